Source: an optimization exercise on an open RTL-to-GDS flow (aim: small area and a short achievable clock period). Production flows keep margins and buffers that such runs may drop. Where RTL was checked, it was by simulation tests only, not by an equivalence proof against the original. The runs stand in the order in which they began. Some may have run side by side, so a run need not build on the results above it, and the first need not be the original design. Not every run is shown, and edits may drop behaviour that the tests do not exercise. Function not checked in runs 2 to 4, 13 and 16 to 30: the RTL went through the layout flow alone. The clock port is modelled as an ideal driver; clocking choices that lean on that would not hold on a real chip. No activity file was given, so power comes from the tool's default toggle rates.

==> design/flow/design.v <==
module cpu(clock,rst,inputs,leds3,leds2,leds1,leds0,setButton,displayButton,executeButton,reset,LED4,LED9,LED0,LED8);
	input clock,setButton,executeButton,reset;  
	input rst;  
	reg lastPush,currentPush;
	reg setButtonLast;  
	input displayButton;  
	input [7:0] inputs;  
	reg [2:0] Q;  
	output reg LED4;
	wire [7:0] bytes [7:0];  
	wire [3:0] opCode;  
	wire [2:0] regID1,regID2;
	wire [7:0] immValue;
	wire [17:0] instruction;
	wire [17:0] instructionMem0,instructionMem1,instructionMem2,instructionMem3,instructionMem4,
instructionMem5,instructionMem6,instructionMem7,instructionMem8,instructionMem9;  
	wire [1:7] opCodeDisplay3,opCodeDisplay2,opCodeDisplay1,opCodeDisplay0;  
	wire [1:7] reg1Display3,reg1Display2,reg1Display1,reg1Display0;  
	wire [1:7] reg2Display3,reg2Display2,reg2Display1,reg2Display0;  
	wire [1:7] immDisplay3,immDisplay2,immDisplay1,immDisplay0;
	wire [1:7] display3,display2,display1,display0;  
	output reg [1:7] leds3,leds2,leds1,leds0;  
	reg instructionDone;  
	output LED9,LED0,LED8;
	wire [3:0] instructionsSet;  
	always@(posedge clock) begin
		if(rst) begin
			setButtonLast <= 1;
			currentPush <= 0;
		end
		else begin
			setButtonLast <= setButton;
			if(setButtonLast && !setButton) currentPush <= !currentPush;
		end
	end
	always@(posedge clock)begin
		if(rst) begin
			LED4 <= 0;
			Q <= 0;
			lastPush <= 0;
			instructionDone <= 0;
			leds3 <= 7'b1111111;
			leds2 <= 7'b1111111;
			leds1 <= 7'b1111111;
			leds0 <= 7'b1111111;
		end
		else begin
		if(bytes[0]==0) LED4<=1;
		else LED4 <= 0;
		if(!displayButton)begin  
			leds3 <= display3;
			leds2 <= display2;
			leds1 <= display1;
			leds0 <= display0;
		end
		else if(lastPush!=currentPush)begin
			case(Q)
				0 : begin  
				Q <= 1;
				end
				1 : begin   
				Q <= 2;
				end
				2 : begin  
				Q <= 3;
				end
				3 : begin  
				instructionDone <= 1;
				Q <= 0;
				end
			endcase
			lastPush <= currentPush;
		end
		else begin
		case(Q)
		0 : begin  
		leds3 <= opCodeDisplay3;  
		leds2 <= opCodeDisplay2;
		leds1 <= opCodeDisplay1;
		leds0 <= opCodeDisplay0;
		instructionDone <= 0;
		end
		1 : begin
		leds3 <= reg1Display3;  
		leds2 <= reg1Display2;
		leds1 <= reg1Display1;
		leds0 <= reg1Display0;
		end
		2 : begin
		leds3 <= reg2Display3;  
		leds2 <= reg2Display2;
		leds1 <= reg2Display1;
		leds0 <= reg2Display0;
		end
		3: begin
		leds3 <= immDisplay3;  
		leds2 <= immDisplay2;
		leds1 <= immDisplay1;
		leds0 <= immDisplay0;
		end
		endcase
		end
		end
	end
	setOpCodeDisplay op1(clock,rst,opCode,opCodeDisplay3,opCodeDisplay2,opCodeDisplay1,opCodeDisplay0);
	setRegDisplay regDis1(clock,rst,{1'b0,regID1},reg1Display3,reg1Display2,reg1Display1,reg1Display0);
	setRegDisplay regDis2(clock,rst,{1'b0,regID2},reg2Display3,reg2Display2,reg2Display1,reg2Display0);
	setImmValueDisplay immDis1(clock,rst,Q,immValue,immDisplay3,immDisplay2,immDisplay1,immDisplay0);
	setDisplay stage1(clock,rst,Q,{1'b0,regID1},{1'b0,regID2},bytes[0],bytes[1],bytes[2],bytes[3],bytes[4],bytes[5],bytes[6],
		bytes[7],display3,display2,display1,display0);
	instructionFetcher fetch1(LED0,clock,rst,inputs,Q,instruction,opCode,regID1,regID2,immValue);
	instructionMemory mem1(clock,rst,instruction,instructionDone,reset,Q,instructionMem0,
		instructionMem1,instructionMem2,instructionMem3,instructionMem4,
		instructionMem5,instructionMem6,instructionMem7,instructionMem8,instructionMem9,instructionsSet);
	alu alu1(clock,rst,executeButton,instructionsSet,LED8,LED9,bytes[0],bytes[1],bytes[2],bytes[3],bytes[4],bytes[5],bytes[6],bytes[7],
		instructionMem0,instructionMem1,instructionMem2,instructionMem3,instructionMem4,
		instructionMem5,instructionMem6,instructionMem7,instructionMem8,instructionMem9);
endmodule
module instructionFetcher(LED0,clock,rst,switches,state,instruction,opCode,regID1,regID2,immValue);
input [7:0] switches;  
input clock;  
input rst;
input [2:0] state;  
output reg [17:0] instruction;  
output reg [3:0] opCode;
output reg [2:0] regID1,regID2;
output reg [7:0] immValue;
output reg LED0;
	always@(posedge clock)begin
		if(rst) begin
			instruction <= 0;
			opCode <= 0;
			regID1 <= 0;
			regID2 <= 0;
			immValue <= 0;
			LED0 <= 0;
		end
		else begin
		case(state)
			0 : begin  
				opCode <= switches[3:0];
			end
			1 : begin  
				regID1 <= switches[2:0];
			end
			2 : begin 
				regID2 <= switches[2:0];
			end
			3 : begin 
				immValue <= switches;
				if (immValue==192) LED0<=1;
				else LED0<=0;
			end
		endcase
			instruction[17:14] <= opCode;
			instruction[13:11] <= regID1;
			instruction[10:8] <= regID2;
			instruction[7:0] <= immValue;
		end
	end
endmodule
module instructionMemory(clock,rst,instruction,instructionDone,reset,state,instructionMem0,
instructionMem1,instructionMem2,instructionMem3,instructionMem4,
instructionMem5,instructionMem6,instructionMem7,instructionMem8,instructionMem9,instructionsSet);
input clock,rst,reset;
input [2:0] state;
input[17:0]instruction;
input instructionDone;
reg[3:0] i;
reg instructionDoneLast;  
output reg[3:0] instructionsSet;  
output reg [17:0] instructionMem0,
instructionMem1,instructionMem2,instructionMem3,instructionMem4,
instructionMem5,instructionMem6,instructionMem7,instructionMem8,instructionMem9;
always@(posedge clock)begin
	if(rst) begin
		i <= 0;
		instructionsSet <= 0;
		instructionDoneLast <= 0;
		instructionMem0 <= 0;
		instructionMem1 <= 0;
		instructionMem2 <= 0;
		instructionMem3 <= 0;
		instructionMem4 <= 0;
		instructionMem5 <= 0;
		instructionMem6 <= 0;
		instructionMem7 <= 0;
		instructionMem8 <= 0;
		instructionMem9 <= 0;
	end
	else begin
		instructionDoneLast <= instructionDone;
		if(instructionDone && !instructionDoneLast) begin
		case(i)
			0 : instructionMem0 <= instruction;
			1 : instructionMem1 <= instruction;
			2 : instructionMem2 <= instruction;
			3 : instructionMem3 <= instruction;
			4 : instructionMem4 <= instruction;
			5 : instructionMem5 <= instruction;
			6 : instructionMem6 <= instruction;
			7 : instructionMem7 <= instruction;
			8 : instructionMem8 <= instruction;
			9 : instructionMem9 <= instruction;
		endcase
		instructionsSet <= i;  
		if(reset) i <= 0;  
		else i <= i + 1;
		end
	end
end
endmodule
module alu(clock,rst,executeButton,instructionsSet,LED8,LED9,reg0,reg1,reg2,reg3,reg4,reg5,reg6,reg7,instructionMem0,instructionMem1,instructionMem2,instructionMem3,instructionMem4,
instructionMem5,instructionMem6,instructionMem7,instructionMem8,instructionMem9);
input clock,rst,executeButton;
input [17:0] instructionMem0,instructionMem1,instructionMem2,instructionMem3,instructionMem4,
instructionMem5,instructionMem6,instructionMem7,instructionMem8,instructionMem9;
input [3:0] instructionsSet;  
reg [17:0] instruction;
output reg [7:0] reg0,reg1,reg2,reg3,reg4,reg5,reg6,reg7;
output LED8;
output reg LED9;
assign LED8 = 1'b0;  
reg execute;
reg [7:0] r0,r1,r2,r3,r4,r5,r6,r7;
reg [7:0] opReg1,opReg2;
wire [3:0] j = 0;
always@(posedge clock)begin
if(rst) begin
	execute <= 0;
	LED9 <= 0;
	reg0 <= 2; reg1 <= 4; reg2 <= 44; reg3 <= 0; reg4 <= 0; reg5 <= 0;
	reg6 <= 0; reg7 <= 77;
end
else begin
if(!executeButton)begin
	execute <= 1;
end
if(execute)begin
	r0 = reg0; r1 = reg1; r2 = reg2; r3 = reg3;
	r4 = reg4; r5 = reg5; r6 = reg6; r7 = reg7;
	case(j)
	0 : instruction = instructionMem0;
	1 : instruction = instructionMem1;
	2 : instruction = instructionMem2;
	3 : instruction = instructionMem3;
	4 : instruction = instructionMem4;
	5 : instruction = instructionMem5;
	6 : instruction = instructionMem6;
	7 : instruction = instructionMem7;
	8 : instruction = instructionMem8;
	9 : instruction = instructionMem9;
	default : instruction = instructionMem0;
	endcase
	case(instruction[13:11]) 
	3'b000 : opReg1 = r0;
	3'b001 : opReg1 = r1;
	3'b010 : opReg1 = r2;
	3'b011 : opReg1 = r3;
	3'b100 : opReg1 = r4;
	3'b101 : opReg1 = r5;
	3'b110 : opReg1 = r6;
	3'b111 : opReg1 = r7;
	endcase
	case(instruction[10:8]) 
	3'b000 : opReg2 = r0;
	3'b001 : opReg2 = r1;
	3'b010 : opReg2 = r2;
	3'b011 : opReg2 = r3;
	3'b100 : opReg2 = r4;
	3'b101 : opReg2 = r5;
	3'b110 : opReg2 = r6;
	3'b111 : opReg2 = r7;
	endcase
	case(instruction[17:14]) 
	4'b0000 : begin
		r7 = opReg1 + opReg2;
	end
	4'b0001 : begin
	 	r7 = opReg1 - opReg2;
	 end
	4'b0010 : begin
		opReg1[7] = !opReg1[7];
		opReg1[6] = !opReg1[6];
		opReg1[5] = !opReg1[5];
		opReg1[4] = !opReg1[4];
		opReg1[3] = !opReg1[3];
		opReg1[2] = !opReg1[2];
		opReg1[1] = !opReg1[1];
		opReg1[0] = !opReg1[0];
	end
	4'b0011 : begin
		r7[7] = opReg1[7] & opReg2[7];
		r7[6] = opReg1[6] & opReg2[6];
		r7[5] = opReg1[5] & opReg2[5];
		r7[4] = opReg1[4] & opReg2[4];
		r7[3] = opReg1[3] & opReg2[3];
		r7[2] = opReg1[2] & opReg2[2];
		r7[1] = opReg1[1] & opReg2[1];
		r7[0] = opReg1[0] & opReg2[0];
	end
	4'b0100 : begin
		r7[7] = opReg1[7] | opReg2[7];
		r7[6] = opReg1[6] | opReg2[6];
		r7[5] = opReg1[5] | opReg2[5];
		r7[4] = opReg1[4] | opReg2[4];
		r7[3] = opReg1[3] | opReg2[3];
		r7[2] = opReg1[2] | opReg2[2];
		r7[1] = opReg1[1] | opReg2[1];
		r7[0] = opReg1[0] | opReg2[0];
	end
	4'b0101 : begin
		r7[7] = opReg1[7] ^ opReg2[7];
		r7[6] = opReg1[6] ^ opReg2[6];
		r7[5] = opReg1[5] ^ opReg2[5];
		r7[4] = opReg1[4] ^ opReg2[4];
		r7[3] = opReg1[3] ^ opReg2[3];
		r7[2] = opReg1[2] ^ opReg2[2];
		r7[1] = opReg1[1] ^ opReg2[1];
		r7[0] = opReg1[0] ^ opReg2[0];
	end
	4'b0110 : begin
		opReg1 = opReg1 + 1;
	end
	4'b0111 : begin
		opReg1[0] = opReg1[1];
		opReg1[1] = opReg1[2];
		opReg1[2] = opReg1[3];
		opReg1[3] = opReg1[4];
		opReg1[4] = opReg1[5];
		opReg1[5] = opReg1[6];
		opReg1[6] = opReg1[7];
		opReg1[7] = 0;
	end
	4'b1000 : begin
		opReg1[7] = opReg1[6];
		opReg1[6] = opReg1[5];
		opReg1[5] = opReg1[4];
		opReg1[4] = opReg1[3];
		opReg1[3] = opReg1[2];
		opReg1[2] = opReg1[1];
		opReg1[1] = opReg1[0];
		opReg1[0] = 0;
	end
	4'b1001 : ;
	4'b1010 : begin
		case(opReg1)  
		8'd0 : r0 = instruction[7:0];  
		8'd1 : r1 = instruction[7:0];
		8'd2 : r2 = instruction[7:0];
		8'd3 : r3 = instruction[7:0];
		8'd4 : r4 = instruction[7:0];
		default : ;
		endcase
	end
	4'b1011 : ;
	4'b1100 : begin
		opReg2 = opReg1;
	end
	4'b1101 : ;
	4'b1110 : ;
	4'b1111 : ;
	endcase
	case(instruction[13:11]) 
	3'b000 : r0 = opReg1;
	3'b001 : r1 = opReg1;
	3'b010 : r2 = opReg1;
	3'b011 : r3 = opReg1;
	3'b100 : r4 = opReg1;
	3'b101 : r5 = opReg1;
	3'b110 : r6 = opReg1;
	3'b111 : r7 = opReg1;
	endcase
	case(instruction[10:8]) 
	3'b000 : r0 = opReg2;
	3'b001 : r1 = opReg2;
	3'b010 : r2 = opReg2;
	3'b011 : r3 = opReg2;
	3'b100 : r4 = opReg2;
	3'b101 : r5 = opReg2;
	3'b110 : r6 = opReg2;
	3'b111 : r7 = opReg2;
	endcase
	reg0 <= r0; reg1 <= r1; reg2 <= r2; reg3 <= r3;
	reg4 <= r4; reg5 <= r5; reg6 <= r6; reg7 <= r7;
LED9<=1;  
end  
end  
end  
endmodule
module setOpCodeDisplay(clock, rst, opCode, display3,display2,display1,display0);
input clock;
input rst;
input [3:0] opCode;
output reg [1:7] display3,display2,display1,display0;
always@(posedge clock)
	if(rst) begin
	display3 <= 7'b1111111;
	display2 <= 7'b1111111;
	display1 <= 7'b1111111;
	display0 <= 7'b1111111;
	end
	else
	case(opCode)
	4'b0000 : begin  
	display3 <= 7'b1111111;  
	display2 <= 7'b0001000;  
	display1 <= 7'b1000010;  
	display0 <= 7'b1000010;  
	end
	4'b0001 : begin  
	display3 <= 7'b1111111;  
	display2 <= 7'b0100100;  
	display1 <= 7'b1100011;  
	display0 <= 7'b1100000;  
	end
	4'b0010 : begin  
	display3 <= 7'b1111111;  
	display2 <= 7'b1101111;  
	display1 <= 7'b1101010;  
	display0 <= 7'b1100011;  
	end
	4'b0011 : begin  
	display3 <= 7'b1111111;  
	display2 <= 7'b0001000;  
	display1 <= 7'b1101010;  
	display0 <= 7'b1000010;  
	end
	4'b0100 : begin  
	display3 <= 7'b1111111;  
	display2 <= 7'b1111111;  
	display1 <= 7'b1100010;  
	display0 <= 7'b1111010;  
	end
	4'b0101 : begin  
	display3 <= 7'b0110000;  
	display2 <= 7'b1001000;  
	display1 <= 7'b1100010;  
	display0 <= 7'b1111010;  
	end
	4'b0110 : begin  
	display3 <= 7'b1111111;  
	display2 <= 7'b1101111;  
	display1 <= 7'b1101010;  
	display0 <= 7'b1110010;  
	end
	4'b0111 : begin  
	display3 <= 7'b1111111;  
	display2 <= 7'b1111111;  
	display1 <= 7'b0100100;  
	display0 <= 7'b1111010;  
	end
	4'b1000 : begin  
	display3 <= 7'b1111111;  
	display2 <= 7'b1111111;  
	display1 <= 7'b0100100;  
	display0 <= 7'b1110001;  
	end
	4'b1001 : begin  
	display3 <= 7'b1111111;  
	display2 <= 7'b1111111;  
	display1 <= 7'b1110010;  
	display0 <= 7'b0011000;  
	end
	4'b1010 : begin  
	display3 <= 7'b1110001;  
	display2 <= 7'b0000001;  
	display1 <= 7'b0001000;  
	display0 <= 7'b1000010;  
	end
	4'b1011 : begin  
	display3 <= 7'b1111111;  
	display2 <= 7'b1111111;  
	display1 <= 7'b1111111;  
	display0 <= 7'b0010010;  
	end
	4'b1100 : begin  
	display3 <= 7'b1111010;  
	display2 <= 7'b1101010;  
	display1 <= 7'b1100010;  
	display0 <= 7'b1100011;  
	end
	4'b1101 : begin  
	display3 <= 7'b1111111;  
	display2 <= 7'b1100000;  
	display1 <= 7'b1111010;  
	display0 <= 7'b0110000;  
	end
	4'b1110 : begin  
	display3 <= 7'b1111111;  
	display2 <= 7'b1100000;  
	display1 <= 7'b1111010;  
	display0 <= 7'b0100000;  
	end
	4'b1111 : begin  
	display3 <= 7'b1111111;  
	display2 <= 7'b0001111;  
	display1 <= 7'b1100000;  
	display0 <= 7'b1000010;  
	end
	endcase
endmodule
module setRegDisplay(clock, rst, regID, display3,display2,display1,display0);
input clock;
input rst;
input [3:0] regID;
output reg [1:7] display3,display2,display1,display0;
always@(posedge clock)begin
	if(rst) begin
	display3 <= 7'b1111111;
	display2 <= 7'b1111111;
	display1 <= 7'b1111111;
	display0 <= 7'b1111111;
	end
	else
	case(regID)
	4'b0000 : begin  
	display3 <= 7'b1111010;  
	display2 <= 7'b0110000;  
	display1 <= 7'b0000100;  
	display0 <= 7'b0000001;  
	end
	4'b0001 : begin  
	display3 <= 7'b1111010;  
	display2 <= 7'b0110000;  
	display1 <= 7'b0000100;  
	display0 <= 7'b1001111;  
	end
	4'b0010 : begin  
	display3 <= 7'b1111010;  
	display2 <= 7'b0110000;  
	display1 <= 7'b0000100;  
	display0 <= 7'b0010010;  
	end
	4'b0011 : begin 
	display3 <= 7'b1111010;  
	display2 <= 7'b0110000;  
	display1 <= 7'b0000100;  
	display0 <= 7'b0000110;  
	end
	4'b0100 : begin 
	display3 <= 7'b1111010;  
	display2 <= 7'b0110000;  
	display1 <= 7'b0000100;  
	display0 <= 7'b1001100;  
	end
	4'b0101 : begin 
	display3 <= 7'b1111010;  
	display2 <= 7'b0110000;  
	display1 <= 7'b0000100;  
	display0 <= 7'b0100100;  
	end
	4'b0110 : begin 
	display3 <= 7'b1111010;  
	display2 <= 7'b0110000;  
	display1 <= 7'b0000100;  
	display0 <= 7'b0100000;  
	end
	4'b0111 : begin 
	display3 <= 7'b1111010;  
	display2 <= 7'b0110000;  
	display1 <= 7'b0000100;  
	display0 <= 7'b0001111;  
	end
	endcase
end
endmodule
module setImmValueDisplay(clock,rst,Q,immValue,display3,display2,display1,display0);
	input clock;
	input rst;
	input [2:0] Q;
	output reg [1:7] display3,display2,display1,display0;
	input [7:0] immValue;  
	reg [3:0] noRem1;  
	reg [3:0] noRem2;
	reg [11:0] BCD;  
	always@(posedge clock)begin
		if(rst) begin
		display3 <= 7'b1111111;
		display2 <= 7'b1111111;
		display1 <= 7'b1111111;
		display0 <= 7'b1111111;
		end
		else begin
		BCD[3:0] = immValue % 10;  
		noRem1 = (immValue-BCD[3:0])/10;
		BCD[7:4] = noRem1 % 10;  
		noRem2 = (noRem1-BCD[7:4])/10;
		BCD[11:8] = noRem2 % 10;  
		display3 <= 7'b0000001;  
		case(BCD[11:8])   
			0: display2<=7'b0000001; 
			1: display2<=7'b1001111; 
			2: display2<=7'b0010010; 
			3: display2<=7'b0000110; 
			4: display2<=7'b1001100; 
			5: display2<=7'b0100100; 
			6: display2<=7'b0100000; 
			7: display2<=7'b0001111; 
			8: display2<=7'b0000000; 
			9: display2<=7'b0000100; 
		endcase
		case(BCD[7:4])   
			0: display1<=7'b0000001; 
			1: display1<=7'b1001111; 
			2: display1<=7'b0010010; 
			3: display1<=7'b0000110; 
			4: display1<=7'b1001100; 
			5: display1<=7'b0100100; 
			6: display1<=7'b0100000; 
			7: display1<=7'b0001111; 
			8: display1<=7'b0000000; 
			9: display1<=7'b0000100; 
		endcase
		case(BCD[3:0])   
			0: display0<=7'b0000001; 
			1: display0<=7'b1001111; 
			2: display0<=7'b0010010; 
			3: display0<=7'b0000110; 
			4: display0<=7'b1001100; 
			5: display0<=7'b0100100; 
			6: display0<=7'b0100000; 
			7: display0<=7'b0001111; 
			8: display0<=7'b0000000; 
			9: display0<=7'b0000100; 
		endcase
	end
	end
endmodule
module setDisplay(clock,rst,Q,regID1,regID2,reg0,reg1,reg2,reg3,reg4,
	reg5,reg6,reg7,display3,display2,display1,display0);
	input clock;
	input rst;
	input [2:0] Q;
	input [3:0] regID1,regID2;
	input [7:0] reg0,reg1,reg2,reg3,reg4,reg5,reg6,reg7;
	output reg [1:7] display3,display2,display1,display0;
	reg [7:0] displayReg;  
	reg [3:0] noRem1;  
	reg [3:0] noRem2;
	reg [11:0] BCD;  
	always@(posedge clock)begin
		if(rst) begin
		displayReg <= 0;
		display3 <= 7'b1111111;
		display2 <= 7'b1111111;
		display1 <= 7'b1111111;
		display0 <= 7'b1111111;
		end
		else begin
		case(Q)
		0 : ;
		1 : begin  
			case(regID1)
			4'b0000 : displayReg <= reg0;
			4'b0001 : displayReg <= reg1;
			4'b0010 : displayReg <= reg2;
			4'b0011 : displayReg <= reg3;
			4'b0100 : displayReg <= reg4;
			4'b0101 : displayReg <= reg5;
			4'b0110 : displayReg <= reg6;
			4'b0111 : displayReg <= reg7;
			endcase
		end
		2 : begin  
			case(regID2)
			4'b0000 : displayReg <= reg0;
			4'b0001 : displayReg <= reg1;
			4'b0010 : displayReg <= reg2;
			4'b0011 : displayReg <= reg3;
			4'b0100 : displayReg <= reg4;
			4'b0101 : displayReg <= reg5;
			4'b0110 : displayReg <= reg6;
			4'b0111 : displayReg <= reg7;
			endcase
		end
		3 : begin  
			case(regID1)
			4'b0000 : displayReg <= reg0;
			4'b0001 : displayReg <= reg1;
			4'b0010 : displayReg <= reg2;
			4'b0011 : displayReg <= reg3;
			4'b0100 : displayReg <= reg4;
			4'b0101 : displayReg <= reg5;
			4'b0110 : displayReg <= reg6;
			4'b0111 : displayReg <= reg7;
			endcase
		end
		endcase
		BCD[3:0] = displayReg % 10;  
		noRem1 = (displayReg-BCD[3:0])/10;
		BCD[7:4] = noRem1 % 10;  
		noRem2 = (noRem1-BCD[7:4])/10;
		BCD[11:8] = noRem2 % 10;  
		display3 <= 7'b0000001;  
		case(BCD[11:8])   
			0: display2<=7'b0000001; 
			1: display2<=7'b1001111; 
			2: display2<=7'b0010010; 
			3: display2<=7'b0000110; 
			4: display2<=7'b1001100; 
			5: display2<=7'b0100100; 
			6: display2<=7'b0100000; 
			7: display2<=7'b0001111; 
			8: display2<=7'b0000000; 
			9: display2<=7'b0000100; 
		endcase
		case(BCD[7:4])   
			0: display1<=7'b0000001; 
			1: display1<=7'b1001111; 
			2: display1<=7'b0010010; 
			3: display1<=7'b0000110; 
			4: display1<=7'b1001100; 
			5: display1<=7'b0100100; 
			6: display1<=7'b0100000; 
			7: display1<=7'b0001111; 
			8: display1<=7'b0000000; 
			9: display1<=7'b0000100; 
		endcase
		case(BCD[3:0])   
			0: display0<=7'b0000001; 
			1: display0<=7'b1001111; 
			2: display0<=7'b0010010; 
			3: display0<=7'b0000110; 
			4: display0<=7'b1001100; 
			5: display0<=7'b0100100; 
			6: display0<=7'b0100000; 
			7: display0<=7'b0001111; 
			8: display0<=7'b0000000; 
			9: display0<=7'b0000100; 
		endcase
	end
	end
endmodule
==> design/flow/run.sh <==
#!/bin/bash
# synth_recipe.tcl (not shown) runs the flow's synth.tcl, then flattens the netlist and writes it again
# the make line also repeats each setting of config.mk as NAME=value (left out here)
make -C /OpenROAD-flow-scripts/flow DESIGN_CONFIG=/design/flow/config.mk WORK_HOME=/design/flow/orfs CLKGATE_MAP_FILE= SYNTH_SCRIPT=/design/flow/synth_recipe.tcl finish
==> design/flow/config.mk <==
export PLATFORM = sky130hd
export DESIGN_NAME = cpu
export DESIGN_NICKNAME = cpu
export VERILOG_FILES = /design/flow/design.v
export SDC_FILE = /design/flow/constraint.sdc
export NUM_CORES = 4
export LEC_CHECK = 0
export ABC_AREA = 1
export CAP_MARGIN = 20
export CORE_MARGIN = 2
export CORE_UTILIZATION = 40
export SLEW_MARGIN = 20
==> design/flow/constraint.sdc <==
create_clock -name core_clock -period 12.0 [get_ports {clock}]
set_input_delay 2.4000 -clock core_clock [delete_from_list [all_inputs] [get_ports {clock}]]
set_output_delay 2.4000 -clock core_clock [all_outputs]
set_load 0.01 [all_outputs]
==> results of run 1 <==
-- worst register-to-register path, delay by kind of cell, from the launching register on --
family | cells | cell delay [ns]
AND/OR/NAND/NOR | 39 | 4.47
adder cells (fa/ha/maj) | 6 | 1.66
buffers and inverters | 16 | 1.15
AO/OA/AOI/OAI | 5 | 1.02
XOR/XNOR | 2 | 0.50
flip-flops | 1 | 0.44
-- per-layer routing --
| layer | part of all wire, % | vias up |
|---|---|---|
| met3 | 9.7 | 114 |
| met4 | 3.1 | 0 |
| met1 | 46 | 7943 |
| met5 | 0 | - |
| met2 | 41 | 781 |
| li1 | - | 8180 |
-- state kept, by name, indices dropped and copies added (netlist names), 8 cells and up --
name                  cells
alu1.reg4                 8
alu1.reg7                 8
alu1.reg2                 8
alu1.reg0                 8
alu1.reg1                 8
fetch1.immValue           8
alu1.reg3                 8
stage1.displayReg         8
fetch1.instruction       18
alu1.reg6                 8
mem1.instructionMem0     18
alu1.reg5                 8
-- final timing paths --
kind                              end  slack [ns]  cells past startpoint
min          mem1.instructionDoneLast        0.44                      2
min reg2reg  mem1.instructionDoneLast        0.44                      2
max                stage1.display2[4]        2.70                     68
max reg2reg        stage1.display2[4]        2.70                     68
-- cell families after synthesis --
family / Yosys count
simple gates: 887
compound gates: 725
buf+inv: 410
flops: 251
fa+ha+maj: 67
xor+xnor: 33
other cells: 2
-- placed cells by master, fill, tap and decap left out, drive strengths merged, types with 2 or more instances in the layout --
| cell | n |
|---|---|
| nand4 | 37 |
| clkbuf | 39 |
| nand3b | 5 |
| nor2 | 175 |
| fa | 2 |
| nand2 | 484 |
| xnor2 | 11 |
| ha | 65 |
| buf | 21 |
| o31ai | 6 |
| a22oi | 33 |
| a31oi | 30 |
| xor2 | 22 |
| o2111ai | 12 |
| a211oi | 7 |
| a41oi | 7 |
| clkinv | 19 |
| a2111oi | 9 |
| or2 | 6 |
| o21ai | 226 |
| and2 | 5 |
| bufinv | 3 |
| conb | 4 |
| a221oi | 24 |
| dfxtp | 251 |
| inv | 320 |
| clkinvlp | 2 |
| nor4 | 5 |
| a21oi | 233 |
| clkdlybuf4s50 | 43 |
| o211ai | 35 |
| o22ai | 80 |
| nand3 | 151 |
| o221ai | 13 |
| nor3 | 19 |
-- cell type report --
cell class	instances	area, sq um	area share (%)
multi-input combinational	1716	9490	52.8
clock buffer	39	823	4.58
inverter	333	1250	6.98
sequential	251	5020	27.9
timing repair buffer	64	586	3.26
clock inverter	11	153	0.849
tap	525	657	3.65
-- metrics by stage --
stage	cells	util, %
after floorplan	2377	-
after global routing	2939	45.4
after global placement	2889	42.9
after detailed placement	2889	42.9
final	2939	45.4
after CTS	2939	45.3
==> results.sh, run 1 <==
export IMPL_synth_most_common_cell="nand2_1"
export IMPL_synthArstFlopShare_pct=0
export IMPL_grt_busiest_layer="met1"
export IMPL_insertedDiodeCount=0
export IMPL_clock_root_buffer="clkbuf_16"
export IMPL_critPathTopFamily="simple AND/OR/NAND/NOR gates"
export IMPL_synthXorXnorAreaFrac_pct=2.06
export IMPL_synth_top_family_by_area="compound AO/OA/AOI/OAI gates"
export IMPL_worstHoldStart="instructionDone"
export IMPL_timing_final_max_slew_violations=0
export IMPL_die_y_um=204
export IMPL_slew_headroom_pct=18.4
export IMPL_fin_ws_ns=2.70
export IMPL_ys_ff_latch=251
export IMPL_grt_total_usage_pct=27.4
export IMPL_routabilityCongestion=0.989
export IMPL_cts_sinks=251
export IMPL_syn_area_per_cell_sq_um=6.75
export IMPL_drt_pre_antenna_iters=5
export IMPL_crit_type="flip-flop to flip-flop"
export IMPL_dieArea_sq_mm=0.0417
export IMPL_coreArea_sq_mm=0.0396
export IMPL_path_max_fanout=8
export IMPL_post_cts_resized=0
export IMPL_r2r_start="stage1.displayReg[6]"
export IMPL_syn_cell_area_sq_mm=0.0160
export IMPL_critPathLaunchType="flip-flop"
export IMPL_post_cts_buffers=0
export IMPL_area_growth_pct=12.2
export IMPL_cts_made_buffers=28
export IMPL_tightestPinTransition_ns=1.21
export IMPL_fin_setup_tns_ns=0
export IMPL_grt_first_pass_wirelength_mm=89.7
export IMPL_grt_pass1_vias=15800
export IMPL_fill_cells=4168
export IMPL_crit_top_cell="nand2_1"
export IMPL_routed_wirelength_mm=57.6
export IMPL_syn_instance_count=2375
export IMPL_die_w_um=204
export IMPL_netlist_cell_type_count=65
export IMPL_startpoint="stage1.displayReg[6]"
export IMPL_final_nets=2475
export IMPL_rsz0062_at_grt="no"
export IMPL_design_area_sq_mm=0.0180
export IMPL_drv_cap=0
export IMPL_drive_gt1_share_pct=8.00
export IMPL_port_buffers=44
export IMPL_critPathCaptureType="flip-flop"
export IMPL_met1_usage_pct=40.3
export IMPL_htreeDepth=1
export IMPL_global_route_usage_met2_pct=40.2
export IMPL_status="timing/DRC/antenna clean"
export IMPL_met3_usage_pct=5.02
export IMPL_crit_arrival_ns=9.78
export IMPL_hold_ws_ns=0.444
export IMPL_synthAdderAreaFrac_pct=5.32
export IMPL_synth_mux_area_fraction_pct=0
export IMPL_timing_final_crit_share_pct=77.5
export IMPL_hold_viol=0
export IMPL_num_vias=17000
export IMPL_detail_route_wl_per_cell_um=19.6
export IMPL_cts_hold_buffers=0
export IMPL_ios=46
export IMPL_cts_buffer_depth=3
export IMPL_synth_commonest_cells="nand2_1, inv_1, dfxtp_1"
export IMPL_rows=73
export IMPL_grt_max_degree=78
export IMPL_placed_area_sq_mm=0.0170
export IMPL_slowest_stage="dfxtp_1"
export IMPL_setup_violations_final=0
export IMPL_yosysSeqAreaShare_pct=31.3
export IMPL_yosys_warnings=8
export IMPL_antenna_found_initial=0
export IMPL_drcViolationCount=0
export IMPL_drt_iter0_drc=1782
export IMPL_start_util_pct=40.5
export IMPL_min_period_ns=9.30
export IMPL_crit_buf_inv=16
export IMPL_synth_compound_area_share_pct=26.8
export IMPL_dp_slack_ns=2.84
export IMPL_critPathMaxStageDelay_ns=0.44
export IMPL_yosys_area_top_type="dfxtp_1"
export IMPL_fin_skew_ns=0.0173
export IMPL_ys_flop_type="dfxtp_1"
export IMPL_fmax_mhz=108
export IMPL_synth_edf_count=0
export IMPL_synthSimpleGateAreaFrac_pct=24.7
export IMPL_via_per_inst=5.79
export IMPL_grt_overflow=0
export IMPL_crit_required_ns=12.48
export IMPL_cts_tree="yes"
export IMPL_synth_top_area_share_pct=31.3
export IMPL_worstSkewPairLatency_ns=0.56
export IMPL_dpl_hpwl_mm=43.6
export IMPL_min_path_type="flip-flop to flip-flop"
export IMPL_final_antenna_net_count=0
export IMPL_clk_pin_slew_ns=0.06
export IMPL_synth_area_leaders="dfxtp_1, nand2_1, a21oi_1"
Power of run 1 is left out: the tool's default activity adds up to more than one toggle a clock period on the data nets, which glitch-free logic cannot reach.
==> run 2, diff against run 1 <==
==> design/flow/design.v (replaced) <==
module cpu(clock,rst,inputs,leds3,leds2,leds1,leds0,setButton,displayButton,executeButton,reset,LED4,LED9,LED0,LED8);
	input clock,rst,setButton,displayButton,executeButton,reset;
	input [7:0] inputs;
	output [1:7] leds3,leds2,leds1,leds0;
	output reg LED4,LED9,LED0;
	output LED8;
	assign LED8 = 1'b0;
	function [7:0] conv;
		input [7:0] x;
		reg [7:0] q, o;
		begin
			q = x / 8'd10;
			o = x - q * 8'd10;
			conv = {q[3:0], o[3:0]};
		end
	endfunction
	reg setButtonLast, pend;
	reg [1:0] Q;
	wire press = setButtonLast & ~setButton;
	wire consume = displayButton & pend;
	wire [1:0] Qn = consume ? Q + 2'd1 : Q;
	always @(posedge clock)
		if (rst) begin
			setButtonLast <= 1'b1;
			pend <= 1'b0;
			Q <= 2'd0;
		end else begin
			setButtonLast <= setButton;
			pend <= (pend & ~displayButton) ^ press;
			Q <= Qn;
		end
	reg [3:0] opCode;
	reg [2:0] regID1, regID2;
	reg [7:0] immValue;
	reg [7:0] immLast;    
	reg [3:0] viewLast;   
	always @(posedge clock) begin
		if (rst) begin
			opCode <= 0; regID1 <= 0; regID2 <= 0; immValue <= 0; LED0 <= 0;
		end else
			case (Q)
				2'd0: opCode <= inputs[3:0];
				2'd1: regID1 <= inputs[2:0];
				2'd2: regID2 <= inputs[2:0];
				2'd3: begin immValue <= inputs; LED0 <= (immValue == 8'd192); end
			endcase
		immLast <= immValue;
		case (Qn)
			2'd0: viewLast <= opCode;
			2'd1: viewLast <= {1'b0, regID1};
			default: viewLast <= {1'b0, regID2};
		endcase
	end
	reg instructionDone, wr;
	reg [3:0] slot;
	reg [17:0] mem0;
	always @(posedge clock)
		if (rst) begin
			instructionDone <= 0; wr <= 0; slot <= 0; mem0 <= 0;
		end else begin
			wr <= consume & (Q == 2'd3) & ~instructionDone;
			if (consume & (Q == 2'd3)) instructionDone <= 1'b1;
			else if (displayButton & ~pend & (Q == 2'd0)) instructionDone <= 1'b0;
			if (wr) begin
				if (slot == 4'd0) mem0 <= {opCode, regID1, regID2, immLast};
				slot <= reset ? 4'd0 : slot + 4'd1;
			end
		end
	reg execute;
	reg [7:0] r0,r1,r2,r3,r4,r5,r6,r7;
	wire [3:0] op = mem0[17:14];
	wire [2:0] ra = mem0[13:11], rb = mem0[10:8];
	wire [7:0] imm = mem0[7:0];
	reg [7:0] A, B;
	always @* begin
		case (ra)
			3'd0: A = r0; 3'd1: A = r1; 3'd2: A = r2; 3'd3: A = r3;
			3'd4: A = r4; 3'd5: A = r5; 3'd6: A = r6; default: A = r7;
		endcase
		case (rb)
			3'd0: B = r0; 3'd1: B = r1; 3'd2: B = r2; 3'd3: B = r3;
			3'd4: B = r4; 3'd5: B = r5; 3'd6: B = r6; default: B = r7;
		endcase
	end
	wire isSub = (op == 4'd1);
	wire isInc = (op == 4'd6);
	wire [7:0] sum = A + ((B & {8{~isInc}}) ^ {8{isSub}}) + {7'd0, isSub | isInc};
	wire binOp = (op == 4'd0) | (op == 4'd1) | (op == 4'd3) | (op == 4'd4) | (op == 4'd5);
	wire unOp = (op == 4'd2) | (op == 4'd6) | (op == 4'd7) | (op == 4'd8);
	wire mvOp = (op == 4'd12);
	wire ldOp = (op == 4'd10);
	reg [7:0] wd;
	reg [2:0] wa;
	always @* begin
		case (op)
			4'd0, 4'd1, 4'd6: wd = sum;
			4'd3: wd = A & B;
			4'd4: wd = A | B;
			4'd5: wd = A ^ B;
			4'd2: wd = ~A;
			4'd7: wd = {1'b0, A[7:1]};
			4'd8: wd = {A[6:0], 1'b0};
			4'd12: wd = A;
			default: wd = imm;
		endcase
		wa = binOp ? 3'd7 : unOp ? ra : mvOp ? rb : A[2:0];
	end
	wire ldOk = (A[7:3] == 5'd0) & (A[2:0] <= 3'd4) & (A[2:0] != ra) & (A[2:0] != rb);
	wire we = execute & ((binOp & (ra != 3'd7) & (rb != 3'd7)) | (unOp & (ra != rb)) | mvOp | (ldOp & ldOk));
	always @(posedge clock)
		if (rst) begin
			execute <= 0; LED9 <= 0;
			r0 <= 8'd2; r1 <= 8'd4; r2 <= 8'd44; r3 <= 0; r4 <= 0; r5 <= 0; r6 <= 0; r7 <= 8'd77;
		end else begin
			if (!executeButton) execute <= 1'b1;
			LED9 <= execute;
			if (we)
				case (wa)
					3'd0: r0 <= wd; 3'd1: r1 <= wd; 3'd2: r2 <= wd; 3'd3: r3 <= wd;
					3'd4: r4 <= wd; 3'd5: r5 <= wd; 3'd6: r6 <= wd; default: r7 <= wd;
				endcase
		end
	reg [7:0] displayReg;
	reg [7:0] dispDec;    
	reg rstLast;
	reg [7:0] S;
	always @* begin
		case (Q == 2'd2 ? regID2 : regID1)
			3'd0: S = r0; 3'd1: S = r1; 3'd2: S = r2; 3'd3: S = r3;
			3'd4: S = r4; 3'd5: S = r5; 3'd6: S = r6; default: S = r7;
		endcase
	end
	always @(posedge clock) begin
		if (rst) begin
			displayReg <= 0; LED4 <= 0;
		end else begin
			if (Q != 2'd0) displayReg <= S;
			LED4 <= (r0 == 8'd0);
		end
		dispDec <= conv(displayReg);
		rstLast <= rst;
	end
	localparam BLANK = 2'd0, OPV = 2'd1, REGV = 2'd2, DECV = 2'd3;
	reg [1:0] lm;
	reg [7:0] ld;
	always @(posedge clock)
		if (rst) lm <= BLANK;
		else if (!displayButton) begin
			lm <= rstLast ? BLANK : DECV;
			ld <= dispDec;
		end else if (!pend) begin
			lm <= rstLast ? BLANK : (Q == 2'd0) ? OPV : (Q == 2'd3) ? DECV : REGV;
			ld <= (Q == 2'd3) ? conv(immLast) : {4'd0, viewLast};
		end
	localparam [15:0] SEG1 = 16'h4812;
	localparam [15:0] SEG2 = 16'h8060;
	localparam [15:0] SEG3 = 16'h1004;
	localparam [15:0] SEG4 = 16'h4892;
	localparam [15:0] SEG5 = 16'heaba;
	localparam [15:0] SEG6 = 16'h388e;
	localparam [15:0] SEG7 = 16'h0c83;
	localparam [15:0] OP3_1 = 16'hffdf;
	localparam [15:0] OP3_2 = 16'hffff;
	localparam [15:0] OP3_3 = 16'hffff;
	localparam [15:0] OP3_4 = 16'hfbdf;
	localparam [15:0] OP3_5 = 16'hebdf;
	localparam [15:0] OP3_6 = 16'hfbdf;
	localparam [15:0] OP3_7 = 16'hefdf;
	localparam [15:0] OP2_1 = 16'h7bf4;
	localparam [15:0] OP2_2 = 16'h7bd6;
	localparam [15:0] OP2_3 = 16'h0b90;
	localparam [15:0] OP2_4 = 16'h9bfd;
	localparam [15:0] OP2_5 = 16'h8bd6;
	localparam [15:0] OP2_6 = 16'h9bd4;
	localparam [15:0] OP2_7 = 16'h8fd4;
	localparam [15:0] OP1_1 = 16'hfa7f;
	localparam [15:0] OP1_2 = 16'hfbfe;
	localparam [15:0] OP1_3 = 16'h6a00;
	localparam [15:0] OP1_4 = 16'h6c4c;
	localparam [15:0] OP1_5 = 16'h0980;
	localparam [15:0] OP1_6 = 16'h7a7f;
	localparam [15:0] OP1_7 = 16'h0802;
	localparam [15:0] OP0_1 = 16'h95ff;
	localparam [15:0] OP0_2 = 16'h71f6;
	localparam [15:0] OP0_3 = 16'h2bf0;
	localparam [15:0] OP0_4 = 16'h02b0;
	localparam [15:0] OP0_5 = 16'h0000;
	localparam [15:0] OP0_6 = 16'h9cfd;
	localparam [15:0] OP0_7 = 16'h1104;
	function [6:0] seg;   
		input [3:0] d;
		seg = {SEG1[d], SEG2[d], SEG3[d], SEG4[d], SEG5[d], SEG6[d], SEG7[d]};
	endfunction
	wire [3:0] o = ld[3:0];
	wire [27:0] opName = {OP3_1[o], OP3_2[o], OP3_3[o], OP3_4[o], OP3_5[o], OP3_6[o], OP3_7[o],
		OP2_1[o], OP2_2[o], OP2_3[o], OP2_4[o], OP2_5[o], OP2_6[o], OP2_7[o],
		OP1_1[o], OP1_2[o], OP1_3[o], OP1_4[o], OP1_5[o], OP1_6[o], OP1_7[o],
		OP0_1[o], OP0_2[o], OP0_3[o], OP0_4[o], OP0_5[o], OP0_6[o], OP0_7[o]};
	reg [27:0] view;
	always @*
		case (lm)
			BLANK: view = {28{1'b1}};
			OPV:   view = opName;
			REGV:  view = {7'b1111010, 7'b0110000, 7'b0000100, seg(ld[3:0])};
			default: view = {7'b0000001, (ld[7:4] >= 4'd10) ? 7'b1001111 : 7'b0000001, seg(ld[7:4]), seg(ld[3:0])};
		endcase
	assign {leds3, leds2, leds1, leds0} = view;
endmodule
==> results.sh, run 2 <==
export IMPL_p_int_uw=933
export IMPL_grt_max_degree=73
export IMPL_insertedDiodeCount=0
export IMPL_min_period_ns=5.10
export IMPL_timing_final_max_slew_violations=0
export IMPL_crit_arrival_ns=2.70
export IMPL_setup_violations_final=0
export IMPL_crit_required_ns=9.60
export IMPL_post_cts_resized=0
export IMPL_drv_cap=0
export IMPL_reg2reg_slack_ns=7.50
export IMPL_status="timing/DRC/antenna clean"
export IMPL_synthArstFlopShare_pct=0
export IMPL_synth_edf_count=8
export IMPL_fin_setup_tns_ns=0
export IMPL_syn_area_per_cell_sq_um=6.57
export IMPL_cts_buffer_depth=2
export IMPL_syn_cell_area_sq_mm=0.00981
export IMPL_ir_drop_mv=0.0789
export IMPL_post_cts_buffers=0
export IMPL_grt_overflow=0
export IMPL_tightestPinTransition_ns=1.11
export IMPL_grt_first_pass_wirelength_mm=52.1
export IMPL_cts_hold_buffers=0
export IMPL_design_area_sq_mm=0.0111
export IMPL_ys_ff_latch=153
export IMPL_drcViolationCount=0
export IMPL_syn_instance_count=1492
export IMPL_port_buffers=44
export IMPL_die_y_um=161
export IMPL_area_growth_pct=13.4
export IMPL_synth_commonest_cells="nand2_1, inv_1, nor2_1"
export IMPL_power_per_cell_area_mw_per_mm2=118
export IMPL_grt_total_usage_pct=25.4
export IMPL_dp_cells=1822
export IMPL_hold_depth=0
export IMPL_hold_viol=0
export IMPL_path_max_fanout=12
export IMPL_hold_ws_ns=0.357
export IMPL_critPathCaptureType="output port"
export IMPL_cts_tree="yes"
export IMPL_synth_area_leaders="dfxtp_1, nand2_1, inv_1"
export IMPL_coreArea_sq_mm=0.0242
export IMPL_rsz0062_at_grt="no"
export IMPL_routabilityCongestion=1.02
export IMPL_finalNonFillerCells=1854
export IMPL_dieArea_sq_mm=0.0258
export IMPL_slew_headroom_pct=25.4
export IMPL_detail_route_wl_per_cell_um=17.8
export IMPL_holdPathEnd="dispDec[0]"
export IMPL_dpl_hpwl_mm=24.6
export IMPL_start_util_pct=40.6
export IMPL_largest_register="mem0"
export IMPL_cts_sinks=153
export IMPL_grt_pass1_vias=9442
export IMPL_fill_cells=2496
export IMPL_power_share_sequential_pct=42.3
export IMPL_drt_pre_antenna_iters=6
export IMPL_cts_made_buffers=17
export IMPL_synth_top_area_share_pct=29.6
export IMPL_clk_pin_slew_ns=0.06
export IMPL_layout_commonest_cell="nand2_1"
export IMPL_layout_common_cells="nand2_1, inv_1, nor2_1, dfxtp_1, nand3_1"
export IMPL_total_power_mw=1.31
export IMPL_final_antenna_net_count=0
export IMPL_yosysSeqAreaShare_pct=32.0
export IMPL_htreeDepth=4
export IMPL_r2r_start="mem0[8]"
export IMPL_drive_gt1_share_pct=4.97
export IMPL_combinationalPowerShare_pct=14.1
export IMPL_yosys_area_top_type="dfxtp_1"
export IMPL_yosys_warnings=1
export IMPL_netlist_cell_type_count=50
export IMPL_ys_flop_type="dfxtp_1"
export IMPL_largest_reg_flops=18
export IMPL_via_per_inst=5.57
export IMPL_fmax_mhz=196
export IMPL_placed_area_sq_mm=0.0105
export IMPL_worstHoldStart="displayReg[0]"
export IMPL_p_switching_uw=381
export IMPL_critPathLaunchType="flip-flop"
export IMPL_p_sw_share_pct=29.0
export IMPL_reg2reg_depth=25
export IMPL_rows=57
export IMPL_drt_iter0_drc=1118
export IMPL_ios=46
export IMPL_clock_power_share_pct=43.6
export IMPL_r2r_end="r7[6]"
export IMPL_fin_skew_ns=0.0133
export IMPL_p_leak_nw=4.79
export IMPL_final_nets=1577
export IMPL_crit_type="flip-flop to output port"
export IMPL_antenna_found_initial=0
export IMPL_timing_final_crit_share_pct=42.5
export IMPL_num_vias=10300
export IMPL_worstSkewPairLatency_ns=0.43
export IMPL_die_w_um=161
export IMPL_synth_most_common_cell="nand2_1"
export IMPL_min_path_type="flip-flop to flip-flop"
export IMPL_routed_wirelength_mm=33.0
export IMPL_clock_root_buffer="clkbuf_16"
==> run 2: cell count changes after synthesis, sizes merged, moves of 26 or more <==
cell,previous run,this run
nand3,151,112
clkbuf,58,31
nand2,484,319
dfxtp,251,145
a21oi,233,86
a22oi,33,0
inv,317,211
o21ai,226,116
nand4,37,11
==> run 2: through the flow <==
| stage | utilization [%] | worst slack, ns |
|---|---|---|
| after floorplan | - | 8.10 |
| after global placement | 43.4 | 7.41 |
| after detailed placement | 43.4 | 7.38 |
| after CTS | 46.0 | 6.93 |
| after global routing | 46.0 | 6.70 |
| final | 46.0 | 6.90 |
==> run 2: final cells by class <==
type / instances / area, sq um / area share (%)
multi-input combinational: 1079 / 5650 / 50.8
inverter: 215 / 812 / 7.30
clock buffer: 18 / 450 / 4.05
clock inverter: 14 / 175 / 1.58
tap: 324 / 405 / 3.65
sequential: 153 / 3140 / 28.3
timing repair buffer: 51 / 488 / 4.39
==> run 2: logic make-up (layout without fill, tap and decap cells) <==
family          after synthesis  in the layout  synth area share (%)
compound gates              358            358                  21.6
simple gates                655            655                  28.0
fa+ha+maj                    46             46                  6.17
flops                       153            153                  32.0
xor+xnor                     19             19                  1.70
buf+inv                     260            298                  10.4
other cells                   1              1                0.0382
==> run 2: power groups by stage <==
stage          combinational [mW]  clock, mW  sequential, mW
2_1_floorplan               0.128          0           0.557
3_3_place_gp                0.183          0           0.567
3_5_place_dp                0.183          0           0.567
4_1_cts                     0.184      0.583           0.555
5_1_grt                     0.209      0.602           0.559
6_report                    0.185      0.573           0.556
==> run 2: routing by layer <==
metal | vias to the layer above | track usage, % | part of all wire, %
li1 | 5035 | - | -
met5 | - | 0 | 0
met1 | 4811 | 33.7 | 45
met3 | 75 | 4.00 | 5.9
met2 | 411 | 42.3 | 46
met4 | 0 | 8.11 | 3.0
==> run 2: worst max-delay path by stage <==
stage / depth (start not counted) / from / endpoint
floorplan: 7 / ld[1] / leds2[4]
global placement: 7 / ld[2] / leds2[4]
detailed placement: 7 / ld[2] / leds2[4]
CTS: 7 / ld[2] / leds2[4]
global route: 7 / ld[2] / leds2[4]
finish: 7 / ld[2] / leds2[4]
==> run 2: worst max-delay path: stages, from the launching register on <==
cell and delay (ns):
edfxtp_1 0.57, clkinv_1 0.35, nor2_1 0.32, inv_1 0.11
nand3_1 0.10, o21ai_0 0.09, o21ai_0 0.17, clkdlybuf4s50_1 0.56
==> run 3, diff against run 2 <==
--- a/design/flow/design.v
+++ b/design/flow/design.v
@@ -140,18 +140,6 @@
 		dispDec <= conv(displayReg);
 		rstLast <= rst;
 	end
-	localparam BLANK = 2'd0, OPV = 2'd1, REGV = 2'd2, DECV = 2'd3;
-	reg [1:0] lm;
-	reg [7:0] ld;
-	always @(posedge clock)
-		if (rst) lm <= BLANK;
-		else if (!displayButton) begin
-			lm <= rstLast ? BLANK : DECV;
-			ld <= dispDec;
-		end else if (!pend) begin
-			lm <= rstLast ? BLANK : (Q == 2'd0) ? OPV : (Q == 2'd3) ? DECV : REGV;
-			ld <= (Q == 2'd3) ? conv(immLast) : {4'd0, viewLast};
-		end
 	localparam [15:0] SEG1 = 16'h4812;
 	localparam [15:0] SEG2 = 16'h8060;
 	localparam [15:0] SEG3 = 16'h1004;
@@ -191,18 +179,22 @@
 		input [3:0] d;
 		seg = {SEG1[d], SEG2[d], SEG3[d], SEG4[d], SEG5[d], SEG6[d], SEG7[d]};
 	endfunction
-	wire [3:0] o = ld[3:0];
+	wire [3:0] o = viewLast;
 	wire [27:0] opName = {OP3_1[o], OP3_2[o], OP3_3[o], OP3_4[o], OP3_5[o], OP3_6[o], OP3_7[o],
 		OP2_1[o], OP2_2[o], OP2_3[o], OP2_4[o], OP2_5[o], OP2_6[o], OP2_7[o],
 		OP1_1[o], OP1_2[o], OP1_3[o], OP1_4[o], OP1_5[o], OP1_6[o], OP1_7[o],
 		OP0_1[o], OP0_2[o], OP0_3[o], OP0_4[o], OP0_5[o], OP0_6[o], OP0_7[o]};
-	reg [27:0] view;
-	always @*
-		case (lm)
-			BLANK: view = {28{1'b1}};
-			OPV:   view = opName;
-			REGV:  view = {7'b1111010, 7'b0110000, 7'b0000100, seg(ld[3:0])};
-			default: view = {7'b0000001, (ld[7:4] >= 4'd10) ? 7'b1001111 : 7'b0000001, seg(ld[7:4]), seg(ld[3:0])};
-		endcase
-	assign {leds3, leds2, leds1, leds0} = view;
+	function [27:0] decView;
+		input [7:0] d;
+		decView = {7'b0000001, (d[7:4] >= 4'd10) ? 7'b1001111 : 7'b0000001, seg(d[7:4]), seg(d[3:0])};
+	endfunction
+	wire [27:0] regView = {7'b1111010, 7'b0110000, 7'b0000100, seg(viewLast)};
+	wire [27:0] normView = rstLast ? {28{1'b1}} : (Q == 2'd0) ? opName : (Q == 2'd3) ? decView(conv(immLast)) : regView;
+	wire [27:0] dispView = rstLast ? {28{1'b1}} : decView(dispDec);
+	reg [27:0] leds;
+	always @(posedge clock)
+		if (rst) leds <= {28{1'b1}};
+		else if (!displayButton) leds <= dispView;
+		else if (!pend) leds <= normView;
+	assign {leds3, leds2, leds1, leds0} = leds;
 endmodule
==> design/flow/flow/run.sh (new file) <==
#!/bin/bash
# Standard layout with fast port buffers and timing repair aimed at a short period.
set -uo pipefail
export BUFFER_PORTS_ARGS="-buffer_cell sky130_fd_sc_hd__buf_2"
export SETUP_SLACK_MARGIN=8.6
bash standard.sh > make.log 2>&1
==> design/flow/standard.sh (new file) <==
#!/bin/bash
# synth_recipe.tcl (not shown) runs the flow's synth.tcl, then flattens the netlist and writes it again
# the make line also repeats each setting of config.mk as NAME=value (left out here)
make -C /OpenROAD-flow-scripts/flow DESIGN_CONFIG=/design/flow/config.mk WORK_HOME=/design/flow/orfs CLKGATE_MAP_FILE= SYNTH_SCRIPT=/design/flow/synth_recipe.tcl "${@:-finish}"
removed: design/flow/run.sh
==> results.sh, run 3 <==
export IMPL_ys_flop_type="dfxtp_1"
export IMPL_die_y_um=169
export IMPL_ir_drop_mv=0.0741
export IMPL_min_period_ns=4.00
export IMPL_met3_usage_pct=3.65
export IMPL_syn_area_per_cell_sq_um=6.78
export IMPL_cts_hold_buffers=0
export IMPL_netlist_cell_type_count=59
export IMPL_dpl_hpwl_mm=25.9
export IMPL_cts_tree="yes"
export IMPL_synthArstFlopShare_pct=0
export IMPL_fmax_mhz=250
export IMPL_grt_pass1_vias=10900
export IMPL_cts_buffer_depth=2
export IMPL_dp_slack_ns=7.42
export IMPL_r2r_start="immLast[7]"
export IMPL_reg2reg_depth=32
export IMPL_layout_common_cells="nand2_1, inv_1, nor2_1, dfxtp_1, a21oi_1"
export IMPL_worstSkewPairLatency_ns=0.45
export IMPL_hold_viol=0
export IMPL_fill_cells=2607
export IMPL_start_util_pct=40.6
export IMPL_drt_iter0_drc=1406
export IMPL_ys_ff_latch=169
export IMPL_placed_area_sq_mm=0.0114
export IMPL_routabilityCongestion=0.935
export IMPL_post_route_util_pct=53.0
export IMPL_global_route_usage_met2_pct=42.8
export IMPL_drive_gt1_share_pct=27.5
export IMPL_slew_headroom_pct=40.5
export IMPL_grt_first_pass_wirelength_mm=59.0
export IMPL_yosys_warnings=1
export IMPL_grt_total_usage_pct=26.0
export IMPL_design_area_sq_mm=0.0142
export IMPL_critPathMaxStageDelay_ns=0.53
export IMPL_rows=60
export IMPL_area_growth_pct=30.7
export IMPL_dp_cells=1935
export IMPL_timing_final_crit_share_pct=33.3
export IMPL_drcViolationCount=0
export IMPL_p_leak_nw=6.01
export IMPL_status="timing/DRC/antenna clean"
export IMPL_largest_register="leds"
export IMPL_num_vias=11800
export IMPL_largest_reg_flops=26
export IMPL_routed_wirelength_mm=38.8
export IMPL_fin_skew_ns=0.0198
export IMPL_grt_busiest_layer="met2"
export IMPL_tightestPinTransition_ns=0.887
export IMPL_holdPathEnd="dispDec[0]"
export IMPL_syn_cell_area_sq_mm=0.0109
export IMPL_total_power_mw=1.65
export IMPL_syn_instance_count=1604
export IMPL_cts_sinks=169
export IMPL_insertedDiodeCount=0
export IMPL_ios=46
export IMPL_htreeDepth=4
export IMPL_fin_ws_ns=8.00
export IMPL_power_per_cell_area_mw_per_mm2=116
export IMPL_synth_edf_count=0
export IMPL_grt_overflow=0
export IMPL_timing_final_max_slew_violations=0
export IMPL_grt_max_degree=116
export IMPL_cts_made_buffers=17
export IMPL_met1_usage_pct=34.1
export IMPL_slowest_stage="fa_2"
export IMPL_crit_required_ns=12.35
export IMPL_synth_commonest_cells="nand2_1, inv_1, nor2_1"
export IMPL_clk_pin_slew_ns=0.08
export IMPL_drv_cap=0
export IMPL_top_regs="leds: 26 flops, mem0: 18 flops"
export IMPL_yosysSeqAreaShare_pct=31.1
export IMPL_yosys_area_top_type="dfxtp_1"
export IMPL_clock_root_buffer="clkbuf_16"
export IMPL_synth_area_leaders="dfxtp_1, nand2_1, inv_1"
export IMPL_fin_setup_tns_ns=0
export IMPL_min_path_type="flip-flop to flip-flop"
export IMPL_die_w_um=169
export IMPL_r2r_end="leds[0]"
export IMPL_worstHoldStart="displayReg[0]"
export IMPL_reg2reg_slack_ns=8.00
export IMPL_final_nets=1798
export IMPL_via_per_inst=5.70
export IMPL_critPathCaptureType="flip-flop"
export IMPL_synth_top_area_share_pct=31.1
export IMPL_crit_top_cell="nand2_1"
export IMPL_finalNonFillerCells=2072
export IMPL_crit_arrival_ns=4.35
export IMPL_path_max_fanout=8
export IMPL_crit_type="flip-flop to flip-flop"
export IMPL_hold_ws_ns=0.353
export IMPL_final_antenna_net_count=0
export IMPL_port_buffers=44
export IMPL_hold_depth=0
export IMPL_coreArea_sq_mm=0.0268
export IMPL_drt_pre_antenna_iters=7
export IMPL_setup_violations_final=0
export IMPL_rsz0062_at_grt="yes"
export IMPL_layout_commonest_cell="nand2_1"
export IMPL_dieArea_sq_mm=0.0285
export IMPL_antenna_found_initial=0
export IMPL_critPathLaunchType="flip-flop"
export IMPL_synth_most_common_cell="nand2_1"
export IMPL_detail_route_wl_per_cell_um=18.7
run 3: worst max-delay path, delay by kind of cell, from the launching register on:
family / cells / cell delay [ns]
AO/OA/AOI/OAI: 5 / 0.56
adder cells (fa/ha/maj): 3 / 0.97
buffers and inverters: 3 / 0.20
flip-flops: 1 / 0.41
AND/OR/NAND/NOR: 21 / 1.74
run 3: worst max path at each step:
stage / start / end / slack, ns / cells past startpoint
6_report: immLast[7] / leds[0] / 8.00 / 32
3_5_place_dp: mem0[10] / r5[6] / 7.42 / 20
3_3_place_gp: mem0[10] / r5[6] / 7.47 / 20
4_1_cts: immLast[7] / leds[5] / 8.08 / 33
2_1_floorplan: immLast[7] / leds[3] / 8.25 / 32
5_1_grt: immLast[7] / leds[5] / 7.76 / 33
run 3: what timing repair did:
action	4_1_cts	5_1_grt
cloned	2	1
pin swaps	95	112
resized for setup	183	181
endpoints found under the setup margin	147	96
buffers inserted	65	36
endpoints found under the hold margin	0	0
run 3: power by group:
part           leakage [nW]  total, mW  internal, mW  switching, mW
clock network         0.294      0.583         0.299          0.284
logic                  4.33      0.432         0.177          0.255
registers              1.39      0.631         0.593         0.0385
run 3: cells by family (layout without fill, tap and decap cells):
family | count (synthesis) | after routing | synth area share, %
and+or+nand+nor | 604 | 604 | 23.4
xor gates and xnor gates | 23 | 23 | 1.85
AOI/OAI and AO/OA | 448 | 448 | 25.0
buffers and inverters | 293 | 420 | 10.7
other | 1 | 1 | 0.0345
adders and majority gates | 66 | 66 | 7.87
DFF | 169 | 169 | 31.1
run 3: layer usage:
layer	wire length (um)	vias to the layer above	part of all wire (%)
li1	-	5659	-
met1	16500	5540	43
met2	18300	506	47
met3	2480	114	6.4
met4	1510	0	3.9
met5	0	-	0
run 3: final cells by class:
class,count,area [sq um],share of cell area (%)
clock inverter,15,178,1.25
multi-input combinational,1142,7610,53.6
inverter,235,930,6.54
sequential,169,3430,24.1
timing repair buffer,151,1200,8.48
timing repair inverter,2,12.5,0.0880
tap,341,427,3.00
clock buffer,17,425,2.99
==> run 4, diff against run 3 <==
==> design/flow/run.sh (new file) <==
#!/bin/bash
# synth_recipe.tcl (not shown) runs the flow's synth.tcl, then flattens the netlist and writes it again
# the make line also repeats each setting of config.mk as NAME=value (left out here)
make -C /OpenROAD-flow-scripts/flow DESIGN_CONFIG=/design/flow/config.mk WORK_HOME=/design/flow/orfs CLKGATE_MAP_FILE= SYNTH_SCRIPT=/design/flow/synth_recipe.tcl finish
--- a/design/flow/config.mk
+++ b/design/flow/config.mk
@@ -9,4 +9,5 @@
 export CAP_MARGIN = 20
 export CORE_MARGIN = 2
 export CORE_UTILIZATION = 40
+export SETUP_SLACK_MARGIN = 5
 export SLEW_MARGIN = 20
removed: design/flow/flow/run.sh
removed: design/flow/standard.sh
==> results.sh, run 4 <==
export IMPL_crit_arrival_ns=5.65
export IMPL_via_per_inst=5.53
export IMPL_fmax_mhz=188
export IMPL_layout_common_cells="nand2_1, inv_1, nor2_1, dfxtp_1, o21ai_0"
export IMPL_start_util_pct=40.6
export IMPL_drt_pre_antenna_iters=5
export IMPL_coreArea_sq_mm=0.0268
export IMPL_ys_ff_latch=169
export IMPL_final_antenna_net_count=0
export IMPL_critPathLaunchType="flip-flop"
export IMPL_tightestPinTransition_ns=0.972
export IMPL_yosysSeqAreaShare_pct=31.1
export IMPL_clock_root_buffer="clkbuf_16"
export IMPL_path_max_fanout=11
export IMPL_insertedDiodeCount=0
export IMPL_routabilityCongestion=0.978
export IMPL_antenna_found_initial=0
export IMPL_largest_reg_flops=26
export IMPL_cts_sinks=169
export IMPL_min_period_ns=5.31
export IMPL_worstSkewPairLatency_ns=0.45
export IMPL_critPathCaptureType="flip-flop"
export IMPL_ios=46
export IMPL_syn_instance_count=1604
export IMPL_timing_final_crit_share_pct=44.3
export IMPL_yosys_warnings=1
export IMPL_post_cts_buffers=0
export IMPL_slowest_stage="fa_1"
export IMPL_drv_cap=0
export IMPL_area_growth_pct=11.1
export IMPL_htreeDepth=4
export IMPL_min_path_type="flip-flop to flip-flop"
export IMPL_grt_max_degree=116
export IMPL_cts_made_buffers=17
export IMPL_clk_pin_slew_ns=0.07
export IMPL_crit_required_ns=12.33
export IMPL_post_cts_resized=0
export IMPL_die_w_um=169
export IMPL_drive_gt1_share_pct=4.79
export IMPL_synthArstFlopShare_pct=0
export IMPL_netlist_cell_type_count=59
export IMPL_synth_most_common_cell="nand2_1"
export IMPL_yosys_area_top_type="dfxtp_1"
export IMPL_fin_skew_ns=0.0144
export IMPL_drt_iter0_drc=1033
export IMPL_dpl_hpwl_mm=25.2
export IMPL_routed_wirelength_mm=34.3
export IMPL_num_vias=10900
export IMPL_cts_hold_buffers=0
export IMPL_grt_first_pass_wirelength_mm=54.9
export IMPL_ir_drop_mv=0.0751
export IMPL_drcViolationCount=0
export IMPL_p_leak_nw=5.25
export IMPL_syn_cell_area_sq_mm=0.0109
export IMPL_synth_edf_count=0
export IMPL_grt_overflow=0
export IMPL_placed_area_sq_mm=0.0115
export IMPL_status="timing/DRC/antenna clean"
export IMPL_synth_area_leaders="dfxtp_1, nand2_1, inv_1"
export IMPL_rows=60
export IMPL_layout_commonest_cell="nand2_1"
export IMPL_slew_headroom_pct=34.9
export IMPL_power_per_cell_area_mw_per_mm2=125
export IMPL_synth_commonest_cells="nand2_1, inv_1, nor2_1"
export IMPL_crit_type="flip-flop to flip-flop"
export IMPL_total_power_mw=1.51
export IMPL_post_route_util_pct=45.1
export IMPL_die_y_um=169
export IMPL_rsz0062_at_grt="no"
export IMPL_cts_buffer_depth=2
export IMPL_grt_total_usage_pct=24.3
export IMPL_cts_tree="yes"
export IMPL_detail_route_wl_per_cell_um=17.4
export IMPL_final_nets=1696
export IMPL_setup_violations_final=0
export IMPL_syn_area_per_cell_sq_um=6.78
export IMPL_top_regs="leds: 26 flops, mem0: 18 flops"
export IMPL_fill_cells=2819
export IMPL_design_area_sq_mm=0.0121
export IMPL_dieArea_sq_mm=0.0285
export IMPL_fin_setup_tns_ns=0
export IMPL_ys_flop_type="dfxtp_1"
export IMPL_timing_final_max_slew_violations=0
export IMPL_grt_pass1_vias=10200
export IMPL_synth_top_area_share_pct=31.1
export IMPL_largest_register="leds"
export IMPL_critPathMaxStageDelay_ns=0.49
export IMPL_port_buffers=44
export IMPL_crit_top_cell="nand2_1"
export IMPL_hold_viol=0
## run 4: cell counts after synthesis
No cell type changed its count.
## run 4: cells by family (layout without fill, tap and decap cells)
kind of cell | count (synthesis) | after routing | share of synthesized area [%]
fa+ha+maj | 66 | 66 | 7.87
simple gates | 604 | 604 | 23.4
flops | 169 | 169 | 31.1
other cells | 1 | 1 | 0.0345
compound gates | 448 | 448 | 25.0
xor+xnor | 23 | 23 | 1.85
buf+inv | 293 | 318 | 10.7
## run 4: cell type report
cell class	count	area, sq um	area share [%]
timing repair buffer	51	497	4.11
clock inverter	13	111	0.922
inverter	235	882	7.30
tap	341	427	3.53
sequential	169	3380	28.0
multi-input combinational	1142	6330	52.4
clock buffer	19	453	3.75
## run 4: worst max-delay path: cells and delay by family, from the launching register on
family,cells,cell delay (ns)
AND/OR/NAND/NOR,23,2.44
adder cells (fa/ha/maj),3,1.05
buffers and inverters,5,0.69
AO/OA/AOI/OAI,3,0.62
flip-flops,1,0.43
## run 4: worst paths after layout
| path | start | cells past startpoint | slack [ns] | to |
|---|---|---|---|---|
| min | displayReg[0] | 0 | 0.35 | dispDec[0] |
| max | immLast[7] | 34 | 6.69 | leds[6] |
| min reg2reg | displayReg[0] | 0 | 0.35 | dispDec[0] |
| max reg2reg | immLast[7] | 34 | 6.69 | leds[6] |
## run 4: stage by stage
stage	cells	setup WS [ns]	hold slack, ns
after floorplan	1604	7.75	0.326
after global placement	1938	6.73	0.335
after detailed placement	1938	6.75	0.336
after CTS	1970	6.69	0.350
after global routing	1970	5.91	0.368
final	1970	6.69	0.353
## run 4: metal layers
layer | GRT usage (%) | wire length, um
met1 | 32.3 | 16000
met2 | 40.1 | 15800
met3 | 3.81 | 1510
met4 | 8.21 | 891
met5 | 0 | 0
## run 4: where the power goes
group	internal, mW	switching [mW]
clock network	0.282	0.260
logic	0.124	0.211
registers	0.594	0.0364
==> run 5, diff against run 4 <==
--- a/design/flow/design.v
+++ b/design/flow/design.v
@@ -33,6 +33,7 @@
 	reg [2:0] regID1, regID2;
 	reg [7:0] immValue;
 	reg [7:0] immLast;    
+	reg [7:0] immDec;     
 	reg [3:0] viewLast;   
 	always @(posedge clock) begin
 		if (rst) begin
@@ -45,6 +46,7 @@
 				2'd3: begin immValue <= inputs; LED0 <= (immValue == 8'd192); end
 			endcase
 		immLast <= immValue;
+		immDec <= conv(immValue);
 		case (Qn)
 			2'd0: viewLast <= opCode;
 			2'd1: viewLast <= {1'b0, regID1};
@@ -66,17 +68,21 @@
 				slot <= reset ? 4'd0 : slot + 4'd1;
 			end
 		end
+	reg [7:0] S;
+	always @* begin
+		case (Q == 2'd2 ? regID2 : regID1)
+			3'd0: S = r0; 3'd1: S = r1; 3'd2: S = r2; 3'd3: S = r3;
+			3'd4: S = r4; 3'd5: S = r5; 3'd6: S = r6; default: S = r7;
+		endcase
+	end
 	reg execute;
 	reg [7:0] r0,r1,r2,r3,r4,r5,r6,r7;
 	wire [3:0] op = mem0[17:14];
 	wire [2:0] ra = mem0[13:11], rb = mem0[10:8];
 	wire [7:0] imm = mem0[7:0];
-	reg [7:0] A, B;
+	reg [7:0] A;
+	reg [7:0] B;
 	always @* begin
-		case (ra)
-			3'd0: A = r0; 3'd1: A = r1; 3'd2: A = r2; 3'd3: A = r3;
-			3'd4: A = r4; 3'd5: A = r5; 3'd6: A = r6; default: A = r7;
-		endcase
 		case (rb)
 			3'd0: B = r0; 3'd1: B = r1; 3'd2: B = r2; 3'd3: B = r3;
 			3'd4: B = r4; 3'd5: B = r5; 3'd6: B = r6; default: B = r7;
@@ -111,7 +117,10 @@
 		if (rst) begin
 			execute <= 0; LED9 <= 0;
 			r0 <= 8'd2; r1 <= 8'd4; r2 <= 8'd44; r3 <= 0; r4 <= 0; r5 <= 0; r6 <= 0; r7 <= 8'd77;
-		end else begin
+			A <= 8'd2;
+		end else begin
+			if (wr & (slot == 4'd0)) A <= (we & (wa == regID1)) ? wd : S;
+			else if (we & unOp) A <= wd;
 			if (!executeButton) execute <= 1'b1;
 			LED9 <= execute;
 			if (we)
@@ -123,13 +132,6 @@
 	reg [7:0] displayReg;
 	reg [7:0] dispDec;    
 	reg rstLast;
-	reg [7:0] S;
-	always @* begin
-		case (Q == 2'd2 ? regID2 : regID1)
-			3'd0: S = r0; 3'd1: S = r1; 3'd2: S = r2; 3'd3: S = r3;
-			3'd4: S = r4; 3'd5: S = r5; 3'd6: S = r6; default: S = r7;
-		endcase
-	end
 	always @(posedge clock) begin
 		if (rst) begin
 			displayReg <= 0; LED4 <= 0;
@@ -189,12 +191,13 @@
 		decView = {7'b0000001, (d[7:4] >= 4'd10) ? 7'b1001111 : 7'b0000001, seg(d[7:4]), seg(d[3:0])};
 	endfunction
 	wire [27:0] regView = {7'b1111010, 7'b0110000, 7'b0000100, seg(viewLast)};
-	wire [27:0] normView = rstLast ? {28{1'b1}} : (Q == 2'd0) ? opName : (Q == 2'd3) ? decView(conv(immLast)) : regView;
+	wire [27:0] normView = rstLast ? {28{1'b1}} : (Q == 2'd0) ? opName : (Q == 2'd3) ? decView(immDec) : regView;
 	wire [27:0] dispView = rstLast ? {28{1'b1}} : decView(dispDec);
 	reg [27:0] leds;
 	always @(posedge clock)
 		if (rst) leds <= {28{1'b1}};
 		else if (!displayButton) leds <= dispView;
 		else if (!pend) leds <= normView;
-	assign {leds3, leds2, leds1, leds0} = leds;
+	assign leds3 = {leds[27:26], leds[26], leds[24:23], leds[24], leds[21]};
+	assign {leds2, leds1, leds0} = leds[20:0];
 endmodule
==> design/flow/flow/run.sh (new file) <==
#!/bin/bash
# Standard layout with fast port buffers and timing repair aimed at a short period.
set -uo pipefail
export BUFFER_PORTS_ARGS="-buffer_cell sky130_fd_sc_hd__buf_2"
export SETUP_SLACK_MARGIN=8.6
bash standard.sh > make.log 2>&1
==> design/flow/standard.sh (new file) <==
#!/bin/bash
# synth_recipe.tcl (not shown) runs the flow's synth.tcl, then flattens the netlist and writes it again
# the make line also repeats each setting of config.mk as NAME=value (left out here)
make -C /OpenROAD-flow-scripts/flow DESIGN_CONFIG=/design/flow/config.mk WORK_HOME=/design/flow/orfs CLKGATE_MAP_FILE= SYNTH_SCRIPT=/design/flow/synth_recipe.tcl "${@:-finish}"
--- a/design/flow/config.mk
+++ b/design/flow/config.mk
@@ -9,5 +9,4 @@
 export CAP_MARGIN = 20
 export CORE_MARGIN = 2
 export CORE_UTILIZATION = 40
-export SETUP_SLACK_MARGIN = 5
 export SLEW_MARGIN = 20
removed: design/flow/run.sh
==> results.sh, run 5 <==
export IMPL_port_buffers=44
export IMPL_critPathMaxStageDelay_ns=0.41
export IMPL_dp_slack_ns=7.42
export IMPL_cts_tree="yes"
export IMPL_layout_commonest_cell="inv_1"
export IMPL_r2r_start="mem0[8]"
export IMPL_status="timing/DRC/antenna clean"
export IMPL_grt_total_usage_pct=23.5
export IMPL_synth_top_area_share_pct=33.4
export IMPL_synth_most_common_cell="nand2_1"
export IMPL_power_per_cell_area_mw_per_mm2=122
export IMPL_clk_pin_slew_ns=0.08
export IMPL_yosys_warnings=1
export IMPL_timing_final_max_slew_violations=0
export IMPL_cts_made_buffers=17
export IMPL_area_growth_pct=16.2
export IMPL_drv_cap=0
export IMPL_fmax_mhz=286
export IMPL_htreeDepth=4
export IMPL_largest_register="leds"
export IMPL_fill_cells=2705
export IMPL_reg2reg_depth=20
export IMPL_slew_headroom_pct=47.6
export IMPL_hold_depth=0
export IMPL_routabilityCongestion=1.01
export IMPL_dieArea_sq_mm=0.0289
export IMPL_ir_drop_mv=0.0720
export IMPL_worstHoldStart="displayReg[0]"
export IMPL_yosysSeqAreaShare_pct=33.4
export IMPL_crit_arrival_ns=3.81
export IMPL_syn_cell_area_sq_mm=0.0110
export IMPL_drcViolationCount=0
export IMPL_path_max_fanout=7
export IMPL_rsz0062_at_grt="yes"
export IMPL_hold_viol=0
export IMPL_setup_violations_final=0
export IMPL_design_area_sq_mm=0.0128
export IMPL_synth_area_leaders="dfxtp_1, o21ai_0, nand2_1"
export IMPL_ios=46
export IMPL_holdPathEnd="dispDec[0]"
export IMPL_coreArea_sq_mm=0.0270
export IMPL_r2r_end="A[2]"
export IMPL_fin_skew_ns=0.0164
export IMPL_top_regs="leds: 26 flops, mem0: 18 flops"
export IMPL_cp_cell_sequence="clkinvlp_4, nand3_4, o22ai_2, nor3_2, o221ai_2, o21ai_2, nor2_1, xor2_1, fa_2, inv_2, fa_2, buf_4, nor2_2, nor2_1, a221oi_2, nand3_2, inv_4, nand2_1, nand2_1, a21oi_1"
export IMPL_detail_route_wl_per_cell_um=17.5
export IMPL_grt_max_degree=113
export IMPL_crit_required_ns=12.31
export IMPL_dpl_hpwl_mm=24.3
export IMPL_cts_sinks=184
export IMPL_syn_area_per_cell_sq_um=7.09
export IMPL_drive_gt1_share_pct=18.0
export IMPL_grt_pass1_vias=10100
export IMPL_synthArstFlopShare_pct=0
export IMPL_grt_overflow=0
export IMPL_layout_common_cells="inv_1, nand2_1, dfxtp_1, o21ai_0, a21oi_1"
export IMPL_timing_final_crit_share_pct=29.2
export IMPL_cts_hold_buffers=0
export IMPL_synth_edf_count=0
export IMPL_finalNonFillerCells=1954
export IMPL_insertedDiodeCount=0
export IMPL_ys_flop_type="dfxtp_1"
export IMPL_clock_root_buffer="clkbuf_16"
export IMPL_cts_buffer_depth=2
export IMPL_grt_first_pass_wirelength_mm=53.6
export IMPL_reg2reg_slack_ns=8.50
export IMPL_num_vias=11000
export IMPL_p_leak_nw=5.23
export IMPL_slowest_stage="dfxtp_4"
export IMPL_drt_iter0_drc=1001
export IMPL_fin_ws_ns=8.50
export IMPL_critPathLaunchType="flip-flop"
export IMPL_synth_commonest_cells="nand2_1, inv_1, dfxtp_1"
export IMPL_min_path_type="flip-flop to flip-flop"
export IMPL_dp_cells=1886
export IMPL_final_nets=1681
export IMPL_crit_type="flip-flop to flip-flop"
export IMPL_placed_area_sq_mm=0.0114
export IMPL_tightestPinTransition_ns=0.784
export IMPL_final_antenna_net_count=0
export IMPL_fin_setup_tns_ns=0
export IMPL_netlist_cell_type_count=61
export IMPL_min_period_ns=3.50
export IMPL_drt_pre_antenna_iters=6
export IMPL_largest_reg_flops=26
export IMPL_via_per_inst=5.64
export IMPL_die_w_um=170
export IMPL_die_y_um=170
export IMPL_start_util_pct=40.8
export IMPL_critPathCaptureType="flip-flop"
export IMPL_routed_wirelength_mm=34.2
export IMPL_rows=60
export IMPL_ys_ff_latch=184
export IMPL_yosys_area_top_type="dfxtp_1"
export IMPL_syn_instance_count=1556
export IMPL_antenna_found_initial=0
export IMPL_hold_ws_ns=0.348
export IMPL_worstSkewPairLatency_ns=0.45
==> run 5: cell count changes after synthesis, sizes merged, moves of 15 or more <==
cell / delta
a21oi: +52
dfxtp: +15
nand2: -55
nand3: +18
nor2: -65
o21ai: +41
o22ai: -24
==> run 5: layout make-up <==
cell class	count	area [sq um]	area share, %
Multi-Input combinational cell	1081	6590	51.4
Sequential cell	184	3710	29.0
Inverter	233	912	7.12
Timing Repair Buffer	84	566	4.42
Clock buffer	22	474	3.70
Tap cell	341	427	3.33
Clock inverter	7	119	0.928
Timing Repair inverter	2	12.5	0.0977
==> run 5: power by group <==
group	switching (mW)	internal, mW
registers	0.0420	0.642
clock network	0.242	0.341
logic	0.188	0.107
total	0.473	1.09
==> run 5: worst max-delay path by stage <==
stage	startpoint	endpoint	slack (ns)	cells after the start
after detailed placement	rst	mem0[9]	7.42	5
final	mem0[8]	A[2]	8.50	20
after floorplan	mem0[8]	A[4]	8.64	23
after global placement	rst	mem0[9]	7.40	5
after global routing	mem0[8]	r4[6]	8.33	25
after CTS	mem0[8]	r4[6]	8.51	25
==> run 5: cell families (layout without fill, tap and decap cells) <==
family	count (synthesis)	count (layout)	synth area share, %
buffers and inverters	292	348	10.6
AOI/OAI and AO/OA	503	504	26.6
xor gates and xnor gates	19	19	1.51
adders and majority gates	64	64	7.54
other	1	1	0.0340
and+or+nand+nor	493	493	20.4
DFF	184	184	33.4
==> run 5: stage by stage <==
step	power [mW]	util (%)
after detailed placement	0.969	42.2
after global routing	1.65	47.4
final	1.56	47.4
after floorplan	0.888	-
after CTS	1.55	45.8
after global placement	0.967	42.2
==> run 5: worst max-delay path: cells and delay by family (launching register included) <==
kind | cells | cell delay (ns)
DFF | 1 | 0.41
xor gates and xnor gates | 1 | 0.17
and+or+nand+nor | 8 | 0.98
buffers and inverters | 4 | 0.53
adders and majority gates | 2 | 0.58
AOI/OAI and AO/OA | 5 | 0.69
==> run 5: metal layers <==
metal | GRT usage [%] | vias up | share of wire (%)
met4 | 12.9 | 0 | 5.1
met2 | 37.4 | 428 | 45
li1 | - | 5389 | -
met3 | 3.63 | 112 | 5.7
met5 | 0 | - | 0
met1 | 30.6 | 5086 | 44
==> run 5: repair_timing <==
action	4_1_cts	5_1_grt
buffers inserted	20	16
resized for setup	62	89
endpoints found under the setup margin	149	78
pin swaps	10	26
gates cloned	2	1
==> run 6, diff against run 5 <==
==> design/flow/flow/run.sh (replaced) <==
#!/bin/bash
# Layout flow: the standard synthesis, its combinational logic re-mapped with a
# stronger ABC script (flip-flops kept, equivalence proven, else the standard
# netlist is used), then the standard layout with buf_2 port buffers and timing
# repair aimed at a short clock period.
set -uo pipefail
export BUFFER_PORTS_ARGS="-buffer_cell sky130_fd_sc_hd__buf_2"
export SETUP_SLACK_MARGIN=8.6
R=orfs/results/${FLOW_PLATFORM}/cpu/base
bash standard.sh synth > make_synth.log 2>&1 || exit 1
cp $R/1_2_yosys.v std_synth.v
if yosys -c flow/resyn.tcl > resyn.log 2>&1 && yosys -c flow/equiv.tcl > equiv.log 2>&1 && grep -q '^RESYN_EQUIV_OK' equiv.log; then
  cp resyn.v $R/1_2_yosys.v
  rm -f $R/1_synth.odb
  echo "using re-mapped netlist" > resyn_used.txt
else
  echo "using standard netlist" > resyn_used.txt
fi
bash standard.sh > make.log 2>&1
==> design/flow/flow/deep.abc (new file) <==
strash
&get -n
&deepsyn -T 30
&put
dch -f
amap
topo
==> design/flow/flow/equiv.tcl (new file) <==
# Proves resyn.v equivalent to std_synth.v (same flip-flops, paired by name).
set lib $::env(FLOW_HOME)/platforms/sky130hd/lib/sky130_fd_sc_hd__tt_025C_1v80.lib
yosys read_liberty -ignore_miss_func $lib
yosys read_verilog std_synth.v
yosys rename cpu gold
yosys read_verilog resyn.v
yosys rename cpu gate
yosys hierarchy -check
yosys flatten gold gate
yosys opt_clean
yosys equiv_make gold gate equiv
yosys hierarchy -top equiv
yosys equiv_simple
yosys equiv_induct
yosys equiv_status -assert
puts "RESYN_EQUIV_OK"
==> design/flow/flow/resyn.tcl (new file) <==
# Re-maps the combinational logic of the standard synthesis (std_synth.v) with a
# stronger ABC script; flip-flops and tie cells are kept as they are, by name.
set lib $::env(FLOW_HOME)/platforms/sky130hd/lib/sky130_fd_sc_hd__tt_025C_1v80.lib
yosys read_liberty -ignore_miss_func $lib
yosys read_verilog std_synth.v
yosys hierarchy -top cpu
yosys setattr -mod -set keep_hierarchy 1 sky130_fd_sc_hd__dfxtp_* sky130_fd_sc_hd__edfxtp_* sky130_fd_sc_hd__conb_1
yosys flatten
yosys opt_clean
yosys opt -fast
yosys abc -script flow/deep.abc -liberty $lib -dont_use sky130_fd_sc_hd__probe_p_8 -dont_use sky130_fd_sc_hd__probec_p_8 -dont_use *lpflow*
yosys opt_clean -purge
yosys hilomap -singleton -hicell sky130_fd_sc_hd__conb_1 HI -locell sky130_fd_sc_hd__conb_1 LO
yosys splitnets
yosys opt_clean -purge
yosys insbuf -buf sky130_fd_sc_hd__buf_4 A X
yosys tee -o resyn_stat.txt stat -liberty $lib
yosys select -module cpu
yosys write_verilog -noattr -noexpr -selected resyn.v
==> results.sh, run 6 <==
export IMPL_dieArea_sq_mm=0.0229
export IMPL_grt_max_degree=25
export IMPL_tightestPinTransition_ns=1.38
export IMPL_regArea_sq_mm=0.00370
export IMPL_coreArea_sq_mm=0.0212
export IMPL_reg2reg_depth=22
export IMPL_fmax_mhz=239
export IMPL_hold_depth=0
export IMPL_crit_top_cell="a21oi_2"
export IMPL_largest_reg_flops=26
export IMPL_crit_arrival_ns=4.45
export IMPL_crit_type="flip-flop to flip-flop"
export IMPL_fill_cells=1995
export IMPL_detail_route_wl_per_cell_um=20.5
export IMPL_drt_iter0_drc=945
export IMPL_hold_viol=0
export IMPL_routed_wirelength_mm=31.1
export IMPL_fin_setup_tns_ns=0
export IMPL_multi_input_area_sq_mm=0.00493
export IMPL_htreeDepth=4
export IMPL_critPathLaunchType="flip-flop"
export IMPL_rsz0062_at_grt="yes"
export IMPL_cts_hold_buffers=0
export IMPL_timing_final_crit_share_pct=34.9
export IMPL_power_per_cell_area_mw_per_mm2=123
export IMPL_critPathCaptureType="flip-flop"
export IMPL_top_regs="leds: 26 flops, mem0: 18 flops"
export IMPL_layout_commonest_cell="dfxtp_1"
export IMPL_insertedDiodeCount=0
export IMPL_drcViolationCount=0
export IMPL_die_w_um=151
export IMPL_slew_headroom_pct=7.13
export IMPL_cts_buffer_depth=2
export IMPL_setup_violations_final=0
export IMPL_largest_register="leds"
export IMPL_rows=53
export IMPL_grt_total_usage_pct=27.1
export IMPL_layout_common_cells="dfxtp_1, clkinv_1, o22ai_1, nor2_1, nand2_1"
export IMPL_start_util_pct=41.1
export IMPL_timing_final_max_slew_violations=0
export IMPL_reg2reg_slack_ns=7.81
export IMPL_ir_drop_mv=0.0819
export IMPL_cts_sinks=184
export IMPL_worstSkewPairLatency_ns=0.43
export IMPL_via_per_inst=6.10
export IMPL_syn_area_per_cell_sq_um=7.62
export IMPL_area_growth_pct=26.6
export IMPL_final_antenna_net_count=0
export IMPL_drive_gt1_share_pct=21.4
export IMPL_num_vias=9279
export IMPL_r2r_start="mem0[10]"
export IMPL_post_route_util_pct=52.0
export IMPL_path_max_fanout=6
export IMPL_min_path_type="flip-flop to flip-flop"
export IMPL_syn_cell_area_sq_mm=0.00869
export IMPL_die_y_um=151
export IMPL_grt_pass1_vias=8400
export IMPL_yosys_warnings=1
export IMPL_p_leak_nw=3.71
export IMPL_r2r_end="A[7]"
export IMPL_critPathMaxStageDelay_ns=0.39
export IMPL_drt_pre_antenna_iters=8
export IMPL_dpl_hpwl_mm=21.6
export IMPL_ios=46
export IMPL_slowest_stage="dfxtp_4"
export IMPL_grt_first_pass_wirelength_mm=47.5
export IMPL_clock_root_buffer="clkbuf_16"
export IMPL_placed_area_sq_mm=0.00932
export IMPL_crit_required_ns=12.27
export IMPL_antenna_found_initial=0
export IMPL_routabilityCongestion=1.02
export IMPL_status="timing/DRC/antenna clean"
export IMPL_drv_cap=0
export IMPL_cp_cell_sequence="buf_4, nand3_4, buf_4, o22ai_1, nor4_4, clkinv_1, o22ai_1, nand2_1, o21ai_0, nor2_2, a21oi_2, nor2_2, a21oi_2, nor2_2, a21oi_2, nor2_1, a21oi_2, o21ai_2, o311ai_4, o2111ai_4, o21ai_4, a311oi_1"
export IMPL_fin_skew_ns=0.0107
export IMPL_cts_tree="yes"
export IMPL_design_area_sq_mm=0.0110
export IMPL_holdPathEnd="immLast[4]"
export IMPL_final_nets=1246
export IMPL_clk_pin_slew_ns=0.07
export IMPL_min_period_ns=4.19
export IMPL_port_buffers=44
export IMPL_grt_overflow=0
export IMPL_syn_instance_count=1140
export IMPL_cts_made_buffers=17
export IMPL_worstHoldStart="immValue[4]"
[run 6: cell count changes in the layout (fill, tap and decap cells not counted), sizes merged, moves of 14 or more]
| cell | change |
|---|---|
| nor3 | +15 |
| nand3 | -77 |
| inv | -214 |
| nor2 | +31 |
| nor4 | +14 |
| o22ai | +124 |
| nand2 | -150 |
| ha | -60 |
| o211ai | -17 |
| a21oi | -120 |
| o22a | +15 |
| clkinv | +170 |
| o21ai | -122 |
[run 6: final cells by class]
class                      count  area share (%)
clock buffer                  21            4.18
sequential                   184            33.7
timing repair inverter         1          0.0796
tap                          275            3.13
clock inverter                11           0.830
timing repair buffer          96            6.17
inverter                     185            7.20
multi-input combinational    747            44.8
[run 6: metrics by stage]
stage | cells | setup WS [ns] | power [mW] | hold slack, ns
finish | 1520 | 7.81 | 1.35 | 0.352
global route | 1520 | 7.63 | 1.41 | 0.355
CTS | 1501 | 8.01 | 1.35 | 0.354
detailed placement | 1434 | 7.70 | 0.817 | 0.342
global placement | 1434 | 7.70 | 0.819 | 0.344
floorplan | 1140 | 8.40 | 0.773 | 0.338
[run 6: report_power, final]
group	leakage (nW)	total, mW	internal [mW]	switching (mW)
sequential	1.50	0.646	0.630	0.0165
combinational	1.95	0.175	0.0577	0.118
clock	0.262	0.529	0.280	0.249
[run 6: worst max-delay path: cells and delay by family (launching register included)]
kind / cells / cell delay [ns]
compound gates: 12 / 2.23
buf+inv: 3 / 0.45
flops: 1 / 0.39
simple gates: 7 / 0.96
[run 6: routing by layer]
metal  up-vias  wire [um]  global-route usage (%)
li1       4340          -                       -
met5         -          0                       0
met2       537      13400                    41.5
met1      4285      13400                    37.7
met4         0       1590                    10.7
met3       117       2760                    5.06
[run 6: worst max-delay path by stage]
stage,startpoint,end,slack (ns),cells after the start
3_3_place_gp,mem0[17],A[1],7.70,10
3_5_place_dp,mem0[9],A[7],7.70,24
6_report,mem0[10],A[7],7.81,22
5_1_grt,mem0[10],A[7],7.63,27
2_1_floorplan,mem0[10],A[7],8.40,24
4_1_cts,mem0[8],A[7],8.01,26
[run 6: repair_timing]
| item | CTS | global route |
|---|---|---|
| buffers inserted | 31 | 18 |
| endpoints found under the setup margin | 124 | 83 |
| pin swaps | 27 | 19 |
| cloned | 4 | 1 |
| resized for setup | 83 | 70 |
==> run 7, diff against run 6 <==
==> design/flow/flow/deep.abc (replaced) <==
strash
&get -n
&deepsyn -T 30
&put
dch -f
map -D 1500
topo
==> results.sh, run 7 <==
export IMPL_slowest_stage="dfxtp_1"
export IMPL_ios=46
export IMPL_global_route_usage_met2_pct=41.8
export IMPL_die_y_um=155
export IMPL_dpl_hpwl_mm=22.9
export IMPL_final_antenna_net_count=0
export IMPL_start_util_pct=40.6
export IMPL_placed_area_sq_mm=0.00972
export IMPL_dp_cells=1588
export IMPL_critPathMaxStageDelay_ns=0.35
export IMPL_ir_drop_mv=0.0837
export IMPL_r2r_end="r2[7]"
export IMPL_drv_cap=0
export IMPL_setup_violations_final=0
export IMPL_min_path_type="flip-flop to flip-flop"
export IMPL_grt_max_degree=55
export IMPL_holdPathEnd="dispDec[0]"
export IMPL_timing_final_crit_share_pct=27.8
export IMPL_critPathCaptureType="output port"
export IMPL_grt_first_pass_wirelength_mm=47.8
export IMPL_critPathTopFamily="flip-flops"
export IMPL_cts_tree="yes"
export IMPL_regArea_sq_mm=0.00370
export IMPL_met1_usage_pct=31.9
export IMPL_tightestPinTransition_ns=0.802
export IMPL_clk_pin_slew_ns=0.07
export IMPL_slew_headroom_pct=46.0
export IMPL_met3_usage_pct=4.99
export IMPL_clock_root_buffer="clkbuf_16"
export IMPL_grt_pass1_vias=8795
export IMPL_power_per_cell_area_mw_per_mm2=126
export IMPL_fmax_mhz=300
export IMPL_coreArea_sq_mm=0.0225
export IMPL_path_max_fanout=2
export IMPL_cts_sinks=184
export IMPL_worstSkewPairLatency_ns=0.45
export IMPL_status="timing/DRC/antenna clean"
export IMPL_crit_type="flip-flop to output port"
export IMPL_layout_commonest_cell="clkinv_1"
export IMPL_dp_slack_ns=7.59
export IMPL_fin_ws_ns=8.67
export IMPL_grt_busiest_layer="met2"
export IMPL_detail_route_wl_per_cell_um=18.7
export IMPL_cp_cell_sequence="buf_2"
export IMPL_timing_final_max_slew_violations=0
export IMPL_die_w_um=155
export IMPL_fill_cells=2261
export IMPL_reg2reg_slack_ns=8.72
export IMPL_num_vias=9496
export IMPL_dieArea_sq_mm=0.0241
export IMPL_drt_iter0_drc=903
export IMPL_syn_area_per_cell_sq_um=7.14
export IMPL_port_buffers=44
export IMPL_grt_total_usage_pct=25.4
export IMPL_top_regs="leds: 26 flops, mem0: 18 flops"
export IMPL_area_growth_pct=19.2
export IMPL_syn_cell_area_sq_mm=0.00913
export IMPL_largest_reg_flops=26
export IMPL_critPathLaunchType="flip-flop"
export IMPL_worstHoldStart="displayReg[0]"
export IMPL_largest_register="leds"
export IMPL_routed_wirelength_mm=30.9
export IMPL_crit_arrival_ns=0.93
export IMPL_via_per_inst=5.76
export IMPL_fin_skew_ns=0.0152
export IMPL_antenna_found_initial=0
export IMPL_reg2reg_depth=15
export IMPL_yosys_warnings=1
export IMPL_fin_setup_tns_ns=0
export IMPL_total_power_mw=1.37
export IMPL_drcViolationCount=0
export IMPL_rows=55
export IMPL_htreeDepth=4
export IMPL_routabilityCongestion=0.960
export IMPL_final_nets=1365
export IMPL_crit_buf_inv=1
export IMPL_syn_instance_count=1280
export IMPL_rsz0062_at_grt="yes"
export IMPL_grt_overflow=0
export IMPL_cts_made_buffers=17
export IMPL_finalNonFillerCells=1649
export IMPL_r2r_start="mem0[9]"
export IMPL_layout_common_cells="clkinv_1, dfxtp_1, nand2_1, nor2_1, o22ai_1"
export IMPL_design_area_sq_mm=0.0109
export IMPL_hold_viol=0
export IMPL_drive_gt1_share_pct=14.7
export IMPL_min_period_ns=3.33
export IMPL_drt_pre_antenna_iters=8
export IMPL_multi_input_area_sq_mm=0.00482
export IMPL_cts_buffer_depth=2
export IMPL_hold_depth=0
export IMPL_crit_required_ns=9.60
export IMPL_p_leak_nw=3.91
export IMPL_insertedDiodeCount=0
## run 7: cell types whose count changed in the layout (fill, tap and decap cells not counted), moves of 10 or more
| cell | delta |
|---|---|
| nand3_1 | +64 |
| a21oi_1 | +27 |
| nand2_1 | +89 |
| or2_0 | -10 |
| clkinv_1 | +53 |
| o22ai_1 | -49 |
| nand4_1 | +20 |
| o22a_1 | -15 |
| a22oi_1 | +27 |
## run 7: how the worst max path moves through the flow
stage                        from        to  slack, ns  cells after the start
floorplan           displayButton  leds[14]       8.47                      6
global placement    displayButton        wr       7.58                      7
detailed placement  displayButton        wr       7.59                      7
CTS                 displayButton   leds[0]       8.60                     11
global route              mem0[8]     r1[7]       8.55                     14
finish                    leds[0]  leds0[7]       8.67                      1
## run 7: power by group
part / internal, mW / switching (mW) / total, mW
Sequential: 0.629 / 0.0133 / 0.643
Combinational: 0.0484 / 0.108 / 0.157
Clock: 0.316 / 0.259 / 0.575
## run 7: layout make-up
class	instances	area share [%]
flip-flops and latches	184	34.0
clock inverters	12	1.30
clock buffers	20	4.10
inverters	225	8.44
repair buffers	79	4.67
well taps	285	3.28
multi-input cells	844	44.3
## run 7: repair_timing
action,in CTS,in global routing
hold endpoints to repair,0,0
cloned,0,1
hold buffers,0,0
buffers inserted,14,14
gates resized for setup,38,49
endpoints found under the setup margin,128,71
pin swaps,4,7
## run 7: stage by stage
stage,util [%],hold slack (ns)
after detailed placement,43.2,0.341
after floorplan,-,0.331
after CTS,47.0,0.355
after global routing,48.4,0.366
final,48.4,0.355
after global placement,43.2,0.339
## run 7: routing by layer
layer	up-vias	wire, um
li1	4647	-
met1	4343	13000
met2	408	14300
met3	98	2080
met4	0	1470
met5	-	0
==> run 8, diff against run 7 <==
--- a/design/flow/design.v
+++ b/design/flow/design.v
@@ -89,44 +89,49 @@
 		endcase
 	end
 	wire isSub = (op == 4'd1);
-	wire isInc = (op == 4'd6);
-	wire [7:0] sum = A + ((B & {8{~isInc}}) ^ {8{isSub}}) + {7'd0, isSub | isInc};
 	wire binOp = (op == 4'd0) | (op == 4'd1) | (op == 4'd3) | (op == 4'd4) | (op == 4'd5);
 	wire unOp = (op == 4'd2) | (op == 4'd6) | (op == 4'd7) | (op == 4'd8);
 	wire mvOp = (op == 4'd12);
 	wire ldOp = (op == 4'd10);
-	reg [7:0] wd;
-	reg [2:0] wa;
-	always @* begin
+	wire [7:0] sum = A + (B ^ {8{isSub}}) + {7'd0, isSub};
+	reg [7:0] wdBin;
+	always @*
+		case (op[2:0])
+			3'd3: wdBin = A & B;
+			3'd4: wdBin = A | B;
+			3'd5: wdBin = A ^ B;
+			default: wdBin = sum;
+		endcase
+	reg [7:0] wdNb;
+	always @*
 		case (op)
-			4'd0, 4'd1, 4'd6: wd = sum;
-			4'd3: wd = A & B;
-			4'd4: wd = A | B;
-			4'd5: wd = A ^ B;
-			4'd2: wd = ~A;
-			4'd7: wd = {1'b0, A[7:1]};
-			4'd8: wd = {A[6:0], 1'b0};
-			4'd12: wd = A;
-			default: wd = imm;
-		endcase
-		wa = binOp ? 3'd7 : unOp ? ra : mvOp ? rb : A[2:0];
-	end
+			4'd2: wdNb = ~A;
+			4'd6: wdNb = A + 8'd1;
+			4'd7: wdNb = {1'b0, A[7:1]};
+			4'd8: wdNb = {A[6:0], 1'b0};
+			4'd12: wdNb = A;
+			default: wdNb = imm;
+		endcase
+	wire [2:0] waNb = unOp ? ra : mvOp ? rb : A[2:0];
 	wire ldOk = (A[7:3] == 5'd0) & (A[2:0] <= 3'd4) & (A[2:0] != ra) & (A[2:0] != rb);
-	wire we = execute & ((binOp & (ra != 3'd7) & (rb != 3'd7)) | (unOp & (ra != rb)) | mvOp | (ldOp & ldOk));
+	wire weBin = execute & binOp & (ra != 3'd7) & (rb != 3'd7);
+	wire weNb = execute & ((unOp & (ra != rb)) | mvOp | (ldOp & ldOk));
 	always @(posedge clock)
 		if (rst) begin
 			execute <= 0; LED9 <= 0;
 			r0 <= 8'd2; r1 <= 8'd4; r2 <= 8'd44; r3 <= 0; r4 <= 0; r5 <= 0; r6 <= 0; r7 <= 8'd77;
 			A <= 8'd2;
 		end else begin
-			if (wr & (slot == 4'd0)) A <= (we & (wa == regID1)) ? wd : S;
-			else if (we & unOp) A <= wd;
+			if (wr & (slot == 4'd0))
+				A <= (weBin & (regID1 == 3'd7)) ? wdBin : (weNb & (waNb == regID1)) ? wdNb : S;
+			else if (weNb & unOp) A <= wdNb;
 			if (!executeButton) execute <= 1'b1;
 			LED9 <= execute;
-			if (we)
-				case (wa)
-					3'd0: r0 <= wd; 3'd1: r1 <= wd; 3'd2: r2 <= wd; 3'd3: r3 <= wd;
-					3'd4: r4 <= wd; 3'd5: r5 <= wd; 3'd6: r6 <= wd; default: r7 <= wd;
+			if (weBin) r7 <= wdBin;
+			if (weNb)
+				case (waNb)
+					3'd0: r0 <= wdNb; 3'd1: r1 <= wdNb; 3'd2: r2 <= wdNb; 3'd3: r3 <= wdNb;
+					3'd4: r4 <= wdNb; 3'd5: r5 <= wdNb; 3'd6: r6 <= wdNb; default: r7 <= wdNb;
 				endcase
 		end
 	reg [7:0] displayReg;
==> results.sh, run 8 <==
export IMPL_insertedDiodeCount=0
export IMPL_largest_reg_flops=26
export IMPL_global_route_usage_met2_pct=41.3
export IMPL_holdPathEnd="dispDec[0]"
export IMPL_r2r_start="Q[1]"
export IMPL_grt_busiest_layer="met2"
export IMPL_drt_pre_antenna_iters=5
export IMPL_fmax_mhz=295
export IMPL_layout_commonest_cell="clkinv_1"
export IMPL_grt_overflow=0
export IMPL_top_regs="leds: 26 flops, mem0: 18 flops"
export IMPL_tightestPinTransition_ns=1.19
export IMPL_p_sw_share_pct=27.1
export IMPL_worstHoldStart="displayReg[0]"
export IMPL_grt_max_degree=56
export IMPL_antenna_found_initial=0
export IMPL_met1_usage_pct=36.4
export IMPL_final_nets=1354
export IMPL_die_y_um=156
export IMPL_yosys_warnings=1
export IMPL_post_route_util_pct=47.4
export IMPL_p_leak_nw=3.83
export IMPL_rows=55
export IMPL_multi_input_area_sq_mm=0.00486
export IMPL_fin_setup_tns_ns=0
export IMPL_timing_final_max_slew_violations=0
export IMPL_min_period_ns=3.39
export IMPL_combinationalPowerShare_pct=10.7
export IMPL_clk_pin_slew_ns=0.07
export IMPL_routed_wirelength_mm=31.9
export IMPL_setup_violations_final=0
export IMPL_detail_route_wl_per_cell_um=19.5
export IMPL_drt_iter0_drc=994
export IMPL_path_max_fanout=25
export IMPL_fin_skew_ns=0.0105
export IMPL_reg2reg_slack_ns=8.70
export IMPL_drcViolationCount=0
export IMPL_htreeDepth=4
export IMPL_crit_required_ns=12.30
export IMPL_cts_buffer_depth=2
export IMPL_p_int_mw=1.03
export IMPL_crit_type="input pin to flip-flop"
export IMPL_syn_instance_count=1288
export IMPL_layout_common_cells="clkinv_1, dfxtp_1, nand2_1, nor2_1, nand3_1"
export IMPL_ir_drop_mv=0.0940
export IMPL_routabilityCongestion=0.959
export IMPL_cts_tree="yes"
export IMPL_power_share_sequential_pct=45.6
export IMPL_timing_final_crit_share_pct=28.3
export IMPL_dieArea_sq_mm=0.0243
export IMPL_num_vias=9694
export IMPL_regArea_sq_mm=0.00369
export IMPL_slew_headroom_pct=20.6
export IMPL_fill_cells=2261
export IMPL_grt_pass1_vias=8768
export IMPL_ios=46
export IMPL_grt_first_pass_wirelength_mm=49.4
export IMPL_port_buffers=44
export IMPL_die_w_um=156
export IMPL_critPathLaunchType="input pin"
export IMPL_critPathCaptureType="flip-flop"
export IMPL_reg2reg_depth=13
export IMPL_met3_usage_pct=5.14
export IMPL_hold_depth=0
export IMPL_syn_cell_area_sq_mm=0.00924
export IMPL_grt_total_usage_pct=26.2
export IMPL_largest_register="leds"
export IMPL_status="timing/DRC/antenna clean"
export IMPL_cts_made_buffers=17
export IMPL_crit_arrival_ns=3.69
export IMPL_r2r_end="A[6]"
export IMPL_placed_area_sq_mm=0.00976
export IMPL_dpl_hpwl_mm=23.8
export IMPL_total_power_mw=1.41
export IMPL_hold_viol=0
export IMPL_clock_root_buffer="clkbuf_16"
export IMPL_final_antenna_net_count=0
export IMPL_min_path_type="flip-flop to flip-flop"
export IMPL_via_per_inst=5.92
export IMPL_design_area_sq_mm=0.0107
export IMPL_drive_gt1_share_pct=12.9
export IMPL_power_per_cell_area_mw_per_mm2=132
export IMPL_area_growth_pct=16.1
export IMPL_syn_area_per_cell_sq_um=7.17
export IMPL_p_switching_uw=383
export IMPL_rsz0062_at_grt="yes"
export IMPL_worstSkewPairLatency_ns=0.44
export IMPL_cts_sinks=184
export IMPL_drv_cap=0
export IMPL_coreArea_sq_mm=0.0226
export IMPL_start_util_pct=40.8
export IMPL_clock_power_share_pct=43.7
-- run 8: cell type report --
cell class | instances | share of cell area [%]
Timing Repair Buffer | 61 | 3.40
Sequential cell | 184 | 34.5
Inverter | 200 | 7.47
Tap cell | 285 | 3.33
Clock buffer | 17 | 3.97
Clock inverter | 15 | 2.00
Multi-Input combinational cell | 876 | 45.4
-- run 8: worst max-delay path by stage --
stage / from / endpoint / slack, ns / cells after the start
6_report: rst / r5[3] / 8.61 / 5
5_1_grt: mem0[15] / r7[6] / 8.50 / 13
4_1_cts: rst / mem0[12] / 8.58 / 4
3_5_place_dp: rst / mem0[3] / 7.24 / 4
3_3_place_gp: rst / mem0[3] / 7.29 / 4
2_1_floorplan: displayButton / leds[0] / 8.44 / 9
-- run 8: timing repair --
action                     in CTS  in global routing
pin swaps                       4                  4
setup endpoints to repair     154                 88
gates resized for setup        35                 39
hold buffers                    0                  0
setup buffers                   5                  4
-- run 8: power by group through the flow --
stage	sequential [mW]	combinational, mW	clock (mW)
after detailed placement	0.659	0.140	0
after global routing	0.648	0.166	0.650
after CTS	0.645	0.144	0.622
final	0.645	0.151	0.619
after global placement	0.659	0.140	0
after floorplan	0.655	0.107	0
-- run 8: routing by layer --
layer  vias up  wire length [um]  share of wire (%)
met5         -                 0                  0
met4         0               719                2.3
met3        43              2560                8.0
met2       431             14200                 45
met1      4520             14400                 45
li1       4700                 -                  -
-- run 8: stage by stage --
stage	setup slack [ns]	hold WS, ns	instances
floorplan	8.44	0.331	1288
global placement	7.29	0.350	1597
detailed placement	7.24	0.347	1597
CTS	8.58	0.360	1634
global route	8.50	0.363	1638
finish	8.61	0.359	1638
-- run 8: worst max-delay path, stage by stage --
cell	delay [ns]
buf_6	0.18
nor3_1	0.31
nand2_1	0.40
nand2_1	0.28
o22ai_1	0.10
==> run 9, diff against run 8 <==
--- a/design/flow/config.mk
+++ b/design/flow/config.mk
@@ -8,5 +8,6 @@
 export ABC_AREA = 1
 export CAP_MARGIN = 20
 export CORE_MARGIN = 2
-export CORE_UTILIZATION = 40
+export CORE_UTILIZATION = 60
+export CTS_BUF_LIST = sky130_fd_sc_hd__clkbuf_4 sky130_fd_sc_hd__clkbuf_8
 export SLEW_MARGIN = 20
==> results.sh, run 9 <==
export IMPL_status="timing/DRC/antenna clean"
export IMPL_layout_common_cells="clkinv_1, dfxtp_1, nand2_1, nor2_1, nand3_1"
export IMPL_drt_pre_antenna_iters=6
export IMPL_crit_arrival_ns=3.74
export IMPL_clk_pin_slew_ns=0.09
export IMPL_startpoint="rst"
export IMPL_final_antenna_net_count=0
export IMPL_rows=45
export IMPL_endpoint="r3[5]"
export IMPL_final_nets=1350
export IMPL_drv_cap=0
export IMPL_top_regs="leds: 26 flops, mem0: 18 flops"
export IMPL_rsz0062_at_grt="yes"
export IMPL_grt_first_pass_wirelength_mm=46.7
export IMPL_critPathMaxStageDelay_ns=0.30
export IMPL_reg2reg_depth=14
export IMPL_routed_wirelength_mm=29.7
export IMPL_insertedDiodeCount=0
export IMPL_worstSkewPairLatency_ns=0.48
export IMPL_cts_made_buffers=17
export IMPL_num_vias=9789
export IMPL_crit_buf_inv=2
export IMPL_p_leak_nw=3.71
export IMPL_syn_instance_count=1288
export IMPL_antenna_found_initial=0
export IMPL_cts_tree="yes"
export IMPL_largest_reg_flops=26
export IMPL_crit_required_ns=12.32
export IMPL_layout_commonest_cell="clkinv_1"
export IMPL_drcViolationCount=0
export IMPL_ir_drop_mv=0.171
export IMPL_timing_final_max_slew_violations=0
export IMPL_setup_violations_final=0
export IMPL_ios=46
export IMPL_hold_depth=0
export IMPL_dp_slack_ns=7.36
export IMPL_cts_hold_buffers=0
export IMPL_global_route_usage_met2_pct=52.6
export IMPL_coreArea_sq_mm=0.0151
export IMPL_dieArea_sq_mm=0.0164
export IMPL_hold_viol=0
export IMPL_yosys_warnings=1
export IMPL_via_per_inst=6.37
export IMPL_fin_skew_ns=0.0138
export IMPL_path_max_fanout=25
export IMPL_dpl_hpwl_mm=22.4
export IMPL_fin_ws_ns=8.58
export IMPL_min_period_ns=3.42
export IMPL_area_growth_pct=12.1
export IMPL_reg2reg_slack_ns=8.64
export IMPL_htreeDepth=4
export IMPL_detail_route_wl_per_cell_um=19.3
export IMPL_clock_root_buffer="clkbuf_8"
export IMPL_drt_iter0_drc=1241
export IMPL_grt_overflow=0
export IMPL_slowest_stage="nor2_2"
export IMPL_tightestPinTransition_ns=1.09
export IMPL_r2r_end="A[6]"
export IMPL_grt_max_degree=56
export IMPL_critPathTopFamily="simple AND/OR/NAND/NOR gates"
export IMPL_syn_cell_area_sq_mm=0.00924
export IMPL_fill_cells=1359
export IMPL_fmax_mhz=293
export IMPL_critPathLaunchType="input pin"
export IMPL_die_w_um=128
export IMPL_timing_final_crit_share_pct=28.5
export IMPL_drive_gt1_share_pct=12.5
export IMPL_syn_area_per_cell_sq_um=7.17
export IMPL_grt_busiest_layer="met1"
export IMPL_die_y_um=128
export IMPL_met1_usage_pct=53.3
export IMPL_hold_ws_ns=0.360
export IMPL_port_buffers=44
export IMPL_r2r_start="mem0[10]"
export IMPL_crit_type="input pin to flip-flop"
export IMPL_power_per_cell_area_mw_per_mm2=123
export IMPL_cts_buffer_depth=2
export IMPL_routabilityCongestion=1.04
export IMPL_grt_pass1_vias=8559
export IMPL_cp_cell_sequence="buf_6, nor2_1, clkinv_1, nor2_4, nor2_2, nand3_4, nand2_2, o22ai_1"
export IMPL_grt_total_usage_pct=36.6
export IMPL_min_path_type="flip-flop to flip-flop"
export IMPL_fin_setup_tns_ns=0
export IMPL_largest_register="leds"
export IMPL_cp_depth=8
export IMPL_met3_usage_pct=11.0
export IMPL_critPathCaptureType="flip-flop"
export IMPL_cts_sinks=184
export IMPL_total_power_mw=1.27
export IMPL_slew_headroom_pct=27.1
export IMPL_start_util_pct=61.0
[run 9: final cells by class]
class	count	area, sq um	area share, %
Clock buffer	21	270	2.61
Multi-Input combinational cell	876	4830	46.6
Tap cell	188	235	2.27
Inverter	200	790	7.62
Clock inverter	11	184	1.78
Sequential cell	184	3700	35.8
Timing Repair Buffer	57	344	3.32
[run 9: worst min path at each step]
stage / endpoint / start / slack, ns
3_5_place_dp: immDec[0] / immValue[0] / 0.34
2_1_floorplan: dispDec[0] / displayReg[0] / 0.33
4_1_cts: immDec[0] / immValue[0] / 0.36
6_report: immDec[0] / immValue[0] / 0.36
3_3_place_gp: immDec[0] / immValue[0] / 0.34
5_1_grt: immDec[0] / immValue[0] / 0.37
[run 9: metrics by stage]
step | cell area [sq um] | util (%) | cells
after floorplan | 9320 | - | 1288
after global placement | 9640 | 63.6 | 1499
after detailed placement | 9640 | 63.6 | 1499
after CTS | 10200 | 67.3 | 1533
after global routing | 10400 | 68.4 | 1537
final | 10400 | 68.4 | 1537
[run 9: per-layer routing]
metal / vias up / share of wire (%)
li1: 4664 / -
met1: 4473 / 44
met2: 594 / 42
met3: 58 / 12
met4: 0 / 2.1
met5: - / 0
[run 9: worst register-to-register path, delay by kind of cell (launching register included)]
family,cells,cell delay (ns)
and+or+nand+nor,7,1.19
AOI/OAI and AO/OA,6,1.19
buffers and inverters,1,0.29
DFF,1,0.57
[run 9: timing repair]
item	in CTS	in global routing
pin swaps	2	6
setup buffers	2	4
hold endpoints to repair	0	0
gates resized for setup	31	40
setup endpoints to repair	151	70
[run 9: where the power goes]
part / leakage (nW) / internal, mW / switching [mW]
clock network: 0.226 / 0.244 / 0.231
logic: 1.99 / 0.0466 / 0.104
registers: 1.50 / 0.631 / 0.0145
total: 3.71 / 0.922 / 0.350
==> run 10, diff against run 9 <==
--- a/design/flow/flow/run.sh
+++ b/design/flow/flow/run.sh
@@ -5,7 +5,7 @@
 # repair aimed at a short clock period.
 set -uo pipefail
 export BUFFER_PORTS_ARGS="-buffer_cell sky130_fd_sc_hd__buf_2"
-export SETUP_SLACK_MARGIN=8.6
+export SETUP_SLACK_MARGIN=8.85
 R=orfs/results/${FLOW_PLATFORM}/cpu/base
 bash standard.sh synth > make_synth.log 2>&1 || exit 1
 cp $R/1_2_yosys.v std_synth.v
==> results.sh, run 10 <==
export IMPL_fmax_mhz=296
export IMPL_ios=46
export IMPL_port_buffers=44
export IMPL_routabilityCongestion=1.06
export IMPL_fin_setup_tns_ns=0
export IMPL_drive_gt1_share_pct=21.4
export IMPL_area_growth_pct=23.8
export IMPL_cts_buffer_depth=2
export IMPL_critPathMaxStageDelay_ns=0.37
export IMPL_crit_type="flip-flop to output port"
export IMPL_slowest_stage="dfxtp_4"
export IMPL_grt_first_pass_wirelength_mm=50.3
export IMPL_grt_total_usage_pct=39.3
export IMPL_crit_buf_inv=1
export IMPL_yosys_warnings=1
export IMPL_die_w_um=128
export IMPL_fin_skew_ns=0.0149
export IMPL_grt_max_degree=56
export IMPL_syn_instance_count=1288
export IMPL_clk_pin_slew_ns=0.10
export IMPL_critPathCaptureType="output port"
export IMPL_dieArea_sq_mm=0.0164
export IMPL_final_nets=1407
export IMPL_worstSkewPairLatency_ns=0.48
export IMPL_insertedDiodeCount=0
export IMPL_fill_cells=1192
export IMPL_largest_reg_flops=26
export IMPL_min_period_ns=3.37
export IMPL_layout_commonest_cell="clkinv_1"
export IMPL_final_antenna_net_count=0
export IMPL_cts_hold_buffers=0
export IMPL_cp_cell_sequence="buf_6"
export IMPL_path_max_fanout=3
export IMPL_setup_violations_final=0
export IMPL_timing_final_crit_share_pct=28.1
export IMPL_largest_register="leds"
export IMPL_routed_wirelength_mm=32.5
export IMPL_critPathLaunchType="flip-flop"
export IMPL_drv_cap=0
export IMPL_drcViolationCount=0
export IMPL_timing_final_max_slew_violations=0
export IMPL_antenna_found_initial=0
export IMPL_syn_cell_area_sq_mm=0.00924
export IMPL_detail_route_wl_per_cell_um=20.4
export IMPL_grt_pass1_vias=9244
export IMPL_cts_tree="yes"
export IMPL_ir_drop_mv=0.129
export IMPL_start_util_pct=61.0
export IMPL_num_vias=10400
export IMPL_min_path_type="flip-flop to flip-flop"
export IMPL_via_per_inst=6.52
export IMPL_coreArea_sq_mm=0.0151
export IMPL_crit_arrival_ns=0.97
export IMPL_grt_overflow=0
export IMPL_die_y_um=128
export IMPL_drt_iter0_drc=1650
export IMPL_htreeDepth=4
export IMPL_drt_pre_antenna_iters=7
export IMPL_hold_viol=0
export IMPL_rsz0062_at_grt="yes"
export IMPL_syn_area_per_cell_sq_um=7.17
export IMPL_status="timing/DRC/antenna clean"
export IMPL_top_regs="leds: 26 flops, mem0: 18 flops"
export IMPL_critPathTopFamily="flip-flops"
export IMPL_tightestPinTransition_ns=1.10
export IMPL_dpl_hpwl_mm=22.9
export IMPL_p_leak_nw=4.24
export IMPL_layout_common_cells="clkinv_1, nand2_1, dfxtp_1, nor2_1, nand3_1"
export IMPL_rows=45
export IMPL_power_per_cell_area_mw_per_mm2=111
export IMPL_slew_headroom_pct=26.8
export IMPL_crit_required_ns=9.60
export IMPL_post_route_util_pct=75.5
export IMPL_cts_made_buffers=17
export IMPL_cts_sinks=184
export IMPL_clock_root_buffer="clkbuf_8"
run 10: area by class of cell:
| class | instances | area, sq um | share of cell area [%] |
|---|---|---|---|
| Tap cell | 188 | 235 | 2.06 |
| Inverter | 200 | 841 | 7.35 |
| Timing Repair Buffer | 113 | 1030 | 9.02 |
| Sequential cell | 184 | 3740 | 32.7 |
| Clock buffer | 22 | 284 | 2.48 |
| Multi-Input combinational cell | 877 | 5190 | 45.4 |
| Clock inverter | 10 | 110 | 0.963 |
run 10: routing by layer:
layer	global-route usage (%)	up-vias	share of wire [%]
li1	-	4796	-
met1	55.4	4743	41
met2	57.5	732	42
met3	12.0	117	13
met4	12.6	0	3.3
met5	0	-	0
run 10: worst paths after layout:
| check | start | endpoint | slack [ns] | depth (start not counted) |
|---|---|---|---|---|
| max | leds[26] | leds3[3] | 8.63 | 1 |
| max reg2reg | mem0[16] | r7[2] | 8.96 | 9 |
| min reg2reg | immValue[0] | immDec[0] | 0.36 | 0 |
| min | immValue[0] | immDec[0] | 0.36 | 0 |
run 10: power by group:
part           leakage (nW)  internal (mW)  total (mW)  switching [mW]
Sequential             1.49          0.632       0.650          0.0178
Clock                 0.201          0.187       0.424           0.237
Combinational          2.54         0.0742       0.195           0.121
run 10: metrics by stage:
stage | power, mW | std cells | worst slack, ns | hold WS (ns) | instance area [sq um]
finish | 1.27 | 1594 | 8.63 | 0.364 | 11400
global route | 1.31 | 1594 | 8.60 | 0.382 | 11400
CTS | 1.24 | 1564 | 8.62 | 0.366 | 10900
detailed placement | 0.804 | 1498 | 7.73 | 0.353 | 9820
global placement | 0.804 | 1498 | 7.75 | 0.336 | 9810
floorplan | 0.765 | 1288 | 8.44 | 0.331 | 9500
run 10: timing repair:
action / in CTS / in global routing
endpoints found under the setup margin: 176 / 114
resized for setup: 109 / 74
cloned: 3 / 0
pin swaps: 18 / 17
buffers inserted: 31 / 30
==> run 11, diff against run 10 <==
--- a/design/flow/flow/run.sh
+++ b/design/flow/flow/run.sh
@@ -5,7 +5,7 @@
 # repair aimed at a short clock period.
 set -uo pipefail
 export BUFFER_PORTS_ARGS="-buffer_cell sky130_fd_sc_hd__buf_2"
-export SETUP_SLACK_MARGIN=8.85
+export SETUP_SLACK_MARGIN=8.3
 R=orfs/results/${FLOW_PLATFORM}/cpu/base
 bash standard.sh synth > make_synth.log 2>&1 || exit 1
 cp $R/1_2_yosys.v std_synth.v
==> results.sh, run 11 <==
export IMPL_drt_pre_antenna_iters=6
export IMPL_p_sw_share_pct=29.0
export IMPL_final_antenna_net_count=0
export IMPL_dpl_hpwl_mm=22.4
export IMPL_clock_root_buffer="clkbuf_8"
export IMPL_cts_sinks=184
export IMPL_antenna_found_initial=0
export IMPL_final_nets=1351
export IMPL_syn_cell_area_sq_mm=0.00924
export IMPL_drv_cap=0
export IMPL_timing_final_max_slew_violations=0
export IMPL_setup_violations_final=0
export IMPL_hold_viol=0
export IMPL_power_per_cell_area_mw_per_mm2=122
export IMPL_post_route_util_pct=67.0
export IMPL_fin_setup_tns_ns=0
export IMPL_layout_common_cells="clkinv_1, dfxtp_1, nand2_1, nor2_1, nand3_1"
export IMPL_start_util_pct=61.0
export IMPL_insertedDiodeCount=0
export IMPL_timing_final_crit_share_pct=30.1
export IMPL_fmax_mhz=277
export IMPL_layout_commonest_cell="clkinv_1"
export IMPL_area_growth_pct=9.94
export IMPL_status="timing/DRC/antenna clean"
export IMPL_clk_pin_slew_ns=0.10
export IMPL_drt_iter0_drc=1358
export IMPL_critPathCaptureType="flip-flop"
export IMPL_crit_arrival_ns=3.95
export IMPL_cts_made_buffers=17
export IMPL_syn_instance_count=1288
export IMPL_drcViolationCount=0
export IMPL_combinationalPowerShare_pct=11.7
export IMPL_fin_ws_ns=8.39
export IMPL_die_y_um=128
export IMPL_p_switching_uw=358
export IMPL_fin_skew_ns=0.0163
export IMPL_largest_register="leds"
export IMPL_rows=45
export IMPL_syn_area_per_cell_sq_um=7.17
export IMPL_min_period_ns=3.61
export IMPL_fill_cells=1383
export IMPL_grt_overflow=0
export IMPL_path_max_fanout=25
export IMPL_grt_first_pass_wirelength_mm=46.3
export IMPL_ir_drop_mv=0.0925
export IMPL_regArea_sq_mm=0.00369
export IMPL_rsz0062_at_grt="yes"
export IMPL_power_share_sequential_pct=52.3
export IMPL_grt_total_usage_pct=36.6
export IMPL_via_per_inst=6.46
export IMPL_die_w_um=128
export IMPL_reg2reg_slack_ns=8.43
export IMPL_crit_type="input pin to flip-flop"
export IMPL_multi_input_area_sq_mm=0.00470
export IMPL_worstSkewPairLatency_ns=0.48
export IMPL_tightestPinTransition_ns=1.21
export IMPL_routed_wirelength_mm=30.0
export IMPL_p_int_uw=877
export IMPL_cts_hold_buffers=0
export IMPL_num_vias=9929
export IMPL_grt_pass1_vias=8575
export IMPL_htreeDepth=4
export IMPL_routabilityCongestion=1.01
export IMPL_detail_route_wl_per_cell_um=19.5
export IMPL_largest_reg_flops=26
export IMPL_hold_ws_ns=0.348
export IMPL_crit_required_ns=12.34
export IMPL_cts_buffer_depth=2
export IMPL_critPathLaunchType="input pin"
export IMPL_yosys_warnings=1
export IMPL_drive_gt1_share_pct=9.86
export IMPL_slew_headroom_pct=19.5
export IMPL_coreArea_sq_mm=0.0151
export IMPL_p_leak_nw=3.66
export IMPL_dieArea_sq_mm=0.0164
export IMPL_top_regs="leds: 26 flops, mem0: 18 flops"
export IMPL_grt_max_degree=56
export IMPL_port_buffers=44
export IMPL_clock_power_share_pct=36.0
export IMPL_dp_slack_ns=7.37
export IMPL_ios=46
export IMPL_min_path_type="flip-flop to flip-flop"
export IMPL_cts_tree="yes"
==> run 11: what timing repair did <==
item                                    in CTS  in global routing
pin swaps                                    1                  2
endpoints found under the setup margin     136                 46
resized for setup                           15                 22
setup buffers                                2                  5
==> run 11: metal layers <==
layer  up-vias  share of wire, %  global-route usage [%]  routed length (um)
met3        59                13                    9.22                3830
met5         -             0.047                       0                  14
li1       4677                 -                       -                   -
met2       640                42                    52.4               12500
met4         2               2.6                    12.1                 775
met1      4551                43                    53.8               12900
==> run 11: layout make-up <==
type / instances / share of cell area [%]
well taps: 188 / 2.32
inverters: 200 / 7.69
repair buffers: 58 / 3.25
flip-flops and latches: 184 / 36.3
multi-input cells: 876 / 46.3
clock buffers: 19 / 2.58
clock inverters: 12 / 1.52
==> run 11: power by group through the flow <==
stage	sequential, mW	combinational [mW]	clock (mW)
after floorplan	0.655	0.104	0
after global placement	0.659	0.138	0
after detailed placement	0.659	0.137	0
after CTS	0.645	0.139	0.445
after global routing	0.648	0.158	0.471
final	0.645	0.144	0.445
==> run 11: path summary, 6_finish.rpt <==
check | cells after the start | start | to
worst min register to register | 0 | displayReg[0] | dispDec[0]
worst max register to register | 10 | Q[1] | A[6]
worst min-delay path | 0 | displayReg[0] | dispDec[0]
worst max-delay path | 8 | rst | r3[5]
==> run 11: metrics by stage <==
stage	total power, mW	std cells	instance area (sq um)
final	1.23	1537	10200
after global routing	1.28	1537	10200
after CTS	1.23	1530	10000
after detailed placement	0.796	1497	9550
after global placement	0.796	1497	9550
after floorplan	0.759	1288	9250
==> run 11: worst max-delay path: stages <==
cell      delay [ns]
buf_4           0.30
nor2_1          0.12
clkinv_1        0.08
nor2_1          0.08
nor2_1          0.29
nand3_2         0.29
nand2_1         0.26
o22ai_1         0.10
==> run 12, diff against run 11 <==
--- a/design/flow/flow/run.sh
+++ b/design/flow/flow/run.sh
@@ -5,7 +5,7 @@
 # repair aimed at a short clock period.
 set -uo pipefail
 export BUFFER_PORTS_ARGS="-buffer_cell sky130_fd_sc_hd__buf_2"
-export SETUP_SLACK_MARGIN=8.3
+export SETUP_SLACK_MARGIN=8.75
 R=orfs/results/${FLOW_PLATFORM}/cpu/base
 bash standard.sh synth > make_synth.log 2>&1 || exit 1
 cp $R/1_2_yosys.v std_synth.v
==> design/flow/flow/deep.abc (replaced) <==
strash
&get -n
&deepsyn -T 30
&put
&get -n
&dch -f
&nf -D 1500
&put
topo
==> results.sh, run 12 <==
export IMPL_status="timing/DRC/antenna clean"
export IMPL_power_share_sequential_pct=53.1
export IMPL_startpoint="leds[26]"
export IMPL_start_util_pct=61.7
export IMPL_clock_root_buffer="clkbuf_8"
export IMPL_rsz0062_at_grt="yes"
export IMPL_hold_ws_ns=0.359
export IMPL_cp_cell_sequence="buf_6"
export IMPL_cts_tree="yes"
export IMPL_routabilityCongestion=1.03
export IMPL_fill_cells=1103
export IMPL_top_regs="leds: 26 flops, mem0: 18 flops"
export IMPL_syn_cell_area_sq_mm=0.00900
export IMPL_clock_power_share_pct=33.2
export IMPL_worstHoldStart="displayReg[0]"
export IMPL_p_int_uw=863
export IMPL_critPathLaunchType="flip-flop"
export IMPL_finalNonFillerCells=1332
export IMPL_r2r_start="mem0[9]"
export IMPL_layout_commonest_cell="dfxtp_1"
export IMPL_fin_skew_ns=0.0162
export IMPL_dp_slack_ns=7.79
export IMPL_grt_pass1_vias=8013
export IMPL_routed_wirelength_mm=29.7
export IMPL_critPathTopFamily="flip-flops"
export IMPL_grt_total_usage_pct=35.2
export IMPL_crit_type="flip-flop to output port"
export IMPL_htreeDepth=4
export IMPL_ios=46
export IMPL_slew_headroom_pct=21.4
export IMPL_insertedDiodeCount=0
export IMPL_critPathCaptureType="output port"
export IMPL_area_growth_pct=21.0
export IMPL_crit_buf_inv=1
export IMPL_drt_iter0_drc=1358
export IMPL_cts_buffer_depth=2
export IMPL_syn_instance_count=1046
export IMPL_p_switching_uw=375
export IMPL_yosys_warnings=1
export IMPL_largest_reg_flops=26
export IMPL_setup_violations_final=0
export IMPL_grt_overflow=0
export IMPL_power_per_cell_area_mw_per_mm2=114
export IMPL_critPathMaxStageDelay_ns=0.37
export IMPL_via_per_inst=6.96
export IMPL_dp_cells=1255
export IMPL_num_vias=9272
export IMPL_coreArea_sq_mm=0.0146
export IMPL_p_leak_nw=4.10
export IMPL_grt_first_pass_wirelength_mm=44.5
export IMPL_min_path_type="flip-flop to flip-flop"
export IMPL_hold_viol=0
export IMPL_drcViolationCount=0
export IMPL_grt_max_degree=26
export IMPL_clk_pin_slew_ns=0.11
export IMPL_worstSkewPairLatency_ns=0.49
export IMPL_timing_final_crit_share_pct=28.1
export IMPL_final_antenna_net_count=0
export IMPL_fmax_mhz=297
export IMPL_combinationalPowerShare_pct=13.7
export IMPL_cts_made_buffers=17
export IMPL_drt_pre_antenna_iters=8
export IMPL_cts_sinks=184
export IMPL_crit_arrival_ns=0.97
export IMPL_ir_drop_mv=0.0926
export IMPL_die_y_um=126
export IMPL_rows=44
export IMPL_detail_route_wl_per_cell_um=22.3
export IMPL_crit_required_ns=9.60
export IMPL_timing_final_max_slew_violations=0
export IMPL_fin_ws_ns=8.63
export IMPL_drv_cap=0
export IMPL_syn_area_per_cell_sq_um=8.60
export IMPL_largest_register="leds"
export IMPL_dpl_hpwl_mm=20.0
export IMPL_final_nets=1149
export IMPL_port_buffers=44
export IMPL_slowest_stage="dfxtp_2"
export IMPL_p_sw_share_pct=30.3
export IMPL_die_w_um=126
export IMPL_layout_common_cells="dfxtp_1, nand2_1, nor2_1, a22o_1"
export IMPL_antenna_found_initial=0
export IMPL_path_max_fanout=3
export IMPL_min_period_ns=3.37
export IMPL_drive_gt1_share_pct=21.3
export IMPL_fin_setup_tns_ns=0
export IMPL_tightestPinTransition_ns=1.17
export IMPL_dieArea_sq_mm=0.0160
run 12: cell types whose count changed in the layout (fill, tap and decap cells not counted), sizes merged, moves of 18 or more:
cell / change
o21ai: -27
nand2b: +27
a22o: +90
a222oi: +18
and3: +21
nand3: -78
o22ai: -78
a21oi: -18
buf: +40
nor2: -26
nand2: -71
clkinv: -167
run 12: area by class of cell:
type                       count  area, sq um  area share, %
tap                          184          230           2.11
sequential                   184         3740           34.3
inverter                      26          140           1.29
timing repair buffer          97          903           8.30
clock inverter                12          111           1.02
multi-input combinational    809         5510           50.6
clock buffer                  20          263           2.41
run 12: repair_timing:
| action | 4_1_cts | 5_1_grt |
|---|---|---|
| endpoints found under the setup margin | 170 | 84 |
| gates resized for setup | 95 | 63 |
| gates cloned | 2 | 1 |
| hold buffers | 0 | 0 |
| setup buffers | 12 | 30 |
| pin swaps | 6 | 18 |
| endpoints found under the hold margin | 0 | 0 |
run 12: path summary, 6_finish.rpt:
check,to,cells past startpoint,slack [ns]
min,dispDec[0],0,0.36
max,leds3[2],1,8.63
max reg2reg,A[6],12,8.70
min reg2reg,dispDec[0],0,0.36
run 12: per-stage QoR:
step	cell area, sq um	power, mW	util, %
after floorplan	9210	0.767	-
after global placement	9520	0.805	65.3
after detailed placement	9540	0.806	65.4
after CTS	10400	1.22	71.2
after global routing	10900	1.27	74.6
final	10900	1.24	74.6
run 12: metal layers:
metal	global-route usage (%)	vias up	part of all wire, %
met3	10.1	124	12
met4	10.9	0	4.2
met5	0	-	0
met1	49.6	4332	42
li1	-	4188	-
met2	52.4	628	42
run 12: power groups by stage:
stage               Combinational [mW]  Clock (mW)  Sequential, mW
floorplan                        0.107           0           0.660
global placement                 0.139           0           0.666
detailed placement               0.140           0           0.666
CTS                              0.156       0.406           0.655
global route                     0.181       0.432           0.660
finish                           0.170       0.412           0.657
==> run 13, diff against run 12 <==
--- a/design/flow/design.v
+++ b/design/flow/design.v
@@ -33,8 +33,7 @@
 	reg [2:0] regID1, regID2;
 	reg [7:0] immValue;
 	reg [7:0] immLast;    
-	reg [7:0] immDec;     
-	reg [3:0] viewLast;   
+	reg [7:0] viewLast;   
 	always @(posedge clock) begin
 		if (rst) begin
 			opCode <= 0; regID1 <= 0; regID2 <= 0; immValue <= 0; LED0 <= 0;
@@ -46,11 +45,11 @@
 				2'd3: begin immValue <= inputs; LED0 <= (immValue == 8'd192); end
 			endcase
 		immLast <= immValue;
-		immDec <= conv(immValue);
 		case (Qn)
-			2'd0: viewLast <= opCode;
-			2'd1: viewLast <= {1'b0, regID1};
-			default: viewLast <= {1'b0, regID2};
+			2'd0: viewLast <= {4'd0, opCode};
+			2'd1: viewLast <= {5'd0, regID1};
+			2'd2: viewLast <= {5'd0, regID2};
+			default: viewLast <= conv(immValue);
 		endcase
 	end
 	reg instructionDone, wr;
@@ -186,7 +185,7 @@
 		input [3:0] d;
 		seg = {SEG1[d], SEG2[d], SEG3[d], SEG4[d], SEG5[d], SEG6[d], SEG7[d]};
 	endfunction
-	wire [3:0] o = viewLast;
+	wire [3:0] o = viewLast[3:0];
 	wire [27:0] opName = {OP3_1[o], OP3_2[o], OP3_3[o], OP3_4[o], OP3_5[o], OP3_6[o], OP3_7[o],
 		OP2_1[o], OP2_2[o], OP2_3[o], OP2_4[o], OP2_5[o], OP2_6[o], OP2_7[o],
 		OP1_1[o], OP1_2[o], OP1_3[o], OP1_4[o], OP1_5[o], OP1_6[o], OP1_7[o],
@@ -195,8 +194,8 @@
 		input [7:0] d;
 		decView = {7'b0000001, (d[7:4] >= 4'd10) ? 7'b1001111 : 7'b0000001, seg(d[7:4]), seg(d[3:0])};
 	endfunction
-	wire [27:0] regView = {7'b1111010, 7'b0110000, 7'b0000100, seg(viewLast)};
-	wire [27:0] normView = rstLast ? {28{1'b1}} : (Q == 2'd0) ? opName : (Q == 2'd3) ? decView(immDec) : regView;
+	wire [27:0] regView = {7'b1111010, 7'b0110000, 7'b0000100, seg(viewLast[3:0])};
+	wire [27:0] normView = rstLast ? {28{1'b1}} : (Q == 2'd0) ? opName : (Q == 2'd3) ? decView(viewLast) : regView;
 	wire [27:0] dispView = rstLast ? {28{1'b1}} : decView(dispDec);
 	reg [27:0] leds;
 	always @(posedge clock)
--- a/design/flow/flow/run.sh
+++ b/design/flow/flow/run.sh
@@ -5,7 +5,7 @@
 # repair aimed at a short clock period.
 set -uo pipefail
 export BUFFER_PORTS_ARGS="-buffer_cell sky130_fd_sc_hd__buf_2"
-export SETUP_SLACK_MARGIN=8.75
+export SETUP_SLACK_MARGIN=8.6
 R=orfs/results/${FLOW_PLATFORM}/cpu/base
 bash standard.sh synth > make_synth.log 2>&1 || exit 1
 cp $R/1_2_yosys.v std_synth.v
==> results.sh, run 13 <==
export IMPL_cts_sinks=181
export IMPL_critPathLaunchType="flip-flop"
export IMPL_fin_setup_tns_ns=0
export IMPL_r2r_start="Q[0]"
export IMPL_syn_instance_count=1085
export IMPL_yosys_warnings=1
export IMPL_grt_max_degree=34
export IMPL_cp_cell_sequence="nand2b_1, mux2i_1, nor3_1, a221oi_1, and3_1, nor3_1, a221o_1, a21o_1"
export IMPL_area_growth_pct=13.8
export IMPL_cts_tree="yes"
export IMPL_worstHoldStart="displayReg[0]"
export IMPL_die_y_um=127
export IMPL_ios=46
export IMPL_reg2reg_slack_ns=8.62
export IMPL_min_path_type="flip-flop to flip-flop"
export IMPL_p_switching_uw=349
export IMPL_min_period_ns=3.38
export IMPL_drt_iter0_drc=1210
export IMPL_path_max_fanout=9
export IMPL_layout_commonest_cell="dfxtp_1"
export IMPL_routabilityCongestion=1.05
export IMPL_drive_gt1_share_pct=13.7
export IMPL_cts_buffer_depth=2
export IMPL_fill_cells=1282
export IMPL_setup_violations_final=0
export IMPL_total_power_mw=1.22
export IMPL_r2r_end="A[5]"
export IMPL_tightestPinTransition_ns=1.18
export IMPL_top_regs="leds: 26 flops, mem0: 18 flops"
export IMPL_hold_viol=0
export IMPL_largest_reg_flops=26
export IMPL_fmax_mhz=296
export IMPL_critPathMaxStageDelay_ns=0.99
export IMPL_status="timing/DRC/antenna clean"
export IMPL_largest_register="leds"
export IMPL_port_buffers=44
export IMPL_final_antenna_net_count=0
export IMPL_clock_root_buffer="clkbuf_8"
export IMPL_dp_slack_ns=7.83
export IMPL_reg2reg_depth=8
export IMPL_critPathTopFamily="simple AND/OR/NAND/NOR gates"
export IMPL_dpl_hpwl_mm=20.7
export IMPL_grt_overflow=0
export IMPL_power_share_sequential_pct=52.9
export IMPL_die_w_um=127
export IMPL_power_per_cell_area_mw_per_mm2=118
export IMPL_routed_wirelength_mm=30.2
export IMPL_drv_cap=0
export IMPL_syn_cell_area_sq_mm=0.00912
export IMPL_timing_final_max_slew_violations=0
export IMPL_holdPathEnd="dispDec[0]"
export IMPL_start_util_pct=60.7
export IMPL_grt_pass1_vias=8218
export IMPL_antenna_found_initial=1
export IMPL_slew_headroom_pct=21.0
export IMPL_ir_drop_mv=0.103
export IMPL_crit_buf_inv=0
export IMPL_via_per_inst=6.88
export IMPL_crit_required_ns=12.43
export IMPL_slowest_stage="nor3_1"
export IMPL_rsz0062_at_grt="yes"
export IMPL_clock_power_share_pct=34.7
export IMPL_cts_made_buffers=17
export IMPL_p_int_uw=872
export IMPL_crit_type="flip-flop to flip-flop"
export IMPL_detail_route_wl_per_cell_um=22.5
export IMPL_syn_area_per_cell_sq_um=8.40
export IMPL_crit_top_cell="nor3_1"
export IMPL_grt_total_usage_pct=36.4
export IMPL_layout_common_cells="dfxtp_1, nand2_1, nor2_1, o21ai_0, a22o_1"
export IMPL_timing_final_crit_share_pct=28.2
export IMPL_p_leak_nw=3.82
export IMPL_dieArea_sq_mm=0.0162
export IMPL_rows=45
export IMPL_final_nets=1158
export IMPL_worstSkewPairLatency_ns=0.48
export IMPL_crit_arrival_ns=3.81
export IMPL_clk_pin_slew_ns=0.10
export IMPL_grt_first_pass_wirelength_mm=46.1
export IMPL_combinationalPowerShare_pct=12.5
export IMPL_critPathCaptureType="flip-flop"
export IMPL_fin_ws_ns=8.62
export IMPL_drcViolationCount=0
export IMPL_htreeDepth=4
export IMPL_drt_pre_antenna_iters=8
export IMPL_fin_skew_ns=0.0181
export IMPL_cts_hold_buffers=0
export IMPL_coreArea_sq_mm=0.0150
export IMPL_num_vias=9259
export IMPL_hold_depth=0
export IMPL_p_sw_share_pct=28.6
run 13: repair_timing:
item,CTS,global route
cloned,2,1
endpoints found under the setup margin,115,58
resized for setup,34,44
pin swaps,3,6
endpoints found under the hold margin,0,0
setup buffers,1,13
run 13: worst max path at each step:
stage / from / to / slack, ns / depth (start not counted)
detailed placement: rst / r3[2] / 7.83 / 7
global placement: rst / r3[5] / 7.84 / 6
CTS: mem0[8] / r7[7] / 8.55 / 11
finish: Q[0] / A[5] / 8.62 / 8
global route: mem0[10] / r7[7] / 8.51 / 12
floorplan: displayButton / leds[10] / 8.50 / 7
run 13: worst register-to-register path, stage by stage (launching register included):
cell,delay (ns)
dfxtp_1,0.53
nand2b_1,0.36
mux2i_1,0.26
nor3_1,0.99
a221oi_1,0.36
and3_1,0.35
nor3_1,0.25
a221o_1,0.18
a21o_1,0.08
run 13: layout make-up:
class / count / area, sq um / area share (%)
repair buffers: 68 / 503 / 4.85
clock inverters: 12 / 144 / 1.39
well taps: 188 / 235 / 2.27
inverters: 14 / 56.3 / 0.543
multi-input cells: 862 / 5530 / 53.3
clock buffers: 18 / 248 / 2.39
diodes: 2 / 5.00 / 0.0482
flip-flops and latches: 181 / 3650 / 35.2
run 13: power by group through the flow:
stage                     Clock (mW)  Sequential (mW)  Combinational [mW]
final                          0.424            0.645               0.152
after global placement             0            0.658               0.136
after detailed placement           0            0.658               0.135
after floorplan                    0            0.650               0.105
after global routing           0.450            0.648               0.165
after CTS                      0.423            0.644               0.141
run 13: through the flow:
step                      util, %  cells  hold WS [ns]  instance area, sq um
after detailed placement     63.3   1296         0.350                  9520
after CTS                    67.1   1329         0.363                 10100
after global placement       63.3   1296         0.342                  9520
after global routing         69.0   1343         0.368                 10400
final                        69.0   1345         0.358                 10400
after floorplan                 -   1085         0.331                  9210
run 13: routing by layer:
metal	track usage (%)	share of wire (%)
met1	52.5	42
met2	53.0	42
met3	9.51	12
met4	12.0	3.0
met5	0	0
==> run 14, diff against run 13 <==
--- a/design/flow/design.v
+++ b/design/flow/design.v
@@ -33,7 +33,8 @@
 	reg [2:0] regID1, regID2;
 	reg [7:0] immValue;
 	reg [7:0] immLast;    
-	reg [7:0] viewLast;   
+	reg [7:0] immDec;     
+	reg [3:0] viewLast;   
 	always @(posedge clock) begin
 		if (rst) begin
 			opCode <= 0; regID1 <= 0; regID2 <= 0; immValue <= 0; LED0 <= 0;
@@ -45,11 +46,11 @@
 				2'd3: begin immValue <= inputs; LED0 <= (immValue == 8'd192); end
 			endcase
 		immLast <= immValue;
+		immDec <= conv(immValue);
 		case (Qn)
-			2'd0: viewLast <= {4'd0, opCode};
-			2'd1: viewLast <= {5'd0, regID1};
-			2'd2: viewLast <= {5'd0, regID2};
-			default: viewLast <= conv(immValue);
+			2'd0: viewLast <= opCode;
+			2'd1: viewLast <= {1'b0, regID1};
+			default: viewLast <= {1'b0, regID2};
 		endcase
 	end
 	reg instructionDone, wr;
@@ -185,7 +186,7 @@
 		input [3:0] d;
 		seg = {SEG1[d], SEG2[d], SEG3[d], SEG4[d], SEG5[d], SEG6[d], SEG7[d]};
 	endfunction
-	wire [3:0] o = viewLast[3:0];
+	wire [3:0] o = viewLast;
 	wire [27:0] opName = {OP3_1[o], OP3_2[o], OP3_3[o], OP3_4[o], OP3_5[o], OP3_6[o], OP3_7[o],
 		OP2_1[o], OP2_2[o], OP2_3[o], OP2_4[o], OP2_5[o], OP2_6[o], OP2_7[o],
 		OP1_1[o], OP1_2[o], OP1_3[o], OP1_4[o], OP1_5[o], OP1_6[o], OP1_7[o],
@@ -194,8 +195,8 @@
 		input [7:0] d;
 		decView = {7'b0000001, (d[7:4] >= 4'd10) ? 7'b1001111 : 7'b0000001, seg(d[7:4]), seg(d[3:0])};
 	endfunction
-	wire [27:0] regView = {7'b1111010, 7'b0110000, 7'b0000100, seg(viewLast[3:0])};
-	wire [27:0] normView = rstLast ? {28{1'b1}} : (Q == 2'd0) ? opName : (Q == 2'd3) ? decView(viewLast) : regView;
+	wire [27:0] regView = {7'b1111010, 7'b0110000, 7'b0000100, seg(viewLast)};
+	wire [27:0] normView = rstLast ? {28{1'b1}} : (Q == 2'd0) ? opName : (Q == 2'd3) ? decView(immDec) : regView;
 	wire [27:0] dispView = rstLast ? {28{1'b1}} : decView(dispDec);
 	reg [27:0] leds;
 	always @(posedge clock)
--- a/design/flow/config.mk
+++ b/design/flow/config.mk
@@ -9,5 +9,7 @@
 export CAP_MARGIN = 20
 export CORE_MARGIN = 2
 export CORE_UTILIZATION = 60
-export CTS_BUF_LIST = sky130_fd_sc_hd__clkbuf_4 sky130_fd_sc_hd__clkbuf_8
+export CTS_BUF_LIST = sky130_fd_sc_hd__clkbuf_8
+export CTS_CLUSTER_DIAMETER = 100
+export CTS_CLUSTER_SIZE = 30
 export SLEW_MARGIN = 20
==> results.sh, run 14 <==
export IMPL_crit_type="flip-flop to flip-flop"
export IMPL_critPathCaptureType="flip-flop"
export IMPL_multi_input_area_sq_mm=0.00534
export IMPL_final_nets=1122
export IMPL_timing_final_crit_share_pct=28.1
export IMPL_grt_max_degree=46
export IMPL_routabilityCongestion=0.992
export IMPL_dpl_hpwl_mm=19.9
export IMPL_crit_arrival_ns=3.75
export IMPL_drcViolationCount=0
export IMPL_fin_skew_ns=0.0178
export IMPL_crit_required_ns=12.38
export IMPL_critPathLaunchType="flip-flop"
export IMPL_cts_tree="yes"
export IMPL_critPathTopFamily="compound AO/OA/AOI/OAI gates"
export IMPL_syn_cell_area_sq_mm=0.00900
export IMPL_drt_pre_antenna_iters=9
export IMPL_p_leak_nw=3.83
export IMPL_fmax_mhz=297
export IMPL_rsz0062_at_grt="yes"
export IMPL_grt_pass1_vias=7917
export IMPL_crit_buf_inv=1
export IMPL_clk_pin_slew_ns=0.10
export IMPL_clock_root_buffer="clkbuf_8"
export IMPL_cts_sinks=184
export IMPL_via_per_inst=6.89
export IMPL_min_period_ns=3.37
export IMPL_final_antenna_net_count=0
export IMPL_cts_made_buffers=17
export IMPL_routed_wirelength_mm=28.6
export IMPL_min_path_type="flip-flop to flip-flop"
export IMPL_fin_setup_tns_ns=0
export IMPL_grt_first_pass_wirelength_mm=43.4
export IMPL_fill_cells=1189
export IMPL_drv_cap=0
export IMPL_start_util_pct=61.7
export IMPL_ios=46
export IMPL_syn_area_per_cell_sq_um=8.60
export IMPL_regArea_sq_mm=0.00371
export IMPL_critPathMaxStageDelay_ns=0.51
export IMPL_coreArea_sq_mm=0.0146
export IMPL_largest_reg_flops=26
export IMPL_cts_buffer_depth=2
export IMPL_slew_headroom_pct=34.3
export IMPL_cp_cell_sequence="buf_8, nor3b_4, a211oi_1, a31oi_1, o21ai_0, o31ai_4, o211ai_1, a32oi_2, mux2i_1, a21oi_1, o22ai_1, a2111oi_0"
export IMPL_slowest_stage="a211oi_1"
export IMPL_ir_drop_mv=0.103
export IMPL_area_growth_pct=13.9
export IMPL_setup_violations_final=0
export IMPL_hold_viol=0
export IMPL_num_vias=9003
export IMPL_status="timing/DRC/antenna clean"
export IMPL_port_buffers=44
export IMPL_die_y_um=126
export IMPL_detail_route_wl_per_cell_um=21.9
export IMPL_worstSkewPairLatency_ns=0.50
export IMPL_htreeDepth=4
export IMPL_syn_instance_count=1046
export IMPL_layout_commonest_cell="dfxtp_1"
export IMPL_drive_gt1_share_pct=15.5
export IMPL_power_per_cell_area_mw_per_mm2=119
export IMPL_rows=44
export IMPL_grt_total_usage_pct=34.4
export IMPL_largest_register="leds"
export IMPL_grt_overflow=0
export IMPL_yosys_warnings=1
export IMPL_dieArea_sq_mm=0.0160
export IMPL_path_max_fanout=24
export IMPL_top_regs="leds: 26 flops, mem0: 18 flops"
export IMPL_post_route_util_pct=70.2
export IMPL_layout_common_cells="dfxtp_1, nand2_1, nor2_1, a22o_1, o21ai_0"
export IMPL_drt_iter0_drc=1164
export IMPL_antenna_found_initial=0
export IMPL_cts_hold_buffers=0
export IMPL_timing_final_max_slew_violations=0
export IMPL_tightestPinTransition_ns=0.983
export IMPL_die_w_um=126
-- run 14: layout make-up --
class	count	share of cell area, %
Multi-Input combinational cell	808	52.1
Inverter	26	1.03
Clock buffer	18	2.42
Tap cell	184	2.25
Clock inverter	14	1.37
Timing Repair Buffer	71	4.59
Sequential cell	184	36.2
Antenna cell	1	0.0244
-- run 14: what timing repair did --
item                                    in CTS  in global routing
gates cloned                                 0                  1
endpoints found under the hold margin        0                  0
endpoints found under the setup margin     125                 98
resized for setup                           25                 56
pin swaps                                    3                  4
buffers inserted                             4                 12
-- run 14: path summary, 6_finish.rpt --
path | end | cells after the start | from | slack, ns
setup reg to reg | A[6] | 12 | mem0[9] | 8.63
hold reg to reg | dispDec[0] | 0 | displayReg[0] | 0.36
hold / removal | dispDec[0] | 0 | displayReg[0] | 0.36
setup / recovery | A[6] | 12 | mem0[9] | 8.63
-- run 14: metal layers --
metal | wire, um | vias to the layer above | global-route usage, % | part of all wire [%]
met2 | 12300 | 568 | 49.7 | 43
li1 | - | 4128 | - | -
met4 | 822 | 0 | 12.8 | 2.9
met1 | 12000 | 4221 | 48.7 | 42
met3 | 3430 | 86 | 10.0 | 12
met5 | 0 | - | 0 | 0
-- run 14: per-stage QoR --
stage          power (mW)  cells  setup WS, ns  hold slack [ns]  area (sq um)
4_1_cts              1.21   1292          8.59            0.359          9930
3_3_place_gp        0.802   1256          7.66            0.336          9430
3_5_place_dp        0.802   1256          7.64            0.343          9440
6_report             1.22   1306          8.63            0.360         10200
2_1_floorplan       0.764   1046          8.59            0.331          9110
5_1_grt              1.26   1305          8.48            0.370         10200
-- run 14: report_power, final --
part           internal (mW)  switching, mW
combinational         0.0521         0.0941
clock                  0.176          0.247
sequential             0.632         0.0211
total                  0.860          0.362
==> run 15, diff against run 14 <==
--- a/design/flow/config.mk
+++ b/design/flow/config.mk
@@ -9,7 +9,5 @@
 export CAP_MARGIN = 20
 export CORE_MARGIN = 2
 export CORE_UTILIZATION = 60
-export CTS_BUF_LIST = sky130_fd_sc_hd__clkbuf_8
-export CTS_CLUSTER_DIAMETER = 100
-export CTS_CLUSTER_SIZE = 30
+export CTS_BUF_LIST = sky130_fd_sc_hd__clkbuf_4 sky130_fd_sc_hd__clkbuf_8
 export SLEW_MARGIN = 20
==> results.sh, run 15 <==
export IMPL_cts_buffer_depth=2
export IMPL_cts_tree="yes"
export IMPL_reg2reg_slack_ns=8.62
export IMPL_critPathLaunchType="input pin"
export IMPL_largest_reg_flops=26
export IMPL_grt_pass1_vias=7917
export IMPL_layout_common_cells="dfxtp_1, nand2_1, nor2_1, a22o_1, o21ai_0"
export IMPL_area_growth_pct=13.9
export IMPL_fill_cells=1190
export IMPL_timing_final_max_slew_violations=0
export IMPL_rsz0062_at_grt="yes"
export IMPL_grt_overflow=0
export IMPL_cts_hold_buffers=0
export IMPL_min_path_type="flip-flop to flip-flop"
export IMPL_syn_cell_area_sq_mm=0.00900
export IMPL_start_util_pct=61.7
export IMPL_finalNonFillerCells=1305
export IMPL_worstSkewPairLatency_ns=0.49
export IMPL_ios=46
export IMPL_dieArea_sq_mm=0.0160
export IMPL_cp_depth=8
export IMPL_layout_commonest_cell="dfxtp_1"
export IMPL_tightestPinTransition_ns=0.966
export IMPL_timing_final_crit_share_pct=28.1
export IMPL_drive_gt1_share_pct=15.6
export IMPL_rows=44
export IMPL_die_y_um=126
export IMPL_hold_viol=0
export IMPL_die_w_um=126
export IMPL_critPathTopFamily="buffers and inverters"
export IMPL_cts_sinks=184
export IMPL_antenna_found_initial=0
export IMPL_htreeDepth=4
export IMPL_power_per_cell_area_mw_per_mm2=119
export IMPL_post_route_util_pct=70.3
export IMPL_cp_cell_sequence="buf_2, buf_12, clkinv_4, nand2_4, o21ai_2, nor2_4, buf_4, a22o_1"
export IMPL_ir_drop_mv=0.102
export IMPL_routed_wirelength_mm=28.5
export IMPL_fin_setup_tns_ns=0
export IMPL_global_route_usage_met2_pct=49.7
export IMPL_syn_area_per_cell_sq_um=8.60
export IMPL_grt_first_pass_wirelength_mm=43.4
export IMPL_insertedDiodeCount=0
export IMPL_hold_depth=0
export IMPL_detail_route_wl_per_cell_um=21.8
export IMPL_critPathMaxStageDelay_ns=0.28
export IMPL_fmax_mhz=296
export IMPL_largest_register="leds"
export IMPL_slowest_stage="o21ai_2"
export IMPL_placed_area_sq_mm=0.00944
export IMPL_fin_skew_ns=0.0173
export IMPL_port_buffers=44
export IMPL_top_regs="leds: 26 flops, mem0: 18 flops"
export IMPL_status="timing/DRC/antenna clean"
export IMPL_setup_violations_final=0
export IMPL_crit_arrival_ns=3.75
export IMPL_drt_pre_antenna_iters=10
export IMPL_crit_buf_inv=4
export IMPL_grt_max_degree=46
export IMPL_drv_cap=0
export IMPL_path_max_fanout=23
export IMPL_grt_total_usage_pct=34.4
export IMPL_routabilityCongestion=0.992
export IMPL_crit_type="input pin to flip-flop"
export IMPL_dpl_hpwl_mm=19.9
export IMPL_yosys_warnings=1
export IMPL_min_period_ns=3.38
export IMPL_met3_usage_pct=10.0
export IMPL_cts_made_buffers=17
export IMPL_dp_cells=1256
export IMPL_regArea_sq_mm=0.00371
export IMPL_drt_iter0_drc=1180
export IMPL_num_vias=8922
export IMPL_met1_usage_pct=48.7
export IMPL_clock_root_buffer="clkbuf_8"
export IMPL_via_per_inst=6.84
export IMPL_p_leak_nw=3.83
export IMPL_design_area_sq_mm=0.0102
export IMPL_critPathCaptureType="flip-flop"
export IMPL_final_nets=1122
export IMPL_multi_input_area_sq_mm=0.00534
export IMPL_coreArea_sq_mm=0.0146
export IMPL_slew_headroom_pct=35.4
export IMPL_grt_busiest_layer="met2"
export IMPL_clk_pin_slew_ns=0.09
export IMPL_final_antenna_net_count=0
export IMPL_reg2reg_depth=12
export IMPL_drcViolationCount=0
export IMPL_syn_instance_count=1046
export IMPL_crit_required_ns=12.38
-- run 15: final timing paths --
check / from / end
setup reg to reg: mem0[9] / A[6]
hold reg to reg: displayReg[0] / dispDec[0]
hold / removal: displayReg[0] / dispDec[0]
setup / recovery: rst / r3[3]
-- run 15: what timing repair did --
action / 4_1_cts / 5_1_grt
resized for setup: 25 / 56
setup endpoints to repair: 125 / 98
setup buffers: 4 / 12
cloned: 0 / 1
pin swaps: 3 / 4
-- run 15: routing by layer --
layer | vias to the layer above | wire length [um]
met5 | - | 0
met4 | 0 | 960
met3 | 90 | 3400
met2 | 518 | 12100
met1 | 4196 | 12000
li1 | 4118 | -
-- run 15: layout make-up --
type                    instances  share of cell area, %
inverters                      26                   1.03
multi-input cells             808                   52.1
repair buffers                 71                   4.59
well taps                     184                   2.25
clock inverters                13                   1.33
clock buffers                  19                   2.49
flip-flops and latches        184                   36.2
-- run 15: worst register-to-register path, delay by kind of cell, from the launching register on --
| family | cells | cell delay (ns) |
|---|---|---|
| AOI/OAI and AO/OA | 9 | 2.41 |
| DFF | 1 | 0.35 |
| buffers and inverters | 1 | 0.23 |
| muxes | 1 | 0.16 |
| and+or+nand+nor | 1 | 0.10 |
-- run 15: per-stage QoR --
step	power, mW	hold WS, ns	setup slack, ns
after floorplan	0.764	0.331	8.59
after CTS	1.22	0.359	8.59
after global routing	1.26	0.370	8.48
final	1.22	0.360	8.62
after global placement	0.802	0.336	7.66
after detailed placement	0.802	0.343	7.64
-- run 15: report_power, final --
part	internal, mW	total, mW	switching [mW]	leakage [nW]
clock	0.179	0.424	0.244	0.202
combinational	0.0521	0.146	0.0942	2.13
sequential	0.632	0.653	0.0210	1.50
==> run 16, diff against run 15 <==
--- a/design/flow/design.v
+++ b/design/flow/design.v
@@ -33,8 +33,7 @@
 	reg [2:0] regID1, regID2;
 	reg [7:0] immValue;
 	reg [7:0] immLast;    
-	reg [7:0] immDec;     
-	reg [3:0] viewLast;   
+	reg [7:0] viewLast;   
 	always @(posedge clock) begin
 		if (rst) begin
 			opCode <= 0; regID1 <= 0; regID2 <= 0; immValue <= 0; LED0 <= 0;
@@ -46,11 +45,11 @@
 				2'd3: begin immValue <= inputs; LED0 <= (immValue == 8'd192); end
 			endcase
 		immLast <= immValue;
-		immDec <= conv(immValue);
 		case (Qn)
-			2'd0: viewLast <= opCode;
-			2'd1: viewLast <= {1'b0, regID1};
-			default: viewLast <= {1'b0, regID2};
+			2'd0: viewLast <= {4'd0, opCode};
+			2'd1: viewLast <= {5'd0, regID1};
+			2'd2: viewLast <= {5'd0, regID2};
+			default: viewLast <= conv(immValue);
 		endcase
 	end
 	reg instructionDone, wr;
@@ -186,7 +185,7 @@
 		input [3:0] d;
 		seg = {SEG1[d], SEG2[d], SEG3[d], SEG4[d], SEG5[d], SEG6[d], SEG7[d]};
 	endfunction
-	wire [3:0] o = viewLast;
+	wire [3:0] o = viewLast[3:0];
 	wire [27:0] opName = {OP3_1[o], OP3_2[o], OP3_3[o], OP3_4[o], OP3_5[o], OP3_6[o], OP3_7[o],
 		OP2_1[o], OP2_2[o], OP2_3[o], OP2_4[o], OP2_5[o], OP2_6[o], OP2_7[o],
 		OP1_1[o], OP1_2[o], OP1_3[o], OP1_4[o], OP1_5[o], OP1_6[o], OP1_7[o],
@@ -195,8 +194,8 @@
 		input [7:0] d;
 		decView = {7'b0000001, (d[7:4] >= 4'd10) ? 7'b1001111 : 7'b0000001, seg(d[7:4]), seg(d[3:0])};
 	endfunction
-	wire [27:0] regView = {7'b1111010, 7'b0110000, 7'b0000100, seg(viewLast)};
-	wire [27:0] normView = rstLast ? {28{1'b1}} : (Q == 2'd0) ? opName : (Q == 2'd3) ? decView(immDec) : regView;
+	wire [27:0] regView = {7'b1111010, 7'b0110000, 7'b0000100, seg(viewLast[3:0])};
+	wire [27:0] normView = rstLast ? {28{1'b1}} : (Q == 2'd0) ? opName : (Q == 2'd3) ? decView(viewLast) : regView;
 	wire [27:0] dispView = rstLast ? {28{1'b1}} : decView(dispDec);
 	reg [27:0] leds;
 	always @(posedge clock)
--- a/design/flow/flow/run.sh
+++ b/design/flow/flow/run.sh
@@ -16,4 +16,4 @@
 else
   echo "using standard netlist" > resyn_used.txt
 fi
-bash standard.sh > make.log 2>&1
+bash standard.sh MATCH_CELL_FOOTPRINT=0 finish > make.log 2>&1
==> results.sh, run 16 <==
export IMPL_cp_depth=8
export IMPL_clock_power_share_pct=34.7
export IMPL_clock_root_buffer="clkbuf_8"
export IMPL_cts_buffer_depth=2
export IMPL_p_sw_share_pct=28.7
export IMPL_min_period_ns=3.37
export IMPL_timing_final_crit_share_pct=28.1
export IMPL_cp_cell_sequence="nand2b_1, mux2i_1, nor3_1, a221oi_1, and3_1, nor3_1, a221o_1, a21o_1"
export IMPL_fmax_mhz=297
export IMPL_setup_violations_final=0
export IMPL_largest_register="leds"
export IMPL_worstSkewPairLatency_ns=0.48
export IMPL_p_leak_nw=3.83
export IMPL_grt_first_pass_wirelength_mm=46.4
export IMPL_tightestPinTransition_ns=1.18
export IMPL_grt_pass1_vias=8256
export IMPL_htreeDepth=4
export IMPL_drive_gt1_share_pct=13.8
export IMPL_syn_cell_area_sq_mm=0.00912
export IMPL_fin_skew_ns=0.0168
export IMPL_drv_cap=0
export IMPL_dieArea_sq_mm=0.0162
export IMPL_combinationalPowerShare_pct=12.5
export IMPL_final_nets=1163
export IMPL_grt_overflow=0
export IMPL_num_vias=9374
export IMPL_critPathTopFamily="simple AND/OR/NAND/NOR gates"
export IMPL_port_buffers=44
export IMPL_p_switching_uw=351
export IMPL_min_path_type="flip-flop to flip-flop"
export IMPL_crit_buf_inv=0
export IMPL_routabilityCongestion=1.05
export IMPL_rows=45
export IMPL_critPathMaxStageDelay_ns=0.99
export IMPL_detail_route_wl_per_cell_um=22.4
export IMPL_ios=46
export IMPL_timing_final_max_slew_violations=0
export IMPL_crit_required_ns=12.43
export IMPL_via_per_inst=6.94
export IMPL_top_regs="leds: 26 flops, mem0: 18 flops"
export IMPL_area_growth_pct=14.0
export IMPL_die_y_um=127
export IMPL_crit_type="flip-flop to flip-flop"
export IMPL_critPathLaunchType="flip-flop"
export IMPL_yosys_warnings=1
export IMPL_antenna_found_initial=2
export IMPL_syn_instance_count=1085
export IMPL_crit_top_cell="nor3_1"
export IMPL_power_share_sequential_pct=52.8
export IMPL_r2r_start="Q[0]"
export IMPL_cts_made_buffers=17
export IMPL_slowest_stage="nor3_1"
export IMPL_layout_commonest_cell="dfxtp_1"
export IMPL_clk_pin_slew_ns=0.10
export IMPL_path_max_fanout=9
export IMPL_cts_tree="yes"
export IMPL_hold_depth=0
export IMPL_layout_common_cells="dfxtp_1, nand2_1, nor2_1, o21ai_0, a22o_1"
export IMPL_hold_viol=0
export IMPL_die_w_um=127
export IMPL_power_per_cell_area_mw_per_mm2=118
export IMPL_cts_sinks=181
export IMPL_drt_iter0_drc=1202
export IMPL_dpl_hpwl_mm=20.7
export IMPL_crit_arrival_ns=3.80
export IMPL_status="timing/DRC/antenna clean"
export IMPL_drcViolationCount=0
export IMPL_slew_headroom_pct=20.7
export IMPL_p_int_uw=872
export IMPL_routed_wirelength_mm=30.2
export IMPL_coreArea_sq_mm=0.0150
export IMPL_grt_max_degree=34
export IMPL_placed_area_sq_mm=0.00952
export IMPL_cts_hold_buffers=0
export IMPL_largest_reg_flops=26
export IMPL_syn_area_per_cell_sq_um=8.40
export IMPL_fill_cells=1274
export IMPL_grt_total_usage_pct=36.7
export IMPL_fin_setup_tns_ns=0
export IMPL_reg2reg_depth=8
export IMPL_holdPathEnd="dispDec[0]"
export IMPL_design_area_sq_mm=0.0104
export IMPL_critPathCaptureType="flip-flop"
export IMPL_start_util_pct=60.7
export IMPL_reg2reg_slack_ns=8.63
export IMPL_r2r_end="A[5]"
export IMPL_final_antenna_net_count=0
export IMPL_worstHoldStart="displayReg[0]"
export IMPL_drt_pre_antenna_iters=9
export IMPL_ir_drop_mv=0.105
export IMPL_rsz0062_at_grt="yes"
==> run 16: power by group through the flow <==
stage	combinational, mW	sequential (mW)	clock, mW
6_report	0.153	0.645	0.425
5_1_grt	0.166	0.648	0.451
4_1_cts	0.143	0.644	0.423
3_5_place_dp	0.135	0.658	0
3_3_place_gp	0.136	0.658	0
2_1_floorplan	0.105	0.650	0
==> run 16: timing repair <==
action	CTS	global route
setup buffers	9	9
pin swaps	3	6
resized for setup	33	45
cloned	2	1
endpoints found under the setup margin	115	80
==> run 16: worst max path at each step <==
| stage | from | endpoint |
|---|---|---|
| after floorplan | displayButton | leds[10] |
| after global placement | rst | r3[5] |
| after detailed placement | rst | r3[2] |
| after CTS | mem0[10] | r7[7] |
| after global routing | mem0[10] | r7[7] |
| final | Q[0] | A[5] |
==> run 16: final cells by class <==
type | count | area [sq um] | area share (%)
Multi-Input combinational cell | 862 | 5510 | 53.0
Sequential cell | 181 | 3650 | 35.1
Timing Repair Buffer | 73 | 543 | 5.22
Clock buffer | 18 | 248 | 2.38
Tap cell | 188 | 235 | 2.26
Clock inverter | 12 | 144 | 1.38
Inverter | 14 | 56.3 | 0.542
Antenna cell | 3 | 7.51 | 0.0722
==> run 16: through the flow <==
step | hold slack [ns] | setup slack (ns) | instances | util [%] | total power [mW]
finish | 0.357 | 8.63 | 1351 | 69.1 | 1.22
floorplan | 0.331 | 8.50 | 1085 | - | 0.755
detailed placement | 0.350 | 7.83 | 1296 | 63.3 | 0.793
global placement | 0.342 | 7.84 | 1296 | 63.3 | 0.794
global route | 0.368 | 8.55 | 1348 | 69.1 | 1.26
CTS | 0.363 | 8.54 | 1337 | 67.4 | 1.21
==> run 16: metal layers <==
metal / track usage [%] / vias to the layer above / part of all wire, %
li1: - / 4270 / -
met1: 51.6 / 4383 / 42
met2: 53.6 / 624 / 42
met3: 11.3 / 97 / 13
met4: 12.3 / 0 / 3.0
met5: 0 / - / 0
==> run 17, diff against run 16 <==
--- a/design/flow/design.v
+++ b/design/flow/design.v
@@ -67,9 +67,14 @@
 				slot <= reset ? 4'd0 : slot + 4'd1;
 			end
 		end
+	reg [2:0] sSel;
+	always @(posedge clock)
+		if (rst) sSel <= 3'd0;
+		else if (Qn == 2'd2) sSel <= (Q == 2'd2) ? inputs[2:0] : regID2;
+		else sSel <= (Q == 2'd1) ? inputs[2:0] : regID1;
 	reg [7:0] S;
 	always @* begin
-		case (Q == 2'd2 ? regID2 : regID1)
+		case (sSel)
 			3'd0: S = r0; 3'd1: S = r1; 3'd2: S = r2; 3'd3: S = r3;
 			3'd4: S = r4; 3'd5: S = r5; 3'd6: S = r6; default: S = r7;
 		endcase
@@ -195,11 +200,11 @@
 		decView = {7'b0000001, (d[7:4] >= 4'd10) ? 7'b1001111 : 7'b0000001, seg(d[7:4]), seg(d[3:0])};
 	endfunction
 	wire [27:0] regView = {7'b1111010, 7'b0110000, 7'b0000100, seg(viewLast[3:0])};
-	wire [27:0] normView = rstLast ? {28{1'b1}} : (Q == 2'd0) ? opName : (Q == 2'd3) ? decView(viewLast) : regView;
-	wire [27:0] dispView = rstLast ? {28{1'b1}} : decView(dispDec);
+	wire [27:0] normView = (Q == 2'd0) ? opName : (Q == 2'd3) ? decView(viewLast) : regView;
+	wire [27:0] dispView = decView(dispDec);
 	reg [27:0] leds;
 	always @(posedge clock)
-		if (rst) leds <= {28{1'b1}};
+		if (rst | rstLast) leds <= {28{1'b1}};
 		else if (!displayButton) leds <= dispView;
 		else if (!pend) leds <= normView;
 	assign leds3 = {leds[27:26], leds[26], leds[24:23], leds[24], leds[21]};
==> design/flow/flow/run.sh (replaced) <==
#!/bin/bash
# Layout flow: the standard synthesis; its combinational logic re-mapped with a
# stronger ABC script from four random seeds, keeping the smallest netlist whose
# equivalence with the standard one is proven (flip-flops kept by name; the
# standard netlist is used if none is); then the standard layout with buf_2
# port buffers and timing repair aimed at a short clock period.
set -uo pipefail
export BUFFER_PORTS_ARGS="-buffer_cell sky130_fd_sc_hd__buf_2"
export SETUP_SLACK_MARGIN=8.6
R=orfs/results/${FLOW_PLATFORM}/cpu/base
bash standard.sh synth > make_synth.log 2>&1 || exit 1
cp $R/1_2_yosys.v std_synth.v
for s in 0 1 2 3; do
  sed "s/&deepsyn -T 30/\&deepsyn -T 30 -S $s/" flow/deep.abc > deep_$s.abc
  RESYN_ABC=deep_$s.abc RESYN_OUT=resyn_$s.v yosys -c flow/resyn.tcl > resyn_$s.log 2>&1 &
done
wait
best=""
for s in $(for s in 0 1 2 3; do a=$(grep -m1 "Chip area for module '\\\\cpu'" resyn_$s.v.stat 2>/dev/null | awk '{print $NF}'); [ -n "$a" ] && echo "$a $s"; done | sort -g | awk '{print $2}'); do
  if RESYN_OUT=resyn_$s.v yosys -c flow/equiv.tcl > equiv_$s.log 2>&1 && grep -q '^RESYN_EQUIV_OK' equiv_$s.log; then best=$s; break; fi
done
if [ -n "$best" ]; then
  cp resyn_$best.v $R/1_2_yosys.v
  rm -f $R/1_synth.odb
  echo "using re-mapped netlist from seed $best" > resyn_used.txt
else
  echo "using standard netlist" > resyn_used.txt
fi
bash standard.sh > make.log 2>&1
--- a/design/flow/flow/equiv.tcl
+++ b/design/flow/flow/equiv.tcl
@@ -3,7 +3,7 @@
 yosys read_liberty -ignore_miss_func $lib
 yosys read_verilog std_synth.v
 yosys rename cpu gold
-yosys read_verilog resyn.v
+yosys read_verilog $::env(RESYN_OUT)
 yosys rename cpu gate
 yosys hierarchy -check
 yosys flatten gold gate
==> design/flow/flow/resyn.tcl (replaced) <==
# Re-maps the combinational logic of the standard synthesis (std_synth.v) with a
# stronger ABC script; flip-flops and tie cells are kept as they are, by name.
# RESYN_ABC names the ABC script and RESYN_OUT the netlist to write.
set lib $::env(FLOW_HOME)/platforms/sky130hd/lib/sky130_fd_sc_hd__tt_025C_1v80.lib
set out $::env(RESYN_OUT)
yosys read_liberty -ignore_miss_func $lib
yosys read_verilog std_synth.v
yosys hierarchy -top cpu
yosys setattr -mod -set keep_hierarchy 1 sky130_fd_sc_hd__dfxtp_* sky130_fd_sc_hd__edfxtp_* sky130_fd_sc_hd__conb_1
yosys flatten
yosys opt_clean
yosys opt -fast
yosys abc -script $::env(RESYN_ABC) -liberty $lib -dont_use sky130_fd_sc_hd__probe_p_8 -dont_use sky130_fd_sc_hd__probec_p_8 -dont_use *lpflow*
yosys opt_clean -purge
yosys hilomap -singleton -hicell sky130_fd_sc_hd__conb_1 HI -locell sky130_fd_sc_hd__conb_1 LO
yosys splitnets
yosys opt_clean -purge
yosys insbuf -buf sky130_fd_sc_hd__buf_4 A X
yosys tee -o $out.stat stat -liberty $lib
yosys select -module cpu
yosys write_verilog -noattr -noexpr -selected $out
==> results.sh, run 17 <==
export IMPL_drcViolationCount=0
export IMPL_die_w_um=126
export IMPL_fin_setup_tns_ns=0
export IMPL_syn_instance_count=1074
export IMPL_rows=44
export IMPL_clock_root_buffer="clkbuf_8"
export IMPL_fmax_mhz=284
export IMPL_clk_pin_slew_ns=0.09
export IMPL_dieArea_sq_mm=0.0159
export IMPL_rsz0062_at_grt="yes"
export IMPL_yosys_warnings=1
export IMPL_drive_gt1_share_pct=17.0
export IMPL_area_growth_pct=16.6
export IMPL_post_route_util_pct=71.7
export IMPL_crit_arrival_ns=3.94
export IMPL_drt_iter0_drc=1326
export IMPL_insertedDiodeCount=0
export IMPL_crit_buf_inv=2
export IMPL_cts_hold_buffers=0
export IMPL_dp_cells=1280
export IMPL_cts_tree="yes"
export IMPL_tightestPinTransition_ns=1.09
export IMPL_htreeDepth=4
export IMPL_start_util_pct=61.5
export IMPL_layout_commonest_cell="dfxtp_1"
export IMPL_placed_area_sq_mm=0.00938
export IMPL_ir_drop_mv=0.0899
export IMPL_critPathTopFamily="simple AND/OR/NAND/NOR gates"
export IMPL_p_leak_nw=3.85
export IMPL_critPathMaxStageDelay_ns=0.44
export IMPL_detail_route_wl_per_cell_um=21.5
export IMPL_hold_ws_ns=0.363
export IMPL_largest_reg_flops=26
export IMPL_syn_area_per_cell_sq_um=8.32
export IMPL_port_buffers=44
export IMPL_routed_wirelength_mm=28.9
export IMPL_routabilityCongestion=0.935
export IMPL_crit_required_ns=12.42
export IMPL_layout_common_cells="dfxtp_1, nand2_1, nor2_1, a22o_1, a21oi_1"
export IMPL_final_antenna_net_count=0
export IMPL_min_period_ns=3.52
export IMPL_via_per_inst=6.78
export IMPL_largest_register="leds"
export IMPL_grt_total_usage_pct=34.5
export IMPL_drt_pre_antenna_iters=9
export IMPL_regArea_sq_mm=0.00371
export IMPL_cts_sinks=184
export IMPL_grt_first_pass_wirelength_mm=43.8
export IMPL_crit_type="input pin to flip-flop"
export IMPL_status="timing/DRC/antenna clean"
export IMPL_min_path_type="flip-flop to flip-flop"
export IMPL_grt_overflow=0
export IMPL_coreArea_sq_mm=0.0145
export IMPL_multi_input_area_sq_mm=0.00533
export IMPL_slew_headroom_pct=26.7
export IMPL_die_y_um=126
export IMPL_met3_usage_pct=10.7
export IMPL_hold_viol=0
export IMPL_critPathLaunchType="input pin"
export IMPL_grt_pass1_vias=8138
export IMPL_power_per_cell_area_mw_per_mm2=123
export IMPL_ios=46
export IMPL_cts_buffer_depth=2
export IMPL_timing_final_max_slew_violations=0
export IMPL_dp_slack_ns=7.47
export IMPL_num_vias=9136
export IMPL_cp_cell_sequence="buf_12, clkinv_8, nor2_4, nand2_2, a21oi_2, nand2_1, or4_4, o32ai_2, a21oi_1, o21ai_1"
export IMPL_cts_made_buffers=17
export IMPL_dpl_hpwl_mm=19.1
export IMPL_total_power_mw=1.28
export IMPL_fin_ws_ns=8.48
export IMPL_antenna_found_initial=0
export IMPL_timing_final_crit_share_pct=29.4
export IMPL_met1_usage_pct=50.0
export IMPL_grt_busiest_layer="met1"
export IMPL_syn_cell_area_sq_mm=0.00894
export IMPL_slowest_stage="or4_4"
export IMPL_critPathCaptureType="flip-flop"
export IMPL_global_route_usage_met2_pct=48.7
export IMPL_design_area_sq_mm=0.0104
export IMPL_finalNonFillerCells=1347
export IMPL_grt_max_degree=39
export IMPL_setup_violations_final=0
export IMPL_path_max_fanout=6
export IMPL_worstSkewPairLatency_ns=0.49
export IMPL_fill_cells=1176
export IMPL_top_regs="leds: 26 flops, mem0: 18 flops"
export IMPL_final_nets=1165
export IMPL_fin_skew_ns=0.0143
export IMPL_drv_cap=0
[run 17: layout make-up]
| class | instances | area share [%] |
|---|---|---|
| multi-input cells | 835 | 51.2 |
| flip-flops and latches | 184 | 35.6 |
| repair buffers | 84 | 5.82 |
| clock buffers | 19 | 2.45 |
| well taps | 184 | 2.21 |
| clock inverters | 12 | 1.55 |
| inverters | 29 | 1.21 |
[run 17: power breakdown]
| group | switching (mW) | total, mW | internal, mW | leakage (nW) |
|---|---|---|---|---|
| clock network | 0.231 | 0.446 | 0.215 | 0.203 |
| logic | 0.111 | 0.177 | 0.0659 | 2.15 |
| registers | 0.0280 | 0.661 | 0.633 | 1.50 |
| total | 0.370 | 1.28 | 0.915 | 3.85 |
[run 17: path summary, 6_finish.rpt]
check        depth (start not counted)         end  slack [ns]     startpoint
max                                 10     leds[9]        8.48  displayButton
min                                  0  dispDec[0]        0.36  displayReg[0]
max reg2reg                         12       r7[7]        8.63       mem0[10]
min reg2reg                          0  dispDec[0]        0.36  displayReg[0]
[run 17: repair_timing]
action / 4_1_cts / 5_1_grt
resized for setup: 42 / 50
endpoints found under the setup margin: 130 / 75
pin swaps: 4 / 11
cloned: 2 / 2
buffers inserted: 24 / 8
[run 17: per-layer routing]
| layer | vias to the layer above | share of wire [%] |
|---|---|---|
| li1 | 4196 | - |
| met1 | 4204 | 43 |
| met2 | 620 | 41 |
| met3 | 116 | 12 |
| met4 | 0 | 3.4 |
| met5 | - | 0 |
==> run 18, diff against run 17 <==
--- a/design/flow/flow/run.sh
+++ b/design/flow/flow/run.sh
@@ -11,7 +11,7 @@
 bash standard.sh synth > make_synth.log 2>&1 || exit 1
 cp $R/1_2_yosys.v std_synth.v
 for s in 0 1 2 3; do
-  sed "s/&deepsyn -T 30/\&deepsyn -T 30 -S $s/" flow/deep.abc > deep_$s.abc
+  sed "s/&deepsyn -T 30/\&deepsyn -T 60 -S $s/" flow/deep.abc > deep_$s.abc
   RESYN_ABC=deep_$s.abc RESYN_OUT=resyn_$s.v yosys -c flow/resyn.tcl > resyn_$s.log 2>&1 &
 done
 wait
==> results.sh, run 18 <==
export IMPL_status="timing/DRC/antenna clean"
export IMPL_final_antenna_net_count=0
export IMPL_drcViolationCount=0
export IMPL_cts_sinks=184
export IMPL_dieArea_sq_mm=0.0160
export IMPL_rows=44
export IMPL_min_period_ns=3.55
export IMPL_grt_max_degree=23
export IMPL_drive_gt1_share_pct=21.6
export IMPL_p_switching_uw=386
export IMPL_dp_slack_ns=7.53
export IMPL_power_per_cell_area_mw_per_mm2=115
export IMPL_timing_final_max_slew_violations=0
export IMPL_fin_ws_ns=8.45
export IMPL_clk_pin_slew_ns=0.10
export IMPL_r2r_start="mem0[9]"
export IMPL_antenna_found_initial=0
export IMPL_clock_root_buffer="clkbuf_8"
export IMPL_path_max_fanout=7
export IMPL_cts_tree="yes"
export IMPL_area_growth_pct=20.6
export IMPL_ios=46
export IMPL_startpoint="mem0[9]"
export IMPL_tightestPinTransition_ns=1.13
export IMPL_drv_cap=0
export IMPL_syn_cell_area_sq_mm=0.00899
export IMPL_fill_cells=1127
export IMPL_via_per_inst=6.89
export IMPL_critPathMaxStageDelay_ns=0.50
export IMPL_grt_total_usage_pct=36.1
export IMPL_drt_iter0_drc=1310
export IMPL_reg2reg_slack_ns=8.45
export IMPL_coreArea_sq_mm=0.0146
export IMPL_cts_made_buffers=17
export IMPL_crit_arrival_ns=3.99
export IMPL_fmax_mhz=282
export IMPL_p_sw_share_pct=30.9
export IMPL_num_vias=9255
export IMPL_min_path_type="flip-flop to flip-flop"
export IMPL_grt_pass1_vias=8273
export IMPL_power_share_sequential_pct=53.3
export IMPL_dpl_hpwl_mm=19.1
export IMPL_regArea_sq_mm=0.00371
export IMPL_rsz0062_at_grt="yes"
export IMPL_drt_pre_antenna_iters=8
export IMPL_detail_route_wl_per_cell_um=22.1
export IMPL_syn_area_per_cell_sq_um=8.62
export IMPL_largest_reg_flops=26
export IMPL_layout_common_cells="dfxtp_1, nand2_1, a22o_1, a21oi_1, nor2_1"
export IMPL_crit_type="flip-flop to flip-flop"
export IMPL_syn_instance_count=1043
export IMPL_critPathCaptureType="flip-flop"
export IMPL_ir_drop_mv=0.123
export IMPL_final_nets=1160
export IMPL_p_int_uw=864
export IMPL_crit_required_ns=12.44
export IMPL_endpoint="r7[6]"
export IMPL_htreeDepth=4
export IMPL_die_y_um=126
export IMPL_grt_overflow=0
export IMPL_slew_headroom_pct=24.4
export IMPL_multi_input_area_sq_mm=0.00556
export IMPL_slowest_stage="a2111o_1"
export IMPL_routabilityCongestion=0.980
export IMPL_port_buffers=44
export IMPL_layout_commonest_cell="dfxtp_1"
export IMPL_cts_hold_buffers=0
export IMPL_clock_power_share_pct=32.0
export IMPL_combinationalPowerShare_pct=14.7
export IMPL_timing_final_crit_share_pct=29.6
export IMPL_cts_buffer_depth=2
export IMPL_top_regs="leds: 26 flops, mem0: 18 flops"
export IMPL_start_util_pct=61.6
export IMPL_setup_violations_final=0
export IMPL_largest_register="leds"
export IMPL_fin_setup_tns_ns=0
export IMPL_hold_viol=0
export IMPL_yosys_warnings=1
export IMPL_fin_skew_ns=0.0158
export IMPL_die_w_um=126
export IMPL_insertedDiodeCount=0
export IMPL_grt_first_pass_wirelength_mm=45.5
export IMPL_critPathLaunchType="flip-flop"
export IMPL_routed_wirelength_mm=29.6
export IMPL_r2r_end="r7[6]"
export IMPL_reg2reg_depth=13
export IMPL_cp_cell_sequence="buf_12, nor2b_4, a2111o_1, a22o_4, a2111oi_4, a21o_1, o211ai_1, o211a_1, or3_4, and3_4, or2_0, a22oi_2, a211o_1"
export IMPL_worstSkewPairLatency_ns=0.49
export IMPL_p_leak_nw=4.06
-- run 18: final cells by class --
type | count | area share [%]
Timing Repair Buffer | 109 | 7.82
Inverter | 31 | 1.18
Clock inverter | 13 | 1.00
Sequential cell | 184 | 34.2
Tap cell | 184 | 2.12
Clock buffer | 19 | 2.35
Multi-Input combinational cell | 803 | 51.3
-- run 18: what timing repair did --
action / CTS / global route
cloned: 5 / 0
setup endpoints to repair: 104 / 103
pin swaps: 24 / 23
setup buffers: 34 / 22
gates resized for setup: 71 / 47
-- run 18: worst max-delay path, delay by kind of cell (launching register included) --
kind            cells  cell delay (ns)
compound gates      8             2.08
simple gates        4             0.91
flops               1             0.38
buf+inv             1             0.13
-- run 18: power by group through the flow --
stage          clock network, mW  logic, mW  registers [mW]
2_1_floorplan                  0      0.118           0.668
3_3_place_gp                   0      0.151           0.677
3_5_place_dp                   0      0.152           0.677
4_1_cts                    0.401      0.172           0.664
5_1_grt                    0.424      0.197           0.670
6_report                   0.400      0.184           0.666
-- run 18: worst min path at each step --
stage          cells past startpoint     startpoint          to  slack [ns]
2_1_floorplan                      0  displayReg[0]  dispDec[0]        0.33
3_3_place_gp                       0  displayReg[0]  dispDec[0]        0.34
5_1_grt                            0  displayReg[0]  dispDec[0]        0.37
6_report                           0  displayReg[0]  dispDec[0]        0.36
3_5_place_dp                       0  displayReg[0]  dispDec[0]        0.34
4_1_cts                            0  displayReg[0]  dispDec[0]        0.36
-- run 18: stage by stage --
step           power (mW)  utilization, %  std cells  cell area [sq um]  hold slack, ns
2_1_floorplan       0.786               -       1043               9200           0.331
3_3_place_gp        0.829            65.0       1249               9480           0.341
3_5_place_dp        0.829            65.1       1250               9490           0.343
4_1_cts              1.24            72.0       1321              10500           0.359
5_1_grt              1.29            74.3       1343              10800           0.374
6_report             1.25            74.3       1343              10800           0.358
-- run 18: routing by layer --
| layer | GRT usage [%] | vias to the layer above | share of wire, % |
|---|---|---|---|
| li1 | - | 4223 | - |
| met1 | 51.6 | 4323 | 42 |
| met2 | 51.2 | 606 | 42 |
| met3 | 12.4 | 103 | 13 |
| met4 | 12.0 | 0 | 2.8 |
| met5 | 0 | - | 0 |
==> run 19, diff against run 18 <==
--- a/design/flow/design.v
+++ b/design/flow/design.v
@@ -67,14 +67,9 @@
 				slot <= reset ? 4'd0 : slot + 4'd1;
 			end
 		end
-	reg [2:0] sSel;
-	always @(posedge clock)
-		if (rst) sSel <= 3'd0;
-		else if (Qn == 2'd2) sSel <= (Q == 2'd2) ? inputs[2:0] : regID2;
-		else sSel <= (Q == 2'd1) ? inputs[2:0] : regID1;
 	reg [7:0] S;
 	always @* begin
-		case (sSel)
+		case (Q == 2'd2 ? regID2 : regID1)
 			3'd0: S = r0; 3'd1: S = r1; 3'd2: S = r2; 3'd3: S = r3;
 			3'd4: S = r4; 3'd5: S = r5; 3'd6: S = r6; default: S = r7;
 		endcase
@@ -200,11 +195,11 @@
 		decView = {7'b0000001, (d[7:4] >= 4'd10) ? 7'b1001111 : 7'b0000001, seg(d[7:4]), seg(d[3:0])};
 	endfunction
 	wire [27:0] regView = {7'b1111010, 7'b0110000, 7'b0000100, seg(viewLast[3:0])};
-	wire [27:0] normView = (Q == 2'd0) ? opName : (Q == 2'd3) ? decView(viewLast) : regView;
-	wire [27:0] dispView = decView(dispDec);
+	wire [27:0] normView = rstLast ? {28{1'b1}} : (Q == 2'd0) ? opName : (Q == 2'd3) ? decView(viewLast) : regView;
+	wire [27:0] dispView = rstLast ? {28{1'b1}} : decView(dispDec);
 	reg [27:0] leds;
 	always @(posedge clock)
-		if (rst | rstLast) leds <= {28{1'b1}};
+		if (rst) leds <= {28{1'b1}};
 		else if (!displayButton) leds <= dispView;
 		else if (!pend) leds <= normView;
 	assign leds3 = {leds[27:26], leds[26], leds[24:23], leds[24], leds[21]};
==> results.sh, run 19 <==
export IMPL_largest_register="leds"
export IMPL_fin_skew_ns=0.0125
export IMPL_grt_max_degree=56
export IMPL_worstSkewPairLatency_ns=0.47
export IMPL_drive_gt1_share_pct=15.2
export IMPL_r2r_end="A[7]"
export IMPL_drcViolationCount=0
export IMPL_cts_tree="yes"
export IMPL_r2r_start="mem0[9]"
export IMPL_fin_setup_tns_ns=0
export IMPL_fmax_mhz=292
export IMPL_post_route_util_pct=70.0
export IMPL_tightestPinTransition_ns=1.22
export IMPL_hold_depth=0
export IMPL_critPathTopFamily="compound AO/OA/AOI/OAI gates"
export IMPL_num_vias=9144
export IMPL_crit_arrival_ns=3.82
export IMPL_finalNonFillerCells=1323
export IMPL_syn_cell_area_sq_mm=0.00899
export IMPL_grt_pass1_vias=7923
export IMPL_rsz0062_at_grt="yes"
export IMPL_clock_root_buffer="clkbuf_8"
export IMPL_slew_headroom_pct=18.1
export IMPL_ios=46
export IMPL_slowest_stage="dfxtp_4"
export IMPL_cp_depth=13
export IMPL_htreeDepth=4
export IMPL_crit_required_ns=12.39
export IMPL_start_util_pct=61.6
export IMPL_dp_cells=1269
export IMPL_status="timing/DRC/antenna clean"
export IMPL_layout_common_cells="dfxtp_1, nand2_1, nor2_1, a22o_1, o21ai_0"
export IMPL_drt_iter0_drc=1389
export IMPL_insertedDiodeCount=0
export IMPL_cts_buffer_depth=2
export IMPL_clk_pin_slew_ns=0.10
export IMPL_cts_hold_buffers=0
export IMPL_critPathMaxStageDelay_ns=0.42
export IMPL_fin_ws_ns=8.58
export IMPL_path_max_fanout=14
export IMPL_layout_commonest_cell="dfxtp_1"
export IMPL_reg2reg_depth=13
export IMPL_critPathLaunchType="flip-flop"
export IMPL_power_per_cell_area_mw_per_mm2=122
export IMPL_hold_viol=0
export IMPL_grt_first_pass_wirelength_mm=43.8
export IMPL_largest_reg_flops=26
export IMPL_antenna_found_initial=0
export IMPL_coreArea_sq_mm=0.0146
export IMPL_crit_buf_inv=1
export IMPL_setup_violations_final=0
export IMPL_reg2reg_slack_ns=8.58
export IMPL_rows=44
export IMPL_min_period_ns=3.42
export IMPL_routabilityCongestion=1.07
export IMPL_timing_final_crit_share_pct=28.5
export IMPL_port_buffers=44
export IMPL_syn_area_per_cell_sq_um=8.42
export IMPL_grt_total_usage_pct=34.7
export IMPL_final_antenna_net_count=0
export IMPL_crit_type="flip-flop to flip-flop"
export IMPL_cp_cell_sequence="buf_4, or3b_1, nand4_1, a22o_1, nor2_2, a311o_1, a21oi_2, o311ai_2, o32ai_2, xor2_1, o31a_1, o21ai_0, nor3b_1"
export IMPL_p_leak_nw=3.72
export IMPL_fill_cells=1194
export IMPL_routed_wirelength_mm=28.9
export IMPL_total_power_mw=1.25
export IMPL_critPathCaptureType="flip-flop"
export IMPL_top_regs="leds: 26 flops, mem0: 18 flops"
export IMPL_syn_instance_count=1067
export IMPL_ir_drop_mv=0.0808
export IMPL_min_path_type="flip-flop to flip-flop"
export IMPL_die_w_um=126
export IMPL_cts_sinks=181
export IMPL_grt_overflow=0
export IMPL_die_y_um=126
export IMPL_yosys_warnings=1
export IMPL_dp_slack_ns=7.71
export IMPL_via_per_inst=6.91
export IMPL_timing_final_max_slew_violations=0
export IMPL_endpoint="A[7]"
export IMPL_cts_made_buffers=17
export IMPL_worstHoldStart="displayReg[0]"
export IMPL_drv_cap=0
export IMPL_dieArea_sq_mm=0.0160
export IMPL_drt_pre_antenna_iters=8
export IMPL_dpl_hpwl_mm=20.2
export IMPL_final_nets=1140
export IMPL_area_growth_pct=13.6
export IMPL_startpoint="mem0[9]"
export IMPL_detail_route_wl_per_cell_um=21.8
==> run 19: layout make-up <==
type	count	area (sq um)	area share [%]
clock inverters	11	138	1.35
multi-input cells	834	5390	52.8
clock buffers	21	283	2.77
inverters	24	101	0.993
repair buffers	68	419	4.10
flip-flops and latches	181	3650	35.8
well taps	184	230	2.25
==> run 19: power by group <==
part	internal, mW	switching [mW]	leakage, nW
clock	0.209	0.232	0.217
sequential	0.622	0.0264	1.47
combinational	0.0555	0.102	2.03
==> run 19: through the flow <==
step | instance area, sq um | hold WS, ns
floorplan | 9100 | 0.331
detailed placement | 9360 | 0.338
CTS | 9920 | 0.356
global placement | 9360 | 0.334
finish | 10200 | 0.356
global route | 10200 | 0.368
==> run 19: timing repair <==
action / 4_1_cts / 5_1_grt
setup endpoints to repair: 116 / 59
setup buffers: 5 / 17
resized for setup: 37 / 46
pin swaps: 5 / 16
==> run 19: how the worst min path moves through the flow <==
stage | endpoint | slack, ns
6_report | dispDec[0] | 0.36
5_1_grt | dispDec[0] | 0.37
4_1_cts | dispDec[0] | 0.36
3_5_place_dp | dispDec[0] | 0.34
3_3_place_gp | dispDec[0] | 0.33
2_1_floorplan | dispDec[0] | 0.33
==> run 19: metal layers <==
| layer | track usage [%] | vias to the layer above | routed length, um |
|---|---|---|---|
| li1 | - | 4188 | - |
| met1 | 50.5 | 4208 | 12400 |
| met2 | 48.7 | 637 | 11800 |
| met3 | 10.4 | 111 | 3670 |
| met4 | 11.6 | 0 | 1020 |
| met5 | 0 | - | 0 |
==> run 20, diff against run 19 <==
--- a/design/flow/flow/run.sh
+++ b/design/flow/flow/run.sh
@@ -11,7 +11,7 @@
 bash standard.sh synth > make_synth.log 2>&1 || exit 1
 cp $R/1_2_yosys.v std_synth.v
 for s in 0 1 2 3; do
-  sed "s/&deepsyn -T 30/\&deepsyn -T 60 -S $s/" flow/deep.abc > deep_$s.abc
+  sed "s/&deepsyn -T 30/\&deepsyn -J 100 -T 150 -S $s/" flow/deep.abc > deep_$s.abc
   RESYN_ABC=deep_$s.abc RESYN_OUT=resyn_$s.v yosys -c flow/resyn.tcl > resyn_$s.log 2>&1 &
 done
 wait
--- a/design/flow/config.mk
+++ b/design/flow/config.mk
@@ -8,6 +8,7 @@
 export ABC_AREA = 1
 export CAP_MARGIN = 20
 export CORE_MARGIN = 2
-export CORE_UTILIZATION = 60
+export CORE_UTILIZATION = 70
 export CTS_BUF_LIST = sky130_fd_sc_hd__clkbuf_4 sky130_fd_sc_hd__clkbuf_8
+export PLACE_DENSITY = 0.8
 export SLEW_MARGIN = 20
==> results.sh, run 20 <==
export IMPL_routed_wirelength_mm=28.1
export IMPL_critPathCaptureType="flip-flop"
export IMPL_power_per_cell_area_mw_per_mm2=118
export IMPL_grt_first_pass_wirelength_mm=41.9
export IMPL_placed_area_sq_mm=0.00920
export IMPL_clk_pin_slew_ns=0.10
export IMPL_die_w_um=117
export IMPL_drv_cap=0
export IMPL_cts_buffer_depth=2
export IMPL_design_area_sq_mm=0.0103
export IMPL_rsz0062_at_grt="yes"
export IMPL_fmax_mhz=268
export IMPL_cts_tree="yes"
export IMPL_via_per_inst=6.90
export IMPL_die_y_um=117
export IMPL_cts_hold_buffers=0
export IMPL_crit_buf_inv=2
export IMPL_hold_ws_ns=0.358
export IMPL_setup_violations_final=0
export IMPL_cp_depth=13
export IMPL_hold_viol=0
export IMPL_start_util_pct=70.9
export IMPL_slowest_stage="mux2_4"
export IMPL_syn_area_per_cell_sq_um=8.32
export IMPL_largest_register="leds"
export IMPL_rows=41
export IMPL_reg2reg_depth=8
export IMPL_area_growth_pct=15.6
export IMPL_grt_overflow=0
export IMPL_dieArea_sq_mm=0.0136
export IMPL_top_regs="leds: 26 flops, mem0: 18 flops"
export IMPL_ios=46
export IMPL_htreeDepth=4
export IMPL_min_period_ns=3.74
export IMPL_tightestPinTransition_ns=1.12
export IMPL_drcViolationCount=0
export IMPL_crit_arrival_ns=4.15
export IMPL_critPathTopFamily="simple AND/OR/NAND/NOR gates"
export IMPL_cts_made_buffers=17
export IMPL_slew_headroom_pct=24.6
export IMPL_num_vias=9160
export IMPL_timing_final_max_slew_violations=0
export IMPL_clock_root_buffer="clkbuf_8"
export IMPL_routabilityCongestion=0.995
export IMPL_crit_top_cell="nor2_4"
export IMPL_antenna_found_initial=1
export IMPL_fin_skew_ns=0.0188
export IMPL_syn_instance_count=1067
export IMPL_p_leak_nw=3.77
export IMPL_yosys_warnings=1
export IMPL_path_max_fanout=4
export IMPL_dr_wl_met2_mm=11.7
export IMPL_r2r_start="Q[0]"
export IMPL_total_power_mw=1.21
export IMPL_coreArea_sq_mm=0.0125
export IMPL_drt_pre_antenna_iters=9
export IMPL_endpoint="leds[4]"
export IMPL_cp_cell_sequence="buf_8, buf_12, nor2_4, and2_4, nand2_4, nor2_4, o32ai_2, a21oi_2, and3_4, nor2_4, nor2_4, mux2_4, a21oi_2"
export IMPL_detail_route_wl_per_cell_um=21.2
export IMPL_met1Wirelength_mm=11.5
export IMPL_grt_max_degree=27
export IMPL_critPathMaxStageDelay_ns=0.32
export IMPL_dpl_hpwl_mm=18.5
export IMPL_crit_required_ns=12.42
export IMPL_reg2reg_slack_ns=8.70
export IMPL_wl_met3_mm=3.73
export IMPL_grt_total_usage_pct=40.1
export IMPL_critPathLaunchType="input pin"
export IMPL_timing_final_crit_share_pct=31.1
export IMPL_final_antenna_net_count=0
export IMPL_drive_gt1_share_pct=16.6
export IMPL_syn_cell_area_sq_mm=0.00888
export IMPL_worstHoldStart="displayReg[0]"
export IMPL_drt_iter0_drc=1249
export IMPL_r2r_end="A[2]"
export IMPL_dp_cells=1258
export IMPL_worstSkewPairLatency_ns=0.49
export IMPL_port_buffers=44
export IMPL_crit_type="input pin to flip-flop"
export IMPL_fin_setup_tns_ns=0
export IMPL_ir_drop_mv=0.189
export IMPL_final_nets=1155
export IMPL_grt_pass1_vias=7912
export IMPL_status="timing/DRC/antenna clean"
export IMPL_largest_reg_flops=26
export IMPL_finalNonFillerCells=1327
export IMPL_layout_commonest_cell="dfxtp_1"
export IMPL_cts_sinks=181
export IMPL_layout_common_cells="dfxtp_1, nand2_1, nor2_1, o21ai_0, a22o_1"
export IMPL_startpoint="rst"
export IMPL_min_path_type="flip-flop to flip-flop"
export IMPL_top_layer="met4"
-- run 20: cell types whose count changed in the layout (fill, tap and decap cells not counted), moves of 7 or more --
cell / change
a21oi_1: +11
a22o_1: -16
a22oi_1: +10
buf_4: +10
clkinv_1: +8
xnor2_1: +7
-- run 20: layout make-up --
cell class | instances | area (sq um)
inverters | 30 | 121
flip-flops and latches | 181 | 3650
well taps | 172 | 215
clock inverters | 14 | 170
diodes | 1 | 2.50
fillers | 878 | 2250
repair buffers | 83 | 614
multi-input cells | 828 | 5250
clock buffers | 18 | 248
-- run 20: timing repair --
action                                 in CTS  in global routing
buffers inserted                           23                 11
endpoints found under the hold margin       0                  0
setup endpoints to repair                 102                 80
pin swaps                                  14                 15
gates resized for setup                    61                 41
cloned                                      2                  0
-- run 20: worst min-delay path by stage --
stage	end	slack, ns	depth (start not counted)
finish	dispDec[0]	0.36	0
global route	dispDec[0]	0.36	0
global placement	dispDec[0]	0.34	0
CTS	dispDec[0]	0.36	0
detailed placement	dispDec[0]	0.34	0
floorplan	dispDec[0]	0.33	0
-- run 20: stage by stage --
stage	util [%]	setup WS, ns
6_report	82.0	8.26
5_1_grt	82.0	8.22
4_1_cts	80.2	8.29
3_5_place_dp	73.5	7.34
3_3_place_gp	73.5	7.43
2_1_floorplan	-	8.05
-- run 20: power breakdown --
group	switching [mW]	internal, mW
clock network	0.247	0.180
registers	0.0218	0.620
logic	0.0884	0.0552
-- run 20: layer usage --
layer | global-route usage [%] | vias up
met1 | 55.5 | 4179
li1 | - | 4136
met3 | 13.0 | 152
met4 | 14.3 | 0
met2 | 58.9 | 693
met5 | 0 | -
==> run 21, diff against run 20 <==
--- a/design/flow/config.mk
+++ b/design/flow/config.mk
@@ -8,7 +8,6 @@
 export ABC_AREA = 1
 export CAP_MARGIN = 20
 export CORE_MARGIN = 2
-export CORE_UTILIZATION = 70
+export CORE_UTILIZATION = 60
 export CTS_BUF_LIST = sky130_fd_sc_hd__clkbuf_4 sky130_fd_sc_hd__clkbuf_8
-export PLACE_DENSITY = 0.8
 export SLEW_MARGIN = 20
==> results.sh, run 21 <==
export IMPL_status="timing/DRC/antenna clean"
export IMPL_drive_gt1_share_pct=17.9
export IMPL_p_switching_uw=339
export IMPL_die_y_um=126
export IMPL_drcViolationCount=0
export IMPL_rows=44
export IMPL_hold_depth=0
export IMPL_fill_cells=1195
export IMPL_r2r_start="mem0[9]"
export IMPL_power_per_cell_area_mw_per_mm2=115
export IMPL_hold_viol=0
export IMPL_port_buffers=44
export IMPL_grt_overflow=0
export IMPL_coreArea_sq_mm=0.0145
export IMPL_grt_max_degree=27
export IMPL_reg2reg_depth=12
export IMPL_p_leak_nw=3.83
export IMPL_syn_cell_area_sq_mm=0.00888
export IMPL_holdPathEnd="dispDec[0]"
export IMPL_syn_area_per_cell_sq_um=8.32
export IMPL_cts_buffer_depth=2
export IMPL_routed_wirelength_mm=28.6
export IMPL_reg2reg_slack_ns=8.51
export IMPL_layout_common_cells="dfxtp_1, nand2_1, nor2_1, o21ai_0, a22o_1"
export IMPL_top_regs="leds: 26 flops, mem0: 18 flops"
export IMPL_design_area_sq_mm=0.0104
export IMPL_cts_sinks=181
export IMPL_largest_reg_flops=26
export IMPL_r2r_end="r7[7]"
export IMPL_slew_headroom_pct=25.8
export IMPL_cts_tree="yes"
export IMPL_htreeDepth=4
export IMPL_detail_route_wl_per_cell_um=21.1
export IMPL_critPathCaptureType="flip-flop"
export IMPL_fin_setup_tns_ns=0
export IMPL_worstSkewPairLatency_ns=0.47
export IMPL_syn_instance_count=1067
export IMPL_die_w_um=126
export IMPL_ir_drop_mv=0.105
export IMPL_ios=46
export IMPL_final_antenna_net_count=0
export IMPL_routabilityCongestion=0.979
export IMPL_worstHoldStart="displayReg[0]"
export IMPL_critPathLaunchType="input pin"
export IMPL_drt_pre_antenna_iters=7
export IMPL_path_max_fanout=3
export IMPL_min_period_ns=3.74
export IMPL_fmax_mhz=267
export IMPL_clk_pin_slew_ns=0.09
export IMPL_area_growth_pct=17.7
export IMPL_drv_cap=0
export IMPL_clock_power_share_pct=34.0
export IMPL_crit_type="input pin to flip-flop"
export IMPL_via_per_inst=6.74
export IMPL_crit_arrival_ns=4.16
export IMPL_power_share_sequential_pct=53.3
export IMPL_largest_register="leds"
export IMPL_drt_iter0_drc=1160
export IMPL_placed_area_sq_mm=0.00923
export IMPL_cts_made_buffers=17
export IMPL_rsz0062_at_grt="yes"
export IMPL_dieArea_sq_mm=0.0158
export IMPL_p_int_uw=863
export IMPL_post_route_util_pct=72.2
export IMPL_setup_violations_final=0
export IMPL_final_nets=1170
export IMPL_grt_total_usage_pct=34.7
export IMPL_grt_pass1_vias=7960
export IMPL_antenna_found_initial=1
export IMPL_total_power_mw=1.20
export IMPL_clock_root_buffer="clkbuf_8"
export IMPL_combinationalPowerShare_pct=12.7
export IMPL_fin_skew_ns=0.0121
export IMPL_layout_commonest_cell="dfxtp_1"
export IMPL_yosys_warnings=1
export IMPL_tightestPinTransition_ns=1.11
export IMPL_dpl_hpwl_mm=19.1
export IMPL_finalNonFillerCells=1354
export IMPL_timing_final_crit_share_pct=31.2
export IMPL_timing_final_max_slew_violations=0
export IMPL_dp_cells=1271
export IMPL_start_util_pct=61.3
export IMPL_grt_first_pass_wirelength_mm=43.6
export IMPL_crit_required_ns=12.41
export IMPL_num_vias=9132
export IMPL_p_sw_share_pct=28.2
export IMPL_min_path_type="flip-flop to flip-flop"
run 21: worst max-delay path, stage by stage:
cell     delay (ns)
buf_12         0.10
buf_12         0.12
nor2_4         0.08
and2_4         0.16
nand2_4        0.07
nor2_4         0.12
o32ai_2        0.10
a21oi_2        0.17
and3_4         0.24
nor2_4         0.04
nor2_4         0.12
mux2_4         0.31
a21oi_2        0.11
run 21: worst max path at each step:
stage	slack, ns	start	to
after global placement	7.41	rst	leds[4]
after CTS	8.29	rst	leds[4]
after floorplan	8.05	rst	leds[4]
final	8.26	rst	leds[4]
after detailed placement	7.29	rst	leds[4]
after global routing	8.22	rst	leds[4]
run 21: power by group through the flow:
| stage | sequential, mW | clock (mW) | combinational (mW) |
|---|---|---|---|
| after CTS | 0.640 | 0.413 | 0.137 |
| after detailed placement | 0.654 | 0 | 0.117 |
| after floorplan | 0.648 | 0 | 0.0896 |
| after global routing | 0.644 | 0.436 | 0.163 |
| after global placement | 0.654 | 0 | 0.118 |
| final | 0.641 | 0.408 | 0.153 |
run 21: cell type report:
class	instances	area, sq um	share of cell area (%)
tap	184	230	2.20
clock inverter	11	119	1.14
sequential	181	3650	34.9
timing repair buffer	98	767	7.34
clock buffer	21	270	2.59
antenna	1	2.50	0.0240
inverter	30	121	1.16
multi-input combinational	828	5290	50.6
run 21: what timing repair did:
item	CTS	global route
gates resized for setup	62	58
hold buffers	0	0
endpoints found under the setup margin	126	80
pin swaps	17	18
buffers inserted	32	16
gates cloned	2	0
run 21: per-layer routing:
metal | up-vias | track usage [%] | wire length, um
li1 | 4152 | - | -
met1 | 4245 | 51.3 | 12000
met2 | 655 | 49.7 | 12100
met3 | 80 | 9.22 | 3750
met4 | 0 | 10.1 | 713
met5 | - | 0 | 0
run 21: stage by stage:
| stage | setup WS, ns | hold WS, ns |
|---|---|---|
| final | 8.26 | 0.371 |
| after global routing | 8.22 | 0.380 |
| after CTS | 8.29 | 0.365 |
| after detailed placement | 7.29 | 0.347 |
| after global placement | 7.41 | 0.340 |
| after floorplan | 8.05 | 0.331 |
==> run 22, diff against run 21 <==
==> design/flow/flow/run.sh (replaced) <==
#!/bin/bash
set -uo pipefail
export BUFFER_PORTS_ARGS="-buffer_cell sky130_fd_sc_hd__buf_2"
export SETUP_SLACK_MARGIN=8.6
R=orfs/results/${FLOW_PLATFORM}/cpu/base
bash standard.sh synth > make_synth.log 2>&1 || exit 1
cp $R/1_2_yosys.v std_synth.v
cands=""
for sc in deep map; do
  for s in 0 1 2 3; do
    c=${sc}_$s
    sed "s/&deepsyn -T 30/\&deepsyn -J 100 -T 150 -S $s/" flow/$sc.abc > $c.abc
    (RESYN_ABC=$c.abc RESYN_OUT=resyn_$c.v yosys -c flow/resyn.tcl > resyn_$c.log 2>&1 &&
     RESYN_OUT=resyn_$c.v openroad -no_init -exit flow/sta.tcl > sta_$c.log 2>&1) &
    cands="$cands $c"
  done
  wait
done
: > candidates.txt
for c in $cands; do
  a=$(grep -m1 "Chip area for module '\\\\cpu'" resyn_$c.v.stat 2>/dev/null | awk '{print $NF}')
  w=$(grep -m1 '^RESYN_WNS' sta_$c.log 2>/dev/null | awk '{print $2}')
  [ -n "$a" ] && [ -n "$w" ] && echo "$(echo "$a * (12 - $w)" | bc -l) $a $w $c" >> candidates.txt
done
best=""
for c in $(sort -g candidates.txt | awk '{print $4}'); do
  if RESYN_OUT=resyn_$c.v yosys -c flow/equiv.tcl > equiv_$c.log 2>&1 && grep -q '^RESYN_EQUIV_OK' equiv_$c.log; then best=$c; break; fi
done
if [ -n "$best" ]; then
  cp resyn_$best.v $R/1_2_yosys.v
  rm -f $R/1_synth.odb
  echo "using re-mapped netlist $best" > resyn_used.txt
else
  echo "using standard netlist" > resyn_used.txt
fi
bash standard.sh > make.log 2>&1
==> design/flow/flow/map.abc (new file) <==
strash
&get -n
&deepsyn -T 30
&put
dch -f
map -D 1500
topo
==> design/flow/flow/sta.tcl (new file) <==
set p $::env(FLOW_HOME)/platforms/sky130hd
read_lef $p/lef/sky130_fd_sc_hd.tlef
read_lef $p/lef/sky130_fd_sc_hd_merged.lef
read_liberty $p/lib/sky130_fd_sc_hd__tt_025C_1v80.lib
read_verilog $::env(RESYN_OUT)
link_design cpu
read_sdc $::env(FLOW_SDC)
puts "RESYN_WNS [worst_slack -max]"
==> results.sh, run 22 <==
export IMPL_status="timing/DRC/antenna clean"
export IMPL_critPathCaptureType="flip-flop"
export IMPL_antenna_found_initial=0
export IMPL_fill_cells=1260
export IMPL_final_nets=1150
export IMPL_syn_area_per_cell_sq_um=8.31
export IMPL_drive_gt1_share_pct=12.6
export IMPL_routed_wirelength_mm=27.3
export IMPL_ir_drop_mv=0.148
export IMPL_port_buffers=44
export IMPL_layout_commonest_cell="dfxtp_1"
export IMPL_power_per_cell_area_mw_per_mm2=124
export IMPL_r2r_start="Q[1]"
export IMPL_coreArea_sq_mm=0.0146
export IMPL_drt_pre_antenna_iters=6
export IMPL_cts_buffer_depth=2
export IMPL_fin_setup_tns_ns=0
export IMPL_rsz0062_at_grt="yes"
export IMPL_syn_cell_area_sq_mm=0.00904
export IMPL_clock_root_buffer="clkbuf_8"
export IMPL_grt_max_degree=56
export IMPL_top_regs="leds: 26 flops, mem0: 18 flops"
export IMPL_min_period_ns=3.49
export IMPL_routabilityCongestion=0.973
export IMPL_combinationalPowerShare_pct=11.3
export IMPL_total_power_mw=1.25
export IMPL_die_y_um=127
export IMPL_r2r_end="A[2]"
export IMPL_detail_route_wl_per_cell_um=20.5
export IMPL_hold_viol=0
export IMPL_p_int_uw=905
export IMPL_die_w_um=127
export IMPL_clock_power_share_pct=37.4
export IMPL_insertedDiodeCount=0
export IMPL_drv_cap=0
export IMPL_cp_depth=6
export IMPL_area_growth_pct=12.0
export IMPL_dieArea_sq_mm=0.0161
export IMPL_htreeDepth=4
export IMPL_rows=44
export IMPL_syn_instance_count=1088
export IMPL_critPathLaunchType="input pin"
export IMPL_critPathMaxStageDelay_ns=0.35
export IMPL_fin_skew_ns=0.0184
export IMPL_num_vias=8953
export IMPL_worstSkewPairLatency_ns=0.48
export IMPL_crit_type="input pin to flip-flop"
export IMPL_crit_required_ns=12.37
export IMPL_slew_headroom_pct=32.2
export IMPL_drt_iter0_drc=1282
export IMPL_path_max_fanout=55
export IMPL_crit_arrival_ns=3.87
export IMPL_via_per_inst=6.73
export IMPL_slowest_stage="or2_1"
export IMPL_power_share_sequential_pct=51.3
export IMPL_endpoint="r0[5]"
export IMPL_grt_first_pass_wirelength_mm=43.0
export IMPL_crit_buf_inv=2
export IMPL_drcViolationCount=0
export IMPL_reg2reg_depth=10
export IMPL_fmax_mhz=286
export IMPL_p_switching_uw=350
export IMPL_setup_violations_final=0
export IMPL_largest_register="leds"
export IMPL_cts_made_buffers=17
export IMPL_timing_final_max_slew_violations=0
export IMPL_critPathTopFamily="simple AND/OR/NAND/NOR gates"
export IMPL_largest_reg_flops=26
export IMPL_cts_tree="yes"
export IMPL_tightestPinTransition_ns=1.02
export IMPL_timing_final_crit_share_pct=29.1
export IMPL_dpl_hpwl_mm=19.3
export IMPL_p_leak_nw=3.67
export IMPL_clk_pin_slew_ns=0.09
export IMPL_p_sw_share_pct=27.9
export IMPL_reg2reg_slack_ns=8.67
export IMPL_min_path_type="flip-flop to flip-flop"
export IMPL_layout_common_cells="dfxtp_1, nand2_1, nor2_1, o21ai_0, a22o_1"
export IMPL_start_util_pct=61.7
export IMPL_grt_total_usage_pct=33.6
export IMPL_grt_pass1_vias=7981
export IMPL_yosys_warnings=1
export IMPL_multi_input_area_sq_mm=0.00540
export IMPL_final_antenna_net_count=0
export IMPL_startpoint="rst"
export IMPL_ios=46
export IMPL_regArea_sq_mm=0.00364
export IMPL_cts_sinks=181
export IMPL_grt_overflow=0
export IMPL_cp_cell_sequence="buf_2, buf_12, or2_1, nor2_2, nor2_1, a22o_1"
==> run 22: cell types whose count changed in the layout (fill, tap and decap cells not counted), moves of 6 or more <==
cell      change
a221oi_1     +13
a22oi_1      -10
and3_1        +7
buf_4        -30
buf_6         -9
clkinv_1     -11
nand2_1      +24
nor2_1        +6
nor2_4        -8
nor3_1        -8
xnor2_1       -7
==> run 22: through the flow <==
| step | setup WS (ns) | instances | hold slack, ns | instance area [sq um] | utilization, % |
|---|---|---|---|---|---|
| 6_report | 8.51 | 1331 | 0.359 | 10100 | 69.1 |
| 5_1_grt | 8.46 | 1331 | 0.372 | 10100 | 69.1 |
| 4_1_cts | 8.56 | 1326 | 0.362 | 9940 | 67.8 |
| 3_5_place_dp | 7.69 | 1296 | 0.348 | 9390 | 64.1 |
| 3_3_place_gp | 7.74 | 1296 | 0.338 | 9390 | 64.1 |
| 2_1_floorplan | 8.49 | 1088 | 0.331 | 9090 | - |
==> run 22: metal layers <==
layer  track usage [%]  routed length, um  up-vias
li1                  -                  -     4189
met3              7.63               2930       65
met1              50.2              12300     4195
met2              47.8              11400      504
met5                 0                  0        -
met4              11.2                672        0
==> run 22: power by group through the flow <==
stage / sequential, mW / clock, mW / combinational, mW
2_1_floorplan: 0.650 / 0 / 0.0999
3_3_place_gp: 0.657 / 0 / 0.133
3_5_place_dp: 0.657 / 0 / 0.133
4_1_cts: 0.643 / 0.469 / 0.136
5_1_grt: 0.647 / 0.497 / 0.154
6_report: 0.644 / 0.469 / 0.142
==> run 22: final cells by class <==
| class | count | area share, % |
|---|---|---|
| sequential | 181 | 36.0 |
| inverter | 17 | 0.630 |
| clock inverter | 12 | 1.92 |
| multi-input combinational | 862 | 53.3 |
| clock buffer | 18 | 2.45 |
| timing repair buffer | 57 | 3.49 |
| tap | 184 | 2.27 |
==> run 22: worst min-delay path by stage <==
stage	startpoint	to	slack, ns	cells past startpoint
2_1_floorplan	displayReg[0]	dispDec[0]	0.33	0
3_3_place_gp	displayReg[0]	dispDec[0]	0.34	0
3_5_place_dp	displayReg[0]	dispDec[0]	0.35	0
4_1_cts	displayReg[0]	dispDec[0]	0.36	0
5_1_grt	displayReg[0]	dispDec[0]	0.37	0
6_report	displayReg[0]	dispDec[0]	0.36	0
==> run 22: timing repair <==
action | CTS | global route
buffers inserted | 0 | 5
endpoints found under the setup margin | 98 | 86
pin swaps | 0 | 3
hold buffers | 0 | 0
gates resized for setup | 37 | 40
==> run 23, diff against run 22 <==
--- a/design/flow/config.mk
+++ b/design/flow/config.mk
@@ -8,6 +8,7 @@
 export ABC_AREA = 1
 export CAP_MARGIN = 20
 export CORE_MARGIN = 2
-export CORE_UTILIZATION = 60
+export CORE_UTILIZATION = 70
 export CTS_BUF_LIST = sky130_fd_sc_hd__clkbuf_4 sky130_fd_sc_hd__clkbuf_8
+export PLACE_DENSITY = 0.8
 export SLEW_MARGIN = 20
==> results.sh, run 23 <==
export IMPL_status="timing/DRC/antenna clean"
export IMPL_power_share_sequential_pct=54.1
export IMPL_syn_instance_count=1088
export IMPL_start_util_pct=71.6
export IMPL_timing_final_crit_share_pct=28.5
export IMPL_antenna_found_initial=0
export IMPL_syn_area_per_cell_sq_um=8.31
export IMPL_dp_cells=1287
export IMPL_critPathLaunchType="input pin"
export IMPL_htreeDepth=4
export IMPL_path_max_fanout=28
export IMPL_p_sw_share_pct=30.9
export IMPL_num_vias=9310
export IMPL_final_nets=1153
export IMPL_fin_ws_ns=8.58
export IMPL_clock_power_share_pct=33.4
export IMPL_fin_setup_tns_ns=0
export IMPL_clock_root_buffer="clkbuf_8"
export IMPL_min_path_type="flip-flop to flip-flop"
export IMPL_dpl_hpwl_mm=19.4
export IMPL_largest_register="leds"
export IMPL_die_y_um=118
export IMPL_drv_cap=0
export IMPL_grt_first_pass_wirelength_mm=44.0
export IMPL_drive_gt1_share_pct=14.1
export IMPL_grt_overflow=0
export IMPL_fin_skew_ns=0.0168
export IMPL_power_per_cell_area_mw_per_mm2=118
export IMPL_post_route_util_pct=80.2
export IMPL_top_regs="leds: 26 flops, mem0: 18 flops"
export IMPL_combinationalPowerShare_pct=12.5
export IMPL_cts_tree="yes"
export IMPL_setup_violations_final=0
export IMPL_via_per_inst=7.03
export IMPL_design_area_sq_mm=0.0101
export IMPL_grt_pass1_vias=8406
export IMPL_worstHoldStart="displayReg[0]"
export IMPL_insertedDiodeCount=0
export IMPL_multi_input_area_sq_mm=0.00542
export IMPL_p_switching_uw=369
export IMPL_r2r_start="mem0[9]"
export IMPL_slew_headroom_pct=30.2
export IMPL_ios=46
export IMPL_cts_buffer_depth=2
export IMPL_clk_pin_slew_ns=0.10
export IMPL_detail_route_wl_per_cell_um=21.3
export IMPL_r2r_end="r7[7]"
export IMPL_cts_hold_buffers=0
export IMPL_die_w_um=118
export IMPL_drcViolationCount=0
export IMPL_placed_area_sq_mm=0.00939
export IMPL_yosys_warnings=1
export IMPL_grt_total_usage_pct=39.4
export IMPL_area_growth_pct=12.0
export IMPL_drt_pre_antenna_iters=7
export IMPL_crit_type="input pin to flip-flop"
export IMPL_regArea_sq_mm=0.00365
export IMPL_finalNonFillerCells=1324
export IMPL_timing_final_max_slew_violations=0
export IMPL_hold_viol=0
export IMPL_rsz0062_at_grt="yes"
export IMPL_port_buffers=44
export IMPL_routed_wirelength_mm=28.2
export IMPL_routabilityCongestion=1.01
export IMPL_worstSkewPairLatency_ns=0.48
export IMPL_hold_depth=0
export IMPL_cts_sinks=181
export IMPL_rows=41
export IMPL_grt_max_degree=32
export IMPL_reg2reg_slack_ns=8.70
export IMPL_tightestPinTransition_ns=1.05
export IMPL_hold_ws_ns=0.387
export IMPL_dp_slack_ns=7.67
export IMPL_total_power_mw=1.19
export IMPL_layout_commonest_cell="dfxtp_1"
export IMPL_crit_arrival_ns=3.78
export IMPL_largest_reg_flops=26
export IMPL_coreArea_sq_mm=0.0126
export IMPL_dieArea_sq_mm=0.0138
export IMPL_drt_iter0_drc=1217
export IMPL_final_antenna_net_count=0
export IMPL_p_int_uw=825
export IMPL_min_period_ns=3.42
export IMPL_cts_made_buffers=17
export IMPL_syn_cell_area_sq_mm=0.00904
export IMPL_ir_drop_mv=0.130
export IMPL_holdPathEnd="dispDec[0]"
export IMPL_reg2reg_depth=12
export IMPL_layout_common_cells="dfxtp_1, nand2_1, nor2_1, o21ai_0, a22o_1"
export IMPL_critPathCaptureType="flip-flop"
export IMPL_fill_cells=898
export IMPL_crit_required_ns=12.36
export IMPL_fmax_mhz=292
export IMPL_p_leak_nw=3.65
==> run 23: worst max-delay path by stage <==
stage,slack [ns],end,startpoint
floorplan,8.49,leds[3],rst
global placement,7.81,leds[3],rst
detailed placement,7.67,leds[3],rst
CTS,8.56,r7[7],mem0[9]
global route,8.55,r6[7],rst
finish,8.58,leds[5],rst
==> run 23: what timing repair did <==
item	in CTS	in global routing
cloned	1	0
setup buffers	2	2
resized for setup	38	56
pin swaps	4	7
endpoints found under the hold margin	0	0
endpoints found under the setup margin	104	75
==> run 23: area by class of cell <==
| cell class | count | area share [%] |
|---|---|---|
| Clock buffer | 17 | 2.31 |
| Clock inverter | 15 | 1.32 |
| Inverter | 17 | 0.630 |
| Multi-Input combinational cell | 862 | 53.6 |
| Sequential cell | 181 | 36.0 |
| Tap cell | 172 | 2.13 |
| Timing Repair Buffer | 60 | 4.04 |
==> run 23: metal layers <==
| layer | part of all wire [%] | GRT usage, % | up-vias |
|---|---|---|---|
| met1 | 41 | 55.9 | 4293 |
| met4 | 3.2 | 13.6 | 0 |
| li1 | - | - | 4191 |
| met2 | 43 | 57.1 | 714 |
| met5 | 0 | 0 | - |
| met3 | 13 | 11.7 | 112 |
==> run 23: power groups by stage <==
stage	registers [mW]	logic [mW]	clock network, mW
after global placement	0.657	0.132	0
after detailed placement	0.657	0.133	0
after CTS	0.644	0.139	0.395
after floorplan	0.650	0.0999	0
final	0.646	0.149	0.399
after global routing	0.649	0.159	0.421
==> run 23: critical path, stage by stage <==
cell      delay, ns
buf_2          0.15
buf_12         0.18
nor3_1         0.60
o221ai_1       0.23
o21ai_0        0.14
nor2_1         0.06
==> run 24, diff against run 23 <==
--- a/design/flow/flow/run.sh
+++ b/design/flow/flow/run.sh
@@ -33,4 +33,4 @@
 else
   echo "using standard netlist" > resyn_used.txt
 fi
-bash standard.sh > make.log 2>&1
+bash standard.sh MATCH_CELL_FOOTPRINT=0 finish > make.log 2>&1
==> results.sh, run 24 <==
export IMPL_p_leak_nw=3.67
export IMPL_routed_wirelength_mm=28.5
export IMPL_largest_register="leds"
export IMPL_port_buffers=44
export IMPL_dpl_hpwl_mm=19.4
export IMPL_insertedDiodeCount=0
export IMPL_htreeDepth=4
export IMPL_ios=46
export IMPL_yosys_warnings=1
export IMPL_largest_reg_flops=26
export IMPL_wl_met3_mm=4.09
export IMPL_final_nets=1157
export IMPL_drive_gt1_share_pct=14.5
export IMPL_clock_power_share_pct=33.5
export IMPL_die_y_um=118
export IMPL_grt_max_degree=32
export IMPL_coreArea_sq_mm=0.0126
export IMPL_grt_first_pass_wirelength_mm=44.0
export IMPL_total_power_mw=1.20
export IMPL_cts_hold_buffers=0
export IMPL_antenna_found_initial=0
export IMPL_reg2reg_depth=10
export IMPL_r2r_start="mem0[15]"
export IMPL_power_per_cell_area_mw_per_mm2=118
export IMPL_p_switching_uw=372
export IMPL_grt_overflow=0
export IMPL_area_growth_pct=12.6
export IMPL_layout_common_cells="dfxtp_1, nand2_1, nor2_1, o21ai_0, a22o_1"
export IMPL_timing_final_max_slew_violations=0
export IMPL_detail_route_wl_per_cell_um=21.5
export IMPL_met1Wirelength_mm=11.3
export IMPL_top_regs="leds: 26 flops, mem0: 18 flops"
export IMPL_clk_pin_slew_ns=0.10
export IMPL_start_util_pct=71.6
export IMPL_clock_root_buffer="clkbuf_8"
export IMPL_drt_iter0_drc=1315
export IMPL_r2r_end="A[6]"
export IMPL_fmax_mhz=289
export IMPL_hold_depth=0
export IMPL_cts_buffer_depth=2
export IMPL_power_share_sequential_pct=53.9
export IMPL_status="timing/DRC/antenna clean"
export IMPL_grt_pass1_vias=8367
export IMPL_layout_commonest_cell="dfxtp_1"
export IMPL_syn_cell_area_sq_mm=0.00904
export IMPL_routabilityCongestion=1.01
export IMPL_crit_type="input pin to flip-flop"
export IMPL_min_period_ns=3.46
export IMPL_drcViolationCount=0
export IMPL_design_area_sq_mm=0.0102
export IMPL_p_int_uw=825
export IMPL_path_max_fanout=28
export IMPL_min_path_type="flip-flop to flip-flop"
export IMPL_syn_instance_count=1088
export IMPL_rsz0062_at_grt="yes"
export IMPL_worstHoldStart="displayReg[0]"
export IMPL_top_layer="met4"
export IMPL_die_w_um=118
export IMPL_syn_area_per_cell_sq_um=8.31
export IMPL_placed_area_sq_mm=0.00939
export IMPL_crit_arrival_ns=3.84
export IMPL_ir_drop_mv=0.131
export IMPL_combinationalPowerShare_pct=12.6
export IMPL_cts_sinks=181
export IMPL_final_antenna_net_count=0
export IMPL_fin_skew_ns=0.0196
export IMPL_cts_tree="yes"
export IMPL_hold_viol=0
export IMPL_crit_required_ns=12.37
export IMPL_tightestPinTransition_ns=1.08
export IMPL_dieArea_sq_mm=0.0138
export IMPL_critPathCaptureType="flip-flop"
export IMPL_timing_final_crit_share_pct=28.9
export IMPL_slew_headroom_pct=28.1
export IMPL_via_per_inst=7.09
export IMPL_p_sw_share_pct=31.1
export IMPL_setup_violations_final=0
export IMPL_worstSkewPairLatency_ns=0.48
export IMPL_dr_wl_met2_mm=12.2
export IMPL_drv_cap=0
export IMPL_grt_total_usage_pct=39.4
export IMPL_holdPathEnd="dispDec[0]"
export IMPL_cts_made_buffers=17
export IMPL_fin_setup_tns_ns=0
export IMPL_critPathLaunchType="input pin"
export IMPL_rows=41
export IMPL_reg2reg_slack_ns=8.69
export IMPL_num_vias=9409
export IMPL_drt_pre_antenna_iters=9
export IMPL_fill_cells=890
==> run 24: timing repair <==
action,in CTS,in global routing
setup buffers,2,5
gates resized for setup,40,59
setup endpoints to repair,104,82
pin swaps,4,8
cloned,1,1
==> run 24: cell type report <==
cell class / count / area, sq um / area share (%)
multi-input cells: 862 / 5430 / 53.4
well taps: 172 / 215 / 2.12
clock inverters: 15 / 134 / 1.32
repair buffers: 64 / 449 / 4.42
clock buffers: 17 / 234 / 2.30
flip-flops and latches: 181 / 3640 / 35.8
inverters: 17 / 63.8 / 0.627
==> run 24: worst max-delay path by stage <==
stage | slack (ns) | endpoint | cells after the start | from
5_1_grt | 8.54 | r4[6] | 7 | rst
3_5_place_dp | 7.67 | leds[3] | 9 | rst
3_3_place_gp | 7.81 | leds[3] | 9 | rst
2_1_floorplan | 8.49 | leds[3] | 7 | rst
6_report | 8.54 | r2[0] | 6 | rst
4_1_cts | 8.56 | r7[7] | 12 | mem0[9]
==> run 24: worst max-delay path, cell delays in order <==
cell and delay [ns]:
buf_2 0.15, buf_12 0.18, or2_1 0.36, nor2_2 0.28, nor2_1 0.17, a22o_1 0.26
==> run 24: per-layer routing <==
metal,GRT usage (%),vias to the layer above
li1,-,4202
met1,55.7,4370
met2,57.8,733
met3,11.7,104
met4,12.5,0
met5,0,-
==> run 24: power by group through the flow <==
stage / sequential (mW) / combinational [mW] / clock (mW)
global placement: 0.657 / 0.132 / 0
finish: 0.646 / 0.151 / 0.401
floorplan: 0.650 / 0.0999 / 0
global route: 0.648 / 0.160 / 0.420
detailed placement: 0.657 / 0.133 / 0
CTS: 0.644 / 0.138 / 0.395
==> run 24: through the flow <==
step	cells	worst slack, ns	hold WS, ns	utilization (%)
global route	1328	8.54	0.388	80.6
finish	1328	8.54	0.395	80.6
detailed placement	1287	7.67	0.359	74.4
CTS	1322	8.56	0.388	78.5
floorplan	1088	8.49	0.331	-
global placement	1286	7.81	0.336	74.4
==> run 25, diff against run 24 <==
--- a/design/flow/flow/run.sh
+++ b/design/flow/flow/run.sh
@@ -1,7 +1,7 @@
 #!/bin/bash
 set -uo pipefail
 export BUFFER_PORTS_ARGS="-buffer_cell sky130_fd_sc_hd__buf_2"
-export SETUP_SLACK_MARGIN=8.6
+export SETUP_SLACK_MARGIN=8.7
 R=orfs/results/${FLOW_PLATFORM}/cpu/base
 bash standard.sh synth > make_synth.log 2>&1 || exit 1
 cp $R/1_2_yosys.v std_synth.v
==> results.sh, run 25 <==
export IMPL_min_path_type="flip-flop to flip-flop"
export IMPL_dp_cells=1279
export IMPL_largest_register="leds"
export IMPL_grt_pass1_vias=8688
export IMPL_top_layer="met4"
export IMPL_drive_gt1_share_pct=18.3
export IMPL_die_w_um=118
export IMPL_slew_headroom_pct=23.9
export IMPL_power_share_sequential_pct=52.4
export IMPL_finalNonFillerCells=1340
export IMPL_design_area_sq_mm=0.0107
export IMPL_drv_cap=0
export IMPL_worstSkewPairLatency_ns=0.49
export IMPL_drt_iter0_drc=1699
export IMPL_final_nets=1169
export IMPL_cts_made_buffers=17
export IMPL_layout_common_cells="dfxtp_1, nand2_1, nor2_1, o21ai_0, a22o_1"
export IMPL_holdPathEnd="dispDec[0]"
export IMPL_drcViolationCount=0
export IMPL_crit_type="flip-flop to flip-flop"
export IMPL_met1Wirelength_mm=11.9
export IMPL_min_period_ns=3.49
export IMPL_routabilityCongestion=1.01
export IMPL_rows=41
export IMPL_layout_commonest_cell="dfxtp_1"
export IMPL_grt_max_degree=56
export IMPL_dpl_hpwl_mm=19.6
export IMPL_antenna_found_initial=0
export IMPL_grt_total_usage_pct=41.9
export IMPL_path_max_fanout=9
export IMPL_total_power_mw=1.24
export IMPL_timing_final_max_slew_violations=0
export IMPL_critPathLaunchType="flip-flop"
export IMPL_hold_depth=0
export IMPL_worstHoldStart="displayReg[0]"
export IMPL_syn_cell_area_sq_mm=0.00904
export IMPL_top_regs="leds: 26 flops, mem0: 18 flops"
export IMPL_hold_viol=0
export IMPL_clk_pin_slew_ns=0.11
export IMPL_final_antenna_net_count=0
export IMPL_rsz0062_at_grt="yes"
export IMPL_timing_final_crit_share_pct=29.1
export IMPL_cts_tree="yes"
export IMPL_area_growth_pct=18.3
export IMPL_r2r_end="A[2]"
export IMPL_start_util_pct=71.6
export IMPL_power_per_cell_area_mw_per_mm2=116
export IMPL_crit_arrival_ns=3.88
export IMPL_yosys_warnings=1
export IMPL_reg2reg_slack_ns=8.51
export IMPL_p_int_uw=860
export IMPL_syn_area_per_cell_sq_um=8.31
export IMPL_clock_power_share_pct=33.3
export IMPL_wl_met3_mm=4.82
export IMPL_dr_wl_met2_mm=13.8
export IMPL_grt_overflow=0
export IMPL_crit_required_ns=12.39
export IMPL_fin_skew_ns=0.0153
export IMPL_p_sw_share_pct=30.7
export IMPL_cts_hold_buffers=0
export IMPL_detail_route_wl_per_cell_um=23.8
export IMPL_status="timing/DRC/antenna clean"
export IMPL_placed_area_sq_mm=0.00945
export IMPL_htreeDepth=4
export IMPL_clock_root_buffer="clkbuf_8"
export IMPL_port_buffers=44
export IMPL_die_y_um=118
export IMPL_largest_reg_flops=26
export IMPL_grt_first_pass_wirelength_mm=46.5
export IMPL_num_vias=9881
export IMPL_p_switching_uw=381
export IMPL_reg2reg_depth=10
export IMPL_routed_wirelength_mm=31.9
export IMPL_combinationalPowerShare_pct=14.4
export IMPL_tightestPinTransition_ns=1.14
export IMPL_critPathCaptureType="flip-flop"
export IMPL_setup_violations_final=0
export IMPL_dieArea_sq_mm=0.0138
export IMPL_via_per_inst=7.37
export IMPL_r2r_start="Q[1]"
export IMPL_cts_buffer_depth=2
export IMPL_fin_setup_tns_ns=0
export IMPL_syn_instance_count=1088
export IMPL_cts_sinks=181
export IMPL_p_leak_nw=3.87
export IMPL_ir_drop_mv=0.123
export IMPL_insertedDiodeCount=0
export IMPL_fmax_mhz=287
export IMPL_startpoint="Q[1]"
export IMPL_coreArea_sq_mm=0.0126
export IMPL_ios=46
export IMPL_drt_pre_antenna_iters=11
run 25: through the flow:
step	utilization, %	hold slack, ns	setup WS (ns)
5_1_grt	84.7	0.354	8.36
3_5_place_dp	74.9	0.344	7.88
6_report	84.7	0.354	8.51
3_3_place_gp	74.9	0.335	7.90
4_1_cts	81.2	0.357	8.63
2_1_floorplan	-	0.331	8.62
run 25: layer usage:
metal | GRT usage [%] | up-vias
met5 | 0 | -
met4 | 18.1 | 0
met3 | 13.3 | 184
met2 | 61.7 | 896
met1 | 56.5 | 4577
li1 | - | 4224
run 25: cell type report:
cell class / count / area (sq um)
Tap cell: 172 / 215
Multi-Input combinational cell: 862 / 5580
Fill cell: 757 / 1930
Sequential cell: 181 / 3680
Clock buffer: 17 / 234
Timing Repair Buffer: 76 / 773
Inverter: 17 / 63.8
Clock inverter: 15 / 141
run 25: timing repair:
item | 4_1_cts | 5_1_grt
gates resized for setup | 102 | 55
cloned | 0 | 3
setup buffers | 8 | 17
pin swaps | 3 | 10
setup endpoints to repair | 147 | 106
run 25: critical path, cell delays in order, from the launching register on:
cell and delay [ns]:
dfxtp_1 0.54, clkinv_1 0.23, nor2_1 0.32, nor2_1 0.11, or2_0 0.25, nand2b_1 0.18, nor2_1 0.62, a222oi_1 0.18
and3_1 0.30, a221o_1 0.38, a211oi_1 0.27
run 25: how the worst max path moves through the flow:
stage | end | slack [ns] | depth (start not counted)
after global routing | A[2] | 8.36 | 10
after floorplan | r3[0] | 8.62 | 4
final | A[2] | 8.51 | 10
after detailed placement | r0[4] | 7.88 | 7
after global placement | r5[0] | 7.90 | 6
after CTS | A[7] | 8.63 | 6
run 25: power groups by stage:
| stage | logic, mW | registers [mW] | clock network [mW] |
|---|---|---|---|
| floorplan | 0.105 | 0.650 | 0 |
| global placement | 0.135 | 0.657 | 0 |
| detailed placement | 0.136 | 0.658 | 0 |
| CTS | 0.152 | 0.647 | 0.405 |
| global route | 0.187 | 0.652 | 0.429 |
| finish | 0.178 | 0.650 | 0.413 |
==> run 26, diff against run 25 <==
--- a/design/flow/flow/run.sh
+++ b/design/flow/flow/run.sh
@@ -1,7 +1,7 @@
 #!/bin/bash
 set -uo pipefail
 export BUFFER_PORTS_ARGS="-buffer_cell sky130_fd_sc_hd__buf_2"
-export SETUP_SLACK_MARGIN=8.7
+export SETUP_SLACK_MARGIN=8.6
 R=orfs/results/${FLOW_PLATFORM}/cpu/base
 bash standard.sh synth > make_synth.log 2>&1 || exit 1
 cp $R/1_2_yosys.v std_synth.v
@@ -33,4 +33,4 @@
 else
   echo "using standard netlist" > resyn_used.txt
 fi
-bash standard.sh MATCH_CELL_FOOTPRINT=0 finish > make.log 2>&1
+bash standard.sh > make.log 2>&1
--- a/design/flow/flow/resyn.tcl
+++ b/design/flow/flow/resyn.tcl
@@ -8,6 +8,8 @@
 yosys hierarchy -top cpu
 yosys setattr -mod -set keep_hierarchy 1 sky130_fd_sc_hd__dfxtp_* sky130_fd_sc_hd__edfxtp_* sky130_fd_sc_hd__conb_1
 yosys flatten
+# names of flattened cell pins become internal, so flip-flops drive the output ports directly
+yosys rename -hide w:*.*
 yosys opt_clean
 yosys opt -fast
 yosys abc -script $::env(RESYN_ABC) -liberty $lib -dont_use sky130_fd_sc_hd__probe_p_8 -dont_use sky130_fd_sc_hd__probec_p_8 -dont_use *lpflow*
==> results.sh, run 26 <==
export IMPL_tightestPinTransition_ns=1.10
export IMPL_grt_first_pass_wirelength_mm=40.8
export IMPL_fin_setup_tns_ns=0
export IMPL_via_per_inst=7.00
export IMPL_rsz0062_at_grt="yes"
export IMPL_timing_final_crit_share_pct=28.8
export IMPL_drv_cap=0
export IMPL_cts_tree="yes"
export IMPL_final_antenna_net_count=0
export IMPL_largest_register="leds"
export IMPL_layout_commonest_cell="dfxtp_1"
export IMPL_clock_root_buffer="clkbuf_8"
export IMPL_finalNonFillerCells=1341
export IMPL_min_path_type="flip-flop to flip-flop"
export IMPL_syn_cell_area_sq_mm=0.00884
export IMPL_syn_instance_count=1062
export IMPL_die_y_um=116
export IMPL_fmax_mhz=290
export IMPL_final_nets=1170
export IMPL_layout_common_cells="dfxtp_1, nand2_1, nor2_1, o21ai_0, a22o_1"
export IMPL_cts_made_buffers=17
export IMPL_syn_area_per_cell_sq_um=8.33
export IMPL_crit_type="flip-flop to flip-flop"
export IMPL_coreArea_sq_mm=0.0125
export IMPL_detail_route_wl_per_cell_um=21.3
export IMPL_htreeDepth=4
export IMPL_hold_viol=0
export IMPL_routabilityCongestion=0.996
export IMPL_drive_gt1_share_pct=14.8
export IMPL_fill_cells=817
export IMPL_area_growth_pct=17.0
export IMPL_ios=46
export IMPL_drt_pre_antenna_iters=13
export IMPL_path_max_fanout=16
export IMPL_critPathCaptureType="flip-flop"
export IMPL_num_vias=9386
export IMPL_grt_total_usage_pct=38.8
export IMPL_clk_pin_slew_ns=0.10
export IMPL_drcViolationCount=0
export IMPL_rows=41
export IMPL_critPathLaunchType="flip-flop"
export IMPL_routed_wirelength_mm=28.6
export IMPL_dp_cells=1285
export IMPL_largest_reg_flops=26
export IMPL_start_util_pct=70.9
export IMPL_timing_final_max_slew_violations=0
export IMPL_status="timing/DRC/antenna clean"
export IMPL_p_leak_nw=3.78
export IMPL_setup_violations_final=0
export IMPL_insertedDiodeCount=0
export IMPL_reg2reg_slack_ns=8.55
export IMPL_cts_buffer_depth=2
export IMPL_fin_skew_ns=0.0178
export IMPL_grt_pass1_vias=7864
export IMPL_grt_max_degree=56
export IMPL_cts_hold_buffers=0
export IMPL_cts_sinks=181
export IMPL_die_w_um=116
export IMPL_total_power_mw=1.19
export IMPL_ir_drop_mv=0.115
export IMPL_slew_headroom_pct=25.9
export IMPL_min_period_ns=3.45
export IMPL_dieArea_sq_mm=0.0135
export IMPL_antenna_found_initial=0
export IMPL_worstSkewPairLatency_ns=0.48
export IMPL_grt_overflow=0
export IMPL_dpl_hpwl_mm=18.7
export IMPL_crit_arrival_ns=3.82
export IMPL_top_regs="leds: 26 flops, mem0: 18 flops"
export IMPL_port_buffers=44
export IMPL_power_per_cell_area_mw_per_mm2=115
export IMPL_yosys_warnings=1
export IMPL_drt_iter0_drc=1487
export IMPL_crit_required_ns=12.37
==> run 26: cell types whose count changed in the layout (fill, tap and decap cells not counted), moves of 3 or more <==
cell	delta
buf_6	-32
o21ai_0	+3
nor2_1	+7
nor2_2	-4
dfxtp_2	-21
dfxtp_1	+25
nor2_4	-3
dfxtp_4	-4
buf_2	+31
==> run 26: worst paths after layout <==
| path | startpoint | to | cells after the start |
|---|---|---|---|
| worst max-delay path | mem0[10] | A[7] | 12 |
| worst min-delay path | displayReg[0] | dispDec[0] | 0 |
| worst max register to register | mem0[10] | A[7] | 12 |
| worst min register to register | displayReg[0] | dispDec[0] | 0 |
==> run 26: critical path, stage by stage, from the launching register on <==
cell and delay, ns:
dfxtp_2 0.37, buf_12 0.16, nor2b_2 0.21, a2111oi_1 0.66, o21ai_0 0.38, xnor2_1 0.28
or2_0 0.21, o311ai_4 0.13, a31oi_1 0.24, a31o_1 0.17, a22o_1 0.20, nand2_1 0.09
a31o_1 0.24
==> run 26: what timing repair did <==
action / 4_1_cts / 5_1_grt
gates cloned: 0 / 4
pin swaps: 0 / 17
setup buffers: 0 / 20
endpoints found under the setup margin: 102 / 82
gates resized for setup: 34 / 62
hold endpoints to repair: 0 / 0
==> run 26: power by group <==
group,switching (mW),internal (mW)
combinational,0.0956,0.0517
sequential,0.0238,0.621
clock,0.239,0.161
total,0.359,0.833
==> run 26: per-layer routing <==
metal	wire, um	global-route usage, %	up-vias
met5	0	0	-
met4	985	12.5	0
met3	4030	10.8	130
met2	12300	57.2	727
met1	11300	55.3	4303
li1	-	-	4226
==> run 26: cell type report <==
type                    count  area, sq um  area share [%]
repair buffers             77          588            5.68
multi-input cells         862         5460            52.8
inverters                  17         63.8           0.617
flip-flops and latches    181         3640            35.2
clock inverters            13          113            1.09
clock buffers              19          262            2.53
well taps                 172          215            2.08
==> run 26: through the flow <==
step	utilization (%)	hold WS (ns)	cell area [sq um]	worst slack, ns
floorplan	-	0.331	8890	8.49
global placement	75.3	0.337	9380	7.82
detailed placement	75.3	0.337	9380	7.73
CTS	79.0	0.355	9850	8.57
global route	83.0	0.358	10300	8.50
finish	83.0	0.355	10300	8.55
==> run 27, diff against run 26 <==
--- a/design/flow/flow/run.sh
+++ b/design/flow/flow/run.sh
@@ -1,7 +1,7 @@
 #!/bin/bash
 set -uo pipefail
 export BUFFER_PORTS_ARGS="-buffer_cell sky130_fd_sc_hd__buf_2"
-export SETUP_SLACK_MARGIN=8.6
+export SETUP_SLACK_MARGIN=8.5
 R=orfs/results/${FLOW_PLATFORM}/cpu/base
 bash standard.sh synth > make_synth.log 2>&1 || exit 1
 cp $R/1_2_yosys.v std_synth.v
==> results.sh, run 27 <==
export IMPL_power_per_cell_area_mw_per_mm2=122
export IMPL_crit_type="input pin to flip-flop"
export IMPL_critPathCaptureType="flip-flop"
export IMPL_htreeDepth=4
export IMPL_fin_setup_tns_ns=0
export IMPL_ios=46
export IMPL_drt_pre_antenna_iters=7
export IMPL_drcViolationCount=0
export IMPL_largest_register="leds"
export IMPL_dpl_hpwl_mm=18.6
export IMPL_grt_max_degree=56
export IMPL_final_nets=1149
export IMPL_drt_iter0_drc=1170
export IMPL_crit_buf_inv=2
export IMPL_port_buffers=44
export IMPL_fmax_mhz=276
export IMPL_grt_pass1_vias=8075
export IMPL_critPathTopFamily="simple AND/OR/NAND/NOR gates"
export IMPL_syn_instance_count=1062
export IMPL_worstSkewPairLatency_ns=0.49
export IMPL_layout_commonest_cell="dfxtp_1"
export IMPL_yosys_warnings=1
export IMPL_cp_cell_sequence="buf_2, buf_12, or2_0, nor2_1, nor2_1, a22o_1"
export IMPL_timing_final_crit_share_pct=30.2
export IMPL_hold_viol=0
export IMPL_critPathMaxStageDelay_ns=0.41
export IMPL_syn_area_per_cell_sq_um=8.33
export IMPL_grt_total_usage_pct=39.6
export IMPL_drv_cap=0
export IMPL_tightestPinTransition_ns=1.08
export IMPL_routed_wirelength_mm=26.9
export IMPL_fin_skew_ns=0.0148
export IMPL_grt_first_pass_wirelength_mm=41.6
export IMPL_setup_violations_final=0
export IMPL_hold_ws_ns=0.371
export IMPL_cts_buffer_depth=2
export IMPL_crit_top_cell="nor2_1"
export IMPL_clk_pin_slew_ns=0.09
export IMPL_top_regs="leds: 26 flops, mem0: 18 flops"
export IMPL_ir_drop_mv=0.109
export IMPL_path_max_fanout=55
export IMPL_crit_required_ns=12.37
export IMPL_rows=41
export IMPL_final_antenna_net_count=0
export IMPL_routabilityCongestion=0.981
export IMPL_largest_reg_flops=26
export IMPL_cts_sinks=181
export IMPL_grt_overflow=0
export IMPL_timing_final_max_slew_violations=0
export IMPL_area_growth_pct=12.7
export IMPL_detail_route_wl_per_cell_um=20.4
export IMPL_design_area_sq_mm=0.00997
export IMPL_total_power_mw=1.21
export IMPL_die_y_um=116
export IMPL_coreArea_sq_mm=0.0125
export IMPL_insertedDiodeCount=0
export IMPL_crit_arrival_ns=3.99
export IMPL_placed_area_sq_mm=0.00935
export IMPL_start_util_pct=70.9
export IMPL_rsz0062_at_grt="yes"
export IMPL_min_period_ns=3.63
export IMPL_die_w_um=116
export IMPL_drive_gt1_share_pct=11.1
export IMPL_p_leak_nw=3.62
export IMPL_via_per_inst=6.87
export IMPL_status="timing/DRC/antenna clean"
export IMPL_slowest_stage="nor2_1"
export IMPL_num_vias=9067
export IMPL_antenna_found_initial=0
export IMPL_layout_common_cells="dfxtp_1, nand2_1, nor2_1, o21ai_0, a22o_1"
export IMPL_dieArea_sq_mm=0.0135
export IMPL_cts_made_buffers=17
export IMPL_post_route_util_pct=80.0
export IMPL_min_path_type="flip-flop to flip-flop"
export IMPL_syn_cell_area_sq_mm=0.00884
export IMPL_slew_headroom_pct=27.9
export IMPL_critPathLaunchType="input pin"
export IMPL_clock_root_buffer="clkbuf_8"
export IMPL_cts_tree="yes"
## run 27: stage by stage
| stage | cells | setup WS [ns] |
|---|---|---|
| floorplan | 1062 | 8.49 |
| global placement | 1286 | 7.79 |
| detailed placement | 1286 | 7.67 |
| CTS | 1318 | 8.45 |
| global route | 1320 | 8.33 |
| finish | 1320 | 8.37 |
## run 27: layer usage
layer / global-route usage, % / share of wire [%]
met5: 0 / 0
met4: 14.8 / 2.8
met3: 10.9 / 12
met2: 59.0 / 43
met1: 55.2 / 42
## run 27: worst reg2reg max path, delay by kind of cell (launching register included)
family | cells | cell delay [ns]
AOI/OAI and AO/OA | 8 | 2.00
buffers and inverters | 2 | 0.38
DFF | 1 | 0.32
muxes | 1 | 0.28
and+or+nand+nor | 2 | 0.33
## run 27: cell type report
type	count	area, sq um
inverters	17	63.8
clock buffers	19	249
clock inverters	13	146
fillers	888	2500
multi-input cells	862	5330
flip-flops and latches	181	3630
well taps	172	215
repair buffers	56	340
## run 27: path summary, 6_finish.rpt
kind / end / slack [ns] / start / cells after the start
max: r0[5] / 8.37 / rst / 6
min: dispDec[0] / 0.37 / displayReg[0] / 0
max reg2reg: A[5] / 8.60 / mem0[9] / 13
min reg2reg: dispDec[0] / 0.37 / displayReg[0] / 0
## run 27: what timing repair did
action                                  CTS  global route
gates resized for setup                  27            33
endpoints found under the setup margin  100            57
hold buffers                              0             0
endpoints found under the hold margin     0             0
pin swaps                                 0             4
buffers inserted                          0             2
cloned                                    0             0
## run 27: power breakdown
part           total (mW)  switching (mW)  internal, mW
Sequential          0.645          0.0242         0.621
Clock               0.425           0.231         0.193
Combinational       0.142          0.0936        0.0485
==> run 28, diff against run 27 <==
--- a/design/flow/flow/run.sh
+++ b/design/flow/flow/run.sh
@@ -1,7 +1,8 @@
 #!/bin/bash
 set -uo pipefail
 export BUFFER_PORTS_ARGS="-buffer_cell sky130_fd_sc_hd__buf_2"
-export SETUP_SLACK_MARGIN=8.5
+export SETUP_SLACK_MARGIN=8.6
+export TNS_END_PERCENT=5
 R=orfs/results/${FLOW_PLATFORM}/cpu/base
 bash standard.sh synth > make_synth.log 2>&1 || exit 1
 cp $R/1_2_yosys.v std_synth.v
==> results.sh, run 28 <==
export IMPL_status="timing/DRC/antenna clean"
export IMPL_rsz0062_at_grt="yes"
export IMPL_cts_made_buffers=17
export IMPL_fmax_mhz=287
export IMPL_grt_first_pass_wirelength_mm=42.4
export IMPL_critPathLaunchType="input pin"
export IMPL_detail_route_wl_per_cell_um=20.5
export IMPL_cts_hold_buffers=0
export IMPL_total_power_mw=1.21
export IMPL_grt_overflow=0
export IMPL_layout_common_cells="dfxtp_1, nand2_1, nor2_1, o21ai_0, a22o_1"
export IMPL_cts_buffer_depth=2
export IMPL_grt_max_degree=56
export IMPL_syn_area_per_cell_sq_um=8.33
export IMPL_area_growth_pct=13.4
export IMPL_cts_sinks=181
export IMPL_timing_final_max_slew_violations=0
export IMPL_largest_register="leds"
export IMPL_fin_setup_tns_ns=0
export IMPL_clock_root_buffer="clkbuf_8"
export IMPL_port_buffers=44
export IMPL_ir_drop_mv=0.110
export IMPL_insertedDiodeCount=0
export IMPL_rows=41
export IMPL_via_per_inst=6.98
export IMPL_final_antenna_net_count=0
export IMPL_hold_viol=0
export IMPL_top_regs="leds: 26 flops, mem0: 18 flops"
export IMPL_final_nets=1150
export IMPL_syn_instance_count=1062
export IMPL_yosys_warnings=1
export IMPL_dpl_hpwl_mm=18.5
export IMPL_tightestPinTransition_ns=1.03
export IMPL_drive_gt1_share_pct=12.0
export IMPL_min_period_ns=3.48
export IMPL_setup_violations_final=0
export IMPL_multi_input_area_sq_mm=0.00537
export IMPL_coreArea_sq_mm=0.0125
export IMPL_crit_arrival_ns=3.84
export IMPL_htreeDepth=4
export IMPL_grt_total_usage_pct=40.4
export IMPL_min_path_type="flip-flop to flip-flop"
export IMPL_drv_cap=0
export IMPL_crit_required_ns=12.36
export IMPL_die_y_um=116
export IMPL_drt_pre_antenna_iters=7
export IMPL_fin_skew_ns=0.0182
export IMPL_critPathCaptureType="flip-flop"
export IMPL_p_leak_nw=3.62
export IMPL_slew_headroom_pct=31.1
export IMPL_crit_type="input pin to flip-flop"
export IMPL_drt_iter0_drc=1306
export IMPL_routabilityCongestion=0.990
export IMPL_cts_tree="yes"
export IMPL_grt_pass1_vias=8203
export IMPL_regArea_sq_mm=0.00363
export IMPL_routed_wirelength_mm=27.0
export IMPL_layout_commonest_cell="dfxtp_1"
export IMPL_clk_pin_slew_ns=0.09
export IMPL_dieArea_sq_mm=0.0135
export IMPL_num_vias=9203
export IMPL_die_w_um=116
export IMPL_syn_cell_area_sq_mm=0.00884
export IMPL_largest_reg_flops=26
export IMPL_ios=46
export IMPL_antenna_found_initial=0
export IMPL_fill_cells=890
export IMPL_timing_final_crit_share_pct=29.0
export IMPL_power_per_cell_area_mw_per_mm2=121
export IMPL_worstSkewPairLatency_ns=0.49
export IMPL_drcViolationCount=0
export IMPL_path_max_fanout=55
export IMPL_start_util_pct=70.9
## run 28: layout make-up
type,instances,share of cell area [%]
inverter,17,0.636
tap,172,2.15
timing repair buffer,57,3.47
clock inverter,11,1.50
clock buffer,19,2.48
sequential,181,36.2
multi-input combinational,862,53.6
## run 28: path summary, 6_finish.rpt
path                 start    endpoint  slack (ns)  cells past startpoint
max                    rst       r0[0]        8.52                      6
min          displayReg[0]  dispDec[0]        0.38                      0
max reg2reg        mem0[9]        A[5]        8.63                     12
min reg2reg  displayReg[0]  dispDec[0]        0.38                      0
## run 28: repair_timing
item                                   in CTS  in global routing
gates resized for setup                    43                 32
endpoints found under the hold margin       0                  0
pin swaps                                   1                  6
setup buffers                               1                  3
setup endpoints to repair                 111                102
## run 28: routing by layer
| metal | track usage (%) | vias up | wire [um] |
|---|---|---|---|
| met2 | 59.4 | 686 | 11500 |
| met4 | 16.7 | 0 | 999 |
| met3 | 10.7 | 114 | 3450 |
| met5 | 0 | - | 0 |
| met1 | 56.3 | 4218 | 11100 |
| li1 | - | 4185 | - |
## run 28: worst max-delay path, stage by stage
cell and delay (ns):
buf_2 0.11, buf_8 0.21, or2_1 0.37, nor2_2 0.30, nor2_2 0.14, a22o_1 0.29
## run 28: where the power goes
group | internal [mW] | switching (mW) | total [mW]
sequential | 0.620 | 0.0231 | 0.644
combinational | 0.0479 | 0.0907 | 0.139
clock | 0.209 | 0.223 | 0.432
total | 0.878 | 0.337 | 1.21
## run 28: metrics by stage
step	worst slack (ns)	instances	hold WS [ns]	util (%)	cell area, sq um
2_1_floorplan	8.49	1062	0.331	-	8860
3_3_place_gp	7.78	1285	0.352	75.0	9350
4_1_cts	8.52	1316	0.379	79.2	9870
6_report	8.52	1319	0.384	80.4	10000
5_1_grt	8.46	1319	0.398	80.4	10000
3_5_place_dp	7.69	1285	0.354	75.0	9350
==> run 29, diff against run 28 <==
--- a/design/flow/flow/run.sh
+++ b/design/flow/flow/run.sh
@@ -1,7 +1,7 @@
 #!/bin/bash
 set -uo pipefail
 export BUFFER_PORTS_ARGS="-buffer_cell sky130_fd_sc_hd__buf_2"
-export SETUP_SLACK_MARGIN=8.6
+export SETUP_SLACK_MARGIN=8.7
 export TNS_END_PERCENT=5
 R=orfs/results/${FLOW_PLATFORM}/cpu/base
 bash standard.sh synth > make_synth.log 2>&1 || exit 1
==> results.sh, run 29 <==
export IMPL_status="timing/DRC/antenna clean"
export IMPL_hold_viol=0
export IMPL_clock_root_buffer="clkbuf_8"
export IMPL_drt_iter0_drc=1386
export IMPL_cp_cell_sequence="buf_2"
export IMPL_layout_commonest_cell="dfxtp_1"
export IMPL_ir_drop_mv=0.123
export IMPL_area_growth_pct=16.0
export IMPL_path_max_fanout=2
export IMPL_critPathLaunchType="flip-flop"
export IMPL_syn_cell_area_sq_mm=0.00884
export IMPL_timing_final_crit_share_pct=28.4
export IMPL_cts_hold_buffers=0
export IMPL_fin_skew_ns=0.0187
export IMPL_power_per_cell_area_mw_per_mm2=122
export IMPL_p_leak_nw=3.71
export IMPL_crit_arrival_ns=1.00
export IMPL_ios=46
export IMPL_dieArea_sq_mm=0.0135
export IMPL_clk_pin_slew_ns=0.09
export IMPL_cts_buffer_depth=2
export IMPL_syn_area_per_cell_sq_um=8.33
export IMPL_reg2reg_depth=13
export IMPL_hold_depth=0
export IMPL_hold_ws_ns=0.350
export IMPL_fmax_mhz=294
export IMPL_layout_common_cells="dfxtp_1, nand2_1, nor2_1, o21ai_0, a22o_1"
export IMPL_routabilityCongestion=1.02
export IMPL_grt_max_degree=56
export IMPL_cts_tree="yes"
export IMPL_grt_overflow=0
export IMPL_drv_cap=0
export IMPL_drive_gt1_share_pct=13.7
export IMPL_detail_route_wl_per_cell_um=20.9
export IMPL_final_nets=1158
export IMPL_grt_first_pass_wirelength_mm=42.7
export IMPL_port_buffers=44
export IMPL_yosys_warnings=1
export IMPL_fin_setup_tns_ns=0
export IMPL_setup_violations_final=0
export IMPL_rsz0062_at_grt="yes"
export IMPL_critPathTopFamily="flip-flops"
export IMPL_insertedDiodeCount=0
export IMPL_crit_required_ns=9.60
export IMPL_slew_headroom_pct=38.9
export IMPL_crit_buf_inv=1
export IMPL_cts_sinks=181
export IMPL_placed_area_sq_mm=0.00943
export IMPL_tightestPinTransition_ns=0.917
export IMPL_min_path_type="flip-flop to flip-flop"
export IMPL_num_vias=9306
export IMPL_cp_depth=1
export IMPL_drcViolationCount=0
export IMPL_slowest_stage="dfxtp_1"
export IMPL_rows=41
export IMPL_timing_final_max_slew_violations=0
export IMPL_via_per_inst=7.00
export IMPL_grt_total_usage_pct=40.6
export IMPL_htreeDepth=4
export IMPL_min_period_ns=3.40
export IMPL_routed_wirelength_mm=27.8
export IMPL_syn_instance_count=1062
export IMPL_die_y_um=116
export IMPL_post_route_util_pct=82.3
export IMPL_design_area_sq_mm=0.0103
export IMPL_dpl_hpwl_mm=19.1
export IMPL_crit_type="flip-flop to output port"
export IMPL_final_antenna_net_count=0
export IMPL_largest_reg_flops=26
export IMPL_critPathMaxStageDelay_ns=0.38
export IMPL_top_regs="leds: 26 flops, mem0: 18 flops"
export IMPL_cts_made_buffers=17
export IMPL_critPathCaptureType="output port"
export IMPL_antenna_found_initial=0
export IMPL_worstSkewPairLatency_ns=0.48
export IMPL_coreArea_sq_mm=0.0125
export IMPL_start_util_pct=70.9
export IMPL_largest_register="leds"
export IMPL_die_w_um=116
export IMPL_drt_pre_antenna_iters=7
export IMPL_grt_pass1_vias=8133
-- run 29: final cells by class --
cell class                 instances  area [sq um]
sequential                       181          3640
fill                             838          2210
inverter                          17          63.8
tap                              172           215
clock buffer                      18           248
multi-input combinational        862          5450
clock inverter                    14           185
timing repair buffer              65           457
-- run 29: worst paths after layout --
check,startpoint,slack (ns),endpoint
setup / recovery,LED0,8.60,LED0
hold / removal,displayReg[0],0.35,dispDec[0]
hold reg to reg,displayReg[0],0.35,dispDec[0]
setup reg to reg,mem0[10],8.60,r7[6]
-- run 29: where the power goes --
part	internal (mW)	switching, mW	leakage (nW)
sequential	0.620	0.0248	1.47
combinational	0.0503	0.0939	2.01
clock	0.218	0.242	0.221
-- run 29: through the flow --
| stage | power (mW) | instances | setup WS (ns) |
|---|---|---|---|
| finish | 1.25 | 1329 | 8.60 |
| global route | 1.29 | 1329 | 8.49 |
| CTS | 1.23 | 1318 | 8.37 |
| detailed placement | 0.790 | 1285 | 7.88 |
| global placement | 0.789 | 1285 | 7.92 |
| floorplan | 0.741 | 1062 | 8.62 |
-- run 29: layer usage --
metal | wire length, um | GRT usage (%) | vias to the layer above | part of all wire [%]
met5 | 0 | 0 | - | 0
met4 | 785 | 15.1 | 0 | 2.8
met3 | 3350 | 12.5 | 94 | 12
met2 | 12000 | 59.0 | 658 | 43
met1 | 11700 | 56.7 | 4338 | 42
li1 | - | - | 4216 | -
-- run 29: worst register-to-register path: cells and delay by family (launching register included) --
kind            cells  cell delay (ns)
simple gates        2             0.23
compound gates      8             2.07
buf+inv             2             0.32
flops               1             0.40
mux                 1             0.27
-- run 29: what timing repair did --
| item | in CTS | in global routing |
|---|---|---|
| setup buffers | 1 | 9 |
| endpoints found under the setup margin | 155 | 172 |
| gates resized for setup | 32 | 50 |
| pin swaps | 2 | 13 |
| gates cloned | 0 | 2 |
==> run 30, diff against run 29 <==
--- a/design/flow/flow/run.sh
+++ b/design/flow/flow/run.sh
@@ -1,7 +1,7 @@
 #!/bin/bash
 set -uo pipefail
 export BUFFER_PORTS_ARGS="-buffer_cell sky130_fd_sc_hd__buf_2"
-export SETUP_SLACK_MARGIN=8.7
+export SETUP_SLACK_MARGIN=8.6
 export TNS_END_PERCENT=5
 R=orfs/results/${FLOW_PLATFORM}/cpu/base
 bash standard.sh synth > make_synth.log 2>&1 || exit 1
--- a/design/flow/config.mk
+++ b/design/flow/config.mk
@@ -10,5 +10,5 @@
 export CORE_MARGIN = 2
 export CORE_UTILIZATION = 70
 export CTS_BUF_LIST = sky130_fd_sc_hd__clkbuf_4 sky130_fd_sc_hd__clkbuf_8
-export PLACE_DENSITY = 0.8
+export PLACE_DENSITY = 0.7
 export SLEW_MARGIN = 20
==> results.sh, run 30 <==
export IMPL_grt_overflow=0
export IMPL_drive_gt1_share_pct=12.0
export IMPL_start_util_pct=70.9
export IMPL_placed_area_sq_mm=0.00935
export IMPL_largest_reg_flops=26
export IMPL_fin_ws_ns=8.52
export IMPL_worstSkewPairLatency_ns=0.49
export IMPL_min_period_ns=3.48
export IMPL_p_leak_nw=3.62
export IMPL_drt_pre_antenna_iters=7
export IMPL_routabilityCongestion=0.990
export IMPL_dpl_hpwl_mm=18.5
export IMPL_slowest_stage="or2_1"
export IMPL_insertedDiodeCount=0
export IMPL_antenna_found_initial=0
export IMPL_crit_top_cell="nor2_2"
export IMPL_syn_instance_count=1062
export IMPL_timing_final_crit_share_pct=29.0
export IMPL_r2r_start="mem0[9]"
export IMPL_ir_drop_mv=0.110
export IMPL_setup_violations_final=0
export IMPL_die_w_um=116
export IMPL_drcViolationCount=0
export IMPL_fin_skew_ns=0.0182
export IMPL_grt_pass1_vias=8203
export IMPL_port_buffers=44
export IMPL_fin_setup_tns_ns=0
export IMPL_critPathCaptureType="flip-flop"
export IMPL_fmax_mhz=287
export IMPL_largest_register="leds"
export IMPL_layout_commonest_cell="dfxtp_1"
export IMPL_layout_common_cells="dfxtp_1, nand2_1, nor2_1, o21ai_0, a22o_1"
export IMPL_design_area_sq_mm=0.0100
export IMPL_crit_type="input pin to flip-flop"
export IMPL_clk_pin_slew_ns=0.09
export IMPL_syn_cell_area_sq_mm=0.00884
export IMPL_yosys_warnings=1
export IMPL_tightestPinTransition_ns=1.03
export IMPL_cts_made_buffers=17
export IMPL_coreArea_sq_mm=0.0125
export IMPL_met3_usage_pct=10.7
export IMPL_final_nets=1150
export IMPL_critPathLaunchType="input pin"
export IMPL_dieArea_sq_mm=0.0135
export IMPL_grt_first_pass_wirelength_mm=42.4
export IMPL_routed_wirelength_mm=27.0
export IMPL_drt_iter0_drc=1306
export IMPL_crit_arrival_ns=3.84
export IMPL_slew_headroom_pct=31.1
export IMPL_final_antenna_net_count=0
export IMPL_rows=41
export IMPL_area_growth_pct=13.4
export IMPL_num_vias=9203
export IMPL_rsz0062_at_grt="yes"
export IMPL_detail_route_wl_per_cell_um=20.5
export IMPL_timing_final_max_slew_violations=0
export IMPL_grt_busiest_layer="met2"
export IMPL_die_y_um=116
export IMPL_crit_required_ns=12.36
export IMPL_hold_viol=0
export IMPL_path_max_fanout=55
export IMPL_drv_cap=0
export IMPL_cp_cell_sequence="buf_2, buf_8, or2_1, nor2_2, nor2_2, a22o_1"
export IMPL_critPathMaxStageDelay_ns=0.37
export IMPL_cts_buffer_depth=2
export IMPL_cts_tree="yes"
export IMPL_dp_slack_ns=7.69
export IMPL_global_route_usage_met2_pct=59.4
export IMPL_grt_total_usage_pct=40.4
export IMPL_status="timing/DRC/antenna clean"
export IMPL_worstHoldStart="displayReg[0]"
export IMPL_grt_max_degree=56
export IMPL_ios=46
export IMPL_via_per_inst=6.98
export IMPL_met1_usage_pct=56.3
export IMPL_clock_root_buffer="clkbuf_8"
export IMPL_top_regs="leds: 26 flops, mem0: 18 flops"
export IMPL_min_path_type="flip-flop to flip-flop"
export IMPL_syn_area_per_cell_sq_um=8.33
export IMPL_htreeDepth=4
export IMPL_power_per_cell_area_mw_per_mm2=121
export IMPL_startpoint="rst"
export IMPL_cts_sinks=181
run 30: path summary, 6_finish.rpt:
check	to	slack (ns)	cells past startpoint
max	r0[0]	8.52	6
min	dispDec[0]	0.38	0
max reg2reg	A[5]	8.63	12
min reg2reg	dispDec[0]	0.38	0
run 30: report_power, final:
group	internal, mW	switching, mW	leakage, nW	total [mW]
sequential	0.620	0.0231	1.47	0.644
clock	0.209	0.223	0.200	0.432
combinational	0.0479	0.0907	1.95	0.139
run 30: critical path: cells and delay by family:
kind	cells	cell delay, ns
and+or+nand+nor	3	0.81
buffers and inverters	2	0.32
AOI/OAI and AO/OA	1	0.29
run 30: cell type report:
class / count / area (sq um)
inverter: 17 / 63.8
tap: 172 / 215
fill: 890 / 2440
multi-input combinational: 862 / 5370
clock buffer: 19 / 249
clock inverter: 11 / 150
timing repair buffer: 57 / 348
sequential: 181 / 3630
run 30: metal layers:
metal  wire, um  up-vias
met2      11500      686
met5          0        -
li1           -     4185
met4        999        0
met3       3450      114
met1      11100     4218
run 30: timing repair:
item / 4_1_cts / 5_1_grt
endpoints found under the hold margin: 0 / 0
pin swaps: 1 / 6
buffers inserted: 1 / 3
hold buffers: 0 / 0
setup endpoints to repair: 111 / 102
gates resized for setup: 43 / 32
run 30: through the flow:
| step | total power [mW] | util, % | std cells | hold slack (ns) |
|---|---|---|---|---|
| after global placement | 0.785 | 75.0 | 1285 | 0.352 |
| after detailed placement | 0.786 | 75.0 | 1285 | 0.354 |
| final | 1.21 | 80.4 | 1319 | 0.384 |
| after CTS | 1.20 | 79.2 | 1316 | 0.379 |
| after floorplan | 0.737 | - | 1062 | 0.331 |
| after global routing | 1.25 | 80.4 | 1319 | 0.398 |

what the ideal ports hide:
How much do the figures lean on ideal ports? The routed layouts below were timed once more, with nothing changed but the port constraints. Step 1, drivers: a clkbuf_16 drives clock and a buf_2 each remaining input, both assumed. Step 2 also shifts input and output timing later by t, the mid clock arrival at the registers, as if the neighbouring blocks saw the same clock. Three values: no drivers, after step 1, after step 2; two values: the first two.
| run | t (ns) | slack for setup (ns) | hold slack, ns | latest minus earliest clock arrival (ns) |
|---|---|---|---|---|
| run 1 | 0.603 | 2.700 / 2.700 / 2.700 | 0.444 / 0.444 / 0.444 | 0.018 / 0.017 |
| run 2 | 0.477 | 6.901 / 6.851 / 7.328 | 0.357 / 0.357 / 0.357 | 0.015 / 0.014 |
| run 3 | 0.493 | 8.005 / 8.005 / 8.005 | 0.353 / 0.353 / 0.353 | 0.021 / 0.022 |
| run 4 | 0.486 | 6.685 / 6.685 / 6.685 | 0.353 / 0.353 / 0.353 | 0.015 / 0.015 |
| run 5 | 0.486 | 8.499 / 8.499 / 8.232 | 0.348 / 0.348 / 0.348 | 0.016 / 0.017 |
| run 6 | 0.471 | 7.812 / 7.812 / 7.812 | 0.352 / 0.352 / 0.352 | 0.011 / 0.010 |
| run 7 | 0.491 | 8.668 / 8.621 / 8.199 | 0.355 / 0.355 / 0.355 | 0.016 / 0.015 |
| run 8 | 0.481 | 8.608 / 8.625 / 8.144 | 0.359 / 0.359 / 0.359 | 0.010 / 0.011 |
| run 9 | 0.510 | 8.582 / 8.588 / 8.078 | 0.360 / 0.360 / 0.360 | 0.014 / 0.015 |
| run 10 | 0.517 | 8.626 / 8.585 / 8.312 | 0.364 / 0.364 / 0.364 | 0.016 / 0.016 |
| run 11 | 0.518 | 8.389 / 8.410 / 7.891 | 0.348 / 0.348 / 0.348 | 0.017 / 0.017 |
| run 12 | 0.517 | 8.633 / 8.595 / 8.218 | 0.359 / 0.359 / 0.359 | 0.017 / 0.018 |
| run 13 | 0.512 | 8.617 / 8.601 / 8.124 | 0.358 / 0.358 / 0.358 | 0.019 / 0.019 |
| run 14 | 0.528 | 8.630 / 8.589 / 8.126 | 0.360 / 0.360 / 0.360 | 0.017 / 0.017 |
| run 15 | 0.524 | 8.625 / 8.597 / 8.123 | 0.360 / 0.360 / 0.360 | 0.017 / 0.017 |
| run 16 | 0.512 | 8.631 / 8.598 / 8.136 | 0.357 / 0.357 / 0.357 | 0.017 / 0.017 |
| run 17 | 0.518 | 8.475 / 8.423 / 7.905 | 0.363 / 0.363 / 0.363 | 0.015 / 0.014 |
| run 18 | 0.524 | 8.448 / 8.448 / 7.990 | 0.358 / 0.358 / 0.358 | 0.017 / 0.016 |
| run 19 | 0.504 | 8.576 / 8.575 / 8.166 | 0.356 / 0.356 / 0.356 | 0.013 / 0.013 |
| run 20 | 0.520 | 8.265 / 8.265 / 7.745 | 0.358 / 0.358 / 0.358 | 0.019 / 0.020 |
| run 21 | 0.504 | 8.257 / 8.251 / 7.747 | 0.371 / 0.371 / 0.371 | 0.014 / 0.013 |
| run 22 | 0.510 | 8.506 / 8.521 / 8.010 | 0.359 / 0.359 / 0.359 | 0.019 / 0.019 |
| run 23 | 0.510 | 8.581 / 8.590 / 8.090 | 0.387 / 0.387 / 0.387 | 0.017 / 0.017 |
| run 24 | 0.506 | 8.535 / 8.554 / 8.047 | 0.395 / 0.395 / 0.395 | 0.021 / 0.021 |
| run 25 | 0.524 | 8.513 / 8.513 / 8.163 | 0.354 / 0.354 / 0.354 | 0.016 / 0.017 |
| run 26 | 0.513 | 8.548 / 8.548 / 8.088 | 0.355 / 0.355 / 0.355 | 0.018 / 0.018 |
| run 27 | 0.518 | 8.375 / 8.395 / 7.877 | 0.371 / 0.371 / 0.371 | 0.016 / 0.016 |
| run 28 | 0.526 | 8.519 / 8.542 / 8.016 | 0.384 / 0.384 / 0.384 | 0.018 / 0.018 |
| run 29 | 0.508 | 8.595 / 8.557 / 8.131 | 0.350 / 0.350 / 0.350 | 0.019 / 0.019 |
| run 30 | 0.526 | 8.519 / 8.542 / 8.016 | 0.384 / 0.384 / 0.384 | 0.018 / 0.018 |
After both steps every run listed still meets setup and hold. For run 17, which loses most, drivers alone change the setup slack by -0.052 ns; drivers and shift together by -0.570 ns.
